What follows belongs to an exercise in optimizing a design on an open flow for small area and a short achievable clock period; a production flow would make more cautious choices. Where RTL was checked, it was by simulation tests only, not by an equivalence proof against the original. The runs stand in the order in which they began. Some may have run side by side, so a run need not build on the results above it, and the first need not be the original design. The series may have gaps, and a smaller design here may also do less where the tests do not look. Only the layout flow was run in runs 2 to 8, 14 and 16; the RTL was not checked for function there. The clock port is modelled as an ideal driver; clocking choices that lean on that would not hold on a real chip.

`flow/config.mk`:
```
export PLATFORM = sky130hd
export DESIGN_NAME = proc
export DESIGN_NICKNAME = proc
export VERILOG_FILES = /design/flow/design.v
export SDC_FILE = /design/flow/constraint.sdc
export NUM_CORES = 4
export LEC_CHECK = 0
export CAP_MARGIN = 20
export CORE_MARGIN = 2
export CORE_UTILIZATION = 40
export SLEW_MARGIN = 20
```
`flow/constraint.sdc`:
```
create_clock -name core_clock -period 6.5 [get_ports {clk}]
set_input_delay 1.3000 -clock core_clock [delete_from_list [all_inputs] [get_ports {clk}]]
set_output_delay 1.3000 -clock core_clock [all_outputs]
set_load 0.01 [all_outputs]
```
`flow/design.v`:
```
module alucirc (
    input  [11:0] acq,
    input         _alu_add, _alu_and, _alua_m1, _alua_ma, alua_mq0600, alua_mq1107,
    input         alua_pc0600, alua_pc1107, alub_1, _alub_ac, _alub_m1,
    output        _alucout,
    output [11:0] _aluq,
    input         _grpa1q, inc_axb, _lnq, lnq,
    input  [11:0] _maq, maq, mq,
    output        _newlink,
    input  [11:0] pcq);
    wire [11:0] _alua, _alub;
    wire alua_ma1107, alua_ma0600, alua_m1a, alua_m1b;
    wire alub_aca, alub_acb, alub_m1a, alub_m1b;
    wire alu_adda, alu_addb, alu_addc, alu_anda, alu_andb;
    wire cin_add_04, cin_add_08, cin_add_12;
    wire cin_inc_04, cin_inc_08, cin_inc_12;
    wire _cin_add_04, _cin_add_08, _cin_add_12;
    wire _cin_inc_04, _cin_inc_08, _cin_inc_12;
    wire [11:0] aandb, axorb, axbxorc, cin;
    wire grpa1qa, grpa1qb, _oldlink, newnand;
    assign alua_m1a = ~ _alua_m1;
    assign alua_m1b = ~ _alua_m1;
    assign alua_ma1107 = ~ _alua_ma;
    assign alua_ma0600 = ~ _alua_ma;
    assign grpa1qa = ~ _grpa1q;
    assign grpa1qb = ~ _grpa1q;
    assign _alua[11:07] = ~ ({5{alua_ma1107}} & maq[11:07] | {5{alua_mq1107}} & mq[11:07] | {5{alua_pc1107}} & pcq[11:07] | {5{alua_m1a}});
    assign _alua[06:00] = ~ ({7{alua_ma0600}} & maq[06:00] | {7{alua_mq0600}} & mq[06:00] | {7{alua_pc0600}} & pcq[06:00] | {7{alua_m1b}});
    assign alub_aca = ~ _alub_ac;
    assign alub_acb = ~ _alub_ac;
    assign alub_m1a = ~ _alub_m1;
    assign alub_m1b = ~ _alub_m1;
    assign _alub[11:07] = ~ ({5{alub_aca}} & acq[11:07] | {5{alub_m1a}});
    assign _alub[06:01] = ~ ({6{alub_acb}} & acq[06:01] | {6{alub_m1b}});
    assign _alub[00]    = ~ (alub_acb & acq[00] | alub_m1b | alub_1);
    assign alu_adda = ~ _alu_add;
    assign alu_addb = ~ _alu_add;
    assign alu_addc = ~ _alu_add;
    assign alu_anda = ~ _alu_and;
    assign alu_andb = ~ _alu_and;
    assign aandb = ~ (_alua | _alub);
    assign axorb = ~ (aandb | _alua & _alub);
    assign _cin_add_04 = ~ (aandb[03] | axorb[03] & aandb[02] | axorb[03] & axorb[02] & aandb[01] | axorb[03] & axorb[02] & axorb[01] & aandb[00]);
    assign _cin_add_08 = ~ (aandb[07] | axorb[07] & aandb[06] | axorb[07] & axorb[06] & aandb[05] | axorb[07] & axorb[06] & axorb[05] & aandb[04] | axorb[07] & axorb[06] & axorb[05] & axorb[04] & cin_add_04);
    assign _cin_add_12 = ~ (aandb[11] | axorb[11] & aandb[10] | axorb[11] & axorb[10] & aandb[09] | axorb[11] & axorb[10] & axorb[09] & aandb[08] | axorb[11] & axorb[10] & axorb[09] & axorb[08] & cin_add_08);
    assign _cin_inc_04 = ~ (axorb[03] & axorb[02] & axorb[01] & axorb[00] & inc_axb);
    assign _cin_inc_08 = ~ (axorb[07] & axorb[06] & axorb[05] & axorb[04] & cin_inc_04);
    assign _cin_inc_12 = ~ (axorb[11] & axorb[10] & axorb[09] & axorb[08] & cin_inc_08);
    assign cin_add_04 = ~ _cin_add_04;
    assign cin_add_08 = ~ _cin_add_08;
    assign cin_add_12 = ~ _cin_add_12;
    assign cin_inc_04 = ~ _cin_inc_04;
    assign cin_inc_08 = ~ _cin_inc_08;
    assign cin_inc_12 = ~ _cin_inc_12;
    assign cin[00] = inc_axb;
    assign cin[01] = alu_addc & aandb[00] | axorb[00] & cin[00];
    assign cin[02] = alu_addc & aandb[01] | axorb[01] & cin[01];
    assign cin[03] = alu_addc & aandb[02] | axorb[02] & cin[02];
    assign cin[04] = ~ (alu_addc & _cin_add_04 | grpa1qa & _cin_inc_04);
    assign cin[05] = alu_addc & aandb[04] | axorb[04] & cin[04];
    assign cin[06] = alu_addc & aandb[05] | axorb[05] & cin[05];
    assign cin[07] = alu_addc & aandb[06] | axorb[06] & cin[06];
    assign cin[08] = ~ (alu_addc & _cin_add_08 | grpa1qb & _cin_inc_08);
    assign cin[09] = alu_addb & aandb[08] | axorb[08] & cin[08];
    assign cin[10] = alu_addb & aandb[09] | axorb[09] & cin[09];
    assign cin[11] = alu_adda & aandb[10] | axorb[10] & cin[10];
    assign axbxorc = ~ (~ (axorb | cin) | axorb & cin);
    assign _aluq[11:06] = ~ ({6{alu_anda}} & aandb[11:06] | {6{alu_adda}} & axbxorc[11:06] | {6{grpa1qa}} & axbxorc[11:06]);
    assign _aluq[05:00] = ~ ({6{alu_andb}} & aandb[05:00] | {6{alu_addb}} & axbxorc[05:00] | {6{grpa1qb}} & axbxorc[05:00]);
    assign _alucout = ~ (alu_adda & cin_add_12 | grpa1qa & cin_inc_12);
    assign _oldlink = ~ (_grpa1q & lnq | _maq[6] & _maq[4] & lnq | grpa1qb & _maq[6] & maq[4] & _lnq | grpa1qa & maq[6] & maq[4]);
    assign newnand  = ~ (_oldlink & _alucout);
    assign _newlink = ~ (_oldlink & newnand | newnand & _alucout);
endmodule
module aclcirc (
    input         _ac_aluq, _ac_sc,
    output [11:0] acq,
    output        acqzero,
    input  [11:0] _aluq,
    input         clk, _grpa1q,
    output        grpb_skip,
    input         iot2q, _ln_wrt,
    output        _lnq, lnq,
    input  [11:0] _maq, maq,
    input         mql, _newlink, tad3q);
    wire _lnd, ac_sca, _ac_sca;
    wire [11:0] _acq;
    wire grpa1q, grpb_skip_base, grpb_skip_nand, acqzer2;
    wire _rotcin, rotcout;
    wire [11:0] rotq;
    wire _rot_nop, _rot_bsw, _rot_ral, _rot_rtl, _rot_rar, _rot_rtr;
    wire rot_nopa, rot_bswa, rot_rala, rot_rtla, rot_rara, rot_rtra;
    wire rot_nopb, rot_bswb, rot_ralb, rot_rtlb, rot_rarb, rot_rtrb;
    assign grpa1q   = ~ _grpa1q;
    assign _rotcin  = _newlink;
    assign _rot_nop = ~ (_maq[3] & _maq[2] & _maq[1] | _grpa1q);
    assign _rot_bsw = ~ (_maq[3] & _maq[2] &  maq[1] & grpa1q);
    assign _rot_ral = ~ (_maq[3] &  maq[2] & _maq[1] & grpa1q);
    assign _rot_rtl = ~ (_maq[3] &  maq[2] &  maq[1] & grpa1q);
    assign _rot_rar = ~ ( maq[3] & _maq[2] & _maq[1] & grpa1q);
    assign _rot_rtr = ~ ( maq[3] & _maq[2] &  maq[1] & grpa1q);
    assign rot_nopa = ~ _rot_nop;
    assign rot_nopb = ~ _rot_nop;
    assign rot_bswa = ~ _rot_bsw;
    assign rot_bswb = ~ _rot_bsw;
    assign rot_rala = ~ _rot_ral;
    assign rot_ralb = ~ _rot_ral;
    assign rot_rtla = ~ _rot_rtl;
    assign rot_rtlb = ~ _rot_rtl;
    assign rot_rara = ~ _rot_rar;
    assign rot_rarb = ~ _rot_rar;
    assign rot_rtra = ~ _rot_rtr;
    assign rot_rtrb = ~ _rot_rtr;
    assign rotq[00] = ~ (rot_nopa & _aluq[00] | rot_bswa & _aluq[06] | rot_rala & _rotcin   | rot_rtla & _aluq[11] | rot_rara & _aluq[01] | rot_rtra & _aluq[02]);
    assign rotq[01] = ~ (rot_nopa & _aluq[01] | rot_bswa & _aluq[07] | rot_rala & _aluq[00] | rot_rtla & _rotcin   | rot_rara & _aluq[02] | rot_rtra & _aluq[03]);
    assign rotq[02] = ~ (rot_nopa & _aluq[02] | rot_bswa & _aluq[08] | rot_rala & _aluq[01] | rot_rtla & _aluq[00] | rot_rara & _aluq[03] | rot_rtra & _aluq[04]);
    assign rotq[03] = ~ (rot_nopb & _aluq[03] | rot_bswb & _aluq[09] | rot_ralb & _aluq[02] | rot_rtlb & _aluq[01] | rot_rarb & _aluq[04] | rot_rtrb & _aluq[05]);
    assign rotq[04] = ~ (rot_nopb & _aluq[04] | rot_bswb & _aluq[10] | rot_ralb & _aluq[03] | rot_rtlb & _aluq[02] | rot_rarb & _aluq[05] | rot_rtrb & _aluq[06]);
    assign rotq[05] = ~ (rot_nopb & _aluq[05] | rot_bswb & _aluq[11] | rot_ralb & _aluq[04] | rot_rtlb & _aluq[03] | rot_rarb & _aluq[06] | rot_rtrb & _aluq[07]);
    assign rotq[06] = ~ (rot_nopa & _aluq[06] | rot_bswa & _aluq[00] | rot_rala & _aluq[05] | rot_rtla & _aluq[04] | rot_rara & _aluq[07] | rot_rtra & _aluq[08]);
    assign rotq[07] = ~ (rot_nopa & _aluq[07] | rot_bswa & _aluq[01] | rot_rala & _aluq[06] | rot_rtla & _aluq[05] | rot_rara & _aluq[08] | rot_rtra & _aluq[09]);
    assign rotq[08] = ~ (rot_nopa & _aluq[08] | rot_bswa & _aluq[02] | rot_rala & _aluq[07] | rot_rtla & _aluq[06] | rot_rara & _aluq[09] | rot_rtra & _aluq[10]);
    assign rotq[09] = ~ (rot_nopb & _aluq[09] | rot_bswb & _aluq[03] | rot_ralb & _aluq[08] | rot_rtlb & _aluq[07] | rot_rarb & _aluq[10] | rot_rtrb & _aluq[11]);
    assign rotq[10] = ~ (rot_nopb & _aluq[10] | rot_bswb & _aluq[04] | rot_ralb & _aluq[09] | rot_rtlb & _aluq[08] | rot_rarb & _aluq[11] | rot_rtrb & _rotcin);
    assign rotq[11] = ~ (rot_nopb & _aluq[11] | rot_bswb & _aluq[05] | rot_ralb & _aluq[10] | rot_rtlb & _aluq[09] | rot_rarb & _rotcin   | rot_rtrb & _aluq[00]);
    assign rotcout  = ~ (rot_nopa & _rotcin   | rot_bswa & _rotcin   | rot_rala & _aluq[11] | rot_rtla & _aluq[10] | rot_rara & _aluq[00] | rot_rtra & _aluq[01]);
    assign  ac_sca = ~ _ac_sc;
    assign _ac_sca = ~ ac_sca;
    assign _lnd = ~ (tad3q & rotcout |          
                     grpa1q & rotcout |         
                     iot2q & mql |              
                     _ln_wrt & lnq);            
    reg [11:0] acreg;
    reg        lnreg;
    always @(posedge clk) begin
        if (~ _ac_aluq) begin
            acreg[03:00] <= rotq[03:00] & {4{_ac_sc}};
            acreg[07:04] <= rotq[07:04] & {4{_ac_sca}};
            acreg[11:08] <= rotq[11:08] & {4{_ac_sca}};
            lnreg        <= ~ _lnd;
        end
    end
    assign acq  =   acreg;
    assign _acq = ~ acreg;
    assign lnq  =   lnreg;
    assign _lnq = ~ lnreg;
    assign acqzero = & _acq;     
    assign acqzer2 = & _acq;     
    assign grpb_skip_base = ~ (lnq & maq[4] | maq[5] & acqzer2 | maq[6] & acq[11]);
    assign grpb_skip_nand = ~ (maq[3] & grpb_skip_base);
    assign grpb_skip      = ~ (maq[3] & grpb_skip_nand | grpb_skip_nand & grpb_skip_base);
endmodule
module macirc (input [11:0] _aluq, input clk, input _ma_aluq, output [11:0] _maq, output [11:0] maq);
    reg [11:0] mareg;
    always @(posedge clk) begin
        if (~ _ma_aluq) mareg <= ~ _aluq;
    end
    assign  maq =   mareg;
    assign _maq = ~ mareg;
endmodule
module pccirc (input [11:0] _aluq, input clk, input _pc_aluq, input _pc_inc, output [11:0] pcq, input reset);
    wire [11:0] nextpc, _pcq;
    wire [11:1] allones, _allones;
    wire pc_aluqa, pc_aluqb, pc_holda, pc_holdb, pc_inca, pc_incb, pc_incc;
    assign _allones[01] =  _pcq[00];
    assign _allones[02] = ~(pcq[00] & pcq[01]);
    assign _allones[03] = ~(pcq[00] & pcq[01] & pcq[02]);
    assign _allones[04] = ~(pcq[00] & pcq[01] & pcq[02] & pcq[03]);
    assign _allones[05] = ~(pcq[00] & pcq[01] & pcq[02] & pcq[03] & pcq[04]);
    assign _allones[06] = ~(pcq[00] & pcq[01] & pcq[02] & pcq[03] & pcq[04] & pcq[05]);
    assign _allones[07] = ~(allones[06] & pcq[06]);
    assign _allones[08] = ~(allones[06] & pcq[06] & pcq[07]);
    assign _allones[09] = ~(allones[06] & pcq[06] & pcq[07] & pcq[08]);
    assign _allones[10] = ~(allones[06] & pcq[06] & pcq[07] & pcq[08] & pcq[09]);
    assign _allones[11] = ~(allones[06] & pcq[06] & pcq[07] & pcq[08] & pcq[09] & pcq[10]);
    assign allones = ~ _allones;
    assign pc_aluqa = ~ _pc_aluq;
    assign pc_aluqb = ~ _pc_aluq;
    assign pc_inca  = ~ _pc_inc;
    assign pc_incb  = ~ _pc_inc;
    assign pc_incc  = ~ _pc_inc;
    assign pc_holda = ~ (pc_inca | pc_aluqa);
    assign pc_holdb = ~ (pc_incb | pc_aluqb);
    assign nextpc[00] = ~(pc_inca &               pcq[00] |                                     pc_aluqa & _aluq[00] | pc_holda & _pcq[00]);
    assign nextpc[01] = ~(pc_inca & allones[01] & pcq[01] | pc_inca & _allones[01] & _pcq[01] | pc_aluqa & _aluq[01] | pc_holda & _pcq[01]);
    assign nextpc[02] = ~(pc_inca & allones[02] & pcq[02] | pc_inca & _allones[02] & _pcq[02] | pc_aluqa & _aluq[02] | pc_holda & _pcq[02]);
    assign nextpc[03] = ~(pc_inca & allones[03] & pcq[03] | pc_inca & _allones[03] & _pcq[03] | pc_aluqa & _aluq[03] | pc_holda & _pcq[03]);
    assign nextpc[04] = ~(pc_incb & allones[04] & pcq[04] | pc_incb & _allones[04] & _pcq[04] | pc_aluqa & _aluq[04] | pc_holda & _pcq[04]);
    assign nextpc[05] = ~(pc_incb & allones[05] & pcq[05] | pc_incb & _allones[05] & _pcq[05] | pc_aluqa & _aluq[05] | pc_holda & _pcq[05]);
    assign nextpc[06] = ~(pc_incb & allones[06] & pcq[06] | pc_incb & _allones[06] & _pcq[06] | pc_aluqb & _aluq[06] | pc_holdb & _pcq[06]);
    assign nextpc[07] = ~(pc_incb & allones[07] & pcq[07] | pc_incb & _allones[07] & _pcq[07] | pc_aluqb & _aluq[07] | pc_holdb & _pcq[07]);
    assign nextpc[08] = ~(pc_incc & allones[08] & pcq[08] | pc_incc & _allones[08] & _pcq[08] | pc_aluqb & _aluq[08] | pc_holdb & _pcq[08]);
    assign nextpc[09] = ~(pc_incc & allones[09] & pcq[09] | pc_incc & _allones[09] & _pcq[09] | pc_aluqb & _aluq[09] | pc_holdb & _pcq[09]);
    assign nextpc[10] = ~(pc_incc & allones[10] & pcq[10] | pc_incc & _allones[10] & _pcq[10] | pc_aluqb & _aluq[10] | pc_holdb & _pcq[10]);
    assign nextpc[11] = ~(pc_incc & allones[11] & pcq[11] | pc_incc & _allones[11] & _pcq[11] | pc_aluqb & _aluq[11] | pc_holdb & _pcq[11]);
    reg [11:0] pcreg;
    always @(posedge clk or posedge reset) begin
        if (reset) pcreg <= 12'o0000;
        else       pcreg <= nextpc;
    end
    assign  pcq =   pcreg;
    assign _pcq = ~ pcreg;
endmodule
module seqcirc (
    output        _ac_aluq, _ac_sc,
    input         acqzero,
    output        _alu_add, _alu_and, _alua_m1, _alua_ma, alua_mq0600, alua_mq1107,
    output        alua_pc0600, alua_pc1107, alub_1, _alub_ac, _alub_m1,
    input         _alucout, clk,
    output        _grpa1q,
    input         grpb_skip,
    output        _dfrm, _jump, inc_axb, _intak,
    input         intrq,
    output        intak1q, ioinst,
    input         ioskp,
    output        iot2q, _ln_wrt, _ma_aluq,
    input  [11:0] _maq, maq, mq,
    output        _mread, _mwrite, _pc_aluq, _pc_inc,
    input         reset,
    output        tad3q);
    wire _autoidx, autoidx, _meminst, meminst, _endinst, _intrq;
    wire _intak1d, fetch1d, _fetch2d, _defer1d, _defer2d, _defer3d, _exec1d, _exec2d, exec3d;
    wire _ir_arth, _ir_and, _ir_tad, _ir_isz, _ir_dca, _ir_jms, _ir_jmp, _ir_iot, _ir_opr;
    wire [11:9] irq, _irq;
    wire irq_8, irq_11;
    wire fetch1q, _fetch1q, fetch2q, _fetch2q, fetch2qa, defer1q, _defer1q, defer2q, defer3q;
    wire exec1q, _exec1q, exec2q, _exec2q, exec3q, _exec3q, _intak1q;
    wire arith1q, arith2q, and2q, tad2q, isz1q, isz2q, isz3q, dca1q, dca2q, jms1q, jms2q, jms3q, jmp1q;
    wire grpb1q, iot1q, opr1q, grpa1q;
    assign _autoidx = ~ (_maq[11] & _maq[10] & _maq[09] & _maq[08] & _maq[07] & _maq[06] & _maq[05] & _maq[04] & maq[03]);
    assign autoidx = ~ _autoidx;
    assign meminst = ~ (mq[11] & mq[10]);
    assign _meminst = ~ meminst;
    assign _endinst = ~ (and2q | tad3q | dca2q | isz3q | iot2q | grpa1q);
    assign _intrq = ~ intrq;
    assign _intak1d = ~ (~ _endinst & intrq | jmp1q & intrq | jms3q & intrq | grpb1q & intrq);
    assign fetch1d = ~ (_endinst | intrq);
    assign _fetch2d = ~ (fetch1q  | jmp1q & _intrq | jms3q & _intrq | grpb1q & _intrq);
    assign _defer1d = ~ (fetch2qa & meminst & mq[08]);
    assign _defer2d = _defer1q;
    assign _defer3d = ~ (defer2q & autoidx);
    assign _ir_arth = ~ (_irq[11] & _irq[10]);
    assign _ir_and = ~ (_irq[11] & _irq[10] & _ir_tad);
    assign _ir_tad = ~ (_irq[11] & _irq[10] &  irq[09] & ~ acqzero);
    assign _ir_isz = ~ (_irq[11] &  irq[10] & _irq[09]);
    assign _ir_dca = ~ (_irq[11] &  irq[10] &  irq[09]);
    assign _ir_jms = ~ ( irq_11  & _irq[10] & _irq[09]);
    assign _ir_jmp = ~ ( irq_11  & _irq[10] &  irq[09]);
    assign _ir_iot = ~ ( irq_11  &  irq[10] & _irq[09] |
                   irq_11  &  irq[10] & maq[08] & maq[02] |      
                   irq_11  &  irq[10] & maq[08] & maq[01] |      
                   irq_11  &  irq[10] & maq[08] & maq[00]);      
    assign _ir_opr = ~ ( irq_11  &  irq[10] &  irq[09] & _ir_iot);     
    assign _exec1d = ~ (fetch2qa & ~ mq[08] |                          
                  defer2q & _autoidx |                           
                  defer3q |                                      
                  fetch2qa & _meminst);                          
    assign _exec2d = ~ (exec1q & ~ (irq[11] & _ir_jms & _ir_iot) |     
                  intak1q);                                      
     assign exec3d = ~ (_exec2q | _ir_tad & _ir_isz & _ir_jms);        
    assign arith1q = ~ (_exec1q | _ir_arth);            
    assign arith2q = ~ (_exec2q | _ir_arth);            
    assign and2q = ~ (_exec2q | _ir_and);
    assign tad2q = ~ (_exec2q | _ir_tad);
    assign tad3q = ~ (_exec3q | _ir_tad);
    assign isz1q = ~ (_exec1q | _ir_isz);
    assign isz2q = ~ (_exec2q | _ir_isz);
    assign isz3q = ~ (_exec3q | _ir_isz);
    assign dca1q = ~ (_exec1q | _ir_dca);
    assign dca2q = ~ (_exec2q | _ir_dca);
    assign jms1q = ~ (_exec1q | _ir_jms);
    assign jms2q = ~ (_exec2q | _ir_jms);
    assign jms3q = ~ (_exec3q | _ir_jms);
    assign jmp1q = ~ (_exec1q | _ir_jmp);
    assign iot1q = ~ (_exec1q | _ir_iot);             
    assign iot2q = ~ (_exec2q | _ir_iot);
    assign opr1q = ~ (_exec1q | _ir_opr);             
    assign _grpa1q = ~ (opr1q & _maq[8]);               
    assign grpa1q = ~ _grpa1q;
    assign grpb1q = opr1q &  maq[8];                
    assign _mread = ~ (fetch1q | defer1q | arith1q | isz1q | jmp1q & _intrq | jms3q & _intrq | grpb1q & _intrq);
    assign _mwrite = ~ (defer1q & autoidx | jms1q | dca1q | isz1q | intak1q);
    assign _dfrm = ~ (exec1q & _irq[11] & irq_8);
    assign _jump = ~ (exec1q & irq_11 & _irq[10]);
    assign _intak = _intak1q;
    assign ioinst = iot1q;
    assign _alu_add = ~ (defer3q | exec3q | grpb1q);
    assign _alu_and = ~ (_alu_add & _grpa1q);
    assign inc_axb = ~ (_grpa1q | _maq[0]);
    assign _ac_sc = ~ (dca2q | grpb1q & maq[7]);
    assign _ac_aluq = ~ (and2q | tad3q | dca2q | grpa1q | grpb1q & maq[7] | iot2q);
    assign _ln_wrt = ~ (tad3q | grpa1q | iot2q);
    assign _ma_aluq = ~ (fetch2qa | defer2q | defer3q | tad2q | isz2q | intak1q);               
    assign _pc_aluq = ~ (jmp1q | jms3q | grpb1q);
    assign _pc_inc = ~ (fetch2qa | isz3q & ~ _alucout | iot2q & ioskp);
    assign _alua_ma = ~ (defer1q | defer3q | exec1q & _irq[11] | exec1q & _irq[10] | exec3q);
    assign _alua_m1 = ~ (dca2q | iot1q | grpa1q & maq[5]);
    assign alua_mq1107 = fetch2qa & _meminst | defer2q | arith2q | isz2q | iot2q;
    assign alua_mq0600 = fetch2qa | defer2q | arith2q | isz2q | iot2q;
    assign alua_pc1107 = fetch1q | fetch2qa & meminst & mq[07] | jms2q | grpb1q;
    assign alua_pc0600 = fetch1q | jms2q | grpb1q;
    assign _alub_ac = ~ (and2q | tad3q | dca2q | iot1q | grpa1q & _maq[07]);
    assign _alub_m1 = ~ (fetch1q | fetch2q | defer1q | defer2q | jmp1q | jms1q | jms2q |
                  arith1q | tad2q | dca1q | isz1q | isz2q | iot2q | and2q & irq[09]);
    assign alub_1 = defer3q | jms3q | isz3q | grpb1q & grpb_skip;
    reg r_fetch1, r_fetch2, r_intak1, r_defer1, r_defer2, r_defer3, r_exec1, r_exec2, r_exec3;
    always @(posedge clk or posedge reset) begin
        if (reset) begin
            r_fetch1 <= 1'b1;
            r_fetch2 <= 1'b0;
            r_intak1 <= 1'b0;
            r_defer1 <= 1'b0;
            r_defer2 <= 1'b0;
            r_defer3 <= 1'b0;
            r_exec1  <= 1'b0;
            r_exec2  <= 1'b0;
            r_exec3  <= 1'b0;
        end else begin
            r_fetch1 <=   fetch1d;
            r_fetch2 <= ~ _fetch2d;
            r_intak1 <= ~ _intak1d;
            r_defer1 <= ~ _defer1d;
            r_defer2 <= ~ _defer2d;
            r_defer3 <= ~ _defer3d;
            r_exec1  <= ~ _exec1d;
            r_exec2  <= ~ _exec2d;
            r_exec3  <=   exec3d;
        end
    end
    assign  fetch1q =   r_fetch1;
    assign _fetch1q = ~ r_fetch1;
    assign  fetch2q =   r_fetch2;
    assign _fetch2q = ~ r_fetch2;
    assign  intak1q =   r_intak1;
    assign _intak1q = ~ r_intak1;
    assign  defer1q =   r_defer1;
    assign _defer1q = ~ r_defer1;
    assign  defer2q =   r_defer2;
    assign  defer3q =   r_defer3;
    assign  exec1q  =   r_exec1;
    assign _exec1q  = ~ r_exec1;
    assign  exec2q  =   r_exec2;
    assign _exec2q  = ~ r_exec2;
    assign  exec3q  =   r_exec3;
    assign _exec3q  = ~ r_exec3;
    assign fetch2qa = ~ _fetch2q;
    reg [11:8] irreg;
    always @(posedge clk) begin
        if (intak1q) begin
            irreg[11:9] <= 3'b100;
        end else if (fetch2q) begin
            irreg[11:9] <= mq[11:9];
        end
        if (fetch2qa) begin
            irreg[8] <= mq[8];
        end
    end
    assign irq    =   irreg[11:9];
    assign _irq   = ~ irreg[11:9];
    assign irq_8  =   irreg[8];
    assign irq_11 = ~ _irq[11];
endmodule
module proc (
    input         clk,         
    input         reset,       
    input         intrq,       
    input         ioskp,       
    input  [11:0] mq,          
    input         mql,         
    output        dfrm_n,      
    output        jump_n,      
    output        intak_n,     
    output        ioinst,      
    output        mdl_n,       
    output [11:0] md_n,        
    output        mread_n,     
    output        mwrite_n);   
    wire _ac_aluq, _ac_sc, acqzero, _alu_add, _alu_and, _alua_m1, _alua_ma;
    wire alua_mq0600, alua_mq1107, alua_pc0600, alua_pc1107, alub_1, _alub_ac, _alub_m1;
    wire _alucout, _grpa1q, grpb_skip, inc_axb, intak1q, iot2q, _ln_wrt;
    wire _lnq, lnq, _ma_aluq, _newlink, _pc_aluq, _pc_inc, tad3q;
    wire _dfrm, _jump, _intak, _mread, _mwrite;
    wire [11:0] acq, _aluq, _maq, maq, pcq;
    assign dfrm_n   = _dfrm;
    assign jump_n   = _jump;
    assign intak_n  = _intak;
    assign mdl_n    = _lnq;
    assign md_n     = _aluq;
    assign mread_n  = _mread;
    assign mwrite_n = _mwrite;
    aclcirc acl (
        ._ac_aluq (_ac_aluq), ._ac_sc (_ac_sc), .acq (acq), .acqzero (acqzero), ._aluq (_aluq),
        .clk (clk), ._grpa1q (_grpa1q), .grpb_skip (grpb_skip), .iot2q (iot2q), ._ln_wrt (_ln_wrt),
        ._lnq (_lnq), .lnq (lnq), ._maq (_maq), .maq (maq), .mql (mql), ._newlink (_newlink), .tad3q (tad3q));
    alucirc alu (
        .acq (acq), ._alu_add (_alu_add), ._alu_and (_alu_and), ._alua_m1 (_alua_m1), ._alua_ma (_alua_ma),
        .alua_mq0600 (alua_mq0600), .alua_mq1107 (alua_mq1107), .alua_pc0600 (alua_pc0600), .alua_pc1107 (alua_pc1107),
        .alub_1 (alub_1), ._alub_ac (_alub_ac), ._alub_m1 (_alub_m1), ._alucout (_alucout), ._aluq (_aluq),
        ._grpa1q (_grpa1q), .inc_axb (inc_axb), ._lnq (_lnq), .lnq (lnq), ._maq (_maq), .maq (maq), .mq (mq),
        ._newlink (_newlink), .pcq (pcq));
    macirc ma (._aluq (_aluq), .clk (clk), ._ma_aluq (_ma_aluq), ._maq (_maq), .maq (maq));
    pccirc pc (._aluq (_aluq), .clk (clk), ._pc_aluq (_pc_aluq), ._pc_inc (_pc_inc), .pcq (pcq), .reset (reset));
    seqcirc seq (
        ._ac_aluq (_ac_aluq), ._ac_sc (_ac_sc), .acqzero (acqzero), ._alu_add (_alu_add), ._alu_and (_alu_and),
        ._alua_m1 (_alua_m1), ._alua_ma (_alua_ma), .alua_mq0600 (alua_mq0600), .alua_mq1107 (alua_mq1107),
        .alua_pc0600 (alua_pc0600), .alua_pc1107 (alua_pc1107), .alub_1 (alub_1), ._alub_ac (_alub_ac),
        ._alub_m1 (_alub_m1), ._alucout (_alucout), .clk (clk), ._grpa1q (_grpa1q), .grpb_skip (grpb_skip),
        ._dfrm (_dfrm), ._jump (_jump), .inc_axb (inc_axb), ._intak (_intak), .intrq (intrq), .intak1q (intak1q),
        .ioinst (ioinst), .ioskp (ioskp), .iot2q (iot2q), ._ln_wrt (_ln_wrt), ._ma_aluq (_ma_aluq),
        ._maq (_maq), .maq (maq), .mq (mq), ._mread (_mread), ._mwrite (_mwrite), ._pc_aluq (_pc_aluq),
        ._pc_inc (_pc_inc), .reset (reset), .tad3q (tad3q));
endmodule
```
`flow/run.sh`:
```
#!/bin/bash
# synth_recipe.tcl (not shown) runs the flow's synth.tcl, then flattens the netlist and writes it again
# the make line also repeats each setting of config.mk as NAME=value (left out here)
make -C /OpenROAD-flow-scripts/flow DESIGN_CONFIG=/design/flow/config.mk WORK_HOME=/design/flow/orfs CLKGATE_MAP_FILE= SYNTH_SCRIPT=/design/flow/synth_recipe.tcl finish
```
==> impl_metrics.py, run 1 <==
metrics = {
    "worst_setup_path": {
        "reg2reg_depth": 24,
        "r2r_start": "ma.mareg[0]$_DFFE_PP_",
        "path_buf_inv": 2,
        "r2r-end": "acl.acreg[9]$_DFFE_PP_",
        "end_kind": "output port",
        "setup.worst_path.start_class": "input pin",
        "critPathTopFamily": "compound AO/OA/AOI/OAI gates",
        "path_cells": "clkdlybuf4s50_1 -> nand3_1 -> nand3_1 -> a221oi_1 -> o21ai_1 -> ha_1 -> a21oi_1 -> o21ai_0 -> o32a_1 -> ha_1 -> a21o_1 -> ha_1 -> a21o_1 -> ha_1 -> a21oi_1 -> xnor2_1 -> mux2i_2 -> clkbuf_2",
        "required_ns": 5.20,
        "arrival_ns": 4.92,
        "path_common_cell": "ha_1",
        "critPathKind": "in -> out",
        "reg2reg_slack_ns": 1.10,
        "crit_fanout": 4,
        "slowest_delay_ns": 0.47,
        "critPathSlowestCell": "clkdlybuf4s50_1",
    },
    "synthesis": {
        "synth_top_cell_by_area": "edfxtp_1",
        "synth_edf_count": 26,
        "synth_top_area_frac": 0.196,
        "synthArstFlopShare": 0.420,
        "ys_seq_elements": 50,
        "synth-main-ff-cell": "edfxtp_1",
        "synthTopCellsByArea": "edfxtp_1, dfrtp_1, ha_1",
        "yosysSeqAreaShare": 0.344,
        "syn-num-nets": 484,
        "syn_area_um2": 3970,
        "avgSynthCellArea_um2": 8.91,
        "synth-warning-count": 4,
        "ys_types": 69,
        "synthCells": 446,
    },
    "sta": {
        "drv_slew": 0,
        "fin_ws_ns": 0.276,
        "hold_viol_final": 0,
        "relSlewSlack": 0.244,
        "fmax_mhz": 161,
        "worstMarginPinSlew_ns": 1.13,
        "rsz0062_at_grt": "false",
        "fin_skew_ns": 0.00972,
        "holdWs_ns": 0.481,
        "period_minus_slack_ns": 6.22,
        "finalSetupViolations": 0,
        "fin_crit_sh": 0.958,
    },
    "grt": {
        "grt_pass1_vias": 3745,
        "grt_pass1_wl_um": 21000,
        "antenna_found_initial": 0,
        "grt.total_usage": 0.250,
        "grt_start_max_net_pins": 22,
        "grt-ovfl-total": 0,
    },
    "place": {
        "place_inst": 628,
        "gp_congestion": 0.941,
        "hpwl_um": 10200,
        "io_buffer_count": 35,
        "place_worst_setup_slack_ns": -0.148,
    },
    "die": {
        "fp.dieW_um": 104,
        "die_area_um2": 10700,
        "core.rowCount": 36,
        "die_h_um": 104,
        "io_pins": 36,
        "start_util": 0.408,
        "core_area_um2": 9730,
    },
    "finish": {
        "final_layout_size_suffix_gt1_frac": 0.167,
        "stdcell_count": 637,
        "final_common_cell": "nand2_1",
        "final_cell_mix": "nand2_1, buf_4, a21oi_1",
        "seq_area_um2": 1370,
        "areaGrowthSynthToFinish_pct": 21.7,
        "nets": 541,
        "diodes": 0,
        "multiInputGateArea_um2": 2430,
        "nFillCells": 957,
    },
    "detailed_routing": {
        "vias_per_cell": 6.10,
        "wl_um": 13400,
        "drt_iter0_drc": 316,
        "wl_met3_um": 997,
        "ant_nets": 0,
        "drt_pre_antenna_iters": 8,
        "vias": 3886,
        "wl_met2_um": 6190,
        "wl_met1_um": 5950,
        "wl_per_cell_um": 21.1,
        "drc": 0,
        "top_layer_used": "met4",
    },
    "clock_tree": {
        "htree_levels": 2,
        "cts_buffer_depth": 2,
        "cts_tree": "done",
        "cts-root-buf": "clkbuf_8",
        "clk_pin_slew_ns": 0.10,
        "cts-buffers-inserted": 5,
        "clk_latency_ns": 0.32,
        "cts_sinks": 50,
    },
    "worst_hold_path": {
        "hold_path_end": "seq.r_defer2$_DFF_PP0_",
        "hold_class": "reg -> reg",
        "hp-start": "seq.r_defer1$_DFF_PP0_",
        "whs_path_depth": 0,
    },
    "outcome": {
        "status": "no timing/DRC/antenna violations",
    },
    "job": {
        "maxCapViolations": 0,
    },
}
[registers in the layout (all words and copies together), names as in the netlist]
register      flops
seq.r_defer2      1
seq.r_fetch1      1
seq.r_intak1      1
pc.pcreg         12
seq.r_defer3      1
seq.r_fetch2      1
ma.mareg         12
seq.r_defer1      1
seq.r_exec2       1
acl.lnreg         1
seq.irreg         4
seq.r_exec3       1
seq.r_exec1       1
acl.acreg        12
[layout make-up]
type | count | area share
Timing Repair Buffer | 75 | 0.134
Tap cell | 133 | 0.0344
Inverter | 29 | 0.0225
Clock buffer | 5 | 0.0142
Sequential cell | 50 | 0.283
Clock inverter | 3 | 0.00983
Multi-Input combinational cell | 342 | 0.502
[cells by family (layout without fill, tap and decap cells)]
kind of cell | Yosys count | in the layout | synth area share
xor+xnor | 5 | 5 | 0.0110
buf+inv | 54 | 112 | 0.0573
simple gates | 146 | 146 | 0.185
fa+ha+maj | 21 | 21 | 0.0661
mux | 19 | 19 | 0.0548
flops | 50 | 50 | 0.344
compound gates | 151 | 151 | 0.281
[metal layers]
layer / GRT usage / up-vias
met3: 0.0371 / 20
met2: 0.395 / 200
met5: 0 / -
met4: 0.0801 / 0
met1: 0.353 / 1849
li1: - / 1817
[cell usage after synthesis, types with 10 or more instances]
cell	number
a21o_1	20
a21oi_1	33
a221oi_1	16
a22oi_1	19
clkbuf_1	15
dfrtp_1	20
edfxtp_1	26
ha_1	21
inv_1	28
mux2i_1	11
nand2_1	55
nand3_1	12
nand4_1	10
nor2_1	20
o21ai_0	21
[repair_timing]
action                                 in CTS  in global routing
setup endpoints to repair                   2                  5
endpoints found under the hold margin       0                  0
hold buffers                                0                  0
pin swaps                                   0                  1
resized for setup                           2                 16
setup buffers                               0                  1
[how the worst max path moves through the flow]
stage                     startpoint       end  slack (ns)  cells past startpoint
2_1_floorplan  ma.mareg[2]$_DFFE_PP_  md_n[11]        0.99                     21
3_3_place_gp                  mq[10]  md_n[11]       -0.08                     18
3_5_place_dp                  mq[10]  md_n[11]       -0.15                     18
4_1_cts        ma.mareg[2]$_DFFE_PP_   md_n[7]        0.09                     21
5_1_grt        ma.mareg[0]$_DFFE_PP_  md_n[11]        0.08                     21
6_report                      mq[10]  md_n[11]        0.28                     18
[metrics by stage]
step           utilization  TNS (ns)  instance area (µm²)
2_1_floorplan            -         0                 3970
3_3_place_gp         0.479   -0.0815                 4660
3_5_place_dp         0.479    -0.159                 4660
4_1_cts              0.491         0                 4780
5_1_grt              0.497         0                 4840
6_report             0.497         0                 4840
Power of run 1 is not shown: the default activity estimate is doubtful for this run.
==> run 2: changes to the inputs <==
==> flow/design.v (replaced) <==
module proc (
    input         clk,
    input         reset,
    input         intrq,
    input         ioskp,
    input  [11:0] mq,
    input         mql,
    output        dfrm_n,
    output        jump_n,
    output        intak_n,
    output        ioinst,
    output        mdl_n,
    output [11:0] md_n,
    output        mread_n,
    output        mwrite_n);
    reg s_f1, s_f2, s_d1, s_d2, s_d3, s_e1, s_e2, s_e3, s_i1;
    reg [11:9] ir;
    reg        ir8;
    reg [11:0] ac, ma, pc;
    reg        lnk;
    wire acz     = ~| ac;
    wire ir0     = ir == 3'o0;
    wire ir1     = ir == 3'o1;
    wire ir2     = ir == 3'o2;
    wire ir3     = ir == 3'o3;
    wire ir4     = ir == 3'o4;
    wire ir5     = ir == 3'o5;
    wire ir6     = ir == 3'o6;
    wire ir7     = ir == 3'o7;
    wire opriot  = ma[8] & (| ma[2:0]);              
    wire iotd    = ir6 | ir7 & opriot;
    wire grpa    = s_e1 & ir7 & ~ ma[8];
    wire grpb    = s_e1 & ir7 & ma[8] & ~ (| ma[2:0]);
    wire arith1  = s_e1 & ~ ir[11] & ~ ir[10];
    wire isz1    = s_e1 & ir2;
    wire dca1    = s_e1 & ir3;
    wire jms1    = s_e1 & ir4;
    wire jmp1    = s_e1 & ir5;
    wire iot1    = s_e1 & iotd;
    wire and2    = s_e2 & (ir0 | ir1 & acz);
    wire tad2    = s_e2 & ir1 & ~ acz;
    wire isz2    = s_e2 & ir2;
    wire dca2    = s_e2 & ir3;
    wire iot2    = s_e2 & iotd;
    wire tad3    = s_e3 & ir[9];      
    wire isz3    = s_e3 & ir[10];
    wire jms3    = s_e3 & ir[11];
    wire autoidx = ma[11:3] == 9'o001;
    wire meminst = ~ (mq[11] & mq[10]);
    wire skip    = ((lnk & ma[4]) | (acz & ma[5]) | (ac[11] & ma[6])) ^ ma[3];
    wire [11:0] pcinc = pc + 12'd1;
    wire [11:0] mainc = ma + 12'd1;
    wire [11:0] addx  = ma & {12{~ s_e1}};
    wire [11:0] addy  = (ac & {12{~ (s_e1 & ma[7])}}) ^ {12{s_e1 & ma[5]}};
    wire        addc  = s_e1 & ma[0];
    wire [12:0] sum   = {1'b0, addx} + {1'b0, addy} + {12'd0, addc};
    wire        oldl  = s_e1 ? (ma[6] ? ma[4] : lnk ^ ma[4]) : lnk;
    wire        newl  = oldl ^ sum[12];
    wire [12:0] lsum  = {newl, sum[11:0]};
    reg  [12:0] rot;
    always @(*) begin
        case ({s_e1, ma[3:1]})
            4'b1001: rot = {newl, sum[5:0], sum[11:6]};
            4'b1010: rot = {lsum[11:0], lsum[12]};
            4'b1011: rot = {lsum[10:0], lsum[12:11]};
            4'b1100: rot = {lsum[0], lsum[12:1]};
            4'b1101: rot = {lsum[1:0], lsum[12:2]};
            4'b1110, 4'b1111: rot = 13'h1fff;
            default: rot = lsum;
        endcase
    end
    wire pcsel = s_f1 | s_e2 & ir[11];                        
    wire masel = s_d1 | s_e1 & ~ (ir[11] & ir[10]);            
    wire incsel = s_d3 | s_e3;                                 
    wire acsel = s_e1 & ir[11] & ir[10] & ~ grpb | s_e2 & ~ ir[11];    
    wire [11:0] mdo = {12{pcsel}} & pc | {12{grpb}} & (skip ? pcinc : pc) |
                      {12{masel}} & ma | {12{incsel}} & mainc | {12{acsel}} & ac;
    wire brk = jmp1 | jms3 | grpb;
    assign md_n     = ~ mdo;
    assign mdl_n    = ~ lnk;
    assign mread_n  = ~ (s_f1 | s_d1 | arith1 | isz1 | brk & ~ intrq);
    assign mwrite_n = ~ (s_d1 & autoidx | jms1 | dca1 | isz1 | s_i1);
    assign dfrm_n   = ~ (s_e1 & ~ ir[11] & ir8);
    assign jump_n   = ~ (s_e1 & ir[11] & ~ ir[10]);
    assign intak_n  = ~ s_i1;
    assign ioinst   = iot1;
    wire endinst = and2 | tad3 | dca2 | isz3 | iot2 | grpa;
    always @(posedge clk or posedge reset) begin
        if (reset) begin
            {s_f1, s_f2, s_d1, s_d2, s_d3, s_e1, s_e2, s_e3, s_i1} <= 9'b100000000;
        end else begin
            s_f1 <= endinst & ~ intrq;
            s_i1 <= (endinst | brk) & intrq;
            s_f2 <= s_f1 | brk & ~ intrq;
            s_d1 <= s_f2 & meminst & mq[8];
            s_d2 <= s_d1;
            s_d3 <= s_d2 & autoidx;
            s_e1 <= s_f2 & ~ (meminst & mq[8]) | s_d2 & ~ autoidx | s_d3;
            s_e2 <= s_e1 & (~ ir[11] | ir4 | iotd) | s_i1;
            s_e3 <= s_e2 & (ir1 & ~ acz | ir2 | ir4);
        end
    end
    wire pcinc_en = s_f2 | isz3 & (& ma) | iot2 & ioskp | grpb & skip;
    always @(posedge clk or posedge reset) begin
        if (reset)         pc <= 12'o0000;
        else if (pcinc_en) pc <= pcinc;
        else if (jmp1)     pc <= ma;
        else if (jms3)     pc <= mainc;
    end
    always @(posedge clk) begin
        if (s_i1)      ir <= 3'o4;
        else if (s_f2) ir <= mq[11:9];
        if (s_f2)      ir8 <= mq[8];
    end
    always @(posedge clk) begin
        if (s_f2)                     ma <= {meminst ? (pc[11:7] & {5{mq[7]}}) : mq[11:7], mq[6:0]};
        else if (s_d2 | tad2 | isz2)  ma <= mq;
        else if (s_d3)                ma <= mainc;
        else if (s_i1)                ma <= 12'o0000;
    end
    always @(posedge clk) begin
        if (and2)                     ac <= mq & (ac | {12{ir[9]}});
        else if (iot2)                ac <= mq;
        else if (dca2 | grpb & ma[7]) ac <= 12'o0000;
        else if (tad3 | grpa)         ac <= rot[11:0];
        if (iot2)                     lnk <= mql;
        else if (tad3 | grpa)         lnk <= rot[12];
    end
endmodule
==> impl_metrics.py, run 2 <==
metrics = {
    "grt": {
        "grt_pass1_vias": 5297,
        "grt.total_usage": 0.271,
        "grt_pass1_wl_um": 29700,
        "grt-ovfl-total": 0,
        "grt_start_max_net_pins": 31,
        "antenna_found_initial": 0,
    },
    "clock_tree": {
        "cts-buffers-inserted": 5,
        "htree_levels": 2,
        "cts_resized": 0,
        "cts_tree": "done",
        "hold_buffers": 0,
        "clk_pin_slew_ns": 0.08,
        "clk_latency_ns": 0.31,
        "cts_buffer_depth": 2,
        "post_cts_buffers": 0,
        "cts_sinks": 50,
        "cts-root-buf": "clkbuf_16",
    },
    "worst_setup_path": {
        "required_ns": 5.20,
        "slowest_delay_ns": 0.77,
        "reg2reg_depth": 12,
        "crit_start": "ma[1]$_DFFE_PP_",
        "r2r-end": "ac[7]$_DFFE_PP_",
        "reg2reg_slack_ns": 2.26,
        "end_kind": "output port",
        "path_buf_inv": 3,
        "setup.worst_path.start_class": "flop",
        "crit_fanout": 17,
        "path_cells": "inv_1 -> ha_1 -> nand4b_1 -> inv_1 -> o21ai_1 -> a222oi_1 -> o21ai_1 -> a21oi_1 -> clkdlybuf4s50_1",
        "critPathTopFamily": "compound AO/OA/AOI/OAI gates",
        "critPathSlowestCell": "o21ai_1",
        "cp-endpoint": "md_n[1]",
        "r2r_start": "s_e1$_DFF_PP0_",
        "arrival_ns": 3.59,
        "critPathKind": "reg -> out",
        "path_depth": 9,
    },
    "detailed_routing": {
        "vias": 5487,
        "ant_nets": 0,
        "drt_pre_antenna_iters": 5,
        "vias_per_cell": 6.38,
        "drc": 0,
        "drt_iter0_drc": 627,
        "wl_um": 18500,
        "wl_per_cell_um": 21.5,
    },
    "synthesis": {
        "synth_edf_count": 26,
        "synth-warning-count": 1,
        "synthCells": 689,
        "yosysSeqAreaShare": 0.265,
        "syn-num-nets": 723,
        "ys_seq_elements": 50,
        "synth_top_cell_by_area": "edfxtp_1",
        "post-synth-top-count-cell": "nand2_1",
        "synthTopCellsByArea": "edfxtp_1, dfrtp_1, nand2_1",
        "avgSynthCellArea_um2": 7.48,
        "syn_area_um2": 5150,
        "synth-main-ff-cell": "edfxtp_1",
        "synth_common_cells": "nand2_1, nor2_1, a21oi_1",
        "synth_top_area_frac": 0.151,
        "synthArstFlopShare": 0.420,
        "ys_types": 71,
    },
    "finish": {
        "final_layout_size_suffix_gt1_frac": 0.0436,
        "largestRegisters": "ac (12), ma (12), pc (12)",
        "final_common_cell": "nand2_1",
        "nets": 721,
        "areaGrowthSynthToFinish_pct": 10.6,
        "final_cell_mix": "nand2_1, nor2_1, a21oi_1",
        "diodes": 0,
        "finalInstanceArea_um2": 5700,
    },
    "sta": {
        "relSlewSlack": 0.324,
        "period_minus_slack_ns": 4.89,
        "tns_ns": 0,
        "rsz0062_at_grt": "false",
        "fmax_mhz": 205,
        "drv_slew": 0,
        "finalSetupViolations": 0,
        "fin_skew_ns": 0.00663,
        "hold_viol_final": 0,
        "worstMarginPinSlew_ns": 1.01,
        "fin_crit_sh": 0.752,
    },
    "place": {
        "gp_congestion": 0.965,
        "hpwl_um": 13900,
        "placed_area_um2": 5540,
        "io_buffer_count": 35,
    },
    "die": {
        "core_area_um2": 12600,
        "die_area_um2": 13800,
        "core.rowCount": 41,
        "die_h_um": 118,
        "start_util": 0.408,
        "io_pins": 36,
        "fp.dieW_um": 118,
    },
    "worst_hold_path": {
        "hold_class": "reg -> reg",
    },
    "job": {
        "maxCapViolations": 0,
    },
    "outcome": {
        "status": "no timing/DRC/antenna violations",
    },
}
## run 2: cell count changes after synthesis, moves of 10 or more
cell and delta:
nor2_1 +40, o21ai_1 +32, nand2_1 +25, a21oi_1 +16, a221oi_1 -10, nor3_1 +12
a22oi_1 -18, a211oi_1 +22, xnor2_1 +17, o21ai_0 +16, clkbuf_1 +11, nand3_1 +27
## run 2: through the flow
| stage | hold slack [ns] | util | std cells | setup slack (ns) |
|---|---|---|---|---|
| final | 0.533 | 0.452 | 860 | 1.61 |
| after global placement | 0.510 | 0.439 | 852 | 1.95 |
| after global routing | 0.554 | 0.452 | 860 | 1.41 |
| after detailed placement | 0.507 | 0.439 | 852 | 1.83 |
| after floorplan | 0.416 | - | 689 | 2.91 |
| after CTS | 0.533 | 0.451 | 860 | 1.49 |
## run 2: worst min path at each step
stage                               end  cells past startpoint  slack [ns]           start
floorplan                s_d2$_DFF_PP0_                      0        0.42  s_d1$_DFF_PP0_
global placement         s_d3$_DFF_PP0_                      1        0.51  s_d2$_DFF_PP0_
detailed placement       s_d3$_DFF_PP0_                      1        0.51  s_d2$_DFF_PP0_
CTS                 ir[10]$_SDFFE_PP0P_                      1        0.53  s_i1$_DFF_PP0_
global route             s_d2$_DFF_PP0_                      0        0.55  s_d1$_DFF_PP0_
finish                   s_d2$_DFF_PP0_                      0        0.53  s_d1$_DFF_PP0_
## run 2: final cells by class
type	instances	area [µm²]
clock buffers	5	125
clock inverters	3	23.8
fillers	1302	6920
inverters	27	101
multi-input cells	564	3490
flip-flops and latches	50	1370
well taps	172	215
repair buffers	39	380
## run 2: routing by layer
layer	routed length, µm	up-vias	global-route usage
li1	-	2557	-
met1	7850	2612	0.372
met2	8730	279	0.439
met3	1330	39	0.0271
met4	589	0	0.108
met5	0	-	0
## run 2: kinds of logic (layout without fill, tap and decap cells)
kind of cell | after synthesis | count (layout) | share of synthesized area
AO/OA/AOI/OAI | 241 | 241 | 0.310
adder cells (fa/ha/maj) | 17 | 17 | 0.0442
AND/OR/NAND/NOR | 269 | 269 | 0.254
flip-flops | 50 | 50 | 0.265
XOR/XNOR | 30 | 30 | 0.0524
buffers and inverters | 75 | 74 | 0.0602
multiplexers | 7 | 7 | 0.0138
Power of run 2 is not shown: the default activity estimate is doubtful for this run.
==> run 3: changes to the inputs <==
==> flow/design.v (replaced) <==
module proc (
    input         clk,
    input         reset,
    input         intrq,
    input         ioskp,
    input  [11:0] mq,
    input         mql,
    output        dfrm_n,
    output        jump_n,
    output        intak_n,
    output        ioinst,
    output        mdl_n,
    output [11:0] md_n,
    output        mread_n,
    output        mwrite_n);
    reg s_f1, s_f2, s_d1, s_d2, s_d3, s_e1, s_e2, s_e3, s_i1;
    reg [11:9] ir;
    reg        ir8;
    reg [11:0] ac, ma, pc;
    reg        lnk;
    wire acz     = ~| ac;
    wire ir0     = ir == 3'o0;
    wire ir1     = ir == 3'o1;
    wire ir2     = ir == 3'o2;
    wire ir3     = ir == 3'o3;
    wire ir4     = ir == 3'o4;
    wire ir5     = ir == 3'o5;
    wire ir6     = ir == 3'o6;
    wire ir7     = ir == 3'o7;
    wire opriot  = ma[8] & (| ma[2:0]);              
    wire iotd    = ir6 | ir7 & opriot;
    wire grpa    = s_e1 & ir7 & ~ ma[8];
    wire grpb    = s_e1 & ir7 & ma[8] & ~ (| ma[2:0]);
    wire arith1  = s_e1 & ~ ir[11] & ~ ir[10];
    wire isz1    = s_e1 & ir2;
    wire dca1    = s_e1 & ir3;
    wire jms1    = s_e1 & ir4;
    wire jmp1    = s_e1 & ir5;
    wire iot1    = s_e1 & iotd;
    wire and2    = s_e2 & (ir0 | ir1 & acz);
    wire dca2    = s_e2 & ir3;
    wire iot2    = s_e2 & iotd;
    wire tad3    = s_e3 & ir[9];      
    wire isz3    = s_e3 & ir[10];
    wire jms3    = s_e3 & ir[11];
    wire autoidx = ma[11:3] == 9'o001;
    wire meminst = ~ (mq[11] & mq[10]);
    wire skip    = ((lnk & ma[4]) | (acz & ma[5]) | (ac[11] & ma[6])) ^ ma[3];
    wire [11:0] pcc, mac;
    genvar i;
    generate for (i = 0; i < 12; i = i + 1) begin : g_inc
        if (i == 0) begin : g0
            assign pcc[i] = 1'b1;
            assign mac[i] = 1'b1;
        end else begin : gn
            assign pcc[i] = & pc[i-1:0];
            assign mac[i] = & ma[i-1:0];
        end
    end endgenerate
    wire incsk = grpb & skip;
    wire selp  = s_f1 | s_e2 & ir[11] | grpb;                  
    wire selmi = s_d3 | s_e3;                                  
    wire selm  = s_d1 | s_e1 & ~ (ir[11] & ir[10]) | selmi;     
    wire sela  = s_e1 & ir[11] & ir[10] & ~ grpb | s_e2 & ~ ir[11];    
    wire [11:0] mdo = {12{selp}} & (pc ^ (pcc & {12{incsk}})) |
                      {12{selm}} & (ma ^ (mac & {12{selmi}})) |
                      {12{sela}} & ac;
    wire brk = jmp1 | jms3 | grpb;
    assign md_n     = ~ mdo;
    assign mdl_n    = ~ lnk;
    assign mread_n  = ~ (s_f1 | s_d1 | arith1 | isz1 | brk & ~ intrq);
    assign mwrite_n = ~ (s_d1 & autoidx | jms1 | dca1 | isz1 | s_i1);
    assign dfrm_n   = ~ (s_e1 & ~ ir[11] & ir8);
    assign jump_n   = ~ (s_e1 & ir[11] & ~ ir[10]);
    assign intak_n  = ~ s_i1;
    assign ioinst   = iot1;
    wire [11:0] ax = ma & {12{~ s_e1}};
    wire [11:0] ay = (ac & {12{~ (s_e1 & ma[7])}}) ^ {12{s_e1 & ma[5]}};
    wire [12:0] cy;
    wire [11:0] sum;
    assign cy[0] = s_e1 & ma[0];
    generate for (i = 0; i < 12; i = i + 1) begin : g_add
        assign sum[i]  = ax[i] ^ ay[i] ^ cy[i];
        assign cy[i+1] = ax[i] & ay[i] | (ax[i] ^ ay[i]) & cy[i];
    end endgenerate
    wire        newl = ((lnk & ~ (s_e1 & ma[6])) ^ (s_e1 & ma[4])) ^ cy[12];
    wire [12:0] ls   = {newl, sum};
    wire r_nop  = ~ s_e1 | ma[3:1] == 3'b000;
    wire r_bsw  = s_e1 & ma[3:1] == 3'b001;
    wire r_ral  = s_e1 & ma[3:1] == 3'b010;
    wire r_rtl  = s_e1 & ma[3:1] == 3'b011;
    wire r_rar  = s_e1 & ma[3:1] == 3'b100;
    wire r_rtr  = s_e1 & ma[3:1] == 3'b101;
    wire r_one  = s_e1 & ma[3] & ma[2];
    wire [12:0] rot = {13{r_nop}} & ls |
                      {13{r_bsw}} & {newl, sum[5:0], sum[11:6]} |
                      {13{r_ral}} & {ls[11:0], ls[12]} |
                      {13{r_rtl}} & {ls[10:0], ls[12:11]} |
                      {13{r_rar}} & {ls[0], ls[12:1]} |
                      {13{r_rtr}} & {ls[1:0], ls[12:2]} |
                      {13{r_one}};
    wire endinst = and2 | tad3 | dca2 | isz3 | iot2 | grpa;
    always @(posedge clk or posedge reset) begin
        if (reset) begin
            {s_f1, s_f2, s_d1, s_d2, s_d3, s_e1, s_e2, s_e3, s_i1} <= 9'b100000000;
        end else begin
            s_f1 <= endinst & ~ intrq;
            s_i1 <= (endinst | brk) & intrq;
            s_f2 <= s_f1 | brk & ~ intrq;
            s_d1 <= s_f2 & meminst & mq[8];
            s_d2 <= s_d1;
            s_d3 <= s_d2 & autoidx;
            s_e1 <= s_f2 & ~ (meminst & mq[8]) | s_d2 & ~ autoidx | s_d3;
            s_e2 <= s_e1 & (~ ir[11] | ir4 | iotd) | s_i1;
            s_e3 <= s_e2 & (ir1 & ~ acz | ir2 | ir4);
        end
    end
    wire pcinc_en = s_f2 | isz3 & mac[11] & ma[11] | iot2 & ioskp | incsk;
    always @(posedge clk or posedge reset) begin
        if (reset)            pc <= 12'o0000;
        else if (jmp1 | jms3) pc <= mdo;
        else                  pc <= pc ^ (pcc & {12{pcinc_en}});
    end
    always @(posedge clk) begin
        if (s_i1)      ir <= 3'o4;
        else if (s_f2) ir <= mq[11:9];
        if (s_f2)      ir8 <= mq[8];
    end
    wire tad2 = s_e2 & ir1 & ~ acz;
    wire isz2 = s_e2 & ir2;
    always @(posedge clk) begin
        if (s_d3 | s_i1)                      ma <= mdo;
        else if (s_f2)                        ma <= {meminst ? (pc[11:7] & {5{mq[7]}}) : mq[11:7], mq[6:0]};
        else if (s_d2 | tad2 | isz2)          ma <= mq;
    end
    always @(posedge clk) begin
        if (and2 | iot2)                      ac <= mq & (ac | {12{ir[9] | ir[11]}});
        else if (dca2 | grpb & ma[7])         ac <= 12'o0000;
        else if (tad3 | grpa)                 ac <= rot[11:0];
        if (iot2)                             lnk <= mql;
        else if (tad3 | grpa)                 lnk <= rot[12];
    end
endmodule
--- a/flow/config.mk
+++ b/flow/config.mk
@@ -6,6 +6,8 @@
 export NUM_CORES = 4
 export LEC_CHECK = 0
+export ABC_AREA = 1
 export CAP_MARGIN = 20
 export CORE_MARGIN = 2
 export CORE_UTILIZATION = 40
+export SETUP_SLACK_MARGIN = 3.0
 export SLEW_MARGIN = 20
==> impl_metrics.py, run 3 <==
metrics = {
    "worst_setup_path": {
        "cp-endpoint": "ac[11]$_DFFE_PP_",
        "required_ns": 6.56,
        "r2r_start": "s_e1$_DFF_PP0_",
        "path_depth": 24,
        "slowest_delay_ns": 0.59,
        "r2r-end": "ac[11]$_DFFE_PP_",
        "critPathSlowestCell": "fa_2",
        "crit_start": "s_e1$_DFF_PP0_",
        "critPathKind": "reg -> reg",
        "reg2reg_depth": 24,
        "end_kind": "flop",
        "path_common_cell": "fa_2",
        "arrival_ns": 5.46,
        "path_buf_inv": 6,
        "path_cells": "nand2_4 -> inv_8 -> xor2_2 -> fa_2 -> fa_2 -> inv_2 -> fa_2 -> inv_2 -> fa_2 -> fa_2 -> fa_2 -> inv_2 -> fa_2 -> fa_2 -> fa_2 -> fa_2 -> inv_2 -> fa_2 -> fa_2 -> inv_4 -> a221oi_2 -> o211ai_1 -> nand2_1 -> nand2_1",
        "reg2reg_slack_ns": 1.10,
        "crit_fanout": 4,
        "setup.worst_path.start_class": "flop",
        "critPathTopFamily": "adder cells",
    },
    "finish": {
        "final_common_cell": "nand2_1",
        "stdcell_count": 897,
        "final_layout_size_suffix_gt1_frac": 0.257,
        "final_cell_mix": "nand2_1, inv_1, nand3_1, buf_4, nor2_1",
        "areaGrowthSynthToFinish_pct": 29.3,
        "largestRegisters": "ac (12), ma (12), pc (12)",
        "diodes": 0,
        "nets": 785,
    },
    "synthesis": {
        "synth_top_cell_by_area": "nand2_1",
        "synth-main-ff-cell": "edfxtp_1",
        "ys_types": 49,
        "synth_top_area_frac": 0.179,
        "syn_area_um2": 4590,
        "synth_edf_count": 26,
        "synth_common_cells": "nand2_1, inv_1, nand3_1",
        "ys_seq_elements": 50,
        "avgSynthCellArea_um2": 6.83,
        "synthCells": 672,
        "post-synth-top-count-cell": "nand2_1",
        "synth-warning-count": 1,
        "synthTopCellsByArea": "nand2_1, edfxtp_1, dfrtp_1",
        "yosysSeqAreaShare": 0.298,
        "synthArstFlopShare": 0.420,
        "syn-num-nets": 704,
    },
    "place": {
        "io_buffer_count": 35,
        "place_inst": 832,
        "hpwl_um": 11100,
        "place_worst_setup_slack_ns": 0.807,
        "gp_congestion": 0.941,
    },
    "clock_tree": {
        "cts_buffer_depth": 2,
        "cts-root-buf": "clkbuf_16",
        "cts_sinks": 50,
        "cts_tree": "done",
        "htree_levels": 2,
        "clk_pin_slew_ns": 0.07,
        "clk_latency_ns": 0.30,
        "hold_buffers": 0,
        "cts-buffers-inserted": 5,
    },
    "detailed_routing": {
        "vias": 4854,
        "drt_iter0_drc": 430,
        "wl_per_cell_um": 16.9,
        "drc": 0,
        "wl_um": 15200,
        "vias_per_cell": 5.41,
        "drt_pre_antenna_iters": 6,
        "ant_nets": 0,
    },
    "sta": {
        "hold_viol_final": 0,
        "worstMarginPinSlew_ns": 0.896,
        "finalSetupViolations": 0,
        "tns_ns": 0,
        "rsz0062_at_grt": "true",
        "fin_skew_ns": 0.00883,
        "fin_crit_sh": 0.831,
        "relSlewSlack": 0.402,
        "fin_ws_ns": 1.10,
        "fmax_mhz": 185,
        "drv_slew": 0,
        "period_minus_slack_ns": 5.40,
    },
    "grt": {
        "grt_pass1_wl_um": 24500,
        "antenna_found_initial": 0,
        "grt_start_max_net_pins": 22,
        "grt.total_usage": 0.247,
        "grt-ovfl-total": 0,
        "grt_pass1_vias": 4626,
    },
    "die": {
        "core.rowCount": 39,
        "core_area_um2": 11300,
        "die_h_um": 111,
        "start_util": 0.405,
        "die_area_um2": 12300,
        "io_pins": 36,
        "fp.dieW_um": 111,
    },
    "job": {
        "maxCapViolations": 0,
    },
    "outcome": {
        "status": "no timing/DRC/antenna violations",
    },
    "worst_hold_path": {
        "hold_class": "reg -> reg",
    },
}
run 3: cell types whose count changed in the layout (fill, tap and decap cells not counted), sizes merged, moves of 36 or more:
cell,change
nand2,+153
inv,+87
buf,+67
o21ai,-45
a21oi,-36
run 3: worst reg2reg max path: cells and delay by family, from the launching register on:
kind	cells	cell delay [ns]
adders and majority gates	12	3.58
DFF	1	0.48
AOI/OAI and AO/OA	2	0.35
buffers and inverters	6	0.31
and+or+nand+nor	3	0.27
xor gates and xnor gates	1	0.17
run 3: cell type report:
cell class	count	area (µm²)
sequential	50	1370
tap	143	179
clock inverter	2	11.3
timing repair buffer	94	840
multi-input combinational	486	2930
inverter	116	462
clock buffer	6	139
fill	1101	5390
run 3: cell families after synthesis:
logic type      synth area share
compound gates             0.142
xor+xnor                  0.0324
flops                      0.298
fa+ha+maj                 0.0605
buf+inv                    0.123
simple gates               0.344
run 3: what timing repair did:
action                                  4_1_cts  5_1_grt
buffers inserted                             45       12
resized for setup                           107       44
cloned                                        0        0
pin swaps                                    35       28
endpoints found under the setup margin       27       27
endpoints found under the hold margin         0        0
run 3: metal layers:
layer | track usage | part of all wire | up-vias
li1 | - | - | 2356
met1 | 0.342 | 0.45 | 2306
met2 | 0.414 | 0.48 | 175
met3 | 0.0284 | 0.057 | 17
met4 | 0.0609 | 0.013 | 0
met5 | 0 | 0 | -
run 3: how the worst min path moves through the flow:
stage / to / depth (start not counted) / slack (ns) / startpoint
after floorplan: s_d2$_DFF_PP0_ / 0 / 0.40 / s_d1$_DFF_PP0_
after global placement: s_d2$_DFF_PP0_ / 0 / 0.46 / s_d1$_DFF_PP0_
after detailed placement: s_d2$_DFF_PP0_ / 0 / 0.46 / s_d1$_DFF_PP0_
after CTS: s_d2$_DFF_PP0_ / 0 / 0.49 / s_d1$_DFF_PP0_
after global routing: s_d2$_DFF_PP0_ / 0 / 0.51 / s_d1$_DFF_PP0_
final: s_d2$_DFF_PP0_ / 0 / 0.48 / s_d1$_DFF_PP0_
run 3: through the flow:
stage	cell area [µm²]	hold slack [ns]	util
floorplan	4690	0.397	-
global placement	5090	0.461	0.449
detailed placement	5090	0.458	0.449
CTS	5730	0.494	0.506
global route	5930	0.509	0.524
finish	5930	0.483	0.524
Power of run 3 is not shown: the default activity estimate is doubtful for this run.
==> run 4: changes to the inputs <==
--- a/flow/config.mk
+++ b/flow/config.mk
@@ -10,4 +10,3 @@
 export CORE_MARGIN = 2
 export CORE_UTILIZATION = 40
-export SETUP_SLACK_MARGIN = 3.0
 export SLEW_MARGIN = 20
==> impl_metrics.py, run 4 <==
metrics = {
    "outcome": {
        "status": "no timing/DRC/antenna violations",
    },
    "worst_setup_path": {
        "required_ns": 6.55,
        "path_common_cell": "fa_1",
        "critPathSlowestCell": "fa_1",
        "slowest_delay_ns": 0.48,
        "reg2reg_depth": 23,
        "crit_fanout": 5,
        "path_buf_inv": 5,
        "path_cells": "nand2_1 -> inv_2 -> xor2_1 -> fa_1 -> fa_1 -> inv_1 -> fa_1 -> inv_1 -> fa_1 -> fa_1 -> fa_1 -> inv_1 -> fa_1 -> fa_1 -> fa_1 -> fa_1 -> inv_1 -> fa_1 -> fa_1 -> xnor2_2 -> xor2_2 -> o21bai_1 -> a31oi_1",
        "critPathKind": "reg -> reg",
        "end_kind": "flop",
        "arrival_ns": 6.21,
        "critPathTopFamily": "adder cells",
        "r2r_start": "s_e1$_DFF_PP0_",
        "reg2reg_slack_ns": 0.34,
        "r2r-end": "lnk$_DFFE_PP_",
        "setup.worst_path.start_class": "flop",
    },
    "synthesis": {
        "synthMuxAreaShare": 0,
        "post-synth-top-count-cell": "nand2_1",
        "synth_edf_count": 26,
        "synthCells": 672,
        "synthSimpleGateAreaFrac": 0.344,
        "synth_common_cells": "nand2_1, inv_1, nand3_1",
        "synth_top_family_by_area": "simple AND/OR/NAND/NOR gates",
        "yosysSeqAreaShare": 0.298,
        "ys_seq_elements": 50,
        "syn_area_um2": 4590,
        "avgSynthCellArea_um2": 6.83,
        "synth-xor-area-share": 0.0324,
        "synth-warning-count": 1,
        "synthTopCellsByArea": "nand2_1, edfxtp_1, dfrtp_1",
        "synth_top_area_frac": 0.179,
        "synth-adder-area-share": 0.0605,
        "synth-main-ff-cell": "edfxtp_1",
        "ys_types": 49,
        "synthArstFlopShare": 0.420,
        "syn-num-nets": 704,
        "synth_top_cell_by_area": "nand2_1",
        "synth_compound_area_frac": 0.142,
    },
    "finish": {
        "final_common_cell": "nand2_1",
        "areaGrowthSynthToFinish_pct": 13.4,
        "final_cell_mix": "nand2_1, inv_1, nand3_1",
        "largestRegisters": "ac (12), ma (12), pc (12)",
        "diodes": 0,
        "nets": 733,
        "nFillCells": 1198,
        "final_layout_size_suffix_gt1_frac": 0.0726,
    },
    "place": {
        "gp_congestion": 0.924,
        "hpwl_um": 11300,
        "place_worst_setup_slack_ns": 0.267,
        "io_buffer_count": 35,
    },
    "clock_tree": {
        "htree_levels": 2,
        "cts_sinks": 50,
        "clk_pin_slew_ns": 0.07,
        "clk_latency_ns": 0.30,
        "cts-buffers-inserted": 5,
        "hold_buffers": 0,
        "cts_buffer_depth": 2,
        "cts_tree": "done",
        "cts-root-buf": "clkbuf_16",
        "cts_resized": 0,
        "post_cts_buffers": 0,
    },
    "sta": {
        "fin_skew_ns": 0.00513,
        "period_minus_slack_ns": 6.16,
        "fmax_mhz": 162,
        "rsz0062_at_grt": "false",
        "tns_ns": 0,
        "finalSetupViolations": 0,
        "hold_viol_final": 0,
        "fin_ws_ns": 0.339,
        "fin_crit_sh": 0.948,
        "drv_slew": 0,
        "worstMarginPinSlew_ns": 0.932,
        "relSlewSlack": 0.378,
    },
    "die": {
        "fp.dieW_um": 111,
        "die_h_um": 111,
        "start_util": 0.405,
        "core.rowCount": 39,
        "core_area_um2": 11300,
        "die_area_um2": 12300,
        "io_pins": 36,
    },
    "grt": {
        "grt_pass1_vias": 4479,
        "antenna_found_initial": 0,
        "grt-ovfl-total": 0,
        "grt_start_max_net_pins": 22,
        "grt.total_usage": 0.238,
        "grt_pass1_wl_um": 23500,
    },
    "worst_hold_path": {
        "hold_class": "reg -> reg",
        "hold_path_end": "s_d2$_DFF_PP0_",
        "hp-start": "s_d1$_DFF_PP0_",
        "whs_path_depth": 0,
    },
    "detailed_routing": {
        "vias_per_cell": 5.47,
        "drt_pre_antenna_iters": 5,
        "wl_um": 14300,
        "ant_nets": 0,
        "vias": 4619,
        "drt_iter0_drc": 416,
        "wl_per_cell_um": 16.9,
        "drc": 0,
    },
    "job": {
        "maxCapViolations": 0,
    },
}
[run 4: cell counts after synthesis]
Identical to the previous run, type by type.
[run 4: cell type report]
class / instances / area (µm²) / area share
multi-input combinational: 486 / 2680 / 0.515
clock inverter: 1 / 6.26 / 0.00120
tap: 143 / 179 / 0.0344
clock buffer: 7 / 133 / 0.0255
timing repair buffer: 42 / 403 / 0.0774
inverter: 116 / 435 / 0.0837
sequential: 50 / 1370 / 0.263
[run 4: how the worst max path moves through the flow]
| stage | startpoint | endpoint | slack [ns] | cells past startpoint |
|---|---|---|---|---|
| global placement | s_e1$_DFF_PP0_ | lnk$_DFFE_PP_ | 0.38 | 23 |
| detailed placement | s_e1$_DFF_PP0_ | lnk$_DFFE_PP_ | 0.27 | 23 |
| CTS | s_e1$_DFF_PP0_ | lnk$_DFFE_PP_ | 0.27 | 23 |
| finish | s_e1$_DFF_PP0_ | lnk$_DFFE_PP_ | 0.34 | 23 |
| floorplan | s_e1$_DFF_PP0_ | lnk$_DFFE_PP_ | 0.25 | 25 |
| global route | s_e1$_DFF_PP0_ | ac[0]$_DFFE_PP_ | 0.01 | 24 |
[run 4: routing by layer]
| layer | wire, µm | GRT usage |
|---|---|---|
| met5 | 0 | 0 |
| met4 | 504 | 0.0864 |
| met3 | 855 | 0.0399 |
| met2 | 6600 | 0.387 |
| met1 | 6340 | 0.320 |
[run 4: through the flow]
step                 util  cell area (µm²)  std cells  hold slack (ns)
global placement    0.445             5040        837            0.455
global route        0.460             5200        845            0.509
detailed placement  0.445             5040        837            0.465
finish              0.460             5200        845            0.479
floorplan               -             4590        672            0.397
CTS                 0.458             5180        845            0.483
[run 4: cells by family after synthesis]
family / after synthesis
simple gates: 358
buf+inv: 136
compound gates: 96
flops: 50
xor+xnor: 17
fa+ha+maj: 15
Power of run 4 is not shown: the default activity estimate is doubtful for this run.
==> run 5: changes to the inputs <==
--- a/flow/design.v
+++ b/flow/design.v
@@ -75,12 +75,15 @@
     assign intak_n  = ~ s_i1;
     assign ioinst   = iot1;
-    wire [11:0] ax = ma & {12{~ s_e1}};
-    wire [11:0] ay = (ac & {12{~ (s_e1 & ma[7])}}) ^ {12{s_e1 & ma[5]}};
+    wire        g1c  = s_e1 & ma[7];
+    wire        g1m  = s_e1 & ma[5];
+    wire [11:0] ay   = (ac & {12{~ g1c}}) ^ {12{g1m}};
+    wire [11:0] gg   = ma & ac & {12{~ s_e1}};
+    wire [11:0] pp   = s_e1 ? ay : ma ^ ac;
     wire [12:0] cy;
     wire [11:0] sum;
     assign cy[0] = s_e1 & ma[0];
     generate for (i = 0; i < 12; i = i + 1) begin : g_add
-        assign sum[i]  = ax[i] ^ ay[i] ^ cy[i];
-        assign cy[i+1] = ax[i] & ay[i] | (ax[i] ^ ay[i]) & cy[i];
+        assign sum[i]  = pp[i] ^ cy[i];
+        assign cy[i+1] = gg[i] | pp[i] & cy[i];
     end endgenerate
     wire        newl = ((lnk & ~ (s_e1 & ma[6])) ^ (s_e1 & ma[4])) ^ cy[12];
--- a/flow/config.mk
+++ b/flow/config.mk
@@ -6,7 +6,7 @@
 export NUM_CORES = 4
 export LEC_CHECK = 0
-export ABC_AREA = 1
 export CAP_MARGIN = 20
 export CORE_MARGIN = 2
 export CORE_UTILIZATION = 40
+export SETUP_SLACK_MARGIN = 3.0
 export SLEW_MARGIN = 20
==> impl_metrics.py, run 5 <==
metrics = {
    "synthesis": {
        "ys_seq_elements": 50,
        "post-synth-top-count-cell": "a21oi_1",
        "ys_types": 71,
        "synth_top_cell_by_area": "edfxtp_1",
        "synth_common_cells": "a21oi_1, nand2_1, nor2_1",
        "synthTopCellsByArea": "edfxtp_1, dfrtp_1, ha_1",
        "synth_top_area_frac": 0.162,
        "syn_area_um2": 4830,
        "synth_edf_count": 26,
        "synthCells": 600,
        "synth-main-ff-cell": "edfxtp_1",
        "synth-warning-count": 1,
        "yosysSeqAreaShare": 0.283,
        "synthArstFlopShare": 0.420,
        "syn-num-nets": 644,
        "avgSynthCellArea_um2": 8.05,
    },
    "clock_tree": {
        "htree_levels": 2,
        "cts_tree": "done",
        "clk_latency_ns": 0.30,
        "cts_sinks": 50,
        "clk_pin_slew_ns": 0.07,
        "cts_buffer_depth": 2,
        "cts-buffers-inserted": 5,
        "cts-root-buf": "clkbuf_16",
    },
    "worst_setup_path": {
        "path_common_cell": "a21o_1",
        "r2r_start": "ac[0]$_DFFE_PP_",
        "r2r-end": "ac[11]$_DFFE_PP_",
        "slowest_delay_ns": 0.44,
        "arrival_ns": 6.03,
        "reg2reg_slack_ns": 0.52,
        "critPathKind": "reg -> reg",
        "reg2reg_depth": 33,
        "setup.worst_path.start_class": "flop",
        "critPathSlowestCell": "edfxtp_1",
        "crit_fanout": 5,
        "end_kind": "flop",
        "required_ns": 6.55,
    },
    "finish": {
        "areaGrowthSynthToFinish_pct": 37.1,
        "final_cell_mix": "a21oi_1, nand2_1, buf_4",
        "largestRegisters": "ac (12), ma (12), pc (12)",
        "nFillCells": 1054,
        "final_common_cell": "a21oi_1",
        "final_layout_size_suffix_gt1_frac": 0.275,
        "nets": 726,
        "diodes": 0,
    },
    "grt": {
        "grt_pass1_wl_um": 28600,
        "grt_pass1_vias": 5063,
        "grt_start_max_net_pins": 37,
        "grt-ovfl-total": 0,
        "antenna_found_initial": 0,
        "grt.total_usage": 0.282,
    },
    "die": {
        "io_pins": 36,
        "fp.dieW_um": 114,
        "core_area_um2": 11900,
        "die_h_um": 114,
        "die_area_um2": 13000,
        "core.rowCount": 40,
        "start_util": 0.405,
    },
    "place": {
        "io_buffer_count": 35,
        "gp_congestion": 0.884,
        "hpwl_um": 11500,
    },
    "sta": {
        "fin_crit_sh": 0.919,
        "hold_viol_final": 0,
        "relSlewSlack": 0.198,
        "fmax_mhz": 167,
        "period_minus_slack_ns": 5.98,
        "drv_slew": 0,
        "rsz0062_at_grt": "true",
        "finalSetupViolations": 0,
        "tns_ns": 0,
        "fin_skew_ns": 0.00747,
        "worstMarginPinSlew_ns": 1.19,
    },
    "detailed_routing": {
        "drt_pre_antenna_iters": 5,
        "vias_per_cell": 6.62,
        "wl_per_cell_um": 22.3,
        "drt_iter0_drc": 779,
        "drc": 0,
        "wl_um": 18500,
        "vias": 5495,
        "ant_nets": 0,
    },
    "worst_hold_path": {
        "hp-start": "s_d2$_DFF_PP0_",
        "whs_path_depth": 1,
        "hold_path_end": "s_d3$_DFF_PP0_",
        "hold_class": "reg -> reg",
    },
    "job": {
        "maxCapViolations": 0,
    },
    "outcome": {
        "status": "no timing/DRC/antenna violations",
    },
}
==> run 5: cell count changes in the layout (fill, tap and decap cells not counted), sizes merged, moves of 22 or more <==
cell | before | now
a21oi | 13 | 62
buf | 7 | 98
ha | 3 | 27
inv | 116 | 13
nand2 | 233 | 50
nand3 | 47 | 12
xnor2 | 2 | 24
==> run 5: layer usage <==
layer | GRT usage | routed length, µm | vias up
met5 | 0 | 0 | -
met4 | 0.0984 | 607 | 0
met3 | 0.0388 | 1370 | 52
met2 | 0.461 | 8860 | 310
met1 | 0.385 | 7690 | 2657
li1 | - | - | 2476
==> run 5: critical path: cells and delay by family (launching register included) <==
family                     cells  cell delay, ns
buffers and inverters          2            0.19
adders and majority gates     13            2.31
AOI/OAI and AO/OA             16            2.41
and+or+nand+nor                2            0.37
DFF                            1            0.44
==> run 5: kinds of logic (layout without fill, tap and decap cells) <==
| family | after synthesis | count (layout) | share of synthesized area |
|---|---|---|---|
| adder cells (fa/ha/maj) | 27 | 27 | 0.0700 |
| flip-flops | 50 | 50 | 0.283 |
| buffers and inverters | 64 | 147 | 0.0524 |
| AO/OA/AOI/OAI | 224 | 224 | 0.310 |
| AND/OR/NAND/NOR | 198 | 198 | 0.215 |
| XOR/XNOR | 28 | 28 | 0.0508 |
| multiplexers | 9 | 9 | 0.0189 |
==> run 5: cell type report <==
type / count / area [µm²] / area share
clock buffers: 6 / 139 / 0.0210
clock inverters: 2 / 60.1 / 0.00907
inverters: 16 / 65.1 / 0.00983
multi-input cells: 486 / 3600 / 0.543
flip-flops and latches: 50 / 1370 / 0.207
well taps: 147 / 184 / 0.0278
repair buffers: 123 / 1200 / 0.182
==> run 5: repair_timing <==
item,4_1_cts,5_1_grt
endpoints found under the setup margin,28,28
hold endpoints to repair,0,0
hold buffers,0,0
gates cloned,2,1
pin swaps,25,34
resized for setup,103,64
setup buffers,55,13
==> run 5: worst max-delay path by stage <==
stage	cells after the start	startpoint	slack, ns	to
after floorplan	34	ma[7]$_DFFE_PP_	0.59	ac[11]$_DFFE_PP_
after global placement	32	ac[0]$_DFFE_PP_	0.50	ac[11]$_DFFE_PP_
after detailed placement	32	ac[0]$_DFFE_PP_	0.31	ac[11]$_DFFE_PP_
after CTS	33	ac[0]$_DFFE_PP_	0.54	ac[11]$_DFFE_PP_
after global routing	33	ac[0]$_DFFE_PP_	0.27	ac[11]$_DFFE_PP_
final	33	ac[0]$_DFFE_PP_	0.52	ac[11]$_DFFE_PP_
==> run 5: per-stage QoR <==
stage | instances | area [µm²] | setup WS [ns] | hold slack, ns | utilization
floorplan | 600 | 4970 | 0.591 | 0.416 | -
global placement | 751 | 5400 | 0.499 | 0.486 | 0.453
detailed placement | 751 | 5400 | 0.310 | 0.492 | 0.453
CTS | 816 | 6250 | 0.541 | 0.507 | 0.525
global route | 830 | 6620 | 0.266 | 0.536 | 0.556
finish | 830 | 6620 | 0.524 | 0.520 | 0.556
Power of run 5 is not shown: the default activity estimate is doubtful for this run.
==> run 6: changes to the inputs <==
--- a/flow/design.v
+++ b/flow/design.v
@@ -75,15 +75,12 @@
     assign intak_n  = ~ s_i1;
     assign ioinst   = iot1;
-    wire        g1c  = s_e1 & ma[7];
-    wire        g1m  = s_e1 & ma[5];
-    wire [11:0] ay   = (ac & {12{~ g1c}}) ^ {12{g1m}};
-    wire [11:0] gg   = ma & ac & {12{~ s_e1}};
-    wire [11:0] pp   = s_e1 ? ay : ma ^ ac;
+    wire [11:0] ax = ma & {12{~ s_e1}};
+    wire [11:0] ay = (ac & {12{~ (s_e1 & ma[7])}}) ^ {12{s_e1 & ma[5]}};
     wire [12:0] cy;
     wire [11:0] sum;
     assign cy[0] = s_e1 & ma[0];
     generate for (i = 0; i < 12; i = i + 1) begin : g_add
-        assign sum[i]  = pp[i] ^ cy[i];
-        assign cy[i+1] = gg[i] | pp[i] & cy[i];
+        assign sum[i]  = ax[i] ^ ay[i] ^ cy[i];
+        assign cy[i+1] = ax[i] & ay[i] | (ax[i] ^ ay[i]) & cy[i];
     end endgenerate
     wire        newl = ((lnk & ~ (s_e1 & ma[6])) ^ (s_e1 & ma[4])) ^ cy[12];
==> flow/flow/run.sh (new file) <==
#!/bin/bash
# Standard synthesis, then the combinational logic re-mapped by ABC (flip-flops untouched),
# then the standard layout from the re-mapped netlist. Each tool's output goes to its own log.
set -euo pipefail
W=$(pwd)
F=$W/flow
R=$W/orfs/results/$FLOW_PLATFORM/proc/base
YOSYS=$FLOW_HOME/../tools/install/yosys/bin/yosys
[[ -x $YOSYS ]] || YOSYS=yosys
bash standard.sh synth > $W/log_synth.txt 2>&1
cp $R/1_2_yosys.v $W/standard_netlist.v
if REMAP_LIB=$FLOW_HOME/platforms/sky130hd/lib/sky130_fd_sc_hd__tt_025C_1v80.lib \
   REMAP_IN=$W/standard_netlist.v REMAP_OUT=$W/remap_netlist.v REMAP_TOP=$FLOW_TOP \
   REMAP_ABC=$F/remap.abc REMAP_STAT_IN=$W/remap_stat_in.txt REMAP_STAT_OUT=$W/remap_stat_out.txt \
   $YOSYS -c $F/remap.tcl > $W/log_remap.txt 2>&1 &&
   python3 $F/flops.py $W/standard_netlist.v | sort > $W/flops_standard.txt &&
   python3 $F/flops.py $W/remap_netlist.v | sort > $W/flops_remap.txt &&
   cmp -s $W/flops_standard.txt $W/flops_remap.txt; then
  echo "using the re-mapped netlist" > $W/remap_choice.txt
  cp $W/remap_netlist.v $R/1_2_yosys.v
  rm -f $R/1_synth.odb $R/1_synth.sdc
else
  echo "re-map failed or changed the flip-flops: using the standard netlist" > $W/remap_choice.txt
fi
bash standard.sh > $W/log_layout.txt 2>&1
==> flow/flow/flops.py (new file) <==
# Prints "celltype instance" for every flip-flop instance in a flat gate-level netlist.
import re, sys
text = open(sys.argv[1]).read()
for m in re.finditer(r'^\s*(sky130_fd_sc_hd__(?:s?e?df\w+|dl\w+))\s+(\S+)\s*\(', text, re.M):
    print(re.sub(r'_\d+$', '', m.group(1)), m.group(2))
==> flow/flow/remap.abc (new file) <==
strash
&get -n
&fraig -x
&put
scorr
dc2
strash
&get -n
&deepsyn -T 20
&dch -f
&nf
&put
==> flow/flow/remap.tcl (new file) <==
# Re-map the combinational logic of the standard synthesis netlist with ABC; the flip-flops
# (and tie cells) are kept as they are, with their names and cell types.
yosys -import
set lib $::env(REMAP_LIB)
read_liberty -ignore_miss_func $lib
setattr -mod -set keep_hierarchy 1 sky130_fd_sc_hd__df* sky130_fd_sc_hd__edf* sky130_fd_sc_hd__sdf* sky130_fd_sc_hd__sedf* sky130_fd_sc_hd__dl* sky130_fd_sc_hd__conb*
read_verilog $::env(REMAP_IN)
hierarchy -top $::env(REMAP_TOP)
flatten
set top $::env(REMAP_TOP)
opt -purge $top
tee -o $::env(REMAP_STAT_IN) stat -liberty $lib $top
abc -liberty $lib -dont_use *probe* -dont_use *lpflow* -script $::env(REMAP_ABC) $top
opt_clean -purge $top
setundef -zero $top
hilomap -singleton -hicell sky130_fd_sc_hd__conb_1 HI -locell sky130_fd_sc_hd__conb_1 LO $top
splitnets $top
opt_clean -purge $top
insbuf -buf sky130_fd_sc_hd__buf_4 A X $top
check $top
tee -o $::env(REMAP_STAT_OUT) stat -liberty $lib $top
select -module $::env(REMAP_TOP)
write_verilog -noattr -nohex -nodec -selected $::env(REMAP_OUT)
==> flow/standard.sh (new file) <==
#!/bin/bash
# synth_recipe.tcl (not shown) runs the flow's synth.tcl, then flattens the netlist and writes it again
# the make line also repeats each setting of config.mk as NAME=value (left out here)
make -C /OpenROAD-flow-scripts/flow DESIGN_CONFIG=/design/flow/config.mk WORK_HOME=/design/flow/orfs CLKGATE_MAP_FILE= SYNTH_SCRIPT=/design/flow/synth_recipe.tcl "${@:-finish}"
removed: flow/run.sh
==> impl_metrics.py, run 6 <==
metrics = {
    "outcome": {
        "status": "no timing/DRC/antenna violations",
    },
    "sta": {
        "finalSetupViolations": 0,
        "fmax_mhz": 197,
        "fin_ws_ns": 1.41,
        "drv_slew": 0,
        "fin_crit_sh": 0.783,
        "tns_ns": 0,
        "rsz0062_at_grt": "true",
        "relSlewSlack": 0.316,
        "worstMarginPinSlew_ns": 1.02,
        "period_minus_slack_ns": 5.09,
        "fin_skew_ns": 0.00710,
        "hold_viol_final": 0,
    },
    "detailed_routing": {
        "drc": 0,
        "ant_nets": 0,
        "vias_per_cell": 6.39,
        "drt_pre_antenna_iters": 7,
        "wl_um": 17300,
        "vias": 5012,
        "drt_iter0_drc": 410,
        "wl_per_cell_um": 22.1,
    },
    "finish": {
        "diodes": 0,
        "final_layout_size_suffix_gt1_frac": 0.361,
        "final_cell_mix": "buf_4, nand2_1, nor2_1",
        "nFillCells": 814,
        "largestRegisters": "ac (12), ma (12), pc (12)",
        "nets": 667,
        "areaGrowthSynthToFinish_pct": 55.0,
        "final_common_cell": "buf_4",
    },
    "die": {
        "start_util": 0.410,
        "core.rowCount": 36,
        "die_area_um2": 10800,
        "core_area_um2": 9730,
        "io_pins": 36,
        "die_h_um": 104,
        "fp.dieW_um": 104,
    },
    "worst_hold_path": {
        "hp-start": "s_d2$_DFF_PP0_",
        "hold_path_end": "s_d3$_DFF_PP0_",
        "whs_path_depth": 1,
        "hold_class": "reg -> reg",
    },
    "worst_setup_path": {
        "path_common_cell": "maj3_2",
        "arrival_ns": 5.17,
        "r2r_start": "ma[5]$_DFFE_PP_",
        "path_cells": "buf_4 -> nand2_1 -> a311oi_4 -> xor2_2 -> buf_4 -> a311oi_4 -> a2111oi_4 -> nor3_2 -> o31a_1 -> a2bb2oi_2 -> o22ai_2 -> maj3_2 -> a22o_1 -> maj3_2 -> maj3_2 -> a21oi_4 -> a2111oi_4 -> or4_4 -> and2_4 -> a211o_1",
        "r2r-end": "ac[0]$_DFFE_PP_",
        "critPathSlowestCell": "or4_4",
        "setup.worst_path.start_class": "flop",
        "critPathKind": "reg -> reg",
        "required_ns": 6.58,
        "reg2reg_depth": 20,
        "slowest_delay_ns": 0.53,
        "reg2reg_slack_ns": 1.41,
        "crit_fanout": 4,
        "end_kind": "flop",
    },
    "grt": {
        "grt_pass1_wl_um": 25100,
        "grt.total_usage": 0.296,
        "grt_start_max_net_pins": 29,
        "grt-ovfl-total": 0,
        "grt_pass1_vias": 4538,
        "antenna_found_initial": 0,
    },
    "synthesis": {
        "synth-warning-count": 1,
        "syn-num-nets": 518,
        "avgSynthCellArea_um2": 7.97,
        "syn_area_um2": 3990,
        "synthCells": 501,
    },
    "clock_tree": {
        "cts_buffer_depth": 2,
        "hold_buffers": 0,
        "cts-buffers-inserted": 5,
        "htree_levels": 2,
        "clk_pin_slew_ns": 0.11,
        "cts_sinks": 50,
        "cts_tree": "done",
        "clk_latency_ns": 0.32,
        "cts-root-buf": "clkbuf_8",
    },
    "place": {
        "io_buffer_count": 35,
        "hpwl_um": 11100,
        "place_worst_setup_slack_ns": 1.11,
        "gp_congestion": 0.898,
    },
    "job": {
        "maxCapViolations": 0,
    },
}
run 6: through the flow:
stage / cell area [µm²] / util / cells / hold WS, ns
3_5_place_dp: 4710 / 0.484 / 672 / 0.488
5_1_grt: 6190 / 0.636 / 784 / 0.538
3_3_place_gp: 4700 / 0.484 / 671 / 0.478
6_report: 6190 / 0.636 / 784 / 0.533
2_1_floorplan: 4170 / - / 501 / 0.404
4_1_cts: 5510 / 0.567 / 744 / 0.518
run 6: repair_timing:
item                                    CTS  global route
pin swaps                                26            37
cloned                                    0             2
setup buffers                            64            38
resized for setup                        97            95
endpoints found under the setup margin   33            53
endpoints found under the hold margin     0             0
run 6: cell type report:
type | instances | area, µm² | share of cell area
Sequential cell | 50 | 1380 | 0.222
Clock inverter | 2 | 16.3 | 0.00263
Multi-Input combinational cell | 433 | 3290 | 0.532
Tap cell | 133 | 166 | 0.0269
Inverter | 20 | 83.8 | 0.0135
Timing Repair Buffer | 140 | 1170 | 0.189
Clock buffer | 6 | 82.6 | 0.0133
run 6: metal layers:
layer / track usage / wire [µm] / vias to the layer above
met3: 0.0451 / 1240 / 83
met1: 0.373 / 6740 / 2432
met4: 0.130 / 1020 / 0
li1: - / - / 2210
met5: 0 / 0 / -
met2: 0.503 / 8340 / 287
run 6: worst max-delay path by stage:
stage | slack [ns] | from | cells past startpoint | endpoint
finish | 1.41 | ma[5]$_DFFE_PP_ | 20 | ac[0]$_DFFE_PP_
global route | 1.29 | ma[5]$_DFFE_PP_ | 20 | ac[0]$_DFFE_PP_
CTS | 1.52 | s_e1$_DFF_PP0_ | 18 | ac[0]$_DFFE_PP_
detailed placement | 1.11 | s_e1$_DFF_PP0_ | 18 | ac[0]$_DFFE_PP_
global placement | 1.21 | s_e1$_DFF_PP0_ | 18 | ac[10]$_DFFE_PP_
floorplan | 1.49 | ma[7]$_DFFE_PP_ | 18 | ac[10]$_DFFE_PP_
run 6: critical path: cells and delay by family, from the launching register on:
kind | cells | cell delay [ns]
simple gates | 4 | 0.92
xor+xnor | 1 | 0.15
fa+ha+maj | 3 | 1.00
buf+inv | 2 | 0.32
flops | 1 | 0.42
compound gates | 10 | 2.04
Power of run 6 is not shown: the default activity estimate is doubtful for this run.
==> run 7: changes to the inputs <==
--- a/flow/design.v
+++ b/flow/design.v
@@ -14,4 +14,5 @@
     output        mread_n,
     output        mwrite_n);
+    genvar i;
     reg s_f1, s_f2, s_d1, s_d2, s_d3, s_e1, s_e2, s_e3, s_i1;
     reg [11:9] ir;
@@ -39,4 +40,6 @@
     wire iot1    = s_e1 & iotd;
     wire and2    = s_e2 & (ir0 | ir1 & acz);
+    wire tad2    = s_e2 & ir1 & ~ acz;
+    wire isz2    = s_e2 & ir2;
     wire dca2    = s_e2 & ir3;
     wire iot2    = s_e2 & iotd;
@@ -48,5 +51,4 @@
     wire skip    = ((lnk & ma[4]) | (acz & ma[5]) | (ac[11] & ma[6])) ^ ma[3];
     wire [11:0] pcc, mac;
-    genvar i;
     generate for (i = 0; i < 12; i = i + 1) begin : g_inc
         if (i == 0) begin : g0
@@ -58,11 +60,13 @@
         end
     end endgenerate
+    wire [11:0] pcinc = pc ^ pcc;
+    wire [11:0] mainc = ma ^ mac;
     wire incsk = grpb & skip;
     wire selp  = s_f1 | s_e2 & ir[11] | grpb;                  
     wire selmi = s_d3 | s_e3;                                  
-    wire selm  = s_d1 | s_e1 & ~ (ir[11] & ir[10]) | selmi;     
+    wire selm  = s_d1 | s_e1 & ~ (ir[11] & ir[10]);            
     wire sela  = s_e1 & ir[11] & ir[10] & ~ grpb | s_e2 & ~ ir[11];    
-    wire [11:0] mdo = {12{selp}} & (pc ^ (pcc & {12{incsk}})) |
-                      {12{selm}} & (ma ^ (mac & {12{selmi}})) |
+    wire [11:0] mdo = {12{selp}} & (incsk ? pcinc : pc) |
+                      {12{selm}} & ma | {12{selmi}} & mainc |
                       {12{sela}} & ac;
     wire brk = jmp1 | jms3 | grpb;
@@ -75,24 +79,48 @@
     assign intak_n  = ~ s_i1;
     assign ioinst   = iot1;
-    wire [11:0] ax = ma & {12{~ s_e1}};
-    wire [11:0] ay = (ac & {12{~ (s_e1 & ma[7])}}) ^ {12{s_e1 & ma[5]}};
-    wire [12:0] cy;
-    wire [11:0] sum;
-    assign cy[0] = s_e1 & ma[0];
-    generate for (i = 0; i < 12; i = i + 1) begin : g_add
-        assign sum[i]  = ax[i] ^ ay[i] ^ cy[i];
-        assign cy[i+1] = ax[i] & ay[i] | (ax[i] ^ ay[i]) & cy[i];
+    wire [11:0] tg = ma & ac;
+    wire [11:0] tp = ma ^ ac;
+    wire [2:0]  bg, bp;
+    generate for (i = 0; i < 3; i = i + 1) begin : g_blk
+        assign bg[i] = tg[4*i+3] | tp[4*i+3] & tg[4*i+2] | tp[4*i+3] & tp[4*i+2] & tg[4*i+1] |
+                       tp[4*i+3] & tp[4*i+2] & tp[4*i+1] & tg[4*i];
+        assign bp[i] = & tp[4*i+3:4*i];
     end endgenerate
-    wire        newl = ((lnk & ~ (s_e1 & ma[6])) ^ (s_e1 & ma[4])) ^ cy[12];
-    wire [12:0] ls   = {newl, sum};
-    wire r_nop  = ~ s_e1 | ma[3:1] == 3'b000;
-    wire r_bsw  = s_e1 & ma[3:1] == 3'b001;
-    wire r_ral  = s_e1 & ma[3:1] == 3'b010;
-    wire r_rtl  = s_e1 & ma[3:1] == 3'b011;
-    wire r_rar  = s_e1 & ma[3:1] == 3'b100;
-    wire r_rtr  = s_e1 & ma[3:1] == 3'b101;
-    wire r_one  = s_e1 & ma[3] & ma[2];
+    wire [3:0]  bc;                          
+    assign bc[0] = 1'b0;
+    assign bc[1] = bg[0];
+    assign bc[2] = bg[1] | bp[1] & bg[0];
+    assign bc[3] = bg[2] | bp[2] & bg[1] | bp[2] & bp[1] & bg[0];
+    wire [11:0] tc;
+    generate for (i = 0; i < 3; i = i + 1) begin : g_in
+        assign tc[4*i]   = bc[i];
+        assign tc[4*i+1] = tg[4*i] | tp[4*i] & bc[i];
+        assign tc[4*i+2] = tg[4*i+1] | tp[4*i+1] & tg[4*i] | tp[4*i+1] & tp[4*i] & bc[i];
+        assign tc[4*i+3] = tg[4*i+2] | tp[4*i+2] & tg[4*i+1] | tp[4*i+2] & tp[4*i+1] & tg[4*i] |
+                           tp[4*i+2] & tp[4*i+1] & tp[4*i] & bc[i];
+    end endgenerate
+    wire [11:0] tsum = tp ^ tc;
+    wire        tlnk = lnk ^ bc[3];
+    wire [11:0] gy = (ac & {12{~ ma[7]}}) ^ {12{ma[5]}};
+    wire [12:0] gc;
+    generate for (i = 0; i < 13; i = i + 1) begin : g_g1
+        if (i == 0) begin : g0
+            assign gc[i] = ma[0];
+        end else begin : gn
+            assign gc[i] = ma[0] & (& gy[i-1:0]);
+        end
+    end endgenerate
+    wire [11:0] gsum = gy ^ gc[11:0];
+    wire        newl = ((lnk & ~ ma[6]) ^ ma[4]) ^ gc[12];
+    wire [12:0] ls   = {newl, gsum};
+    wire r_nop  = ma[3:1] == 3'b000;
+    wire r_bsw  = ma[3:1] == 3'b001;
+    wire r_ral  = ma[3:1] == 3'b010;
+    wire r_rtl  = ma[3:1] == 3'b011;
+    wire r_rar  = ma[3:1] == 3'b100;
+    wire r_rtr  = ma[3:1] == 3'b101;
+    wire r_one  = ma[3] & ma[2];
     wire [12:0] rot = {13{r_nop}} & ls |
-                      {13{r_bsw}} & {newl, sum[5:0], sum[11:6]} |
+                      {13{r_bsw}} & {newl, gsum[5:0], gsum[11:6]} |
                       {13{r_ral}} & {ls[11:0], ls[12]} |
                       {13{r_rtl}} & {ls[10:0], ls[12:11]} |
@@ -118,7 +146,8 @@
     wire pcinc_en = s_f2 | isz3 & mac[11] & ma[11] | iot2 & ioskp | incsk;
     always @(posedge clk or posedge reset) begin
-        if (reset)            pc <= 12'o0000;
-        else if (jmp1 | jms3) pc <= mdo;
-        else                  pc <= pc ^ (pcc & {12{pcinc_en}});
+        if (reset)         pc <= 12'o0000;
+        else if (jmp1)     pc <= ma;
+        else if (jms3)     pc <= mainc;
+        else if (pcinc_en) pc <= pcinc;
     end
     always @(posedge clk) begin
@@ -127,17 +156,19 @@
         if (s_f2)      ir8 <= mq[8];
     end
-    wire tad2 = s_e2 & ir1 & ~ acz;
-    wire isz2 = s_e2 & ir2;
     always @(posedge clk) begin
-        if (s_d3 | s_i1)                      ma <= mdo;
-        else if (s_f2)                        ma <= {meminst ? (pc[11:7] & {5{mq[7]}}) : mq[11:7], mq[6:0]};
-        else if (s_d2 | tad2 | isz2)          ma <= mq;
+        if (s_f2)                     ma <= {meminst ? (pc[11:7] & {5{mq[7]}}) : mq[11:7], mq[6:0]};
+        else if (s_d2 | tad2 | isz2)  ma <= mq;
+        else if (s_d3)                ma <= mainc;
+        else if (s_i1)                ma <= 12'o0000;
     end
+    wire acmq = s_e2 & (ir[11] | ~ ir[10]);       
     always @(posedge clk) begin
-        if (and2 | iot2)                      ac <= mq & (ac | {12{ir[9] | ir[11]}});
-        else if (dca2 | grpb & ma[7])         ac <= 12'o0000;
-        else if (tad3 | grpa)                 ac <= rot[11:0];
-        if (iot2)                             lnk <= mql;
-        else if (tad3 | grpa)                 lnk <= rot[12];
+        if (and2 | iot2 | dca2 | grpb & ma[7] | tad3 | grpa)
+            ac <= {12{acmq}} & mq & (ac | {12{ir[9] | ir[11]}}) |
+                  {12{tad3}} & tsum |
+                  {12{s_e1 & ~ ma[8]}} & rot[11:0];
+        if (iot2)       lnk <= mql;
+        else if (tad3)  lnk <= tlnk;
+        else if (grpa)  lnk <= rot[12];
     end
 endmodule
==> flow/run.sh (new file) <==
#!/bin/bash
# synth_recipe.tcl (not shown) runs the flow's synth.tcl, then flattens the netlist and writes it again
# the make line also repeats each setting of config.mk as NAME=value (left out here)
make -C /OpenROAD-flow-scripts/flow DESIGN_CONFIG=/design/flow/config.mk WORK_HOME=/design/flow/orfs CLKGATE_MAP_FILE= SYNTH_SCRIPT=/design/flow/synth_recipe.tcl finish
removed: flow/flow/run.sh
removed: flow/flow/flops.py
removed: flow/flow/remap.abc
removed: flow/flow/remap.tcl
removed: flow/standard.sh
==> impl_metrics.py, run 7 <==
metrics = {
    "worst_setup_path": {
        "path_cells": "nor3_2 -> and4_1 -> a222oi_1 -> xnor2_1 -> and2_4 -> buf_4 -> buf_8 -> buf_6 -> xnor2_2 -> a221oi_2 -> buf_2",
        "critPathKind": "reg -> out",
        "r2r_start": "ac[1]$_DFFE_PP_",
        "required_ns": 5.20,
        "reg2reg_slack_ns": 2.95,
        "arrival_ns": 2.65,
        "slowest_delay_ns": 0.49,
        "crit_start": "ac[1]$_DFFE_PP_",
        "reg2reg_depth": 17,
        "end_kind": "output port",
        "r2r-end": "lnk$_DFFE_PP_",
        "crit_fanout": 7,
        "setup.worst_path.start_class": "flop",
        "critPathSlowestCell": "edfxtp_1",
    },
    "detailed_routing": {
        "wl_um": 22200,
        "drt_iter0_drc": 717,
        "drc": 0,
        "vias": 6256,
        "vias_per_cell": 6.63,
        "wl_per_cell_um": 23.5,
        "ant_nets": 0,
        "drt_pre_antenna_iters": 8,
    },
    "clock_tree": {
        "clk_pin_slew_ns": 0.08,
        "cts_tree": "done",
        "hold_buffers": 0,
        "cts-root-buf": "clkbuf_16",
        "htree_levels": 2,
        "clk_latency_ns": 0.31,
        "cts_buffer_depth": 2,
        "cts-buffers-inserted": 5,
        "cts_sinks": 50,
    },
    "sta": {
        "drv_slew": 0,
        "finalSetupViolations": 0,
        "relSlewSlack": 0.169,
        "fin_ws_ns": 2.55,
        "period_minus_slack_ns": 3.95,
        "fin_skew_ns": 0.00522,
        "hold_viol_final": 0,
        "rsz0062_at_grt": "true",
        "worstMarginPinSlew_ns": 1.24,
        "fmax_mhz": 253,
        "fin_crit_sh": 0.608,
        "tns_ns": 0,
    },
    "synthesis": {
        "synthArstFlopShare": 0.420,
        "synth-xor-area-share": 0.0698,
        "synth-adder-area-share": 0.0636,
        "post-synth-top-count-cell": "nand2_1",
        "avgSynthCellArea_um2": 7.86,
        "ys_seq_elements": 50,
        "synth_top_area_frac": 0.143,
        "synth-main-ff-cell": "edfxtp_1",
        "syn_area_um2": 5470,
        "synth_top_family_by_area": "compound AO/OA/AOI/OAI gates",
        "synthTopCellsByArea": "edfxtp_1, dfrtp_1, o21ai_0",
        "syn-num-nets": 739,
        "synth_top_cell_by_area": "edfxtp_1",
        "synth_compound_area_frac": 0.320,
        "yosysSeqAreaShare": 0.250,
        "ys_types": 85,
        "synth-warning-count": 1,
        "synth_common_cells": "nand2_1, o21ai_0, a21oi_1, clkbuf_1, nor2_1",
        "synth_edf_count": 26,
        "synthMuxAreaShare": 0.0302,
        "synthSimpleGateAreaFrac": 0.199,
        "synthCells": 696,
    },
    "die": {
        "core.rowCount": 42,
        "start_util": 0.411,
        "die_area_um2": 14600,
        "io_pins": 36,
        "die_h_um": 121,
        "core_area_um2": 13300,
        "fp.dieW_um": 121,
    },
    "grt": {
        "antenna_found_initial": 0,
        "grt_pass1_wl_um": 33400,
        "grt_start_max_net_pins": 43,
        "grt_pass1_vias": 5779,
        "grt.total_usage": 0.297,
        "grt-ovfl-total": 0,
    },
    "finish": {
        "diodes": 0,
        "final_cell_mix": "nand2_1, o21ai_0, buf_4",
        "largestRegisters": "ac (12), ma (12), pc (12)",
        "final_layout_size_suffix_gt1_frac": 0.257,
        "nets": 810,
        "areaGrowthSynthToFinish_pct": 30.9,
        "final_common_cell": "nand2_1",
        "stdcell_count": 944,
    },
    "place": {
        "place_inst": 858,
        "gp_congestion": 0.934,
        "io_buffer_count": 35,
        "place_worst_setup_slack_ns": 1.92,
        "hpwl_um": 13900,
    },
    "outcome": {
        "status": "no timing/DRC/antenna violations",
    },
    "job": {
        "maxCapViolations": 0,
    },
    "worst_hold_path": {
        "hold_path_end": "s_d2$_DFF_PP0_",
        "hold_class": "reg -> reg",
        "whs_path_depth": 0,
        "hp-start": "s_d1$_DFF_PP0_",
    },
}
-- run 7: changes by cell type in the layout (fill, tap and decap cells not counted), moves of 10 or more --
cell,previous run,this run
buf_4,85,57
nand3_1,7,22
and2_0,10,0
o211ai_1,15,5
a21o_1,1,12
ha_1,0,20
o21ai_0,34,62
inv_1,0,27
a21oi_1,23,43
clkinv_1,15,0
-- run 7: worst max-delay path by stage --
stage / end / slack, ns
finish: md_n[0] / 2.55
global route: md_n[7] / 2.49
CTS: md_n[9] / 2.64
detailed placement: md_n[5] / 1.92
global placement: md_n[3] / 1.97
floorplan: md_n[9] / 3.00
-- run 7: layout make-up --
type	count	area [µm²]
Tap cell	176	220
Sequential cell	50	1370
Inverter	31	135
Clock buffer	5	125
Timing Repair Buffer	123	1130
Multi-Input combinational cell	556	4150
Clock inverter	3	28.8
Fill cell	1217	6140
-- run 7: layer usage --
layer	global-route usage	up-vias	routed length (µm)
met5	0	-	0
met2	0.487	449	10400
met4	0.156	0	1430
li1	-	2756	-
met3	0.0352	115	2230
met1	0.384	2936	8140
-- run 7: logic make-up after synthesis --
family,count (synthesis)
adders and majority gates,26
and+or+nand+nor,219
xor gates and xnor gates,41
AOI/OAI and AO/OA,254
buffers and inverters,90
muxes,16
DFF,50
-- run 7: repair_timing --
item / 4_1_cts / 5_1_grt
buffers inserted: 56 / 18
cloned: 2 / 2
endpoints found under the setup margin: 26 / 27
pin swaps: 29 / 35
gates resized for setup: 115 / 68
-- run 7: metrics by stage --
step | utilization | hold WS, ns | instance area, µm²
2_1_floorplan | - | 0.396 | 5500
3_3_place_gp | 0.443 | 0.445 | 5890
3_5_place_dp | 0.443 | 0.439 | 5890
4_1_cts | 0.504 | 0.457 | 6700
5_1_grt | 0.538 | 0.489 | 7160
6_report | 0.538 | 0.473 | 7160
-- run 7: worst max-delay path: cells and delay by family (launching register included) --
| family | cells | cell delay (ns) |
|---|---|---|
| XOR/XNOR | 2 | 0.29 |
| AO/OA/AOI/OAI | 2 | 0.29 |
| buffers and inverters | 4 | 0.56 |
| flip-flops | 1 | 0.49 |
| AND/OR/NAND/NOR | 3 | 0.70 |
Power of run 7 is not shown: the default activity estimate is doubtful for this run.
==> run 8: changes to the inputs <==
--- a/flow/config.mk
+++ b/flow/config.mk
@@ -9,4 +9,4 @@
 export CORE_MARGIN = 2
 export CORE_UTILIZATION = 40
-export SETUP_SLACK_MARGIN = 3.0
+export SETUP_SLACK_MARGIN = 2.0
 export SLEW_MARGIN = 20
==> impl_metrics.py, run 8 <==
metrics = {
    "worst_setup_path": {
        "setup.worst_path.start_class": "flop",
        "required_ns": 5.20,
        "path_common_cell": "xnor2_1",
        "critPathSlowestCell": "edfxtp_1",
        "critPathKind": "reg -> out",
        "path_cells": "nor3_1 -> and4_1 -> a222oi_1 -> xnor2_1 -> and2_4 -> nand2_1 -> xnor2_1 -> a221oi_1 -> clkdlybuf4s50_1",
        "path_buf_inv": 1,
        "end_kind": "output port",
        "slowest_delay_ns": 0.71,
        "crit_fanout": 9,
        "arrival_ns": 3.09,
        "critPathTopFamily": "flip-flops",
    },
    "synthesis": {
        "synthTopCellsByArea": "edfxtp_1, dfrtp_1, o21ai_0",
        "synth_edf_count": 26,
        "synth-warning-count": 1,
        "synthCells": 696,
        "syn_area_um2": 5470,
        "syn-num-nets": 739,
        "synthArstFlopShare": 0.420,
        "post-synth-top-count-cell": "nand2_1",
        "synth-xor-area-share": 0.0698,
        "synth_compound_area_frac": 0.320,
        "synth_top_cell_by_area": "edfxtp_1",
        "yosysSeqAreaShare": 0.250,
        "synth-adder-area-share": 0.0636,
        "synth_top_area_frac": 0.143,
        "synthSimpleGateAreaFrac": 0.199,
        "synth_common_cells": "nand2_1, o21ai_0, a21oi_1, clkbuf_1, nor2_1",
        "synthMuxAreaShare": 0.0302,
        "synth-main-ff-cell": "edfxtp_1",
        "ys_types": 85,
        "synth_top_family_by_area": "compound AO/OA/AOI/OAI gates",
        "ys_seq_elements": 50,
        "avgSynthCellArea_um2": 7.86,
    },
    "place": {
        "io_buffer_count": 35,
        "hpwl_um": 13900,
        "gp_congestion": 0.944,
    },
    "sta": {
        "hold_viol_final": 0,
        "relSlewSlack": 0.365,
        "finalSetupViolations": 0,
        "fin_skew_ns": 0.00653,
        "fin_crit_sh": 0.676,
        "drv_slew": 0,
        "tns_ns": 0,
        "period_minus_slack_ns": 4.39,
        "rsz0062_at_grt": "false",
        "fmax_mhz": 228,
        "worstMarginPinSlew_ns": 0.952,
    },
    "finish": {
        "areaGrowthSynthToFinish_pct": 16.0,
        "nets": 762,
        "largestRegisters": "ac (12), ma (12), pc (12)",
        "diodes": 0,
        "final_cell_mix": "nand2_1, o21ai_0, a21oi_1",
        "nFillCells": 1294,
        "post-route-util": 0.477,
        "final_common_cell": "nand2_1",
        "final_layout_size_suffix_gt1_frac": 0.121,
    },
    "die": {
        "start_util": 0.411,
        "die_h_um": 121,
        "core_area_um2": 13300,
        "die_area_um2": 14600,
        "core.rowCount": 42,
        "fp.dieW_um": 121,
        "io_pins": 36,
    },
    "clock_tree": {
        "htree_levels": 2,
        "cts_buffer_depth": 2,
        "cts_tree": "done",
        "cts_sinks": 50,
        "cts-root-buf": "clkbuf_16",
        "clk_latency_ns": 0.31,
        "clk_pin_slew_ns": 0.08,
        "cts-buffers-inserted": 5,
        "hold_buffers": 0,
    },
    "grt": {
        "grt_pass1_vias": 5345,
        "grt.total_usage": 0.272,
        "grt.busiest_layer": "met2",
        "use_met3": 0.0338,
        "grt_start_max_net_pins": 43,
        "grt-ovfl-total": 0,
        "use_met2": 0.466,
        "grt_pass1_wl_um": 30600,
        "met1_usage": 0.346,
        "antenna_found_initial": 0,
    },
    "detailed_routing": {
        "drt_iter0_drc": 740,
        "vias_per_cell": 6.55,
        "vias": 5865,
        "wl_um": 20400,
        "wl_per_cell_um": 22.8,
        "drt_pre_antenna_iters": 6,
        "drc": 0,
        "ant_nets": 0,
    },
    "worst_hold_path": {
        "hold_class": "reg -> reg",
    },
    "job": {
        "maxCapViolations": 0,
    },
    "outcome": {
        "status": "no timing/DRC/antenna violations",
    },
}
## run 8: timing repair
| item | in CTS | in global routing |
|---|---|---|
| gates resized for setup | 15 | 12 |
| setup endpoints to repair | 13 | 14 |
| gates cloned | 0 | 1 |
| setup buffers | 6 | 25 |
## run 8: through the flow
stage               std cells  hold WS (ns)  setup WS [ns]  area (µm²)
floorplan                 696         0.396           2.75        5470
global placement          856         0.451           1.83        5840
detailed placement        856         0.455           1.77        5840
CTS                       870         0.473           1.96        6100
global route              896         0.493           1.99        6350
finish                    896         0.469           2.11        6350
## run 8: path summary, 6_finish.rpt
check | start | endpoint | slack, ns | cells past startpoint
worst max-delay path | ac[5]$_DFFE_PP_ | md_n[5] | 2.11 | 9
worst max register to register | ma[7]$_DFFE_PP_ | lnk$_DFFE_PP_ | 2.18 | 11
worst min register to register | s_d1$_DFF_PP0_ | s_d2$_DFF_PP0_ | 0.47 | 0
max in group asynchronous | reset | pc[3]$_DFFE_PP0P_ | 4.41 | 2
worst min-delay path | s_d1$_DFF_PP0_ | s_d2$_DFF_PP0_ | 0.47 | 0
min in group asynchronous | reset | pc[10]$_DFFE_PP0P_ | 1.51 | 2
## run 8: cells by family (layout without fill, tap and decap cells)
group,after synthesis,count (layout)
mux,16,16
flops,50,50
simple gates,219,219
fa+ha+maj,26,26
compound gates,254,254
xor+xnor,41,41
buf+inv,90,114
## run 8: worst register-to-register path: stages (launching register included)
cell	delay, ns
edfxtp_1	0.64
inv_1	0.55
ha_1	0.46
and3_1	0.22
a22oi_1	0.10
a2111oi_4	0.29
buf_4	0.27
mux2_2	0.37
o211ai_1	0.52
a221oi_1	0.20
o21ai_0	0.35
o311a_1	0.23
## run 8: metal layers
| layer | share of wire | vias up | routed length [µm] |
|---|---|---|---|
| li1 | - | 2644 | - |
| met3 | 0.080 | 42 | 1640 |
| met5 | 0 | - | 0 |
| met4 | 0.028 | 0 | 573 |
| met1 | 0.39 | 2842 | 8020 |
| met2 | 0.50 | 337 | 10200 |
## run 8: area by class of cell
cell class,count,area [µm²],share of cell area
clock inverters,2,17.5,0.00276
repair buffers,75,693,0.109
inverters,31,123,0.0193
flip-flops and latches,50,1370,0.216
multi-input cells,556,3770,0.595
well taps,176,220,0.0347
clock buffers,6,150,0.0237
Power of run 8 is not shown: the default activity estimate is doubtful for this run.
==> run 9: changes to the inputs <==
--- a/flow/design.v
+++ b/flow/design.v
@@ -18,4 +18,5 @@
     reg [11:9] ir;
     reg        ir8;
+    reg        iotf;                      
     reg [11:0] ac, ma, pc;
     reg        lnk;
@@ -29,8 +30,7 @@
     wire ir6     = ir == 3'o6;
     wire ir7     = ir == 3'o7;
-    wire opriot  = ma[8] & (| ma[2:0]);              
-    wire iotd    = ir6 | ir7 & opriot;
+    wire iotd    = iotf;
     wire grpa    = s_e1 & ir7 & ~ ma[8];
-    wire grpb    = s_e1 & ir7 & ma[8] & ~ (| ma[2:0]);
+    wire grpb    = s_e1 & ir7 & ma[8] & ~ iotf;
     wire arith1  = s_e1 & ~ ir[11] & ~ ir[10];
     wire isz1    = s_e1 & ir2;
@@ -43,4 +43,5 @@
     wire isz2    = s_e2 & ir2;
     wire dca2    = s_e2 & ir3;
+    wire jms2    = s_e2 & ir4;
     wire iot2    = s_e2 & iotd;
     wire tad3    = s_e3 & ir[9];      
@@ -49,25 +50,25 @@
     wire autoidx = ma[11:3] == 9'o001;
     wire meminst = ~ (mq[11] & mq[10]);
-    wire skip    = ((lnk & ma[4]) | (acz & ma[5]) | (ac[11] & ma[6])) ^ ma[3];
-    wire [11:0] pcc, mac;
-    generate for (i = 0; i < 12; i = i + 1) begin : g_inc
-        if (i == 0) begin : g0
-            assign pcc[i] = 1'b1;
-            assign mac[i] = 1'b1;
-        end else begin : gn
-            assign pcc[i] = & pc[i-1:0];
-            assign mac[i] = & ma[i-1:0];
-        end
+    wire mqgrpb  = mq[11:8] == 4'b1111 & mq[2:0] == 3'b000;
+    wire skip    = s_f2 & mqgrpb & (((lnk & mq[4]) | (acz & mq[5]) | (ac[11] & mq[6])) ^ mq[3]);
+    wire [11:0] pcc;
+    assign pcc[0] = 1'b1;
+    assign pcc[1] = pc[0] | skip;
+    generate for (i = 2; i < 12; i = i + 1) begin : g_pcc
+        assign pcc[i] = pcc[1] & (& pc[i-1:1]);
     end endgenerate
-    wire [11:0] pcinc = pc ^ pcc;
-    wire [11:0] mainc = ma ^ mac;
-    wire incsk = grpb & skip;
-    wire selp  = s_f1 | s_e2 & ir[11] | grpb;                  
-    wire selmi = s_d3 | s_e3;                                  
-    wire selm  = s_d1 | s_e1 & ~ (ir[11] & ir[10]);            
-    wire sela  = s_e1 & ir[11] & ir[10] & ~ grpb | s_e2 & ~ ir[11];    
-    wire [11:0] mdo = {12{selp}} & (incsk ? pcinc : pc) |
-                      {12{selm}} & ma | {12{selmi}} & mainc |
-                      {12{sela}} & ac;
+    wire [11:0] pcinc = pc ^ {pcc[11:1], ~ skip};
+    wire [11:0] ix = s_e2 & ir[11] ? ma : mq;
+    wire [11:0] ixc;
+    assign ixc[0] = 1'b1;
+    generate for (i = 1; i < 12; i = i + 1) begin : g_ixc
+        assign ixc[i] = & ix[i-1:0];
+    end endgenerate
+    wire [11:0] ixinc = ix ^ ixc;
+    wire e1iot = s_e1 & ir[11] & ir[10];
+    wire selp  = s_f1 | s_e2 & ir[11] | e1iot & ~ iotd;               
+    wire selm  = s_d1 | s_d3 | s_e1 & ~ (ir[11] & ir[10]) | s_e3;     
+    wire sela  = e1iot & iotd | s_e2 & ~ ir[11];                      
+    wire [11:0] mdo = {12{selp}} & pc | {12{selm}} & ma | {12{sela}} & ac;
     wire brk = jmp1 | jms3 | grpb;
     assign md_n     = ~ mdo;
@@ -79,6 +80,6 @@
     assign intak_n  = ~ s_i1;
     assign ioinst   = iot1;
-    wire [11:0] tg = ma & ac;
-    wire [11:0] tp = ma ^ ac;
+    wire [11:0] tp = ma;
+    wire [11:0] tg = ~ ma & ac;
     wire [2:0]  bg, bp;
     generate for (i = 0; i < 3; i = i + 1) begin : g_blk
@@ -104,10 +105,7 @@
     wire [11:0] gy = (ac & {12{~ ma[7]}}) ^ {12{ma[5]}};
     wire [12:0] gc;
-    generate for (i = 0; i < 13; i = i + 1) begin : g_g1
-        if (i == 0) begin : g0
-            assign gc[i] = ma[0];
-        end else begin : gn
-            assign gc[i] = ma[0] & (& gy[i-1:0]);
-        end
+    assign gc[0] = ma[0];
+    generate for (i = 1; i < 13; i = i + 1) begin : g_g1
+        assign gc[i] = ma[0] & (& gy[i-1:0]);
     end endgenerate
     wire [11:0] gsum = gy ^ gc[11:0];
@@ -144,10 +142,9 @@
         end
     end
-    wire pcinc_en = s_f2 | isz3 & mac[11] & ma[11] | iot2 & ioskp | incsk;
+    wire pcinc_en = s_f2 | isz3 & ~| ma | iot2 & ioskp;
     always @(posedge clk or posedge reset) begin
-        if (reset)         pc <= 12'o0000;
-        else if (jmp1)     pc <= ma;
-        else if (jms3)     pc <= mainc;
-        else if (pcinc_en) pc <= pcinc;
+        if (reset)             pc <= 12'o0000;
+        else if (jmp1 | jms3)  pc <= ma;
+        else if (pcinc_en)     pc <= pcinc;
     end
     always @(posedge clk) begin
@@ -155,10 +152,13 @@
         else if (s_f2) ir <= mq[11:9];
         if (s_f2)      ir8 <= mq[8];
+        if (s_i1)      iotf <= 1'b0;
+        else if (s_f2) iotf <= mq[11:9] == 3'o6 | mq[11:8] == 4'b1111 & (| mq[2:0]);
     end
     always @(posedge clk) begin
-        if (s_f2)                     ma <= {meminst ? (pc[11:7] & {5{mq[7]}}) : mq[11:7], mq[6:0]};
-        else if (s_d2 | tad2 | isz2)  ma <= mq;
-        else if (s_d3)                ma <= mainc;
-        else if (s_i1)                ma <= 12'o0000;
+        if (s_f2)                              ma <= {meminst ? (pc[11:7] & {5{mq[7]}}) : mq[11:7], mq[6:0]};
+        else if (s_d2 & autoidx | isz2 | jms2) ma <= ixinc;
+        else if (s_d2)                         ma <= mq;
+        else if (tad2)                         ma <= mq ^ ac;
+        else if (s_i1)                         ma <= 12'o0000;
     end
     wire acmq = s_e2 & (ir[11] | ~ ir[10]);       
--- a/flow/config.mk
+++ b/flow/config.mk
@@ -9,4 +9,3 @@
 export CORE_MARGIN = 2
 export CORE_UTILIZATION = 40
-export SETUP_SLACK_MARGIN = 2.0
 export SLEW_MARGIN = 20
==> impl_metrics.py, run 9 <==
metrics = {
    "outcome": {
        "status": "no timing/DRC/antenna violations",
    },
    "grt": {
        "antenna_found_initial": 0,
        "grt.total_usage": 0.269,
        "grt_pass1_vias": 5309,
        "grt_pass1_wl_um": 30500,
        "grt-ovfl-total": 0,
        "grt_start_max_net_pins": 41,
    },
    "synthesis": {
        "synth_edf_count": 26,
        "synth-warning-count": 1,
        "synth-adder-area-share": 0.0159,
        "synthSimpleGateAreaFrac": 0.221,
        "synth_compound_area_frac": 0.287,
        "syn_area_um2": 5510,
        "syn-num-nets": 730,
        "synth_common_cells": "nand2_1, o21ai_0, nor2_1",
        "synthCells": 706,
        "ys_seq_elements": 51,
        "synthTopCellsByArea": "edfxtp_1, dfrtp_1, xnor2_1",
        "ys_types": 82,
        "synth-main-ff-cell": "edfxtp_1",
        "synth_top_area_frac": 0.142,
        "yosysSeqAreaShare": 0.252,
        "synth_top_family_by_area": "compound AO/OA/AOI/OAI gates",
        "post-synth-top-count-cell": "nand2_1",
        "avgSynthCellArea_um2": 7.81,
        "synth_top_cell_by_area": "edfxtp_1",
        "synthMuxAreaShare": 0.0436,
        "synth-xor-area-share": 0.0967,
        "synthArstFlopShare": 0.412,
    },
    "worst_hold_path": {
        "hold_class": "reg -> reg",
    },
    "clock_tree": {
        "clk_latency_ns": 0.30,
        "cts-buffers-inserted": 5,
        "htree_levels": 2,
        "cts-root-buf": "clkbuf_16",
        "post_cts_buffers": 0,
        "clk_pin_slew_ns": 0.07,
        "cts_buffer_depth": 2,
        "cts_tree": "done",
        "cts_resized": 0,
        "cts_sinks": 51,
        "hold_buffers": 0,
    },
    "sta": {
        "hold_viol_final": 0,
        "drv_slew": 0,
        "fmax_mhz": 227,
        "finalSetupViolations": 0,
        "fin_ws_ns": 2.10,
        "fin_crit_sh": 0.677,
        "period_minus_slack_ns": 4.40,
        "fin_skew_ns": 0.00368,
        "holdWs_ns": 0.495,
        "tns_ns": 0,
        "rsz0062_at_grt": "false",
        "relSlewSlack": 0.357,
        "worstMarginPinSlew_ns": 0.965,
    },
    "detailed_routing": {
        "drt_pre_antenna_iters": 8,
        "wl_um": 19600,
        "wl_per_cell_um": 22.6,
        "drc": 0,
        "vias_per_cell": 6.56,
        "vias": 5691,
        "ant_nets": 0,
        "drt_iter0_drc": 851,
    },
    "finish": {
        "multiInputGateArea_um2": 3660,
        "areaGrowthSynthToFinish_pct": 8.37,
        "stdcell_count": 867,
        "seq_area_um2": 1390,
        "final_common_cell": "nand2_1",
        "nFillCells": 1366,
        "nets": 714,
        "final_layout_size_suffix_gt1_frac": 0.0724,
        "diodes": 0,
        "final_cell_mix": "nand2_1, o21ai_0, nor2_1",
        "largestRegisters": "ac (12), ma (12), pc (12)",
    },
    "die": {
        "fp.dieW_um": 121,
        "core.rowCount": 42,
        "die_area_um2": 14700,
        "die_h_um": 121,
        "io_pins": 36,
        "start_util": 0.413,
        "core_area_um2": 13300,
    },
    "place": {
        "place_inst": 859,
        "hpwl_um": 13800,
        "io_buffer_count": 35,
        "gp_congestion": 0.915,
        "place_worst_setup_slack_ns": 2.41,
    },
    "worst_setup_path": {
        "arrival_ns": 3.10,
        "setup.worst_path.start_class": "flop",
        "required_ns": 5.20,
        "crit_fanout": 21,
        "reg2reg_slack_ns": 3.02,
        "critPathKind": "reg -> out",
        "end_kind": "output port",
    },
    "job": {
        "maxCapViolations": 0,
    },
}
run 9: cell count changes after synthesis, sizes merged, moves of 9 or more:
cell / previous run / this run
xnor2: 33 / 43
a21o: 12 / 2
mux2i: 12 / 21
ha: 23 / 7
buf: 15 / 26
xor2: 8 / 17
a221oi: 14 / 3
run 9: kinds of logic after synthesis:
| kind of cell | count (synthesis) |
|---|---|
| AND/OR/NAND/NOR | 235 |
| AO/OA/AOI/OAI | 233 |
| buffers and inverters | 97 |
| XOR/XNOR | 60 |
| flip-flops | 51 |
| multiplexers | 23 |
| adder cells (fa/ha/maj) | 7 |
run 9: layer usage:
metal	share of wire	vias up	GRT usage	wire length, µm
met5	0	-	0	0
met4	0.035	0	0.104	687
met3	0.089	58	0.0357	1740
met2	0.46	354	0.436	9050
met1	0.42	2718	0.364	8150
li1	-	2561	-	-
run 9: layout make-up:
| class | instances | area share |
|---|---|---|
| Clock buffer | 8 | 0.0302 |
| Inverter | 30 | 0.0188 |
| Multi-Input combinational cell | 558 | 0.612 |
| Sequential cell | 51 | 0.232 |
| Tap cell | 176 | 0.0369 |
| Timing Repair Buffer | 44 | 0.0699 |
run 9: worst max-delay path, stage by stage (launching register included):
cell and delay, ns:
dfxtp_1 0.62, nand2b_1 0.20, nor2_1 0.05, o21ai_0 0.40
inv_1 0.42, nor2_1 0.26, o21bai_1 0.10, nor3_1 0.17
clkdlybuf4s50_1 0.56
run 9: through the flow:
step            util  cell area (µm²)
2_1_floorplan      -             5510
3_3_place_gp   0.434             5800
4_1_cts        0.448             5980
3_5_place_dp   0.434             5800
6_report       0.448             5980
5_1_grt        0.448             5980
run 9: path summary, 6_finish.rpt:
| path | from | depth (start not counted) | to |
|---|---|---|---|
| hold / removal | s_d1$_DFF_PP0_ | 0 | s_d2$_DFF_PP0_ |
| setup / recovery | ir[10]$_SDFFE_PP0P_ | 8 | mread_n |
| min in group asynchronous | reset | 2 | pc[1]$_DFFE_PP0P_ |
| max in group asynchronous | reset | 2 | s_d1$_DFF_PP0_ |
| hold reg to reg | s_d1$_DFF_PP0_ | 0 | s_d2$_DFF_PP0_ |
| setup reg to reg | ac[1]$_DFFE_PP_ | 13 | pc[11]$_DFFE_PP0P_ |
Power of run 9 is not shown: the default activity estimate is doubtful for this run.
==> run 10: changes to the inputs <==
==> flow/flow/run.sh (new file) <==
#!/bin/bash
# Standard synthesis, then the combinational logic re-mapped by ABC (flip-flops untouched),
# then the standard layout from the re-mapped netlist. Each tool's output goes to its own log.
set -euo pipefail
W=$(pwd)
F=$W/flow
R=$W/orfs/results/$FLOW_PLATFORM/proc/base
YOSYS=$FLOW_HOME/../tools/install/yosys/bin/yosys
[[ -x $YOSYS ]] || YOSYS=yosys
bash standard.sh synth > $W/log_synth.txt 2>&1
cp $R/1_2_yosys.v $W/standard_netlist.v
if REMAP_LIB=$FLOW_HOME/platforms/sky130hd/lib/sky130_fd_sc_hd__tt_025C_1v80.lib \
   REMAP_IN=$W/standard_netlist.v REMAP_OUT=$W/remap_netlist.v REMAP_TOP=$FLOW_TOP \
   REMAP_ABC=$F/remap.abc REMAP_STAT_IN=$W/remap_stat_in.txt REMAP_STAT_OUT=$W/remap_stat_out.txt \
   $YOSYS -c $F/remap.tcl > $W/log_remap.txt 2>&1 &&
   python3 $F/flops.py $W/standard_netlist.v | sort > $W/flops_standard.txt &&
   python3 $F/flops.py $W/remap_netlist.v | sort > $W/flops_remap.txt &&
   cmp -s $W/flops_standard.txt $W/flops_remap.txt; then
  echo "using the re-mapped netlist" > $W/remap_choice.txt
  cp $W/remap_netlist.v $R/1_2_yosys.v
  rm -f $R/1_synth.odb $R/1_synth.sdc
else
  echo "re-map failed or changed the flip-flops: using the standard netlist" > $W/remap_choice.txt
fi
bash standard.sh > $W/log_layout.txt 2>&1
==> flow/flow/flops.py (new file) <==
# Prints "celltype instance" for every flip-flop instance in a flat gate-level netlist.
import re, sys
text = open(sys.argv[1]).read()
for m in re.finditer(r'^\s*(sky130_fd_sc_hd__(?:s?e?df\w+|dl\w+))\s+(\S+)\s*\(', text, re.M):
    print(re.sub(r'_\d+$', '', m.group(1)), m.group(2))
==> flow/flow/remap.abc (new file) <==
strash
&get -n
&fraig -x
&put
scorr
dc2
strash
&get -n
&deepsyn -T 10
&synch2
&if -g -K 6
&synch2
&nf -p
&put
buffer -c
upsize -c
dnsize -c
==> flow/flow/remap.tcl (new file) <==
# Re-map the combinational logic of the standard synthesis netlist with ABC; the flip-flops
# (and tie cells) are kept as they are, with their names and cell types.
yosys -import
set lib $::env(REMAP_LIB)
read_liberty -ignore_miss_func $lib
setattr -mod -set keep_hierarchy 1 sky130_fd_sc_hd__df* sky130_fd_sc_hd__edf* sky130_fd_sc_hd__sdf* sky130_fd_sc_hd__sedf* sky130_fd_sc_hd__dl* sky130_fd_sc_hd__conb*
read_verilog $::env(REMAP_IN)
hierarchy -top $::env(REMAP_TOP)
flatten
set top $::env(REMAP_TOP)
opt -purge $top
tee -o $::env(REMAP_STAT_IN) stat -liberty $lib $top
abc -liberty $lib -dont_use *probe* -dont_use *lpflow* -script $::env(REMAP_ABC) {*}[expr {[info exists ::env(REMAP_D)] ? [list -D $::env(REMAP_D)] : {}}] $top
opt_clean -purge $top
setundef -zero $top
hilomap -singleton -hicell sky130_fd_sc_hd__conb_1 HI -locell sky130_fd_sc_hd__conb_1 LO $top
splitnets $top
opt_clean -purge $top
insbuf -buf sky130_fd_sc_hd__buf_4 A X $top
check $top
tee -o $::env(REMAP_STAT_OUT) stat -liberty $lib $top
select -module $::env(REMAP_TOP)
write_verilog -noattr -nohex -nodec -selected $::env(REMAP_OUT)
==> flow/standard.sh (new file) <==
#!/bin/bash
# synth_recipe.tcl (not shown) runs the flow's synth.tcl, then flattens the netlist and writes it again
# the make line also repeats each setting of config.mk as NAME=value (left out here)
make -C /OpenROAD-flow-scripts/flow DESIGN_CONFIG=/design/flow/config.mk WORK_HOME=/design/flow/orfs CLKGATE_MAP_FILE= SYNTH_SCRIPT=/design/flow/synth_recipe.tcl "${@:-finish}"
removed: flow/run.sh
==> impl_metrics.py, run 10 <==
metrics = {
    "detailed_routing": {
        "vias": 5011,
        "wl_per_cell_um": 23.1,
        "ant_nets": 0,
        "drt_pre_antenna_iters": 7,
        "vias_per_cell": 6.60,
        "wl_um": 17600,
        "drt_iter0_drc": 680,
        "drc": 0,
    },
    "sta": {
        "rsz0062_at_grt": "false",
        "relSlewSlack": 0.424,
        "finalSetupViolations": 0,
        "tns_ns": 0,
        "worstMarginPinSlew_ns": 0.862,
        "fmax_mhz": 228,
        "drv_slew": 0,
        "fin_skew_ns": 0.00680,
        "period_minus_slack_ns": 4.39,
        "hold_viol_final": 0,
        "fin_crit_sh": 0.676,
    },
    "grt": {
        "grt_pass1_wl_um": 27100,
        "antenna_found_initial": 0,
        "grt_start_max_net_pins": 29,
        "grt_pass1_vias": 4665,
        "grt-ovfl-total": 0,
        "grt.total_usage": 0.272,
    },
    "clock_tree": {
        "post_cts_buffers": 0,
        "hold_buffers": 0,
        "htree_levels": 2,
        "clk_latency_ns": 0.30,
        "cts_resized": 0,
        "cts-buffers-inserted": 5,
        "cts_tree": "done",
        "cts_buffer_depth": 2,
        "cts_sinks": 51,
        "clk_pin_slew_ns": 0.07,
        "cts-root-buf": "clkbuf_16",
    },
    "finish": {
        "final_cell_mix": "nand2_1, o21ai_0, nor2_1",
        "nFillCells": 1143,
        "areaGrowthSynthToFinish_pct": 13.9,
        "final_common_cell": "nand2_1",
        "finalInstanceArea_um2": 5380,
        "final_layout_size_suffix_gt1_frac": 0.0666,
        "diodes": 0,
        "largestRegisters": "ac (12), ma (12), pc (12)",
        "nets": 632,
    },
    "place": {
        "placed_area_um2": 5220,
        "gp_congestion": 1.03,
        "hpwl_um": 12600,
        "io_buffer_count": 35,
    },
    "job": {
        "maxCapViolations": 0,
    },
    "synthesis": {
        "synthCells": 584,
        "avgSynthCellArea_um2": 8.08,
        "syn_area_um2": 4720,
        "synth-warning-count": 1,
        "syn-num-nets": 601,
    },
    "worst_setup_path": {
        "reg2reg_slack_ns": 2.85,
        "r2r-end": "ac[10]$_DFFE_PP_",
        "cp-endpoint": "md_n[3]",
        "critPathTopFamily": "simple AND/OR/NAND/NOR gates",
        "path_cells": "nand2_1 -> or3b_2 -> a222oi_1 -> clkdlybuf4s50_1",
        "arrival_ns": 3.09,
        "critPathKind": "reg -> out",
        "slowest_delay_ns": 0.66,
        "crit_start": "s_e2$_DFF_PP0_",
        "setup.worst_path.start_class": "flop",
        "crit_fanout": 21,
        "required_ns": 5.20,
        "reg2reg_depth": 11,
        "r2r_start": "ma[5]$_DFFE_PP_",
        "path_depth": 4,
        "critPathSlowestCell": "nand2_1",
        "end_kind": "output port",
        "path_buf_inv": 1,
    },
    "die": {
        "core_area_um2": 11500,
        "die_h_um": 113,
        "die_area_um2": 12700,
        "io_pins": 36,
        "core.rowCount": 39,
        "start_util": 0.412,
        "fp.dieW_um": 113,
    },
    "outcome": {
        "status": "no timing/DRC/antenna violations",
    },
    "worst_hold_path": {
        "hold_class": "reg -> reg",
    },
}
run 10: stage by stage:
stage | setup slack (ns) | util | cells | hold slack (ns)
global route | 1.99 | 0.469 | 759 | 0.482
finish | 2.11 | 0.469 | 759 | 0.457
detailed placement | 2.28 | 0.455 | 751 | 0.444
CTS | 2.11 | 0.469 | 759 | 0.459
floorplan | 3.26 | - | 584 | 0.392
global placement | 2.33 | 0.455 | 751 | 0.445
run 10: worst register-to-register path, stage by stage, from the launching register on:
cell,delay (ns)
edfxtp_1,0.60
buf_4,0.29
xor2_1,0.19
nor4_2,0.47
a31o_4,0.26
o211a_4,0.23
nor2_1,0.06
xnor2_1,0.48
o21ai_0,0.19
a221o_1,0.30
a221oi_1,0.20
o21ai_0,0.12
run 10: layout make-up:
| type | count | area [µm²] | share of cell area |
|---|---|---|---|
| Sequential cell | 51 | 1390 | 0.258 |
| Multi-Input combinational cell | 502 | 3200 | 0.596 |
| Clock inverter | 1 | 6.26 | 0.00116 |
| Timing Repair Buffer | 40 | 388 | 0.0722 |
| Clock buffer | 7 | 154 | 0.0286 |
| Tap cell | 143 | 179 | 0.0333 |
| Inverter | 15 | 56.3 | 0.0105 |
run 10: worst min path at each step:
stage,endpoint,depth (start not counted),from,slack [ns]
4_1_cts,s_d2$_DFF_PP0_,0,s_d1$_DFF_PP0_,0.46
6_report,s_d2$_DFF_PP0_,0,s_d1$_DFF_PP0_,0.46
2_1_floorplan,s_d2$_DFF_PP0_,0,s_d1$_DFF_PP0_,0.39
3_5_place_dp,s_d2$_DFF_PP0_,0,s_d1$_DFF_PP0_,0.44
5_1_grt,s_d2$_DFF_PP0_,0,s_d1$_DFF_PP0_,0.48
3_3_place_gp,s_d2$_DFF_PP0_,0,s_d1$_DFF_PP0_,0.44
run 10: per-layer routing:
metal	vias up	part of all wire	GRT usage
met5	-	0	0
met4	0	0.037	0.107
met3	47	0.082	0.0346
met2	269	0.46	0.426
met1	2390	0.42	0.382
li1	2305	-	-
Power of run 10 is not shown: the default activity estimate is doubtful for this run.
==> run 11: changes to the inputs <==
--- a/flow/config.mk
+++ b/flow/config.mk
@@ -9,3 +9,4 @@
 export CORE_MARGIN = 2
 export CORE_UTILIZATION = 40
+export SETUP_SLACK_MARGIN = 3.4
 export SLEW_MARGIN = 20
==> impl_metrics.py, run 11 <==
metrics = {
    "finish": {
        "final_layout_size_suffix_gt1_frac": 0.228,
        "final_cell_mix": "nand2_1, buf_4, nor2_1",
        "multiInputGateArea_um2": 4030,
        "finalInstanceArea_um2": 6710,
        "largestRegisters": "ac (12), ma (12), pc (12)",
        "post-route-util": 0.536,
        "areaGrowthSynthToFinish_pct": 31.5,
        "final_common_cell": "nand2_1",
        "nets": 762,
        "nFillCells": 1221,
        "diodes": 0,
        "seq_area_um2": 1400,
    },
    "sta": {
        "drv_slew": 0,
        "fin_skew_ns": 0.00867,
        "worstMarginPinSlew_ns": 0.898,
        "holdWs_ns": 0.531,
        "relSlewSlack": 0.401,
        "finalSetupViolations": 0,
        "rsz0062_at_grt": "true",
        "fmax_mhz": 306,
        "fin_crit_sh": 0.502,
        "tns_ns": 0,
        "period_minus_slack_ns": 3.27,
        "hold_viol_final": 0,
    },
    "clock_tree": {
        "cts_sinks": 51,
        "htree_levels": 2,
        "cts_buffer_depth": 2,
        "cts-root-buf": "clkbuf_16",
        "clk_latency_ns": 0.30,
        "cts_tree": "done",
        "hold_buffers": 0,
        "cts-buffers-inserted": 5,
        "clk_pin_slew_ns": 0.07,
    },
    "job": {
        "maxCapViolations": 0,
    },
    "detailed_routing": {
        "wl_um": 21600,
        "wl_per_cell_um": 23.6,
        "ant_nets": 0,
        "vias": 6167,
        "drt_iter0_drc": 699,
        "vias_per_cell": 6.72,
        "drt_pre_antenna_iters": 6,
        "drc": 0,
    },
    "synthesis": {
        "synthCells": 648,
        "syn_area_um2": 5100,
        "synth-warning-count": 1,
        "syn-num-nets": 665,
        "avgSynthCellArea_um2": 7.87,
    },
    "grt": {
        "grt_pass1_vias": 5792,
        "grt.total_usage": 0.310,
        "antenna_found_initial": 0,
        "grt-ovfl-total": 0,
        "grt_start_max_net_pins": 28,
        "grt_pass1_wl_um": 32100,
    },
    "worst_setup_path": {
        "r2r_start": "ma[7]$_DFFE_PP_",
        "critPathKind": "reg -> out",
        "critPathSlowestCell": "a2111o_2",
        "reg2reg_depth": 9,
        "end_kind": "output port",
        "r2r-end": "ac[8]$_DFFE_PP_",
        "crit_fanout": 6,
        "required_ns": 5.20,
        "setup.worst_path.start_class": "flop",
        "reg2reg_slack_ns": 3.24,
        "arrival_ns": 1.97,
        "path_cells": "a2111o_2 -> buf_6 -> a222oi_1 -> buf_2",
        "slowest_delay_ns": 0.60,
    },
    "die": {
        "die_area_um2": 13700,
        "core_area_um2": 12500,
        "fp.dieW_um": 117,
        "die_h_um": 117,
        "start_util": 0.407,
        "core.rowCount": 41,
        "io_pins": 36,
    },
    "place": {
        "gp_congestion": 0.959,
        "io_buffer_count": 35,
        "hpwl_um": 14100,
        "placed_area_um2": 5670,
    },
    "worst_hold_path": {
        "hold_class": "reg -> reg",
        "hold_path_end": "s_d2$_DFF_PP0_",
        "whs_path_depth": 0,
        "hp-start": "s_d1$_DFF_PP0_",
    },
    "outcome": {
        "status": "no timing/DRC/antenna violations",
    },
}
## run 11: routing by layer
layer,GRT usage,up-vias,routed length (µm),share of wire
met3,0.0463,99,1870,0.086
met4,0.189,0,1420,0.066
li1,-,2719,-,-
met1,0.379,2957,8360,0.39
met2,0.514,392,9990,0.46
met5,0,-,0,0
## run 11: worst max-delay path by stage
stage | from | to | slack, ns | cells past startpoint
after floorplan | ma[5]$_DFFE_PP_ | ac[8]$_DFFE_PP_ | 3.37 | 9
after global placement | intrq | mread_n | 2.53 | 4
after detailed placement | intrq | mread_n | 2.51 | 4
after CTS | s_e1$_DFF_PP0_ | md_n[7] | 3.26 | 4
after global routing | ir[11]$_SDFFE_PP1P_ | mread_n | 3.16 | 6
final | s_e1$_DFF_PP0_ | md_n[7] | 3.23 | 4
## run 11: cell type report
class,instances,share of cell area
Multi-Input combinational cell,564,0.601
Clock buffer,6,0.0192
Inverter,21,0.0118
Timing Repair Buffer,102,0.125
Clock inverter,2,0.00224
Sequential cell,51,0.208
Tap cell,172,0.0321
## run 11: stage by stage
| step | std cells | setup slack (ns) |
|---|---|---|
| after floorplan | 648 | 3.37 |
| after global placement | 845 | 2.53 |
| after detailed placement | 845 | 2.51 |
| after CTS | 893 | 3.26 |
| after global routing | 918 | 3.16 |
| final | 918 | 3.23 |
## run 11: timing repair
item / CTS / global route
pin swaps: 23 / 14
setup buffers: 37 / 24
resized for setup: 125 / 37
gates cloned: 3 / 1
setup endpoints to repair: 43 / 41
## run 11: critical path: cells and delay by family, from the launching register on
family | cells | cell delay (ns)
compound gates | 2 | 0.86
buf+inv | 2 | 0.35
flops | 1 | 0.46
Power of run 11 is not shown: the default activity estimate is doubtful for this run.
==> run 12: changes to the inputs <==
--- a/flow/config.mk
+++ b/flow/config.mk
@@ -9,4 +9,4 @@
 export CORE_MARGIN = 2
 export CORE_UTILIZATION = 40
-export SETUP_SLACK_MARGIN = 3.4
+export SETUP_SLACK_MARGIN = 3.0
 export SLEW_MARGIN = 20
==> impl_metrics.py, run 12 <==
metrics = {
    "clock_tree": {
        "cts-buffers-inserted": 5,
        "htree_levels": 2,
        "cts_buffer_depth": 2,
        "clk_latency_ns": 0.30,
        "cts-root-buf": "clkbuf_16",
        "hold_buffers": 0,
        "cts_tree": "done",
        "cts_sinks": 51,
        "clk_pin_slew_ns": 0.07,
    },
    "finish": {
        "areaGrowthSynthToFinish_pct": 18.3,
        "post-route-util": 0.486,
        "final_cell_mix": "nand2_1, o21ai_0, nor2_1",
        "diodes": 0,
        "final_common_cell": "nand2_1",
        "nets": 657,
        "largestRegisters": "ac (12), ma (12), pc (12)",
        "final_layout_size_suffix_gt1_frac": 0.120,
    },
    "detailed_routing": {
        "drt_iter0_drc": 726,
        "vias": 5276,
        "drc": 0,
        "vias_per_cell": 6.73,
        "ant_nets": 0,
        "wl_per_cell_um": 23.0,
        "drt_pre_antenna_iters": 7,
        "wl_um": 18000,
    },
    "sta": {
        "fin_skew_ns": 0.00951,
        "period_minus_slack_ns": 3.46,
        "finalSetupViolations": 0,
        "hold_viol_final": 0,
        "drv_slew": 0,
        "fin_crit_sh": 0.532,
        "fmax_mhz": 289,
        "relSlewSlack": 0.396,
        "rsz0062_at_grt": "false",
        "tns_ns": 0,
        "worstMarginPinSlew_ns": 0.905,
    },
    "grt": {
        "grt_pass1_vias": 4991,
        "use_met3": 0.0464,
        "grt-ovfl-total": 0,
        "use_met2": 0.443,
        "grt_pass1_wl_um": 28000,
        "antenna_found_initial": 0,
        "grt.total_usage": 0.282,
        "met1_usage": 0.388,
        "grt.busiest_layer": "met2",
        "grt_start_max_net_pins": 26,
    },
    "synthesis": {
        "avgSynthCellArea_um2": 7.90,
        "synth-warning-count": 1,
        "synthCells": 594,
        "syn-num-nets": 611,
        "syn_area_um2": 4690,
    },
    "place": {
        "hpwl_um": 12400,
        "io_buffer_count": 35,
        "gp_congestion": 0.925,
    },
    "worst_setup_path": {
        "arrival_ns": 2.16,
        "required_ns": 5.20,
        "crit_fanout": 6,
        "setup.worst_path.start_class": "flop",
        "critPathKind": "reg -> out",
        "end_kind": "output port",
    },
    "die": {
        "die_h_um": 112,
        "die_area_um2": 12600,
        "start_util": 0.411,
        "fp.dieW_um": 112,
        "core_area_um2": 11400,
        "io_pins": 36,
        "core.rowCount": 39,
    },
    "job": {
        "maxCapViolations": 0,
    },
    "worst_hold_path": {
        "hold_class": "reg -> reg",
    },
    "outcome": {
        "status": "no timing/DRC/antenna violations",
    },
}
==> run 12: worst paths after layout <==
kind / cells past startpoint / end / slack, ns / start
worst max-delay path: 5 / md_n[1] / 3.04 / ir[11]$_SDFFE_PP1P_
worst min-delay path: 0 / s_d2$_DFF_PP0_ / 0.55 / s_d1$_DFF_PP0_
worst max register to register: 11 / ac[2]$_DFFE_PP_ / 3.17 / ma[5]$_DFFE_PP_
worst min register to register: 0 / s_d2$_DFF_PP0_ / 0.55 / s_d1$_DFF_PP0_
max in group asynchronous: 2 / s_e2$_DFF_PP0_ / 4.39 / reset
min in group asynchronous: 2 / pc[5]$_DFFE_PP0P_ / 1.49 / reset
==> run 12: cell type report <==
cell class / count / area (µm²)
fillers: 1167 / 5870
multi-input cells: 510 / 3270
flip-flops and latches: 51 / 1400
repair buffers: 54 / 478
well taps: 143 / 179
clock buffers: 7 / 153
inverters: 18 / 71.3
clock inverters: 1 / 6.26
==> run 12: metrics by stage <==
| stage | cells | worst slack, ns | area (µm²) | hold WS [ns] |
|---|---|---|---|---|
| detailed placement | 764 | 2.52 | 5220 | 0.445 |
| CTS | 776 | 2.84 | 5430 | 0.537 |
| finish | 784 | 3.04 | 5550 | 0.549 |
| floorplan | 594 | 3.40 | 4690 | 0.392 |
| global route | 784 | 2.98 | 5550 | 0.551 |
| global placement | 764 | 2.58 | 5220 | 0.455 |
==> run 12: repair_timing <==
item | in CTS | in global routing
pin swaps | 5 | 5
resized for setup | 29 | 24
cloned | 1 | 0
setup endpoints to repair | 21 | 32
buffers inserted | 3 | 8
==> run 12: routing by layer <==
metal / up-vias / wire, µm
li1: 2367 / -
met1: 2506 / 7220
met2: 338 / 8200
met3: 65 / 1920
met4: 0 / 711
met5: - / 0
==> run 12: critical path: stages (launching register included) <==
cell and delay [ns]:
dfxtp_4 0.39, nand2_4 0.08, a2111o_2 0.57, buf_4 0.17, a222oi_1 0.43, buf_2 0.21
Power of run 12 is not shown: the default activity estimate is doubtful for this run.
==> run 13: changes to the inputs <==
--- a/flow/config.mk
+++ b/flow/config.mk
@@ -9,4 +9,4 @@
 export CORE_MARGIN = 2
 export CORE_UTILIZATION = 40
-export SETUP_SLACK_MARGIN = 3.0
+export SETUP_SLACK_MARGIN = 3.2
 export SLEW_MARGIN = 20
==> impl_metrics.py, run 13 <==
metrics = {
    "die": {
        "die_h_um": 112,
        "io_pins": 36,
        "fp.dieW_um": 112,
        "core_area_um2": 11400,
        "start_util": 0.411,
        "core.rowCount": 39,
        "die_area_um2": 12600,
    },
    "sta": {
        "holdWs_ns": 0.558,
        "worstMarginPinSlew_ns": 0.897,
        "relSlewSlack": 0.401,
        "drv_slew": 0,
        "rsz0062_at_grt": "true",
        "fin_crit_sh": 0.528,
        "hold_viol_final": 0,
        "fmax_mhz": 291,
        "finalSetupViolations": 0,
        "period_minus_slack_ns": 3.43,
        "tns_ns": 0,
        "fin_skew_ns": 0.00791,
        "fin_ws_ns": 3.07,
    },
    "worst_setup_path": {
        "r2r_start": "ac[0]$_DFFE_PP_",
        "crit_fanout": 5,
        "required_ns": 5.20,
        "reg2reg_slack_ns": 3.18,
        "crit_start": "s_d1$_DFF_PP0_",
        "end_kind": "output port",
        "setup.worst_path.start_class": "flop",
        "r2r-end": "ac[8]$_DFFE_PP_",
        "cp-endpoint": "md_n[1]",
        "critPathKind": "reg -> out",
        "reg2reg_depth": 11,
        "arrival_ns": 2.13,
    },
    "finish": {
        "areaGrowthSynthToFinish_pct": 22.4,
        "nets": 668,
        "final_layout_size_suffix_gt1_frac": 0.160,
        "diodes": 0,
        "final_cell_mix": "nand2_1, o21ai_0, nor2_1",
        "largestRegisters": "ac (12), ma (12), pc (12)",
        "final_common_cell": "nand2_1",
        "stdcell_count": 795,
        "nFillCells": 1163,
    },
    "synthesis": {
        "synth-warning-count": 1,
        "avgSynthCellArea_um2": 7.90,
        "syn_area_um2": 4690,
        "syn-num-nets": 611,
        "synthCells": 594,
    },
    "place": {
        "place_worst_setup_slack_ns": 2.52,
        "hpwl_um": 12400,
        "io_buffer_count": 35,
        "place_inst": 764,
        "gp_congestion": 0.925,
    },
    "clock_tree": {
        "cts-buffers-inserted": 5,
        "cts_sinks": 51,
        "htree_levels": 2,
        "clk_latency_ns": 0.30,
        "cts-root-buf": "clkbuf_16",
        "hold_buffers": 0,
        "cts_buffer_depth": 2,
        "cts_tree": "done",
        "clk_pin_slew_ns": 0.07,
    },
    "detailed_routing": {
        "ant_nets": 0,
        "wl_um": 18400,
        "drt_pre_antenna_iters": 6,
        "drt_iter0_drc": 741,
        "wl_per_cell_um": 23.2,
        "vias_per_cell": 6.77,
        "drc": 0,
        "vias": 5383,
    },
    "grt": {
        "grt-ovfl-total": 0,
        "antenna_found_initial": 0,
        "grt.total_usage": 0.284,
        "grt_start_max_net_pins": 26,
        "grt_pass1_wl_um": 28100,
        "grt_pass1_vias": 5045,
    },
    "worst_hold_path": {
        "hold_class": "reg -> reg",
    },
    "job": {
        "maxCapViolations": 0,
    },
    "outcome": {
        "status": "no timing/DRC/antenna violations",
    },
}
run 13: cell count changes in the layout (fill, tap and decap cells not counted), sizes merged:
cell           before  now
dlygate4sd2        11    3
clkbuf              8   10
clkdlybuf4s50      17    9
dlymetal6s2s        4    7
buf                21   40
clkdlybuf4s15       0    3
run 13: layer usage:
layer	vias to the layer above	GRT usage	share of wire
li1	2392	-	-
met1	2579	0.387	0.40
met2	355	0.444	0.46
met3	57	0.0454	0.11
met4	0	0.132	0.036
met5	-	0	0
run 13: timing repair:
item | CTS | global route
buffers inserted | 10 | 12
gates cloned | 1 | 0
endpoints found under the setup margin | 35 | 38
pin swaps | 11 | 22
gates resized for setup | 63 | 55
run 13: metrics by stage:
step / util / area [µm²]
after floorplan: - / 4690
after global placement: 0.457 / 5220
after detailed placement: 0.457 / 5220
after CTS: 0.484 / 5530
after global routing: 0.503 / 5740
final: 0.503 / 5740
run 13: critical path, cell delays in order, from the launching register on:
cell and delay (ns):
dfrtp_1 0.48, a2111o_2 0.54, buf_6 0.16, a222oi_1 0.44
buf_2 0.21
run 13: layout make-up:
| cell class | count | area (µm²) | area share |
|---|---|---|---|
| inverter | 18 | 71.3 | 0.0124 |
| timing repair buffer | 65 | 552 | 0.0961 |
| multi-input combinational | 510 | 3390 | 0.589 |
| clock buffer | 7 | 153 | 0.0266 |
| sequential | 51 | 1400 | 0.243 |
| clock inverter | 1 | 6.26 | 0.00109 |
| tap | 143 | 179 | 0.0311 |
run 13: worst min-delay path by stage:
stage | depth (start not counted) | end | from
floorplan | 0 | s_d2$_DFF_PP0_ | s_d1$_DFF_PP0_
global placement | 0 | s_d2$_DFF_PP0_ | s_d1$_DFF_PP0_
detailed placement | 0 | s_d2$_DFF_PP0_ | s_d1$_DFF_PP0_
CTS | 0 | s_d2$_DFF_PP0_ | s_d1$_DFF_PP0_
global route | 0 | s_d2$_DFF_PP0_ | s_d1$_DFF_PP0_
finish | 0 | s_d2$_DFF_PP0_ | s_d1$_DFF_PP0_
Power of run 13 is not shown: the default activity estimate is doubtful for this run.
==> run 14: changes to the inputs <==
--- a/flow/design.v
+++ b/flow/design.v
@@ -66,13 +66,10 @@
     end endgenerate
     wire [11:0] ixinc = ix ^ ixc;
-    wire e1iot = s_e1 & ir[11] & ir[10];
-    wire selp  = s_f1 | s_e2 & ir[11] | e1iot & ~ iotd;               
-    wire selm  = s_d1 | s_d3 | s_e1 & ~ (ir[11] & ir[10]) | s_e3;     
-    wire sela  = e1iot & iotd | s_e2 & ~ ir[11];                      
-    wire [11:0] mdo = {12{selp}} & pc | {12{selm}} & ma | {12{sela}} & ac;
+    reg q_selp, q_selm, q_sela, q_rda, q_rdb;
+    wire [11:0] mdo = {12{q_selp}} & pc | {12{q_selm}} & ma | {12{q_sela}} & ac;
     wire brk = jmp1 | jms3 | grpb;
     assign md_n     = ~ mdo;
     assign mdl_n    = ~ lnk;
-    assign mread_n  = ~ (s_f1 | s_d1 | arith1 | isz1 | brk & ~ intrq);
+    assign mread_n  = ~ (q_rda | q_rdb & ~ intrq);
     assign mwrite_n = ~ (s_d1 & autoidx | jms1 | dca1 | isz1 | s_i1);
     assign dfrm_n   = ~ (s_e1 & ~ ir[11] & ir8);
@@ -127,17 +124,35 @@
                       {13{r_one}};
     wire endinst = and2 | tad3 | dca2 | isz3 | iot2 | grpa;
+    wire n_f1 = endinst & ~ intrq;
+    wire n_i1 = (endinst | brk) & intrq;
+    wire n_f2 = s_f1 | brk & ~ intrq;
+    wire n_d1 = s_f2 & meminst & mq[8];
+    wire n_d3 = s_d2 & autoidx;
+    wire f2e1 = s_f2 & ~ (meminst & mq[8]);                  
+    wire ide1 = s_d2 & ~ autoidx | s_d3;                      
+    wire n_e1 = f2e1 | ide1;
+    wire n_e2 = s_e1 & (~ ir[11] | ir4 | iotd) | s_i1;
+    wire n_e3 = s_e2 & (ir1 & ~ acz | ir2 | ir4);
+    wire mqiot = mq[11:9] == 3'o6 | mq[11:8] == 4'b1111 & (| mq[2:0]);
     always @(posedge clk or posedge reset) begin
         if (reset) begin
             {s_f1, s_f2, s_d1, s_d2, s_d3, s_e1, s_e2, s_e3, s_i1} <= 9'b100000000;
+            {q_selp, q_selm, q_sela, q_rda, q_rdb} <= 5'b10010;
         end else begin
-            s_f1 <= endinst & ~ intrq;
-            s_i1 <= (endinst | brk) & intrq;
-            s_f2 <= s_f1 | brk & ~ intrq;
-            s_d1 <= s_f2 & meminst & mq[8];
+            s_f1 <= n_f1;
+            s_i1 <= n_i1;
+            s_f2 <= n_f2;
+            s_d1 <= n_d1;
             s_d2 <= s_d1;
-            s_d3 <= s_d2 & autoidx;
-            s_e1 <= s_f2 & ~ (meminst & mq[8]) | s_d2 & ~ autoidx | s_d3;
-            s_e2 <= s_e1 & (~ ir[11] | ir4 | iotd) | s_i1;
-            s_e3 <= s_e2 & (ir1 & ~ acz | ir2 | ir4);
+            s_d3 <= n_d3;
+            s_e1 <= n_e1;
+            s_e2 <= n_e2;
+            s_e3 <= n_e3;
+            q_selp <= n_f1 | jms1 | s_i1 | s_f2 & mqgrpb;
+            q_selm <= s_f2 & meminst | s_d2 | s_d3 | s_e2 & (ir2 | ir4);
+            q_sela <= s_f2 & mqiot | dca1;
+            q_rda  <= n_f1 | n_d1 | f2e1 & ~ mq[11] & ~ (mq[10] & mq[9]) |
+                      ide1 & ~ ir[11] & ~ (ir[10] & ir[9]);
+            q_rdb  <= f2e1 & mq[11:9] == 3'o5 | ide1 & ir5 | s_e2 & ir4 | s_f2 & mqgrpb;
         end
     end
@@ -153,5 +168,5 @@
         if (s_f2)      ir8 <= mq[8];
         if (s_i1)      iotf <= 1'b0;
-        else if (s_f2) iotf <= mq[11:9] == 3'o6 | mq[11:8] == 4'b1111 & (| mq[2:0]);
+        else if (s_f2) iotf <= mqiot;
     end
     always @(posedge clk) begin
--- a/flow/config.mk
+++ b/flow/config.mk
@@ -9,4 +9,4 @@
 export CORE_MARGIN = 2
 export CORE_UTILIZATION = 40
-export SETUP_SLACK_MARGIN = 3.2
+export SETUP_SLACK_MARGIN = 3.0
 export SLEW_MARGIN = 20
==> impl_metrics.py, run 14 <==
metrics = {
    "outcome": {
        "status": "no timing/DRC/antenna violations",
    },
    "synthesis": {
        "syn-num-nets": 646,
        "synthCells": 629,
        "syn_area_um2": 4980,
        "synth-warning-count": 1,
        "avgSynthCellArea_um2": 7.91,
    },
    "clock_tree": {
        "clk_latency_ns": 0.32,
        "cts-root-buf": "clkbuf_16",
        "cts_sinks": 56,
        "cts_tree": "done",
        "htree_levels": 2,
        "cts-buffers-inserted": 5,
        "clk_pin_slew_ns": 0.08,
        "cts_buffer_depth": 2,
    },
    "worst_setup_path": {
        "arrival_ns": 2.16,
        "end_kind": "output port",
        "crit_start": "ma[2]$_DFFE_PP_",
        "reg2reg_depth": 10,
        "critPathKind": "reg -> out",
        "r2r_start": "ac[5]$_DFFE_PP_",
        "r2r-end": "ac[11]$_DFFE_PP_",
        "cp-endpoint": "md_n[2]",
        "required_ns": 5.20,
        "crit_fanout": 14,
        "setup.worst_path.start_class": "flop",
        "reg2reg_slack_ns": 3.10,
    },
    "grt": {
        "grt.total_usage": 0.299,
        "grt_pass1_wl_um": 30200,
        "grt-ovfl-total": 0,
        "grt_pass1_vias": 5113,
        "antenna_found_initial": 0,
        "grt_start_max_net_pins": 30,
    },
    "die": {
        "io_pins": 36,
        "fp.dieW_um": 116,
        "core.rowCount": 40,
        "die_area_um2": 13400,
        "core_area_um2": 12100,
        "die_h_um": 116,
        "start_util": 0.413,
    },
    "finish": {
        "final_common_cell": "nand2_1",
        "final_layout_size_suffix_gt1_frac": 0.110,
        "largestRegisters": "ac (12), ma (12), pc (12)",
        "areaGrowthSynthToFinish_pct": 20.1,
        "final_cell_mix": "nand2_1, a21oi_1, o21ai_0, nor2_1, buf_4",
        "diodes": 0,
        "nets": 714,
    },
    "sta": {
        "fin_skew_ns": 0.00841,
        "fmax_mhz": 289,
        "relSlewSlack": 0.368,
        "period_minus_slack_ns": 3.46,
        "fin_crit_sh": 0.532,
        "worstMarginPinSlew_ns": 0.939,
        "hold_viol_final": 0,
        "finalSetupViolations": 0,
        "tns_ns": 0,
        "rsz0062_at_grt": "false",
        "drv_slew": 0,
    },
    "worst_hold_path": {
        "hold_class": "reg -> reg",
        "whs_path_depth": 0,
        "hp-start": "s_d1$_DFF_PP0_",
    },
    "detailed_routing": {
        "drc": 0,
        "wl_per_cell_um": 22.9,
        "drt_pre_antenna_iters": 6,
        "drt_iter0_drc": 690,
        "vias": 5612,
        "vias_per_cell": 6.48,
        "ant_nets": 0,
        "wl_um": 19800,
    },
    "place": {
        "gp_congestion": 0.994,
        "hpwl_um": 13700,
        "io_buffer_count": 35,
    },
    "job": {
        "maxCapViolations": 0,
    },
}
-- run 14: routing by layer --
layer	track usage	vias up	wire (µm)
met3	0.0528	62	1930
met1	0.411	2702	8280
li1	-	2516	-
met4	0.125	0	771
met2	0.465	332	8820
met5	0	-	0
-- run 14: stage by stage --
stage          instance area, µm²  instances  hold slack, ns   util  setup slack, ns
2_1_floorplan                4980        629           0.354      -             3.40
3_3_place_gp                 5510        821           0.363  0.457             2.16
3_5_place_dp                 5510        821           0.363  0.457             2.09
4_1_cts                      5850        852           0.381  0.485             3.01
5_1_grt                      5980        866           0.399  0.496             2.98
6_report                     5980        866           0.387  0.496             3.04
-- run 14: worst max-delay path, stage by stage, from the launching register on --
cell and delay, ns:
edfxtp_1 0.73, a222oi_1 0.50, clkdlybuf4s50_1 0.61
-- run 14: how the worst min path moves through the flow --
stage	to
floorplan	s_d2$_DFF_PP0_
global placement	s_d2$_DFF_PP0_
detailed placement	s_d2$_DFF_PP0_
CTS	s_d2$_DFF_PP0_
global route	s_d2$_DFF_PP0_
finish	s_d2$_DFF_PP0_
-- run 14: final cells by class --
class,count,area (µm²)
clock buffer,5,125
clock inverter,3,22.5
fill,1190,6080
inverter,29,109
multi-input combinational,529,3340
sequential,56,1520
tap,168,210
timing repair buffer,76,653
-- run 14: what timing repair did --
| action | CTS | global route |
|---|---|---|
| hold buffers | 0 | 0 |
| pin swaps | 1 | 3 |
| resized for setup | 11 | 9 |
| cloned | 0 | 1 |
| buffers inserted | 23 | 13 |
| hold endpoints to repair | 0 | 0 |
| endpoints found under the setup margin | 27 | 21 |
Power of run 14 is not shown: the default activity estimate is doubtful for this run.
==> run 15: changes to the inputs <==
==> flow/design.v: back to that of run 9 <==
--- a/flow/flow/run.sh
+++ b/flow/flow/run.sh
@@ -23,3 +23,3 @@
   echo "re-map failed or changed the flip-flops: using the standard netlist" > $W/remap_choice.txt
 fi
-bash standard.sh > $W/log_layout.txt 2>&1
+bash standard.sh "BUFFER_PORTS_ARGS=-buffer_cell sky130_fd_sc_hd__buf_1" finish > $W/log_layout.txt 2>&1
==> impl_metrics.py, run 15 <==
metrics = {
    "clock_tree": {
        "clk_pin_slew_ns": 0.07,
        "cts-root-buf": "clkbuf_16",
        "cts_sinks": 51,
        "cts-buffers-inserted": 5,
        "cts_buffer_depth": 2,
        "hold_buffers": 0,
        "cts_tree": "done",
        "htree_levels": 2,
        "clk_latency_ns": 0.31,
    },
    "die": {
        "die_area_um2": 12700,
        "die_h_um": 113,
        "core_area_um2": 11500,
        "core.rowCount": 39,
        "io_pins": 36,
        "fp.dieW_um": 113,
        "start_util": 0.412,
    },
    "detailed_routing": {
        "wl_um": 17700,
        "vias": 5106,
        "ant_nets": 0,
        "drt_pre_antenna_iters": 6,
        "drc": 0,
        "drt_iter0_drc": 612,
        "wl_per_cell_um": 22.7,
        "vias_per_cell": 6.55,
    },
    "worst_setup_path": {
        "required_ns": 5.20,
        "crit_fanout": 12,
        "r2r-end": "pc[9]$_DFFE_PP0P_",
        "setup.worst_path.start_class": "flop",
        "reg2reg_depth": 10,
        "slowest_delay_ns": 0.49,
        "critPathKind": "reg -> out",
        "path_cells": "nor3b_1 -> or3b_4 -> a222oi_1 -> buf_1",
        "r2r_start": "ac[6]$_DFFE_PP_",
        "arrival_ns": 2.11,
        "crit_start": "s_e1$_DFF_PP0_",
        "path_buf_inv": 1,
        "reg2reg_slack_ns": 3.14,
        "critPathTopFamily": "simple AND/OR/NAND/NOR gates",
        "end_kind": "output port",
        "path_depth": 4,
        "critPathSlowestCell": "dfrtp_1",
    },
    "grt": {
        "grt.total_usage": 0.275,
        "grt_pass1_vias": 4906,
        "grt-ovfl-total": 0,
        "use_met2": 0.457,
        "grt_start_max_net_pins": 29,
        "met1_usage": 0.372,
        "grt_pass1_wl_um": 27400,
        "antenna_found_initial": 0,
        "use_met3": 0.0265,
        "grt.busiest_layer": "met2",
    },
    "sta": {
        "finalSetupViolations": 0,
        "fin_crit_sh": 0.525,
        "period_minus_slack_ns": 3.41,
        "rsz0062_at_grt": "false",
        "fin_skew_ns": 0.0147,
        "relSlewSlack": 0.437,
        "tns_ns": 0,
        "hold_viol_final": 0,
        "drv_slew": 0,
        "worstMarginPinSlew_ns": 0.843,
        "fin_ws_ns": 3.09,
        "fmax_mhz": 293,
    },
    "synthesis": {
        "syn-num-nets": 601,
        "synthCells": 584,
        "syn_area_um2": 4720,
        "synth-warning-count": 1,
        "avgSynthCellArea_um2": 8.08,
    },
    "finish": {
        "final_common_cell": "nand2_1",
        "multiInputGateArea_um2": 3280,
        "areaGrowthSynthToFinish_pct": 14.2,
        "final_cell_mix": "nand2_1, o21ai_0, nor2_1",
        "final_layout_size_suffix_gt1_frac": 0.113,
        "nets": 652,
        "nFillCells": 1137,
        "seq_area_um2": 1390,
        "largestRegisters": "ac (12), ma (12), pc (12)",
        "diodes": 0,
    },
    "job": {
        "maxCapViolations": 0,
    },
    "place": {
        "io_buffer_count": 35,
        "hpwl_um": 12500,
        "place_worst_setup_slack_ns": 2.63,
        "gp_congestion": 0.989,
    },
    "worst_hold_path": {
        "hold_path_end": "s_d2$_DFF_PP0_",
        "hp-start": "s_d1$_DFF_PP0_",
        "whs_path_depth": 0,
        "hold_class": "reg -> reg",
    },
    "outcome": {
        "status": "no timing/DRC/antenna violations",
    },
}
[run 15: cell type report]
class | count | area share
flip-flops and latches | 51 | 0.259
inverters | 15 | 0.0104
repair buffers | 59 | 0.0578
clock buffers | 7 | 0.0304
clock inverters | 1 | 0.00162
well taps | 143 | 0.0332
multi-input cells | 503 | 0.608
[run 15: worst max-delay path by stage]
| stage | endpoint |
|---|---|
| after global routing | ac[11]$_DFFE_PP_ |
| after global placement | ma[11]$_DFFE_PP_ |
| after CTS | md_n[0] |
| final | md_n[1] |
| after floorplan | md_n[1] |
| after detailed placement | ma[11]$_DFFE_PP_ |
[run 15: timing repair]
action,CTS,global route
pin swaps,0,1
cloned,0,1
endpoints found under the hold margin,0,0
buffers inserted,5,14
endpoints found under the setup margin,22,22
gates resized for setup,9,7
[run 15: metal layers]
| layer | vias up | wire length (µm) |
|---|---|---|
| li1 | 2352 | - |
| met1 | 2462 | 7400 |
| met2 | 257 | 8460 |
| met3 | 35 | 1310 |
| met4 | 0 | 536 |
| met5 | - | 0 |
[run 15: metrics by stage]
stage          hold WS, ns  instance area, µm²  utilization  instances
2_1_floorplan        0.392                4720            -        584
3_3_place_gp         0.439                5000        0.436        751
3_5_place_dp         0.434                5000        0.436        751
4_1_cts              0.465                5250        0.458        764
5_1_grt              0.477                5390        0.470        779
6_report             0.462                5390        0.470        779
Power of run 15 is not shown: the default activity estimate is doubtful for this run.
==> run 16: changes to the inputs <==
==> flow/design.v: back to that of run 14 <==
==> impl_metrics.py, run 16 <==
metrics = {
    "grt": {
        "grt.total_usage": 0.283,
        "grt-ovfl-total": 0,
        "grt_pass1_vias": 5308,
        "grt_start_max_net_pins": 35,
        "antenna_found_initial": 0,
        "grt_pass1_wl_um": 29600,
    },
    "outcome": {
        "status": "no timing/DRC/antenna violations",
    },
    "finish": {
        "areaGrowthSynthToFinish_pct": 10.6,
        "final_cell_mix": "nand2_1, o21ai_0, a21oi_1",
        "final_common_cell": "nand2_1",
        "nets": 708,
        "diodes": 0,
        "largestRegisters": "ac (12), ma (12), pc (12)",
        "final_layout_size_suffix_gt1_frac": 0.0592,
        "nFillCells": 1292,
    },
    "synthesis": {
        "avgSynthCellArea_um2": 7.84,
        "syn_area_um2": 5090,
        "synthCells": 650,
        "synth-warning-count": 1,
        "syn-num-nets": 667,
    },
    "worst_setup_path": {
        "crit_start": "ma[5]$_DFFE_PP_",
        "r2r-end": "ac[6]$_DFFE_PP_",
        "path_cells": "buf_4 -> or4b_1 -> a2111o_1 -> nand4_1 -> nor3b_4 -> nor2_1 -> o31ai_1 -> o2111a_1 -> o21ai_0",
        "reg2reg_depth": 9,
        "reg2reg_slack_ns": 3.11,
        "r2r_start": "ma[5]$_DFFE_PP_",
        "cp-endpoint": "ac[6]$_DFFE_PP_",
        "setup.worst_path.start_class": "flop",
        "end_kind": "flop",
        "arrival_ns": 3.45,
        "slowest_delay_ns": 0.57,
        "critPathSlowestCell": "edfxtp_1",
        "crit_fanout": 26,
        "critPathKind": "reg -> reg",
        "required_ns": 6.56,
    },
    "detailed_routing": {
        "vias_per_cell": 6.57,
        "drc": 0,
        "drt_pre_antenna_iters": 9,
        "wl_um": 19100,
        "drt_iter0_drc": 754,
        "wl_per_cell_um": 22.2,
        "vias": 5678,
        "ant_nets": 0,
    },
    "place": {
        "io_buffer_count": 35,
        "gp_congestion": 0.940,
        "hpwl_um": 13400,
    },
    "sta": {
        "finalSetupViolations": 0,
        "period_minus_slack_ns": 3.39,
        "hold_viol_final": 0,
        "drv_slew": 0,
        "fin_crit_sh": 0.521,
        "rsz0062_at_grt": "false",
        "relSlewSlack": 0.410,
        "fmax_mhz": 295,
        "tns_ns": 0,
        "worstMarginPinSlew_ns": 0.885,
        "fin_skew_ns": 0.0106,
    },
    "clock_tree": {
        "cts-buffers-inserted": 5,
        "clk_pin_slew_ns": 0.08,
        "hold_buffers": 0,
        "cts_buffer_depth": 2,
        "clk_latency_ns": 0.31,
        "cts_tree": "done",
        "htree_levels": 2,
        "cts-root-buf": "clkbuf_16",
        "cts_sinks": 56,
    },
    "die": {
        "io_pins": 36,
        "fp.dieW_um": 117,
        "core.rowCount": 41,
        "die_h_um": 117,
        "core_area_um2": 12500,
        "start_util": 0.407,
        "die_area_um2": 13700,
    },
    "worst_hold_path": {
        "hold_class": "reg -> reg",
    },
    "job": {
        "maxCapViolations": 0,
    },
}
[run 16: critical path, delay by kind of cell (launching register included)]
family | cells | cell delay [ns]
AO/OA/AOI/OAI | 4 | 1.04
AND/OR/NAND/NOR | 4 | 1.15
buffers and inverters | 1 | 0.38
flip-flops | 1 | 0.57
[run 16: final cells by class]
class                      instances  area [µm²]  area share
clock inverter                     3        28.8     0.00511
sequential                        56        1520       0.269
clock buffer                       5         125      0.0222
multi-input combinational        561        3460       0.614
timing repair buffer              45         206      0.0367
tap                              172         215      0.0382
inverter                          22        82.6      0.0147
[run 16: per-layer routing]
metal	global-route usage	vias up	wire (µm)
met5	0	-	0
met4	0.109	0	619
met3	0.0438	47	1830
met2	0.451	342	8800
met1	0.390	2713	7900
li1	-	2576	-
[run 16: what timing repair did]
| action | CTS | global route |
|---|---|---|
| setup buffers | 0 | 5 |
| resized for setup | 0 | 1 |
| hold endpoints to repair | 0 | 0 |
| setup endpoints to repair | 0 | 3 |
[run 16: worst min path at each step]
stage	start	cells after the start	endpoint	slack, ns
finish	s_d1$_DFF_PP0_	0	s_d2$_DFF_PP0_	0.39
global route	s_d1$_DFF_PP0_	0	s_d2$_DFF_PP0_	0.40
CTS	s_d1$_DFF_PP0_	0	s_d2$_DFF_PP0_	0.39
detailed placement	s_d1$_DFF_PP0_	0	s_d2$_DFF_PP0_	0.37
global placement	s_d1$_DFF_PP0_	0	s_d2$_DFF_PP0_	0.37
floorplan	s_d1$_DFF_PP0_	0	s_d2$_DFF_PP0_	0.35
[run 16: metrics by stage]
step	std cells	utilization	instance area [µm²]	worst slack, ns	hold slack [ns]
floorplan	650	-	5090	3.52	0.354
global placement	851	0.434	5440	2.98	0.367
detailed placement	851	0.434	5440	2.88	0.370
CTS	859	0.447	5590	3.13	0.389
global route	864	0.450	5630	2.98	0.398
finish	864	0.450	5630	3.11	0.389
Power of run 16 is not shown: the default activity estimate is doubtful for this run.
==> run 17: changes to the inputs <==
==> flow/design.v: back to that of run 9 <==
--- a/flow/config.mk
+++ b/flow/config.mk
@@ -9,4 +9,4 @@
 export CORE_MARGIN = 2
 export CORE_UTILIZATION = 40
-export SETUP_SLACK_MARGIN = 3.0
+export SETUP_SLACK_MARGIN = 3.6
 export SLEW_MARGIN = 20
==> impl_metrics.py, run 17 <==
metrics = {
    "finish": {
        "areaGrowthSynthToFinish_pct": 34.8,
        "final_cell_mix": "buf_4, nand2_1, o21ai_0",
        "final_common_cell": "buf_4",
        "nFillCells": 1052,
        "final_layout_size_suffix_gt1_frac": 0.289,
        "largestRegisters": "ac (12), ma (12), pc (12)",
        "diodes": 0,
        "nets": 721,
        "multiInputGateArea_um2": 3650,
        "seq_area_um2": 1400,
    },
    "worst_setup_path": {
        "setup.worst_path.start_class": "flop",
        "critPathSlowestCell": "a2111o_2",
        "critPathKind": "reg -> out",
        "slowest_delay_ns": 0.57,
        "critPathTopFamily": "compound AO/OA/AOI/OAI gates",
        "r2r_start": "ac[0]$_DFFE_PP_",
        "crit_start": "s_e1$_DFF_PP0_",
        "crit_fanout": 6,
        "required_ns": 5.20,
        "path_depth": 3,
        "path_cells": "a2111o_2 -> a222oi_1 -> buf_2",
        "end_kind": "output port",
        "reg2reg_slack_ns": 3.27,
        "path_buf_inv": 1,
        "reg2reg_depth": 11,
        "cp-endpoint": "md_n[0]",
        "r2r-end": "ac[8]$_DFFE_PP_",
        "arrival_ns": 1.97,
    },
    "die": {
        "fp.dieW_um": 112,
        "core_area_um2": 11400,
        "die_h_um": 112,
        "io_pins": 36,
        "start_util": 0.411,
        "die_area_um2": 12600,
        "core.rowCount": 39,
    },
    "clock_tree": {
        "cts_buffer_depth": 2,
        "htree_levels": 2,
        "clk_latency_ns": 0.32,
        "cts-buffers-inserted": 5,
        "cts_tree": "done",
        "clk_pin_slew_ns": 0.07,
        "hold_buffers": 0,
        "cts_sinks": 51,
        "cts-root-buf": "clkbuf_16",
    },
    "detailed_routing": {
        "drc": 0,
        "vias": 5759,
        "drt_iter0_drc": 950,
        "vias_per_cell": 6.79,
        "ant_nets": 0,
        "wl_um": 20400,
        "wl_per_cell_um": 24.0,
        "drt_pre_antenna_iters": 7,
    },
    "sta": {
        "relSlewSlack": 0.404,
        "fin_crit_sh": 0.503,
        "holdWs_ns": 0.524,
        "drv_slew": 0,
        "worstMarginPinSlew_ns": 0.892,
        "fin_skew_ns": 0.00562,
        "finalSetupViolations": 0,
        "hold_viol_final": 0,
        "rsz0062_at_grt": "true",
        "fin_ws_ns": 3.23,
        "period_minus_slack_ns": 3.27,
        "tns_ns": 0,
        "fmax_mhz": 306,
    },
    "place": {
        "place_worst_setup_slack_ns": 2.70,
        "io_buffer_count": 35,
        "gp_congestion": 0.942,
        "hpwl_um": 13000,
    },
    "outcome": {
        "status": "no timing/DRC/antenna violations",
    },
    "worst_hold_path": {
        "hold_class": "reg -> reg",
    },
    "grt": {
        "grt_pass1_vias": 5565,
        "grt_start_max_net_pins": 26,
        "antenna_found_initial": 0,
        "grt_pass1_wl_um": 30800,
        "grt-ovfl-total": 0,
        "grt.total_usage": 0.312,
    },
    "synthesis": {
        "avgSynthCellArea_um2": 7.90,
        "synthCells": 594,
        "synth-warning-count": 1,
        "syn_area_um2": 4690,
        "syn-num-nets": 611,
    },
    "job": {
        "maxCapViolations": 0,
    },
}
## run 17: how the worst min path moves through the flow
stage | slack (ns) | end | from | cells past startpoint
after floorplan | 0.41 | s_d2$_DFF_PP0_ | s_d1$_DFF_PP0_ | 0
final | 0.52 | s_d2$_DFF_PP0_ | s_d1$_DFF_PP0_ | 0
after global routing | 0.52 | s_d2$_DFF_PP0_ | s_d1$_DFF_PP0_ | 0
after global placement | 0.47 | s_e1$_DFF_PP0_ | s_d3$_DFF_PP0_ | 2
after detailed placement | 0.48 | s_e1$_DFF_PP0_ | s_d3$_DFF_PP0_ | 2
after CTS | 0.50 | s_d2$_DFF_PP0_ | s_d1$_DFF_PP0_ | 0
## run 17: cell type report
cell class,count,area share
Clock inverter,1,0.00139
Clock buffer,7,0.0243
Tap cell,143,0.0283
Timing Repair Buffer,118,0.136
Multi-Input combinational cell,510,0.577
Inverter,18,0.0119
Sequential cell,51,0.221
## run 17: per-stage QoR
stage	instance area, µm²	std cells	utilization
detailed placement	5080	763	0.445
floorplan	4790	594	-
finish	6320	848	0.554
CTS	6030	830	0.528
global placement	5080	763	0.445
global route	6320	848	0.554
## run 17: what timing repair did
action,CTS,global route
pin swaps,44,20
resized for setup,88,43
gates cloned,1,0
setup endpoints to repair,43,68
setup buffers,58,18
## run 17: routing by layer
layer  global-route usage  wire length (µm)
met1                0.413              7730
met2                0.482              9130
met3               0.0729              2430
met4                0.152              1100
met5                    0                 0
Power of run 17 is not shown: the default activity estimate is doubtful for this run.
==> run 18: changes to the inputs <==
--- a/flow/config.mk
+++ b/flow/config.mk
@@ -9,4 +9,4 @@
 export CORE_MARGIN = 2
 export CORE_UTILIZATION = 40
-export SETUP_SLACK_MARGIN = 3.6
+export SETUP_SLACK_MARGIN = 3.3
 export SLEW_MARGIN = 20
==> impl_metrics.py, run 18 <==
metrics = {
    "grt": {
        "grt_pass1_vias": 4879,
        "grt_start_max_net_pins": 29,
        "antenna_found_initial": 0,
        "grt.total_usage": 0.278,
        "grt-ovfl-total": 0,
        "grt_pass1_wl_um": 27400,
    },
    "worst_setup_path": {
        "required_ns": 5.20,
        "end_kind": "output port",
        "arrival_ns": 2.01,
        "crit_fanout": 6,
        "critPathKind": "reg -> out",
        "crit_start": "ir[11]$_SDFFE_PP1P_",
        "r2r_start": "ac[1]$_DFFE_PP_",
        "setup.worst_path.start_class": "flop",
    },
    "place": {
        "gp_congestion": 0.963,
        "hpwl_um": 12200,
        "io_buffer_count": 35,
    },
    "worst_hold_path": {
        "hold_class": "reg -> reg",
        "hp-start": "s_d1$_DFF_PP0_",
    },
    "die": {
        "core.rowCount": 39,
        "die_h_um": 113,
        "fp.dieW_um": 113,
        "core_area_um2": 11500,
        "die_area_um2": 12700,
        "io_pins": 36,
        "start_util": 0.412,
    },
    "finish": {
        "largestRegisters": "ac (12), ma (12), pc (12)",
        "final_layout_size_suffix_gt1_frac": 0.235,
        "nets": 701,
        "final_cell_mix": "nand2_1, buf_4, o21ai_0",
        "nFillCells": 1087,
        "final_common_cell": "nand2_1",
        "diodes": 0,
        "areaGrowthSynthToFinish_pct": 26.6,
    },
    "synthesis": {
        "synth-warning-count": 1,
        "avgSynthCellArea_um2": 8.08,
        "synthCells": 584,
        "syn_area_um2": 4720,
        "syn-num-nets": 601,
    },
    "sta": {
        "worstMarginPinSlew_ns": 0.876,
        "period_minus_slack_ns": 3.31,
        "drv_slew": 0,
        "fmax_mhz": 302,
        "tns_ns": 0,
        "holdWs_ns": 0.465,
        "rsz0062_at_grt": "true",
        "fin_crit_sh": 0.510,
        "hold_viol_final": 0,
        "relSlewSlack": 0.415,
        "fin_skew_ns": 0.00708,
        "finalSetupViolations": 0,
    },
    "detailed_routing": {
        "wl_per_cell_um": 22.3,
        "ant_nets": 0,
        "drt_iter0_drc": 583,
        "drt_pre_antenna_iters": 7,
        "wl_um": 18500,
        "drc": 0,
        "vias_per_cell": 6.45,
        "vias": 5341,
    },
    "clock_tree": {
        "hold_buffers": 0,
        "cts_buffer_depth": 2,
        "clk_pin_slew_ns": 0.07,
        "cts-buffers-inserted": 5,
        "cts_sinks": 51,
        "cts_tree": "done",
        "htree_levels": 2,
        "clk_latency_ns": 0.30,
        "cts-root-buf": "clkbuf_16",
    },
    "job": {
        "maxCapViolations": 0,
    },
    "outcome": {
        "status": "no timing/DRC/antenna violations",
    },
}
[run 18: per-stage QoR]
step	setup slack, ns	cell area (µm²)	instances	util
after detailed placement	2.72	4990	750	0.436
after floorplan	3.33	4730	584	-
after global routing	3.15	5980	828	0.521
final	3.19	5980	828	0.521
after CTS	3.23	5510	790	0.481
after global placement	2.75	4990	750	0.436
[run 18: layer usage]
metal | track usage | share of wire | vias to the layer above
li1 | - | - | 2444
met1 | 0.357 | 0.38 | 2527
met2 | 0.455 | 0.47 | 307
met3 | 0.0448 | 0.096 | 63
met4 | 0.134 | 0.047 | 0
met5 | 0 | 0 | -
[run 18: area by class of cell]
cell class / instances / area [µm²] / area share
multi-input cells: 505 / 3470 / 0.581
flip-flops and latches: 51 / 1400 / 0.234
repair buffers: 106 / 717 / 0.120
well taps: 143 / 179 / 0.0299
clock buffers: 6 / 139 / 0.0232
inverters: 15 / 58.8 / 0.00984
clock inverters: 2 / 15.0 / 0.00251
[run 18: worst paths after layout]
path                                     endpoint  slack, ns  cells past startpoint
worst max-delay path                      md_n[1]       3.19                      5
worst min-delay path               s_d2$_DFF_PP0_       0.47                      0
worst min register to register     s_d2$_DFF_PP0_       0.47                      0
min in group asynchronous       pc[4]$_DFFE_PP0P_       1.14                      2
worst max register to register  pc[9]$_DFFE_PP0P_       3.36                     11
max in group asynchronous          s_e2$_DFF_PP0_       4.76                      2
[run 18: worst max-delay path: stages, from the launching register on]
cell      delay [ns]
dfxtp_4         0.41
nand2_4         0.08
a2111o_2        0.55
buf_4           0.16
a222oi_1        0.29
buf_2           0.21
[run 18: what timing repair did]
item,CTS,global route
setup endpoints to repair,34,31
buffers inserted,30,37
cloned,2,1
pin swaps,10,24
resized for setup,36,42
endpoints found under the hold margin,0,0
Power of run 18 is not shown: the default activity estimate is doubtful for this run.
==> run 19: changes to the inputs <==
--- a/flow/config.mk
+++ b/flow/config.mk
@@ -8,5 +8,5 @@
 export CAP_MARGIN = 20
 export CORE_MARGIN = 2
-export CORE_UTILIZATION = 40
+export CORE_UTILIZATION = 60
 export SETUP_SLACK_MARGIN = 3.3
 export SLEW_MARGIN = 20
==> impl_metrics.py, run 19 <==
metrics = {
    "outcome": {
        "status": "no timing/DRC/antenna violations",
    },
    "worst_setup_path": {
        "setup.worst_path.start_class": "flop",
        "required_ns": 5.20,
        "crit_fanout": 8,
        "arrival_ns": 1.99,
        "reg2reg_slack_ns": 3.32,
        "critPathKind": "reg -> out",
        "cp-endpoint": "md_n[11]",
        "r2r_start": "ac[1]$_DFFE_PP_",
        "end_kind": "output port",
        "reg2reg_depth": 12,
        "r2r-end": "ac[8]$_DFFE_PP_",
        "crit_start": "s_e1$_DFF_PP0_",
    },
    "grt": {
        "grt_start_max_net_pins": 29,
        "antenna_found_initial": 0,
        "grt-ovfl-total": 0,
        "grt_pass1_vias": 4997,
        "grt_pass1_wl_um": 27700,
        "grt.total_usage": 0.419,
    },
    "place": {
        "hpwl_um": 11600,
        "io_buffer_count": 35,
        "gp_congestion": 0.988,
    },
    "worst_hold_path": {
        "hold_class": "reg -> reg",
        "hp-start": "s_d1$_DFF_PP0_",
        "whs_path_depth": 0,
    },
    "sta": {
        "fin_crit_sh": 0.506,
        "fmax_mhz": 304,
        "relSlewSlack": 0.427,
        "worstMarginPinSlew_ns": 0.859,
        "finalSetupViolations": 0,
        "tns_ns": 0,
        "period_minus_slack_ns": 3.29,
        "fin_skew_ns": 0.0119,
        "drv_slew": 0,
        "hold_viol_final": 0,
        "rsz0062_at_grt": "true",
    },
    "finish": {
        "final_cell_mix": "nand2_1, o21ai_0, buf_4",
        "areaGrowthSynthToFinish_pct": 23.2,
        "multiInputGateArea_um2": 3520,
        "largestRegisters": "ac (12), ma (12), pc (12)",
        "diodes": 0,
        "nets": 691,
        "nFillCells": 594,
        "seq_area_um2": 1400,
        "final_common_cell": "nand2_1",
        "final_layout_size_suffix_gt1_frac": 0.225,
    },
    "detailed_routing": {
        "vias": 5616,
        "wl_um": 18700,
        "drt_iter0_drc": 891,
        "drc": 0,
        "drt_pre_antenna_iters": 8,
        "vias_per_cell": 7.23,
        "wl_per_cell_um": 24.0,
        "ant_nets": 0,
    },
    "synthesis": {
        "synth-warning-count": 1,
        "avgSynthCellArea_um2": 8.08,
        "synthCells": 584,
        "syn_area_um2": 4720,
        "syn-num-nets": 601,
    },
    "die": {
        "start_util": 0.614,
        "die_area_um2": 8590,
        "fp.dieW_um": 92.7,
        "core_area_um2": 7690,
        "core.rowCount": 32,
        "io_pins": 36,
        "die_h_um": 92.7,
    },
    "clock_tree": {
        "clk_latency_ns": 0.32,
        "cts-root-buf": "clkbuf_8",
        "cts_sinks": 51,
        "cts-buffers-inserted": 5,
        "cts_tree": "done",
        "clk_pin_slew_ns": 0.12,
        "htree_levels": 2,
        "cts_buffer_depth": 2,
    },
    "job": {
        "maxCapViolations": 0,
    },
}
[run 19: area by class of cell]
class                           count  share of cell area
Tap cell                          102              0.0220
Inverter                           15              0.0103
Sequential cell                    51               0.241
Clock buffer                        5              0.0118
Clock inverter                      3             0.00452
Timing Repair Buffer               95               0.105
Multi-Input combinational cell    506               0.605
[run 19: metrics by stage]
stage / utilization / hold slack [ns] / instance area (µm²) / setup slack [ns] / std cells
after floorplan: - / 0.392 / 4730 / 3.33 / 584
final: 0.756 / 0.535 / 5810 / 3.21 / 777
after detailed placement: 0.643 / 0.425 / 4940 / 2.69 / 709
after CTS: 0.709 / 0.492 / 5450 / 3.26 / 753
after global placement: 0.643 / 0.434 / 4940 / 2.80 / 709
after global routing: 0.756 / 0.539 / 5810 / 3.16 / 777
[run 19: how the worst min path moves through the flow]
stage	slack [ns]	end
final	0.53	s_d2$_DFF_PP0_
after global placement	0.43	s_d2$_DFF_PP0_
after CTS	0.49	s_d2$_DFF_PP0_
after floorplan	0.39	s_d2$_DFF_PP0_
after global routing	0.54	s_d2$_DFF_PP0_
after detailed placement	0.43	s_d2$_DFF_PP0_
[run 19: worst max-delay path, stage by stage, from the launching register on]
cell	delay [ns]
dfrtp_2	0.48
nor3b_4	0.19
or3b_4	0.43
a222oi_1	0.37
buf_2	0.19
[run 19: routing by layer]
metal	vias up	track usage	wire, µm
met1	2605	0.532	6700
met5	-	0	0
li1	2445	-	-
met4	0	0.203	1120
met3	106	0.0895	2300
met2	460	0.681	8550
[run 19: repair_timing]
action                     CTS  global route
pin swaps                    9            24
resized for setup           40            43
setup buffers               32            23
setup endpoints to repair   33            30
gates cloned                 4             1
hold buffers                 0             0
Power of run 19 is not shown: the default activity estimate is doubtful for this run.
==> run 20: changes to the inputs <==
--- a/flow/config.mk
+++ b/flow/config.mk
@@ -8,5 +8,7 @@
 export CAP_MARGIN = 20
 export CORE_MARGIN = 2
-export CORE_UTILIZATION = 60
+export CORE_UTILIZATION = 40
+export CTS_CLUSTER_DIAMETER = 300
+export CTS_CLUSTER_SIZE = 60
 export SETUP_SLACK_MARGIN = 3.3
 export SLEW_MARGIN = 20
==> impl_metrics.py, run 20 <==
metrics = {
    "outcome": {
        "status": "no timing/DRC/antenna violations",
    },
    "grt": {
        "grt_pass1_vias": 5159,
        "antenna_found_initial": 0,
        "met1_usage": 0.414,
        "grt-ovfl-total": 0,
        "grt_start_max_net_pins": 26,
        "grt.busiest_layer": "met2",
        "grt.total_usage": 0.296,
        "use_met3": 0.0416,
        "grt_pass1_wl_um": 29200,
        "use_met2": 0.454,
    },
    "finish": {
        "nets": 671,
        "multiInputGateArea_um2": 3360,
        "final_common_cell": "nand2_1",
        "diodes": 0,
        "nFillCells": 1145,
        "finalInstanceArea_um2": 5550,
        "seq_area_um2": 1400,
        "areaGrowthSynthToFinish_pct": 18.2,
        "largestRegisters": "ac (12), ma (12), pc (12)",
        "final_cell_mix": "nand2_1, o21ai_0, nor2_1",
        "final_layout_size_suffix_gt1_frac": 0.157,
        "stdcell_count": 798,
    },
    "sta": {
        "holdWs_ns": 0.504,
        "period_minus_slack_ns": 3.29,
        "drv_slew": 0,
        "fin_crit_sh": 0.507,
        "rsz0062_at_grt": "true",
        "hold_viol_final": 0,
        "finalSetupViolations": 0,
        "fmax_mhz": 304,
        "fin_skew_ns": 0.0158,
        "worstMarginPinSlew_ns": 0.887,
        "relSlewSlack": 0.408,
        "tns_ns": 0,
    },
    "synthesis": {
        "syn-num-nets": 611,
        "avgSynthCellArea_um2": 7.90,
        "synthCells": 594,
        "syn_area_um2": 4690,
        "synth-warning-count": 1,
    },
    "worst_hold_path": {
        "hold_class": "reg -> reg",
        "whs_path_depth": 0,
    },
    "detailed_routing": {
        "drt_iter0_drc": 734,
        "drt_pre_antenna_iters": 8,
        "vias_per_cell": 6.90,
        "ant_nets": 0,
        "vias": 5504,
        "drc": 0,
        "wl_per_cell_um": 23.7,
        "wl_um": 18900,
    },
    "place": {
        "gp_congestion": 0.984,
        "place_inst": 763,
        "placed_area_um2": 4990,
        "io_buffer_count": 35,
        "hpwl_um": 12800,
    },
    "die": {
        "die_area_um2": 12600,
        "start_util": 0.411,
        "core_area_um2": 11400,
        "die_h_um": 112,
        "io_pins": 36,
        "core.rowCount": 39,
        "fp.dieW_um": 112,
    },
    "clock_tree": {
        "hold_buffers": 0,
        "cts-buffers-inserted": 5,
        "cts-root-buf": "clkbuf_16",
        "cts_buffer_depth": 2,
        "cts_tree": "done",
        "clk_pin_slew_ns": 0.07,
        "clk_latency_ns": 0.32,
        "htree_levels": 2,
        "cts_sinks": 51,
    },
    "worst_setup_path": {
        "path_cells": "a2111o_2 -> a222oi_1 -> buf_2",
        "path_depth": 3,
        "critPathKind": "reg -> out",
        "end_kind": "output port",
        "setup.worst_path.start_class": "flop",
        "crit_fanout": 6,
        "reg2reg_depth": 11,
        "slowest_delay_ns": 0.56,
        "path_buf_inv": 1,
        "critPathTopFamily": "compound AO/OA/AOI/OAI gates",
        "required_ns": 5.20,
        "critPathSlowestCell": "a2111o_2",
        "arrival_ns": 1.99,
    },
    "job": {
        "maxCapViolations": 0,
    },
}
[run 20: final timing paths]
path	end	slack [ns]	start
min in group asynchronous	pc[5]$_DFFE_PP0P_	1.14	reset
worst min register to register	s_d2$_DFF_PP0_	0.50	s_d1$_DFF_PP0_
worst max-delay path	md_n[0]	3.21	s_d3$_DFF_PP0_
worst min-delay path	s_d2$_DFF_PP0_	0.50	s_d1$_DFF_PP0_
worst max register to register	ac[8]$_DFFE_PP_	3.30	ma[7]$_DFFE_PP_
max in group asynchronous	s_e1$_DFF_PP0_	4.75	reset
[run 20: final cells by class]
| cell class | instances | share of cell area |
|---|---|---|
| multi-input cells | 510 | 0.606 |
| flip-flops and latches | 51 | 0.252 |
| repair buffers | 68 | 0.0708 |
| well taps | 143 | 0.0323 |
| clock buffers | 6 | 0.0232 |
| inverters | 18 | 0.0122 |
| clock inverters | 2 | 0.00316 |
[run 20: routing by layer]
metal  part of all wire  wire length (µm)
met5                  0                 0
met4              0.050               942
met3               0.12              2210
met2               0.44              8390
met1               0.39              7360
[run 20: what timing repair did]
action                                 4_1_cts  5_1_grt
setup endpoints to repair                   40       38
endpoints found under the hold margin        0        0
resized for setup                           21       31
cloned                                       1        0
setup buffers                               14       12
pin swaps                                    5        9
[run 20: stage by stage]
step / setup WS (ns) / util
5_1_grt: 3.17 / 0.486
3_5_place_dp: 2.76 / 0.437
4_1_cts: 3.23 / 0.466
3_3_place_gp: 2.81 / 0.437
6_report: 3.21 / 0.486
2_1_floorplan: 3.40 / -
[run 20: worst reg2reg max path, cell delays in order (launching register included)]
cell      delay (ns)
edfxtp_1        0.35
buf_4           0.32
nand2b_1        0.32
nand2_1         0.12
o31ai_2         0.41
nor3_4          0.12
a31oi_1         0.22
xor2_1          0.56
mux2i_1         0.15
o22ai_1         0.20
o31ai_1         0.12
o221ai_1        0.11
Power of run 20 is not shown: the default activity estimate is doubtful for this run.
==> run 21: changes to the inputs <==
==> flow/flow/run.sh (replaced) <==
#!/bin/bash
# Standard synthesis; then the combinational logic re-mapped by ABC with a few random seeds
# (flip-flops untouched), keeping the smallest result whose unplaced timing is within reach;
# then the standard layout from that netlist. Each tool's output goes to its own log.
set -euo pipefail
W=$(pwd)
F=$W/flow
R=$W/orfs/results/$FLOW_PLATFORM/proc/base
YOSYS=$FLOW_HOME/../tools/install/yosys/bin/yosys
[[ -x $YOSYS ]] || YOSYS=yosys
LIB=$FLOW_HOME/platforms/sky130hd/lib/sky130_fd_sc_hd__tt_025C_1v80.lib
bash standard.sh synth > $W/log_synth.txt 2>&1
cp $R/1_2_yosys.v $W/standard_netlist.v
python3 $F/flops.py $W/standard_netlist.v | sort > $W/flops_standard.txt

remap() {   # $1 = seed
  local s=$1 d=$W/remap_$1
  mkdir -p $d
  sed "s/SEED/$s/" $F/remap.abc > $d/remap.abc
  REMAP_LIB=$LIB REMAP_IN=$W/standard_netlist.v REMAP_OUT=$d/netlist.v REMAP_TOP=$FLOW_TOP \
  REMAP_ABC=$d/remap.abc REMAP_STAT_IN=$d/stat_in.txt REMAP_STAT_OUT=$d/stat_out.txt \
    timeout 600 $YOSYS -c $F/remap.tcl > $d/log_remap.txt 2>&1 || return 0
  python3 $F/flops.py $d/netlist.v | sort > $d/flops.txt
  cmp -s $W/flops_standard.txt $d/flops.txt || return 0
  PRE_NETLIST=$d/netlist.v timeout 300 openroad -no_init -exit $F/pre_sta.tcl > $d/log_sta.txt 2>&1 || return 0
  local area slack
  area=$(grep -o "Chip area for module[^:]*: [0-9.]*" $d/stat_out.txt | awk '{print $NF}')
  slack=$(grep -o "WORST_SLACK [-0-9.e]*" $d/log_sta.txt | awk '{print $2}')
  [[ -n "$area" && -n "$slack" ]] && echo "$s $area $slack" > $d/result.txt
  return 0
}
for s in 0 1 2 3 4 5 6 7; do remap $s & done
wait
cat $W/remap_*/result.txt > $W/remap_results.txt 2>/dev/null || true
# smallest area among results whose unplaced period (clock period less slack) is at most 3.2 ns
best=$(awk -v p=$FLOW_PERIOD_NS '$2 > 0 && p - $3 <= 3.2 {print}' $W/remap_results.txt | sort -k2 -g | head -1 | awk '{print $1}')
if [[ -z "$best" ]]; then
  best=$(sort -k3 -g -r $W/remap_results.txt | head -1 | awk '{print $1}')
fi
if [[ -n "$best" ]]; then
  echo "using the re-mapped netlist of seed $best" > $W/remap_choice.txt
  cp $W/remap_$best/netlist.v $R/1_2_yosys.v
  rm -f $R/1_synth.odb $R/1_synth.sdc
else
  echo "no re-mapped netlist: using the standard netlist" > $W/remap_choice.txt
fi
bash standard.sh "BUFFER_PORTS_ARGS=-buffer_cell sky130_fd_sc_hd__buf_1" finish > $W/log_layout.txt 2>&1
==> flow/flow/pre_sta.tcl (new file) <==
# Pre-layout timing of a gate netlist (no wires, ideal clock): prints the worst setup slack.
set p $::env(FLOW_HOME)/platforms/sky130hd
read_lef $p/lef/sky130_fd_sc_hd.tlef
read_lef $p/lef/sky130_fd_sc_hd_merged.lef
read_liberty $p/lib/sky130_fd_sc_hd__tt_025C_1v80.lib
read_verilog $::env(PRE_NETLIST)
link_design $::env(FLOW_TOP)
read_sdc $::env(FLOW_SDC)
puts "WORST_SLACK [sta::worst_slack -max]"
--- a/flow/flow/remap.abc
+++ b/flow/flow/remap.abc
@@ -7,5 +7,5 @@
 strash
 &get -n
-&deepsyn -T 10
+&deepsyn -J 40 -T 200 -S SEED
 &synch2
 &if -g -K 6
--- a/flow/config.mk
+++ b/flow/config.mk
@@ -9,6 +9,4 @@
 export CORE_MARGIN = 2
 export CORE_UTILIZATION = 40
-export CTS_CLUSTER_DIAMETER = 300
-export CTS_CLUSTER_SIZE = 60
-export SETUP_SLACK_MARGIN = 3.3
+export SETUP_SLACK_MARGIN = 3.2
 export SLEW_MARGIN = 20
==> impl_metrics.py, run 21 <==
metrics = {
    "synthesis": {
        "synthCells": 606,
        "syn_area_um2": 4870,
        "syn-num-nets": 623,
        "avgSynthCellArea_um2": 8.04,
        "synth-warning-count": 1,
    },
    "detailed_routing": {
        "drc": 0,
        "vias": 5556,
        "vias_per_cell": 6.90,
        "wl_per_cell_um": 24.5,
        "wl_um": 19800,
        "drt_iter0_drc": 670,
        "ant_nets": 0,
        "drt_pre_antenna_iters": 8,
    },
    "place": {
        "gp_congestion": 0.967,
        "placed_area_um2": 5170,
        "hpwl_um": 13800,
        "io_buffer_count": 35,
        "place_worst_setup_slack_ns": 2.93,
        "place_inst": 779,
    },
    "die": {
        "io_pins": 36,
        "die_area_um2": 13100,
        "core.rowCount": 40,
        "core_area_um2": 12000,
        "fp.dieW_um": 114,
        "start_util": 0.407,
        "die_h_um": 114,
    },
    "worst_setup_path": {
        "crit_fanout": 6,
        "reg2reg_depth": 8,
        "reg2reg_slack_ns": 3.29,
        "arrival_ns": 2.05,
        "end_kind": "output port",
        "path_cells": "buf_6 -> and2_4 -> or3_4 -> a222oi_1 -> buf_2",
        "critPathKind": "reg -> out",
        "required_ns": 5.20,
        "r2r_start": "ma[7]$_DFFE_PP_",
        "critPathSlowestCell": "or3_4",
        "slowest_delay_ns": 0.43,
        "r2r-end": "ac[4]$_DFFE_PP_",
        "setup.worst_path.start_class": "flop",
    },
    "job": {
        "maxCapViolations": 0,
    },
    "finish": {
        "stdcell_count": 805,
        "nets": 674,
        "final_layout_size_suffix_gt1_frac": 0.119,
        "final_common_cell": "nand2_1",
        "largestRegisters": "ac (12), ma (12), pc (12)",
        "finalInstanceArea_um2": 5560,
        "areaGrowthSynthToFinish_pct": 14.0,
        "diodes": 0,
        "final_cell_mix": "nand2_1, o21ai_0, nor2_1",
    },
    "sta": {
        "fin_skew_ns": 0.00922,
        "rsz0062_at_grt": "true",
        "drv_slew": 0,
        "fin_crit_sh": 0.515,
        "relSlewSlack": 0.400,
        "finalSetupViolations": 0,
        "fmax_mhz": 299,
        "tns_ns": 0,
        "worstMarginPinSlew_ns": 0.900,
        "period_minus_slack_ns": 3.35,
        "fin_ws_ns": 3.15,
        "hold_viol_final": 0,
    },
    "clock_tree": {
        "htree_levels": 2,
        "cts-root-buf": "clkbuf_16",
        "clk_pin_slew_ns": 0.07,
        "cts-buffers-inserted": 5,
        "cts_buffer_depth": 2,
        "clk_latency_ns": 0.32,
        "cts_sinks": 51,
        "hold_buffers": 0,
        "cts_tree": "done",
    },
    "worst_hold_path": {
        "hold_path_end": "s_f1$_DFF_PP1_",
        "hold_class": "reg -> reg",
        "hp-start": "ir[10]$_SDFFE_PP0P_",
        "whs_path_depth": 2,
    },
    "grt": {
        "antenna_found_initial": 0,
        "grt-ovfl-total": 0,
        "grt_pass1_vias": 5275,
        "grt_start_max_net_pins": 28,
        "grt.total_usage": 0.302,
        "grt_pass1_wl_um": 30100,
    },
    "outcome": {
        "status": "no timing/DRC/antenna violations",
    },
}
==> run 21: changes by cell type in the layout (fill, tap and decap cells not counted), sizes merged, moves of 6 or more <==
cell | previous run | this run
o21ai | 68 | 42
a21oi | 40 | 34
nand2b | 10 | 16
mux2i | 15 | 7
nand3 | 31 | 15
or3 | 2 | 8
a21o | 3 | 12
and2 | 5 | 12
buf | 62 | 52
==> run 21: metal layers <==
layer,vias to the layer above,part of all wire,wire [µm],track usage
met1,2639,0.39,7660,0.400
met3,78,0.10,1990,0.0413
met5,-,0,0,0
met2,379,0.46,9180,0.484
met4,0,0.047,931,0.151
li1,2460,-,-,-
==> run 21: repair_timing <==
action                                  4_1_cts  5_1_grt
endpoints found under the setup margin       16       24
endpoints found under the hold margin         0        0
pin swaps                                     4       13
cloned                                        2        0
resized for setup                            14       26
buffers inserted                              5       11
==> run 21: how the worst max path moves through the flow <==
stage / start / endpoint / cells past startpoint
2_1_floorplan: s_e2$_DFF_PP0_ / md_n[0] / 5
3_3_place_gp: mq[5] / pc[11]$_DFFE_PP0P_ / 8
3_5_place_dp: mq[5] / pc[11]$_DFFE_PP0P_ / 8
4_1_cts: ir[11]$_SDFFE_PP1P_ / md_n[11] / 4
5_1_grt: ir[11]$_SDFFE_PP1P_ / md_n[0] / 5
6_report: ir[11]$_SDFFE_PP1P_ / md_n[0] / 5
==> run 21: area by class of cell <==
type	instances	area, µm²
Tap cell	147	184
Multi-Input combinational cell	524	3460
Clock inverter	3	22.5
Fill cell	1192	6400
Clock buffer	5	125
Timing Repair Buffer	55	293
Inverter	20	75.1
Sequential cell	51	1400
==> run 21: worst max-delay path, delay by kind of cell, from the launching register on <==
kind / cells / cell delay (ns)
buffers and inverters: 2 / 0.34
AO/OA/AOI/OAI: 1 / 0.43
AND/OR/NAND/NOR: 2 / 0.59
flip-flops: 1 / 0.37
==> run 21: through the flow <==
stage               hold slack [ns]  utilization
detailed placement            0.466        0.432
CTS                           0.530        0.452
global route                  0.560        0.465
floorplan                     0.396            -
finish                        0.525        0.465
global placement              0.460        0.432
Power of run 21 is not shown: the default activity estimate is doubtful for this run.
==> run 22: changes to the inputs <==
--- a/flow/config.mk
+++ b/flow/config.mk
@@ -9,4 +9,4 @@
 export CORE_MARGIN = 2
 export CORE_UTILIZATION = 40
-export SETUP_SLACK_MARGIN = 3.2
+export SETUP_SLACK_MARGIN = 3.0
 export SLEW_MARGIN = 20
==> impl_metrics.py, run 22 <==
metrics = {
    "die": {
        "start_util": 0.407,
        "die_area_um2": 13100,
        "io_pins": 36,
        "core_area_um2": 12000,
        "die_h_um": 114,
        "fp.dieW_um": 114,
        "core.rowCount": 40,
    },
    "worst_setup_path": {
        "path_cells": "and2_4 -> or3_2 -> a222oi_1 -> buf_1",
        "setup.worst_path.start_class": "flop",
        "arrival_ns": 2.13,
        "slowest_delay_ns": 0.57,
        "required_ns": 5.20,
        "critPathKind": "reg -> out",
        "critPathSlowestCell": "or3_2",
        "critPathTopFamily": "simple AND/OR/NAND/NOR gates",
        "path_buf_inv": 1,
        "end_kind": "output port",
        "crit_fanout": 8,
    },
    "finish": {
        "final_cell_mix": "nand2_1, o21ai_0, nor2_1",
        "final_layout_size_suffix_gt1_frac": 0.0849,
        "diodes": 0,
        "areaGrowthSynthToFinish_pct": 11.1,
        "nFillCells": 1207,
        "nets": 664,
        "largestRegisters": "ac (12), ma (12), pc (12)",
        "final_common_cell": "nand2_1",
    },
    "grt": {
        "grt_start_max_net_pins": 28,
        "grt_pass1_wl_um": 29500,
        "grt_pass1_vias": 5215,
        "grt-ovfl-total": 0,
        "grt.total_usage": 0.294,
        "antenna_found_initial": 0,
    },
    "sta": {
        "drv_slew": 0,
        "worstMarginPinSlew_ns": 0.978,
        "relSlewSlack": 0.347,
        "fin_crit_sh": 0.527,
        "tns_ns": 0,
        "rsz0062_at_grt": "true",
        "hold_viol_final": 0,
        "period_minus_slack_ns": 3.43,
        "fmax_mhz": 292,
        "fin_skew_ns": 0.0122,
        "finalSetupViolations": 0,
    },
    "detailed_routing": {
        "wl_um": 19500,
        "drc": 0,
        "drt_iter0_drc": 667,
        "drt_pre_antenna_iters": 8,
        "vias": 5466,
        "wl_per_cell_um": 24.6,
        "ant_nets": 0,
        "vias_per_cell": 6.88,
    },
    "clock_tree": {
        "cts-root-buf": "clkbuf_16",
        "clk_latency_ns": 0.32,
        "cts_buffer_depth": 2,
        "htree_levels": 2,
        "hold_buffers": 0,
        "cts_sinks": 51,
        "cts_tree": "done",
        "clk_pin_slew_ns": 0.08,
        "cts-buffers-inserted": 5,
    },
    "synthesis": {
        "syn_area_um2": 4870,
        "synth-warning-count": 1,
        "syn-num-nets": 623,
        "avgSynthCellArea_um2": 8.04,
        "synthCells": 606,
    },
    "worst_hold_path": {
        "hold_class": "reg -> reg",
    },
    "outcome": {
        "status": "no timing/DRC/antenna violations",
    },
    "place": {
        "gp_congestion": 0.967,
        "io_buffer_count": 35,
        "hpwl_um": 13800,
    },
    "job": {
        "maxCapViolations": 0,
    },
}
==> run 22: layer usage <==
metal / GRT usage / vias up / wire length (µm)
li1: - / 2446 / -
met1: 0.393 / 2570 / 7820
met2: 0.464 / 377 / 9020
met3: 0.0381 / 73 / 1800
met4: 0.157 / 0 / 913
met5: 0 / - / 0
==> run 22: stage by stage <==
step / hold WS, ns / instances / utilization / setup slack (ns) / cell area (µm²)
2_1_floorplan: 0.396 / 606 / - / 3.42 / 4870
3_3_place_gp: 0.460 / 779 / 0.432 / 2.98 / 5170
3_5_place_dp: 0.466 / 779 / 0.432 / 2.93 / 5170
4_1_cts: 0.485 / 787 / 0.445 / 3.01 / 5330
5_1_grt: 0.563 / 795 / 0.453 / 2.99 / 5410
6_report: 0.545 / 795 / 0.453 / 3.07 / 5410
==> run 22: final timing paths <==
path | start | endpoint | slack (ns) | cells past startpoint
min | ir[10]$_SDFFE_PP0P_ | s_f1$_DFF_PP1_ | 0.55 | 2
min reg2reg | ir[10]$_SDFFE_PP0P_ | s_f1$_DFF_PP1_ | 0.55 | 2
max | s_e2$_DFF_PP0_ | md_n[6] | 3.07 | 4
max in group asynchronous | reset | s_e1$_DFF_PP0_ | 4.79 | 2
min in group asynchronous | reset | pc[9]$_DFFE_PP0P_ | 1.12 | 2
max reg2reg | ma[7]$_DFFE_PP_ | ac[9]$_DFFE_PP_ | 3.16 | 7
==> run 22: worst reg2reg max path: stages, from the launching register on <==
cell and delay (ns):
edfxtp_1 0.34, buf_4 0.33, and4b_1 0.32, a211o_1 0.44
maj3_2 0.37, a2111oi_1 0.90, nor3_1 0.15, o31ai_1 0.30
==> run 22: repair_timing <==
action                                  in CTS  in global routing
pin swaps                                    1                  4
setup buffers                                0                  6
cloned                                       0                  2
endpoints found under the setup margin      13                 11
gates resized for setup                      5                  8
==> run 22: cell type report <==
class / instances / area (µm²) / share of cell area
clock buffers: 5 / 125 / 0.0231
clock inverters: 3 / 22.5 / 0.00416
inverters: 20 / 75.1 / 0.0139
multi-input cells: 524 / 3410 / 0.629
flip-flops and latches: 51 / 1390 / 0.257
well taps: 147 / 184 / 0.0340
repair buffers: 45 / 208 / 0.0384
Power of run 22 is not shown: the default activity estimate is doubtful for this run.
==> run 23: changes to the inputs <==
--- a/flow/flow/run.sh
+++ b/flow/flow/run.sh
@@ -1,4 +1,4 @@
 #!/bin/bash
-# Standard synthesis; then the combinational logic re-mapped by ABC with a few random seeds
+# Standard synthesis; then the combinational logic re-mapped by ABC with 16 random seeds
 # (flip-flops untouched), keeping the smallest result whose unplaced timing is within reach;
 # then the standard layout from that netlist. Each tool's output goes to its own log.
@@ -32,7 +32,9 @@
 for s in 0 1 2 3 4 5 6 7; do remap $s & done
 wait
+for s in 8 9 10 11 12 13 14 15; do remap $s & done
+wait
 cat $W/remap_*/result.txt > $W/remap_results.txt 2>/dev/null || true
-# smallest area among results whose unplaced period (clock period less slack) is at most 3.2 ns
-best=$(awk -v p=$FLOW_PERIOD_NS '$2 > 0 && p - $3 <= 3.2 {print}' $W/remap_results.txt | sort -k2 -g | head -1 | awk '{print $1}')
+# smallest area among results whose unplaced period (clock period less slack) is at most 3.3 ns
+best=$(awk -v p=$FLOW_PERIOD_NS '$2 > 0 && p - $3 <= 3.3 {print}' $W/remap_results.txt | sort -k2 -g | head -1 | awk '{print $1}')
 if [[ -z "$best" ]]; then
   best=$(sort -k3 -g -r $W/remap_results.txt | head -1 | awk '{print $1}')
==> flow/flow/remap.abc (replaced) <==
strash
&get -n
&fraig -x
&put
scorr
dc2
strash
&get -n
&deepsyn -J 40 -T 400 -S SEED
&synch2
&if -g -K 6
&synch2
&nf -p
&put
buffer -c
upsize -c
dnsize -c
==> impl_metrics.py, run 23 <==
metrics = {
    "outcome": {
        "status": "no timing/DRC/antenna violations",
    },
    "place": {
        "hpwl_um": 12400,
        "place_worst_setup_slack_ns": 2.87,
        "gp_congestion": 1.02,
        "io_buffer_count": 35,
    },
    "finish": {
        "seq_area_um2": 1390,
        "areaGrowthSynthToFinish_pct": 12.0,
        "diodes": 0,
        "nFillCells": 1142,
        "final_common_cell": "nand2_1",
        "multiInputGateArea_um2": 3150,
        "nets": 628,
        "largestRegisters": "ac (12), ma (12), pc (12)",
        "final_layout_size_suffix_gt1_frac": 0.0670,
        "final_cell_mix": "nand2_1, a21oi_1, o21ai_0",
    },
    "detailed_routing": {
        "drc": 0,
        "wl_per_cell_um": 23.4,
        "vias_per_cell": 6.80,
        "vias": 5136,
        "drt_iter0_drc": 637,
        "drt_pre_antenna_iters": 8,
        "ant_nets": 0,
        "wl_um": 17700,
    },
    "die": {
        "core_area_um2": 11400,
        "die_area_um2": 12500,
        "start_util": 0.407,
        "core.rowCount": 39,
        "io_pins": 36,
        "die_h_um": 112,
        "fp.dieW_um": 112,
    },
    "clock_tree": {
        "cts-root-buf": "clkbuf_16",
        "cts-buffers-inserted": 5,
        "cts_sinks": 51,
        "htree_levels": 2,
        "clk_latency_ns": 0.30,
        "cts_buffer_depth": 2,
        "cts_tree": "done",
        "clk_pin_slew_ns": 0.07,
        "hold_buffers": 0,
    },
    "sta": {
        "fin_ws_ns": 3.05,
        "fmax_mhz": 290,
        "hold_viol_final": 0,
        "rsz0062_at_grt": "true",
        "fin_crit_sh": 0.531,
        "relSlewSlack": 0.372,
        "finalSetupViolations": 0,
        "worstMarginPinSlew_ns": 0.935,
        "period_minus_slack_ns": 3.45,
        "tns_ns": 0,
        "drv_slew": 0,
        "fin_skew_ns": 0.00795,
    },
    "synthesis": {
        "avgSynthCellArea_um2": 8.19,
        "synth-warning-count": 1,
        "syn-num-nets": 582,
        "synthCells": 565,
        "syn_area_um2": 4630,
    },
    "worst_setup_path": {
        "end_kind": "output port",
        "path_cells": "nand2_1 -> a2111o_1 -> a222oi_1 -> buf_1",
        "setup.worst_path.start_class": "flop",
        "path_buf_inv": 1,
        "crit_fanout": 12,
        "critPathKind": "reg -> out",
        "critPathTopFamily": "compound AO/OA/AOI/OAI gates",
        "critPathSlowestCell": "a2111o_1",
        "required_ns": 5.20,
        "arrival_ns": 2.15,
        "slowest_delay_ns": 0.58,
    },
    "grt": {
        "grt-ovfl-total": 0,
        "grt_start_max_net_pins": 29,
        "grt_pass1_vias": 4794,
        "antenna_found_initial": 0,
        "grt.total_usage": 0.280,
        "grt_pass1_wl_um": 27400,
    },
    "job": {
        "maxCapViolations": 0,
    },
    "worst_hold_path": {
        "hold_class": "reg -> reg",
    },
}
run 23: worst paths after layout:
kind | start | end | slack, ns | cells after the start
worst min register to register | s_d3$_DFF_PP0_ | s_e1$_DFF_PP0_ | 0.50 | 2
max in group asynchronous | reset | s_e3$_DFF_PP0_ | 4.84 | 2
worst max-delay path | ir[10]$_SDFFE_PP0P_ | md_n[2] | 3.05 | 4
worst max register to register | ma[0]$_DFFE_PP_ | lnk$_DFFE_PP_ | 3.14 | 9
min in group asynchronous | reset | pc[8]$_DFFE_PP0P_ | 1.13 | 2
worst min-delay path | s_d3$_DFF_PP0_ | s_e1$_DFF_PP0_ | 0.50 | 2
run 23: per-layer routing:
layer | GRT usage | vias up | share of wire
li1 | - | 2293 | -
met1 | 0.374 | 2403 | 0.40
met2 | 0.436 | 368 | 0.45
met3 | 0.0550 | 72 | 0.10
met4 | 0.139 | 0 | 0.051
met5 | 0 | - | 0
run 23: timing repair:
action / in CTS / in global routing
endpoints found under the setup margin: 14 / 15
pin swaps: 1 / 1
cloned: 0 / 0
setup buffers: 6 / 4
resized for setup: 7 / 2
run 23: final cells by class:
class | count | area share
Clock buffer | 5 | 0.0241
Clock inverter | 3 | 0.00434
Inverter | 17 | 0.0123
Multi-Input combinational cell | 485 | 0.607
Sequential cell | 51 | 0.269
Tap cell | 143 | 0.0345
Timing Repair Buffer | 51 | 0.0488
run 23: through the flow:
step / cell area (µm²) / utilization / hold slack (ns) / std cells
after floorplan: 4630 / - / 0.392 / 565
after global placement: 4940 / 0.434 / 0.453 / 737
after detailed placement: 4940 / 0.434 / 0.477 / 737
after CTS: 5150 / 0.453 / 0.495 / 751
after global routing: 5180 / 0.456 / 0.526 / 755
final: 5180 / 0.456 / 0.496 / 755
run 23: worst reg2reg max path, delay by kind of cell, from the launching register on:
kind / cells / cell delay [ns]
buf+inv: 1 / 0.27
compound gates: 4 / 1.21
flops: 1 / 0.32
mux: 1 / 0.37
simple gates: 3 / 1.03
Power of run 23 is not shown: the default activity estimate is doubtful for this run.
==> run 24: changes to the inputs <==
--- a/flow/config.mk
+++ b/flow/config.mk
@@ -8,5 +8,5 @@
 export CAP_MARGIN = 20
 export CORE_MARGIN = 2
-export CORE_UTILIZATION = 40
+export CORE_UTILIZATION = 50
 export SETUP_SLACK_MARGIN = 3.0
 export SLEW_MARGIN = 20
==> impl_metrics.py, run 24 <==
metrics = {
    "detailed_routing": {
        "ant_nets": 0,
        "drc": 0,
        "vias_per_cell": 7.21,
        "drt_iter0_drc": 795,
        "wl_per_cell_um": 25.2,
        "vias": 5253,
        "drt_pre_antenna_iters": 9,
        "wl_um": 18400,
    },
    "worst_setup_path": {
        "reg2reg_depth": 8,
        "crit_fanout": 13,
        "required_ns": 5.20,
        "slowest_delay_ns": 0.58,
        "reg2reg_slack_ns": 3.07,
        "path_buf_inv": 1,
        "critPathSlowestCell": "a2111o_2",
        "end_kind": "output port",
        "r2r-end": "ac[10]$_DFFE_PP_",
        "critPathTopFamily": "compound AO/OA/AOI/OAI gates",
        "critPathKind": "reg -> out",
        "r2r_start": "ac[3]$_DFFE_PP_",
        "arrival_ns": 2.15,
        "path_cells": "nand2_1 -> a2111o_2 -> a222oi_1 -> buf_1",
        "setup.worst_path.start_class": "flop",
    },
    "die": {
        "io_pins": 36,
        "start_util": 0.508,
        "die_h_um": 100,
        "core_area_um2": 9110,
        "die_area_um2": 10000,
        "fp.dieW_um": 100,
        "core.rowCount": 35,
    },
    "worst_hold_path": {
        "hold_path_end": "s_d2$_DFF_PP0_",
        "hp-start": "s_d1$_DFF_PP0_",
        "hold_class": "reg -> reg",
        "whs_path_depth": 0,
    },
    "grt": {
        "use_met2": 0.560,
        "met1_usage": 0.522,
        "use_met3": 0.0508,
        "grt_pass1_wl_um": 27800,
        "grt_pass1_vias": 4798,
        "grt-ovfl-total": 0,
        "grt.busiest_layer": "met2",
        "grt_start_max_net_pins": 29,
        "antenna_found_initial": 0,
        "grt.total_usage": 0.363,
    },
    "sta": {
        "fin_crit_sh": 0.530,
        "fmax_mhz": 290,
        "fin_ws_ns": 3.05,
        "drv_slew": 0,
        "relSlewSlack": 0.264,
        "finalSetupViolations": 0,
        "tns_ns": 0,
        "fin_skew_ns": 0.0129,
        "worstMarginPinSlew_ns": 1.10,
        "rsz0062_at_grt": "true",
        "holdWs_ns": 0.485,
        "hold_viol_final": 0,
        "period_minus_slack_ns": 3.45,
    },
    "clock_tree": {
        "cts-buffers-inserted": 5,
        "cts-root-buf": "clkbuf_8",
        "cts_tree": "done",
        "cts_sinks": 51,
        "cts_buffer_depth": 2,
        "clk_pin_slew_ns": 0.11,
        "clk_latency_ns": 0.32,
        "htree_levels": 2,
    },
    "place": {
        "hpwl_um": 12900,
        "place_worst_setup_slack_ns": 2.87,
        "io_buffer_count": 35,
        "gp_congestion": 0.999,
    },
    "synthesis": {
        "avgSynthCellArea_um2": 8.19,
        "syn_area_um2": 4630,
        "synthCells": 565,
        "synth-warning-count": 1,
        "syn-num-nets": 582,
    },
    "finish": {
        "final_layout_size_suffix_gt1_frac": 0.0841,
        "multiInputGateArea_um2": 3180,
        "diodes": 0,
        "final_cell_mix": "nand2_1, a21oi_1, o21ai_0",
        "largestRegisters": "ac (12), ma (12), pc (12)",
        "nets": 634,
        "seq_area_um2": 1400,
        "final_common_cell": "nand2_1",
        "nFillCells": 888,
        "areaGrowthSynthToFinish_pct": 11.6,
    },
    "outcome": {
        "status": "no timing/DRC/antenna violations",
    },
    "job": {
        "maxCapViolations": 0,
    },
}
[run 24: changes by cell type in the layout (fill, tap and decap cells not counted), moves of 2 or more]
cell / previous run / this run
buf_4: 16 / 20
clkbuf_16: 5 / 0
clkbuf_8: 0 / 6
inv_6: 2 / 0
[run 24: repair_timing]
item	4_1_cts	5_1_grt
resized for setup	9	6
gates cloned	0	1
hold buffers	0	0
buffers inserted	0	13
pin swaps	0	8
endpoints found under the setup margin	13	22
endpoints found under the hold margin	0	0
[run 24: worst register-to-register path, delay by kind of cell, from the launching register on]
family | cells | cell delay, ns
AO/OA/AOI/OAI | 6 | 1.59
AND/OR/NAND/NOR | 1 | 0.67
flip-flops | 1 | 0.57
multiplexers | 1 | 0.32
[run 24: worst max path at each step]
stage | start | depth (start not counted) | slack [ns] | endpoint
4_1_cts | s_e2$_DFF_PP0_ | 4 | 3.00 | md_n[0]
6_report | ir[11]$_SDFFE_PP1P_ | 4 | 3.05 | md_n[3]
3_5_place_dp | ir[11]$_SDFFE_PP1P_ | 7 | 2.87 | mread_n
2_1_floorplan | s_e2$_DFF_PP0_ | 5 | 3.33 | md_n[0]
3_3_place_gp | mq[2] | 9 | 3.00 | ma[11]$_DFFE_PP_
5_1_grt | ir[11]$_SDFFE_PP1P_ | 7 | 2.97 | mread_n
[run 24: cell type report]
cell class,count,share of cell area
tap,111,0.0269
multi-input combinational,486,0.615
clock inverter,2,0.00291
timing repair buffer,56,0.0567
clock buffer,6,0.0160
sequential,51,0.270
inverter,17,0.0124
[run 24: per-layer routing]
metal	vias to the layer above	wire length, µm	share of wire
met5	-	0	0
met4	0	619	0.034
met3	58	2190	0.12
met2	412	8270	0.45
met1	2476	7290	0.40
li1	2307	-	-
[run 24: stage by stage]
stage / utilization / instances / instance area (µm²)
2_1_floorplan: - / 565 / 4630
3_3_place_gp: 0.540 / 707 / 4910
3_5_place_dp: 0.540 / 707 / 4910
4_1_cts: 0.553 / 715 / 5030
5_1_grt: 0.567 / 729 / 5170
6_report: 0.567 / 729 / 5170
Power of run 24 is not shown: the default activity estimate is doubtful for this run.
==> run 25: changes to the inputs <==
--- a/flow/config.mk
+++ b/flow/config.mk
@@ -8,5 +8,5 @@
 export CAP_MARGIN = 20
 export CORE_MARGIN = 2
-export CORE_UTILIZATION = 50
-export SETUP_SLACK_MARGIN = 3.0
+export CORE_UTILIZATION = 40
+export SETUP_SLACK_MARGIN = 3.2
 export SLEW_MARGIN = 20
==> impl_metrics.py, run 25 <==
metrics = {
    "outcome": {
        "status": "no timing/DRC/antenna violations",
    },
    "die": {
        "core.rowCount": 39,
        "core_area_um2": 11400,
        "io_pins": 36,
        "die_area_um2": 12500,
        "start_util": 0.407,
        "fp.dieW_um": 112,
        "die_h_um": 112,
    },
    "sta": {
        "fin_crit_sh": 0.503,
        "drv_slew": 0,
        "worstMarginPinSlew_ns": 0.888,
        "relSlewSlack": 0.407,
        "hold_viol_final": 0,
        "fin_skew_ns": 0.00662,
        "tns_ns": 0,
        "fmax_mhz": 306,
        "period_minus_slack_ns": 3.27,
        "rsz0062_at_grt": "true",
        "finalSetupViolations": 0,
    },
    "finish": {
        "areaGrowthSynthToFinish_pct": 15.9,
        "nets": 643,
        "diodes": 0,
        "finalInstanceArea_um2": 5370,
        "post-route-util": 0.472,
        "final_layout_size_suffix_gt1_frac": 0.112,
        "nFillCells": 1135,
        "final_common_cell": "nand2_1",
        "largestRegisters": "ac (12), ma (12), pc (12)",
        "final_cell_mix": "nand2_1, a21oi_1, o21ai_0",
    },
    "worst_setup_path": {
        "path_cells": "buf_4 -> a2111o_1 -> a222oi_1 -> buf_1",
        "reg2reg_depth": 8,
        "r2r_start": "ac[3]$_DFFE_PP_",
        "slowest_delay_ns": 0.48,
        "critPathSlowestCell": "a2111o_1",
        "reg2reg_slack_ns": 3.24,
        "crit_fanout": 6,
        "setup.worst_path.start_class": "flop",
        "arrival_ns": 1.97,
        "critPathKind": "reg -> out",
        "r2r-end": "lnk$_DFFE_PP_",
        "required_ns": 5.20,
        "end_kind": "output port",
    },
    "synthesis": {
        "avgSynthCellArea_um2": 8.19,
        "syn-num-nets": 582,
        "syn_area_um2": 4630,
        "synthCells": 565,
        "synth-warning-count": 1,
    },
    "grt": {
        "antenna_found_initial": 0,
        "grt_pass1_vias": 4887,
        "grt-ovfl-total": 0,
        "grt_start_max_net_pins": 29,
        "grt.total_usage": 0.287,
        "grt_pass1_wl_um": 28000,
    },
    "job": {
        "maxCapViolations": 0,
    },
    "detailed_routing": {
        "drt_iter0_drc": 712,
        "drt_pre_antenna_iters": 8,
        "ant_nets": 0,
        "wl_um": 18800,
        "drc": 0,
        "vias_per_cell": 6.93,
        "vias": 5333,
        "wl_per_cell_um": 24.4,
    },
    "place": {
        "placed_area_um2": 4940,
        "io_buffer_count": 35,
        "gp_congestion": 1.02,
        "hpwl_um": 12400,
    },
    "clock_tree": {
        "htree_levels": 2,
        "cts_buffer_depth": 2,
        "clk_latency_ns": 0.30,
        "cts_tree": "done",
        "clk_pin_slew_ns": 0.07,
        "cts-root-buf": "clkbuf_16",
        "cts_sinks": 51,
        "cts-buffers-inserted": 5,
    },
    "worst_hold_path": {
        "hold_class": "reg -> reg",
        "hold_path_end": "ir[10]$_SDFFE_PP0P_",
        "hp-start": "ir[10]$_SDFFE_PP0P_",
        "whs_path_depth": 1,
    },
}
-- run 25: worst max-delay path by stage --
stage | startpoint | endpoint | slack, ns | cells past startpoint
6_report | s_e1$_DFF_PP0_ | md_n[5] | 3.23 | 4
2_1_floorplan | s_e2$_DFF_PP0_ | md_n[0] | 3.33 | 5
3_5_place_dp | mq[10] | pc[11]$_DFFE_PP0P_ | 2.87 | 9
5_1_grt | mq[0] | pc[11]$_DFFE_PP0P_ | 3.10 | 9
4_1_cts | ir[10]$_SDFFE_PP0P_ | mread_n | 3.19 | 7
3_3_place_gp | mq[10] | pc[11]$_DFFE_PP0P_ | 2.93 | 9
-- run 25: per-stage QoR --
step	setup slack (ns)	hold WS [ns]	cells
3_5_place_dp	2.87	0.477	737
6_report	3.23	0.564	770
2_1_floorplan	3.33	0.392	565
4_1_cts	3.19	0.547	757
5_1_grt	3.10	0.576	770
3_3_place_gp	2.93	0.453	737
-- run 25: cell type report --
class                           count  area (µm²)  area share
Tap cell                          143         179      0.0333
Inverter                           17        63.8      0.0119
Sequential cell                    51        1400       0.261
Multi-Input combinational cell    488        3220       0.601
Clock inverter                      3        22.5     0.00420
Clock buffer                        5         125      0.0233
Timing Repair Buffer               63         354      0.0660
-- run 25: critical path: cells and delay by family, from the launching register on --
family                 cells  cell delay [ns]
AO/OA/AOI/OAI              2             0.90
flip-flops                 1             0.43
buffers and inverters      2             0.33
-- run 25: routing by layer --
layer | GRT usage | part of all wire | routed length [µm]
met1 | 0.376 | 0.38 | 7110
met4 | 0.156 | 0.065 | 1220
met2 | 0.446 | 0.44 | 8310
met3 | 0.0572 | 0.11 | 2150
met5 | 0 | 0 | 0
-- run 25: timing repair --
item                                   in CTS  in global routing
endpoints found under the hold margin       0                  0
buffers inserted                           11                 11
pin swaps                                   3                 11
gates cloned                                1                  2
hold buffers                                0                  0
resized for setup                          12                 20
setup endpoints to repair                  20                 25
Power of run 25 is not shown: the default activity estimate is doubtful for this run.
==> run 26: changes to the inputs <==
--- a/flow/config.mk
+++ b/flow/config.mk
@@ -9,4 +9,4 @@
 export CORE_MARGIN = 2
 export CORE_UTILIZATION = 40
-export SETUP_SLACK_MARGIN = 3.2
+export SETUP_SLACK_MARGIN = 3.4
 export SLEW_MARGIN = 20
==> impl_metrics.py, run 26 <==
metrics = {
    "outcome": {
        "status": "no timing/DRC/antenna violations",
    },
    "finish": {
        "final_layout_size_suffix_gt1_frac": 0.208,
        "final_cell_mix": "nand2_1, buf_4, a21oi_1",
        "seq_area_um2": 1400,
        "nFillCells": 1065,
        "diodes": 0,
        "largestRegisters": "ac (12), ma (12), pc (12)",
        "nets": 671,
        "final_common_cell": "nand2_1",
        "stdcell_count": 798,
        "areaGrowthSynthToFinish_pct": 24.7,
        "multiInputGateArea_um2": 3380,
    },
    "grt": {
        "grt_start_max_net_pins": 29,
        "grt.total_usage": 0.302,
        "antenna_found_initial": 0,
        "grt-ovfl-total": 0,
        "grt_pass1_wl_um": 29200,
        "grt_pass1_vias": 4861,
    },
    "worst_setup_path": {
        "slowest_delay_ns": 0.60,
        "critPathSlowestCell": "or4_4",
        "crit_fanout": 11,
        "setup.worst_path.start_class": "flop",
        "path_cells": "or4_4 -> buf_4 -> and4b_1 -> a222oi_1 -> xor2_1 -> o21ai_0 -> buf_4 -> nand4_1 -> or3_1 -> a41oi_1",
        "end_kind": "flop",
        "required_ns": 6.72,
        "path_common_cell": "buf_4",
        "arrival_ns": 3.44,
        "crit_start": "ac[5]$_DFFE_PP_",
        "r2r_start": "ac[5]$_DFFE_PP_",
        "critPathKind": "reg -> reg",
    },
    "synthesis": {
        "avgSynthCellArea_um2": 8.19,
        "synthCells": 565,
        "syn_area_um2": 4630,
        "synth-warning-count": 1,
        "syn-num-nets": 582,
    },
    "sta": {
        "fmax_mhz": 311,
        "rsz0062_at_grt": "true",
        "fin_crit_sh": 0.495,
        "period_minus_slack_ns": 3.22,
        "tns_ns": 0,
        "drv_slew": 0,
        "relSlewSlack": 0.441,
        "hold_viol_final": 0,
        "worstMarginPinSlew_ns": 0.838,
        "fin_skew_ns": 0.00648,
        "finalSetupViolations": 0,
    },
    "detailed_routing": {
        "wl_um": 19600,
        "ant_nets": 0,
        "drt_iter0_drc": 753,
        "drc": 0,
        "vias": 5448,
        "drt_pre_antenna_iters": 9,
        "vias_per_cell": 6.83,
        "wl_per_cell_um": 24.6,
    },
    "clock_tree": {
        "cts-buffers-inserted": 5,
        "clk_pin_slew_ns": 0.08,
        "clk_latency_ns": 0.31,
        "htree_levels": 2,
        "cts_tree": "done",
        "hold_buffers": 0,
        "cts_buffer_depth": 2,
        "cts_sinks": 51,
        "cts-root-buf": "clkbuf_16",
    },
    "job": {
        "maxCapViolations": 0,
    },
    "die": {
        "core.rowCount": 39,
        "die_area_um2": 12500,
        "io_pins": 36,
        "start_util": 0.407,
        "die_h_um": 112,
        "fp.dieW_um": 112,
        "core_area_um2": 11400,
    },
    "place": {
        "hpwl_um": 12300,
        "place_inst": 737,
        "gp_congestion": 0.981,
        "io_buffer_count": 35,
    },
    "worst_hold_path": {
        "hp-start": "s_d1$_DFF_PP0_",
        "hold_class": "reg -> reg",
    },
}
[run 26: changes by cell type in the layout (fill, tap and decap cells not counted), moves of 3 or more]
cell / delta
clkbuf_2: +4
buf_2: +10
a21boi_2: +3
buf_4: +28
buf_1: -15
[run 26: path summary, 6_finish.rpt]
path / to / slack, ns / cells past startpoint
min in group asynchronous: pc[8]$_DFFE_PP0P_ / 1.12 / 2
max: pc[11]$_DFFE_PP0P_ / 3.28 / 10
min: s_d2$_DFF_PP0_ / 0.55 / 0
min reg2reg: s_d2$_DFF_PP0_ / 0.55 / 0
max reg2reg: pc[11]$_DFFE_PP0P_ / 3.28 / 10
max in group asynchronous: s_e1$_DFF_PP0_ / 4.81 / 2
[run 26: layer usage]
layer / up-vias / part of all wire / global-route usage / wire length (µm)
li1: 2384 / - / - / -
met3: 82 / 0.11 / 0.0566 / 2210
met2: 416 / 0.46 / 0.478 / 8930
met1: 2566 / 0.38 / 0.404 / 7470
met4: 0 / 0.051 / 0.136 / 1010
met5: - / 0 / 0 / 0
[run 26: what timing repair did]
item,CTS,global route
setup endpoints to repair,28,31
endpoints found under the hold margin,0,0
pin swaps,22,13
cloned,2,1
resized for setup,45,40
setup buffers,26,24
[run 26: stage by stage]
step                utilization  instance area, µm²  hold slack [ns]  worst slack, ns
global route              0.508                5770            0.557             3.21
floorplan                     -                4630            0.392             3.41
finish                    0.508                5770            0.548             3.28
CTS                       0.478                5440            0.512             3.29
global placement          0.434                4940            0.456             2.93
detailed placement        0.434                4940            0.437             2.90
[run 26: layout make-up]
| cell class | instances | share of cell area |
|---|---|---|
| multi-input combinational | 488 | 0.586 |
| sequential | 51 | 0.242 |
| timing repair buffer | 91 | 0.104 |
| tap | 143 | 0.0310 |
| clock buffer | 5 | 0.0217 |
| inverter | 17 | 0.0111 |
| clock inverter | 3 | 0.00455 |
[run 26: critical path: cells and delay by family, from the launching register on]
kind / cells / cell delay, ns
buf+inv: 2 / 0.40
simple gates: 4 / 1.44
xor+xnor: 1 / 0.21
flops: 1 / 0.50
compound gates: 3 / 0.58
Power of run 26 is not shown: the default activity estimate is doubtful for this run.
==> run 27: changes to the inputs <==
--- a/flow/config.mk
+++ b/flow/config.mk
@@ -9,4 +9,4 @@
 export CORE_MARGIN = 2
 export CORE_UTILIZATION = 40
-export SETUP_SLACK_MARGIN = 3.4
+export SETUP_SLACK_MARGIN = 2.6
 export SLEW_MARGIN = 20
==> impl_metrics.py, run 27 <==
metrics = {
    "outcome": {
        "status": "no timing/DRC/antenna violations",
    },
    "place": {
        "placed_area_um2": 4940,
        "gp_congestion": 1.02,
        "hpwl_um": 12400,
        "io_buffer_count": 35,
        "place_inst": 737,
    },
    "worst_setup_path": {
        "arrival_ns": 2.44,
        "slowest_delay_ns": 0.60,
        "critPathKind": "reg -> out",
        "setup.worst_path.start_class": "flop",
        "crit_fanout": 12,
        "end_kind": "output port",
        "critPathSlowestCell": "or3_1",
        "required_ns": 5.20,
        "path_cells": "and2_1 -> or3_1 -> a222oi_1 -> buf_1",
    },
    "sta": {
        "relSlewSlack": 0.383,
        "period_minus_slack_ns": 3.74,
        "fin_crit_sh": 0.575,
        "hold_viol_final": 0,
        "worstMarginPinSlew_ns": 0.925,
        "holdWs_ns": 0.499,
        "fin_skew_ns": 0.00673,
        "drv_slew": 0,
        "fmax_mhz": 267,
        "tns_ns": 0,
        "finalSetupViolations": 0,
        "rsz0062_at_grt": "false",
    },
    "finish": {
        "final_common_cell": "nand2_1",
        "stdcell_count": 745,
        "final_layout_size_suffix_gt1_frac": 0.0449,
        "diodes": 0,
        "seq_area_um2": 1390,
        "nets": 618,
        "final_cell_mix": "nand2_1, a21oi_1, o21ai_0",
        "finalInstanceArea_um2": 5090,
        "areaGrowthSynthToFinish_pct": 9.97,
        "nFillCells": 1142,
        "multiInputGateArea_um2": 3140,
        "largestRegisters": "ac (12), ma (12), pc (12)",
    },
    "worst_hold_path": {
        "hold_class": "reg -> reg",
    },
    "detailed_routing": {
        "vias": 5080,
        "wl_per_cell_um": 23.1,
        "drt_iter0_drc": 672,
        "drc": 0,
        "ant_nets": 0,
        "wl_um": 17200,
        "drt_pre_antenna_iters": 9,
        "vias_per_cell": 6.82,
    },
    "clock_tree": {
        "post_cts_buffers": 0,
        "cts-root-buf": "clkbuf_16",
        "htree_levels": 2,
        "cts_sinks": 51,
        "cts_buffer_depth": 2,
        "cts_tree": "done",
        "clk_pin_slew_ns": 0.07,
        "cts-buffers-inserted": 5,
        "clk_latency_ns": 0.30,
    },
    "die": {
        "die_area_um2": 12500,
        "die_h_um": 112,
        "fp.dieW_um": 112,
        "core_area_um2": 11400,
        "core.rowCount": 39,
        "io_pins": 36,
        "start_util": 0.407,
    },
    "grt": {
        "grt-ovfl-total": 0,
        "grt_pass1_wl_um": 26800,
        "grt_pass1_vias": 4734,
        "antenna_found_initial": 0,
        "grt.total_usage": 0.272,
        "grt_start_max_net_pins": 29,
    },
    "synthesis": {
        "synthCells": 565,
        "syn_area_um2": 4630,
        "avgSynthCellArea_um2": 8.19,
        "syn-num-nets": 582,
        "synth-warning-count": 1,
    },
    "job": {
        "maxCapViolations": 0,
    },
}
-- run 27: changes by cell type in the layout (fill, tap and decap cells not counted), moves of 3 or more --
cell	previous run	this run
buf_2	14	0
a21boi_2	3	0
and2_4	3	0
a21boi_0	2	5
buf_1	16	35
and2_1	4	7
buf_4	54	6
clkbuf_2	4	0
-- run 27: final timing paths --
| kind | start | to | slack (ns) | cells past startpoint |
|---|---|---|---|---|
| min | s_d3$_DFF_PP0_ | s_e1$_DFF_PP0_ | 0.50 | 2 |
| max | s_e2$_DFF_PP0_ | md_n[0] | 2.76 | 4 |
| max in group asynchronous | reset | pc[1]$_DFFE_PP0P_ | 4.85 | 2 |
| min reg2reg | s_d3$_DFF_PP0_ | s_e1$_DFF_PP0_ | 0.50 | 2 |
| min in group asynchronous | reset | pc[9]$_DFFE_PP0P_ | 1.13 | 2 |
| max reg2reg | ac[1]$_DFFE_PP_ | lnk$_DFFE_PP_ | 2.90 | 8 |
-- run 27: layer usage --
layer | vias up | GRT usage | wire length (µm)
li1 | 2270 | - | -
met1 | 2393 | 0.366 | 6820
met2 | 360 | 0.427 | 7790
met3 | 57 | 0.0572 | 1920
met4 | 0 | 0.113 | 696
met5 | - | 0 | 0
-- run 27: what timing repair did --
| item | in CTS | in global routing |
|---|---|---|
| endpoints found under the setup margin | 1 | 1 |
| pin swaps | 0 | 0 |
| hold buffers | 0 | 0 |
| resized for setup | 1 | 1 |
-- run 27: critical path, delay by kind of cell, from the launching register on --
family	cells	cell delay (ns)
and+or+nand+nor	2	0.98
buffers and inverters	1	0.20
AOI/OAI and AO/OA	1	0.44
DFF	1	0.51
-- run 27: area by class of cell --
| cell class | instances | area share |
|---|---|---|
| inverter | 17 | 0.0125 |
| clock buffer | 5 | 0.0246 |
| tap | 143 | 0.0351 |
| multi-input combinational | 485 | 0.616 |
| sequential | 51 | 0.273 |
| clock inverter | 3 | 0.00442 |
| timing repair buffer | 41 | 0.0347 |
-- run 27: through the flow --
step            util  setup WS [ns]
3_5_place_dp   0.434           2.87
3_3_place_gp   0.434           2.93
5_1_grt        0.448           2.65
6_report       0.448           2.76
2_1_floorplan      -           3.33
4_1_cts        0.448           2.78
Power of run 27 is not shown: the default activity estimate is doubtful for this run.

## re-timing with driven ports
How much do the figures lean on ideal ports? The routed layouts below were timed once more, with nothing changed but the port constraints. Step 1 assumes that a clkbuf_16 drives the clock port and a buf_2 every other input. Step 2 moves the port delays by t, midway between the first and last clock arrival at a register: inputs arrive t later, outputs are due t later. That takes back most of the time a late clock gives input paths. a / b / c = ideal / step 1 / step 2; a / b = the first two.
run	t (ns)	slack for setup (ns)	clock arrival spread, ns	cell pins on the clock port's net
run 1	0.346	0.276 / 0.256 / 0.256	0.010 / 0.010	1
run 2	0.348	1.612 / 1.571 / 1.919	0.006 / 0.007	1
run 3	0.334	1.098 / 1.098 / 1.098	0.009 / 0.008	1
run 4	0.341	0.339 / 0.339 / 0.339	0.005 / 0.005	1
run 5	0.337	0.524 / 0.524 / 0.524	0.007 / 0.007	1
run 6	0.350	1.412 / 1.412 / 1.412	0.007 / 0.007	1
run 7	0.351	2.548 / 2.505 / 2.856	0.005 / 0.005	1
run 8	0.345	2.107 / 2.065 / 2.179	0.006 / 0.006	1
run 9	0.346	2.099 / 2.054 / 2.367	0.003 / 0.003	1
run 10	0.338	2.109 / 2.068 / 2.236	0.007 / 0.007	1
run 11	0.333	3.235 / 3.198 / 3.165	0.009 / 0.008	1
run 12	0.339	3.042 / 3.002 / 2.873	0.010 / 0.010	1
run 13	0.340	3.069 / 3.028 / 2.973	0.008 / 0.008	1
run 14	0.355	3.045 / 3.003 / 2.797	0.008 / 0.008	1
run 15	0.345	3.089 / 3.048 / 2.813	0.015 / 0.015	1
run 16	0.341	3.111 / 3.111 / 2.857	0.011 / 0.011	1
run 17	0.351	3.233 / 3.195 / 3.266	0.005 / 0.006	1
run 18	0.337	3.186 / 3.150 / 3.183	0.007 / 0.007	1
run 19	0.352	3.213 / 3.177 / 3.076	0.012 / 0.012	1
run 20	0.346	3.206 / 3.167 / 3.043	0.016 / 0.016	1
run 21	0.353	3.154 / 3.114 / 2.992	0.009 / 0.010	1
run 22	0.352	3.072 / 3.033 / 2.907	0.012 / 0.012	1
run 23	0.336	3.051 / 3.012 / 2.896	0.008 / 0.008	1
run 24	0.350	3.053 / 3.020 / 2.853	0.013 / 0.013	1
run 25	0.336	3.232 / 3.193 / 2.959	0.006 / 0.006	1
run 26	0.340	3.285 / 3.252 / 3.006	0.006 / 0.006	1
run 27	0.336	2.761 / 2.722 / 2.779	0.007 / 0.007	1
After both steps setup and hold are still met in every run listed. The setup slack of run 26, which loses most, moves by -0.033 ns with the drivers and by -0.279 ns with both steps.
